Source: an optimization exercise on an open RTL-to-GDS flow (aim: small area and a short achievable clock period). Production flows keep margins and buffers that such runs may drop.
RTL that was checked went through simulation tests only; none was proved equivalent to the original.
Runs are listed by start time; runs that overlapped did not see each other's results, and the first one shown may already differ from the original design.
The series may have gaps, and a smaller design here may also do less where the tests do not look.
Only the layout flow was run in runs 2 to 4, 7, 8, 10 to 13, 15, 16 and 19; the RTL was not checked for function there.
Power and IR drop assume default switching activity.

**flow/config.mk**
```make
export PLATFORM = sky130hd
export DESIGN_NAME = CPU_EEPROM
export DESIGN_NICKNAME = CPU_EEPROM
export VERILOG_FILES = /design/flow/design.v
export SDC_FILE = /design/flow/constraint.sdc
export NUM_CORES = 4
export LEC_CHECK = 0
export CAP_MARGIN = 20
export CORE_MARGIN = 2
export CORE_UTILIZATION = 40
export SLEW_MARGIN = 20
```
**flow/constraint.sdc**
```tcl
create_clock -name core_clock -period 7.5 [get_ports {clk}]
set_input_delay 1.5000 -clock core_clock [delete_from_list [all_inputs] [get_ports {clk}]]
set_output_delay 1.5000 -clock core_clock [all_outputs]
set_load 0.01 [all_outputs]
```
**flow/design.v**
```verilog
module CPU_EEPROM(clk, reset, PC, Data, Out, carry, parity, sign, zero);
input clk, reset;
output reg [12:0] PC;
input [7:0] Data;
output reg [7:0] Out;
output reg carry;	 
output reg parity;	 
output reg sign;	 
output reg zero;	 
reg update;
reg [7:0] A;
reg [7:0] B;
reg [7:0] C;
reg [12:0] Stack_mem [15:0];	 
reg [7:0] inst;
reg [3:0] SP;
always @(posedge clk)
begin
	if(!reset)
	begin
	update = 0;
	A = 8'b00000000;
	B = 8'b00000000;
	C = 8'b00000000;
	Out = 8'b00000000;
	carry = 0;
	parity <= 0;
	sign <= 0;
	zero <= 0;
	PC = 13'b0000000000000;
	SP = 4'b1111;
	end
	else
	begin
		if(!update)
			inst = Data;
		if(inst != 8'b11111111)
		begin
			if(!update)
				PC = PC + 1'b1;
			case(inst)
			8'b00000000: 
			begin
				{carry, A} = A + B;
				parity <= ~^A;
				sign <= A[7];
				zero <= ~| A;
			end
			8'b00000001: 
			begin
				{carry, A} = A + C;
				parity <= ~^A;
				sign <= A[7];
				zero <= ~| A;
			end
			8'b00000010: 
			begin
				if(update)
					begin
						Stack_mem[SP] = PC;
						{carry, A} = A + Data;
						parity <= ~^A;
						sign <= A[7];
						zero <= ~| A;
						update = 0;
					end
					else
					begin
						update = 1;
					end
			end
			8'b00000011: 
			begin
				A = A - B;
				carry = 0;
				parity <= ~^A;
				sign <= A[7];
				zero <= ~| A;
			end
			8'b00000100: 
			begin
				A = A - C;
				carry = 0;
				parity <= ~^A;
				sign <= A[7];
				zero <= ~| A;
			end
			8'b00000101: 
			begin
				if(update)
					begin
						Stack_mem[SP] = PC;
						A = A - Data;
						carry = 0;
						parity <= ~^A;
						sign <= A[7];
						zero <= ~| A;
						update = 0;
					end
					else
					begin
						update = 1;
					end
			end
			8'b00000110: 
			begin
				A = A | B;
				carry = 0;
				parity <= ~^A;
				sign <= A[7];
				zero <= ~| A;
			end
			8'b00000111: 
			begin
				A = A | C;
				carry = 0;
				parity <= ~^A;
				sign <= A[7];
				zero <= ~| A;
			end
			8'b00001000: 
			begin
				if(update)
					begin
						Stack_mem[SP] = PC;
						A = A | Data;
						carry = 0;
						parity <= ~^A;
						sign <= A[7];
						zero <= ~| A;
						update = 0;
					end
					else
					begin
						update = 1;
					end
			end
			8'b00001001: 
			begin
				A = A & B;
				carry = 0;
				parity <= ~^A;
				sign <= A[7];
				zero <= ~| A;
			end
			8'b00001010: 
			begin
				A = A & C;
				carry = 0;
				parity <= ~^A;
				sign <= A[7];
				zero <= ~| A;
			end
			8'b00001011: 
			begin
				if(update)
					begin
						Stack_mem[SP] = PC;
						A = A & Data;
						carry = 0;
						parity <= ~^A;
						sign <= A[7];
						zero <= ~| A;
						update = 0;
					end
					else
					begin
						update = 1;
					end
			end
			8'b00001100: 
			begin
				A = A ^ B;
				carry = 0;
				parity <= ~^A;
				sign <= A[7];
				zero <= ~| A;
			end
			8'b00001101: 
			begin
				A = A ^ C;
				carry = 0;
				parity <= ~^A;
				sign <= A[7];
				zero <= ~| A;
			end
			8'b00001110: 
			begin
				if(update)
					begin
						Stack_mem[SP] = PC;
						A = A ^ Data;
						carry = 0;
						parity <= ~^A;
						sign <= A[7];
						zero <= ~| A;
						update = 0;
					end
					else
					begin
						update = 1;
					end
			end
			8'b00001111:
			begin
				PC = {B[4:0], C};
			end
			8'b00010000:
			begin
				if(carry)
				begin
					PC = {B[4:0], C};
				end
			end
			8'b00010001:
			begin
				if(parity)
				begin
					PC = {B[4:0], C};
				end
			end
			8'b00010010:
			begin
				if(sign)
				begin
					PC = {B[4:0], C};
				end
			end
			8'b00010011:
			begin
				if(zero)
				begin
					PC = {B[4:0], C};
				end
			end
			8'b00010100:
			begin
				Stack_mem[SP] = PC;
				SP = SP - 1'b1;
				PC = {B[4:0], C};
			end
			8'b00010101:
			begin
				if(carry)
				begin
					Stack_mem[SP] = PC;
					SP = SP - 1'b1;
					PC = {B[4:0], C};
				end
			end
			8'b00010110:
			begin
				if(parity)
				begin
					Stack_mem[SP] = PC;
					SP = SP - 1'b1;
					PC = {B[4:0], C};
				end
			end
			8'b00010111:
			begin
				if(sign)
				begin
					Stack_mem[SP] = PC;
					SP = SP - 1'b1;
					PC = {B[4:0], C};
				end
			end
			8'b00011000:
			begin
				if(zero)
				begin
					Stack_mem[SP] = PC;
					SP = SP - 1'b1;
					PC = {B[4:0], C};
				end
			end
			8'b00011001:	
			begin
				SP = SP + 1'b1;
				PC = Stack_mem[SP];
			end
			8'b00011010:	
			begin
				A = {A[6:0], A[7]};
				carry = 0;
				parity <= ~^A;
				sign <= A[7];
				zero <= ~| A;
			end
			8'b00011011:	
			begin
				A = {A[0], A[7:1]};
				carry = 0;
				parity <= ~^A;
				sign <= A[7];
				zero <= ~| A;
			end
			8'b00011100:	
			begin
				Out = A;
			end
			8'b00011101:	
			begin
				{carry, A} = A + 1'b1;
				parity <= ~^A;
				sign <= A[7];
				zero <= ~| A;
			end
			8'b00011110:	
			begin
				B = B + 1'b1;
			end
			8'b00011111:	
			begin
				C = C + 1'b1;
			end
			8'b00100000:	
			begin
				A = A - 1'b1;
				carry = 0;
				parity <= ~^A;
				sign <= A[7];
				zero <= ~| A;
			end
			8'b00100001:	
			begin
				B = B - 1'b1;
			end
			8'b00100010:	
			begin
				C = C - 1'b1;
			end
			8'b00100011:	
			begin
				A = 0;
				carry = 0;
				parity <= 0;
				sign <= 0;
				zero <= 0;
			end
			8'b00100100:	
			begin
				B = 0;
			end
			8'b00100101:	
			begin
				C = 0;
			end
			8'b00100110:	
			begin
				A = ~A;
				carry = 0;
				parity <= ~^A;
				sign <= A[7];
				zero <= ~| A;
			end
			8'b00100111:	
			begin
				B = ~B;
			end
			8'b00101000:	
			begin
				C = ~C;
			end
			8'b00100110:	
			begin
				A = ~A;
				carry = 0;
				parity <= ~^A;
				sign <= A[7];
				zero <= ~| A;
			end
			8'b00100110:	
			begin
				A = ~A;
				carry = 0;
				parity <= ~^A;
				sign <= A[7];
				zero <= ~| A;
			end
			8'b00100110:	
			begin
				A = ~A;
				carry = 0;
				parity <= ~^A;
				sign <= A[7];
				zero <= ~| A;
			end
			8'b00101011:
			begin
				if(update)
					begin
						{carry, A} = A + Data;
						parity <= ~^A;
						sign <= A[7];
						zero <= ~| A;
						PC = PC + 1'b1;
						update = 0;
					end
					else
					begin
						update = 1;
					end
			end
			8'b00101100: 
			begin
				if(update)
					begin
						A = A - Data;
						carry = 0;
						parity <= ~^A;
						sign <= A[7];
						zero <= ~| A;
						PC = PC + 1'b1;
						update = 0;
					end
					else
					begin
						update = 1;
					end
			end
			8'b00101101: 
			begin
				if(update)
					begin
						A = A | Data;
						carry = 0;
						parity <= ~^A;
						sign <= A[7];
						zero <= ~| A;
						PC = PC + 1'b1;
						update = 0;
					end
					else
					begin
						update = 1;
					end
			end
			8'b00101110: 
			begin
				if(update)
					begin
						A = A & Data;
						carry = 0;
						parity <= ~^A;
						sign <= A[7];
						zero <= ~| A;
						PC = PC + 1'b1;
						update = 0;
					end
					else
					begin
						update = 1;
					end
			end
			8'b00101111: 
			begin
				if(update)
					begin
						A = A ^ Data;
						carry = 0;
						parity <= ~^A;
						sign <= A[7];
						zero <= ~| A;
						PC = PC + 1'b1;
						update = 0;
					end
					else
					begin
						update = 1;
					end
			end
			8'b00110000: 
			begin
				A = B;
				carry = 0;
				parity <= ~^A;
				sign <= A[7];
				zero <= ~| A;
			end
			8'b00110001: 
			begin
				B = C;
			end
			8'b00110010: 
			begin
				C = B;
			end
			8'b00110011: 
			begin
				A = C;
				carry = 0;
				parity <= ~^A;
				sign <= A[7];
				zero <= ~| A;
			end
			8'b00110100:
			begin
				if(update)
				begin
					A = Data;
					carry = 0;
					parity <= ~^A;
					sign <= A[7];
					zero <= ~| A;
					PC = PC + 1'b1;
					update = 0;
				end
				else
				begin
					update = 1;
				end
			end
			8'b00110101:
			begin
				if(update)
					begin
						B = Data;
						PC = PC + 1'b1;
						update = 0;
					end
					else
					begin
						update = 1;
					end
			end
			8'b00110110:
			begin
				if(update)
					begin
						C = Data;
						PC = PC + 1'b1;
						update = 0;
					end
					else
					begin
						update = 1;
					end
			end
			8'b00110111:	
			begin
				Stack_mem[SP] = A;
				SP = SP - 1'b1;
			end
			8'b00111000:	
			begin
				SP = SP + 1'b1;
				A = Stack_mem[SP];
			end
			8'b00111001:	
			begin
			end
			8'b00111010:
			begin
				Stack_mem[SP] = A;
				{A, B} = {B, A};
			end
			8'b00111011:
			begin
				Stack_mem[SP] = A;
				{A, C} = {C, A};
			end
			8'b00111100:
			begin
				Stack_mem[SP] = B;
				{B, C} = {C, B};
			end
			8'b00111101:
			begin
				A = {A[3:0], A[7:4]};
			end
			8'b00111110:
			begin
				B = {B[3:0], B[7:4]};
			end
			8'b00111111:
			begin
				C = {C[3:0], C[7:4]};
			end
			endcase
		end
	end
end
endmodule
```
**flow/run.sh**
```bash
#!/bin/bash
# synth_recipe.tcl (not shown) runs the flow's synth.tcl, then flattens the netlist and writes it again
# the make line also repeats each setting of config.mk as NAME=value (left out here)
make -C /OpenROAD-flow-scripts/flow DESIGN_CONFIG=/design/flow/config.mk WORK_HOME=/design/flow/orfs CLKGATE_MAP_FILE= SYNTH_SCRIPT=/design/flow/synth_recipe.tcl finish
```
==> impl_results.md, run 1 <==
* Total number of yosys warnings at 2
* Max Cap Violations at 0
* Status: finished clean
* Int Power at 0.00303 W
* Largest net degree at the start of global routing at 56
* I/O pin total at 35
* Multi-input gate area at 12100 um2
* WP data required at 7.92 ns
* Post-CTS sizing at 0
* Pleak at 8.32 nW
* Final setup fails at 0
* Final Cycle Share at 0.779
* Crit Path Max Fanout at 11
* Routed vias/inst at 6.85
* Ratio of cells with drive above 1 in the final layout at 0.0972
* Syn_nets at 2344
* Power Density at 202 nW/um2
* Part of the power in registers at 0.366
* Hold WC Path Type: reg2reg
* CP endpoint kind: flip-flop
* Yosys reg bits at 270
* Vias at 19700
* Crit start category: input pin
* Total Nets Final at 2382
* # clock sinks at 270
* Final Hold Viols at 0
* Relative slew slack at 0.232
* Switching pwr at 0.00162 W
* Minimum clock period at 5.84 ns
* Worst skew pair latency at 0.58 ns
* CTS buffer count at 29
* Area share of the leading cell type in the synthesized netlist at 0.316
* Synth-to-layout area growth at 11.8%
* EDFF count, synth at 216
* Initial antenna violation count at 2
* Pins Over Slew Limit at 0
* Reg area at 7570 um2
* Main synth FF type: edfxtp_1
* Async SR Flop Fraction at 0
* First-pass GRT wire length at 132000 um
* DIE AREA at 53100 um2
* Post-Synthesis Cells at 2131
* # fillers at 4873
* Bufs on Longest Clock Path at 3
* TNS Setup at 0 ns
* Net Sw Frac at 0.348
* Worst setup margin at 1.66 ns
* Setup Skew at 0.0164 ns
* Synth area leaders: edfxtp_1 (32%), ha_1 (12%), dfxtp_1 (5.3%)
* Mapped cell area at 20500 um2
* Avg Cell Area, Syn at 9.63 um2
* RSZ-0062 raised after global routing: no
* Reg clk slew, reported paths at 0.06 ns
* Buffer count from post-CTS setup fixing at 0
* DIE HEIGHT at 231 um
* DP Worst Slack at 1.36 ns
* Most common cell in the netlist: edfxtp_1
* WL/cell at 31.9 um
* Worst Path Arrival at 6.26 ns
* Critical path class: in2reg
* Grt ovf at 0
* Port bufs at 34
* Total track usage at 0.337
* Initial DRT Pass Iterations at 9
* Root buf cell: clkbuf_16
* Leading area contributor after synthesis: edfxtp_1
* Post-DP HPWL at 67000 um
* Seq/Total Area, Yosys at 0.369
* H-tree levels at 1
* Synth top cells by count: edfxtp_1 (216), ha_1 (195), nand2_1 (121)
* Number of DRC markers in iteration 0 at 3149
* Post-cts hold buffer count at 0
* Row cnt at 83
* DIE WIDTH at 231 um
* Starting Density at 0.403
* DRC violations left at 0
* Highest Clock Rate at 171 MHz
* WL final at 91800 um
* Actual slew at the worst max-slew pin at 1.15 ns
* Final GP Congestion at 1.08
* Power share of the clock group at 0.308
* Area of the core at 51000 um2
* CTS tree: done
* Cell variety after synth at 99
* Worst vdd ir at 0.269 mV
* Vias in the first global route at 18500
* Logic gate share of total power at 0.326
* Antenna Violating Nets Remaining at 0
sequential cells by signal, summed over array words and instances (netlist names):
| name | flops |
|---|---|
| inst | 8 |
| update | 1 |
| C | 8 |
| sign | 1 |
| carry | 1 |
| B | 8 |
| Out | 8 |
| A | 8 |
| SP | 4 |
| PC | 13 |
| Stack_mem | 208 |
| zero | 1 |
| parity | 1 |
power by group through the flow:
stage          combinational (W)  clock, W  sequential (W)
5_1_grt                  0.00160   0.00149         0.00170
2_1_floorplan           0.000972         0         0.00172
3_3_place_gp             0.00145         0         0.00173
4_1_cts                  0.00147   0.00144         0.00170
6_report                 0.00151   0.00143         0.00170
3_5_place_dp             0.00146         0         0.00173
layout by cell type (no fill, tap or decap), types with 12 or more instances in the layout:
| cell | instances |
|---|---|
| a31oi_1 | 31 |
| a21o_1 | 12 |
| xor2_1 | 34 |
| or3_1 | 14 |
| dfxtp_1 | 52 |
| nand2_1 | 121 |
| a211oi_1 | 25 |
| edfxtp_1 | 216 |
| nand3b_1 | 14 |
| ha_1 | 193 |
| a21oi_1 | 105 |
| o21ai_0 | 90 |
| o211ai_1 | 12 |
| and4_1 | 14 |
| xnor2_1 | 116 |
| clkdlybuf4s50_1 | 33 |
| o2111ai_1 | 12 |
| a222oi_1 | 13 |
| nand3_1 | 79 |
| clkbuf_16 | 29 |
| o221ai_1 | 14 |
| a32oi_1 | 25 |
| inv_1 | 112 |
| nor2_1 | 109 |
| and3_1 | 25 |
| o22ai_1 | 48 |
| nand2b_1 | 15 |
| a22oi_1 | 60 |
| a221o_1 | 15 |
| a22o_1 | 23 |
| clkinv_1 | 12 |
| a221oi_1 | 40 |
| nand4_1 | 47 |
| and2_1 | 12 |
| nor3_1 | 48 |
| a32o_1 | 19 |
| buf_4 | 95 |
area by class of cell:
type,count,share of cell area
antenna,2,0.000218
tap,680,0.0371
clock buffer,32,0.0321
timing repair buffer,129,0.0457
sequential,270,0.330
multi-input combinational,1623,0.528
inverter,116,0.0190
clock inverter,21,0.00861
worst max-delay path, cell delays in order:
cell,delay [ns]
clkdlybuf4s50_1,0.78
inv_1,0.24
ha_1,0.56
inv_1,0.14
a21o_1,0.19
a21oi_1,0.23
o21bai_1,0.09
a21oi_1,0.18
xnor2_1,0.18
inv_1,0.07
ha_1,0.31
xnor2_1,0.20
xnor2_1,0.15
a22oi_1,0.20
o21ai_0,0.12
nor4_1,0.69
and4_1,0.33
a311oi_1,0.09
worst paths after layout:
| kind | startpoint | end | slack (ns) | cells past startpoint |
|---|---|---|---|---|
| max reg2reg | update | PC[0] | 2.31 | 10 |
| min reg2reg | Out[2] | Out[2] | 0.48 | 2 |
| max | Data[2] | parity | 1.66 | 18 |
| min | Out[2] | Out[2] | 0.48 | 2 |
routing by layer:
layer | share of wire | track usage | up-vias | wire [um]
met5 | 0.00045 | 0 | - | 41
met3 | 0.13 | 0.0841 | 216 | 11700
met2 | 0.41 | 0.478 | 1445 | 37500
li1 | - | - | 8349 | -
met1 | 0.43 | 0.495 | 9666 | 39300
met4 | 0.036 | 0.114 | 2 | 3290
per-stage QoR:
stage | cells | power [W] | utilization | cell area (um2) | hold WS (ns)
floorplan | 2131 | 0.00269 | - | 20500 | 0.498
global placement | 2818 | 0.00318 | 0.431 | 22000 | 0.466
finish | 2873 | 0.00464 | 0.450 | 23000 | 0.477
CTS | 2871 | 0.00461 | 0.450 | 22900 | 0.483
global route | 2871 | 0.00480 | 0.450 | 23000 | 0.495
detailed placement | 2818 | 0.00319 | 0.431 | 22000 | 0.472
logic make-up after synthesis:
group                      Yosys count  synth area share
adders and majority gates          203             0.127
DFF                                270             0.369
muxes                                6           0.00347
xor gates and xnor gates           150            0.0640
and+or+nand+nor                    582             0.151
AOI/OAI and AO/OA                  682             0.241
buffers and inverters              238            0.0458
==> inputs of run 2 (changes only) <==
==> flow/design.v (replaced) <==
module CPU_EEPROM(clk, reset, PC, Data, Out, carry, parity, sign, zero);
input clk, reset;
output reg [12:0] PC;
input [7:0] Data;
output reg [7:0] Out;
output reg carry;
output parity;
output sign;
output zero;
reg        update;
reg [7:0]  A, B, C;
reg [5:0]  op2;           
reg [3:0]  SP;
reg [12:0] stk [15:0];
reg fa;                   
reg p_s, s_s, z_s;        
wire p_a = ~^A;
wire s_a = A[7];
wire z_a = ~|A;
assign parity = fa ? p_a : p_s;
assign sign   = fa ? s_a : s_s;
assign zero   = fa ? z_a : z_s;
wire [12:0] PC1 = PC + 1'b1;
wire [3:0]  SPp = SP + 1'b1;
wire [3:0]  SPm = SP - 1'b1;
wire [12:0] top = stk[SPp];
wire [12:0] BC  = {B[4:0], C};
wire [7:0] D = Data;
wire d_lo = (D[7:6] == 2'b00);
reg a_we;         
reg [2:0] a_sel;  
reg [1:0] m_sel;  
reg y_c;          
reg x_usey, x_inv, x_cin;
reg f_arith;      
reg f_logic;      
reg f_clr;        
reg f_keep;       
reg a_pop;        
reg a_clr;
reg b_we, c_we;
reg [2:0] b_sel;  
reg [2:0] c_sel;  
reg out_we;
reg jmp;          
reg ret;          
reg push;         
reg wr;           
reg pop;          
reg two;          
reg pc_hold;      
reg pc_inc2;      
always @* begin
	a_we = 0; a_sel = 0; m_sel = 0; y_c = 0; x_usey = 0; x_inv = 0; x_cin = 0;
	f_arith = 0; f_logic = 0; f_clr = 0; f_keep = 0; a_pop = 0; a_clr = 0;
	b_we = 0; c_we = 0; b_sel = 0; c_sel = 0; out_we = 0;
	jmp = 0; ret = 0; push = 0; wr = 0; pop = 0; two = 0; pc_hold = 0; pc_inc2 = 0;
	if (update) begin
		case (op2)
		6'h02: begin a_we=1; a_sel=0; x_usey=1; f_arith=1; wr=1; pc_hold=1; end
		6'h05: begin a_we=1; a_sel=0; x_usey=1; x_inv=1; x_cin=1; f_logic=1; wr=1; pc_hold=1; end
		6'h08: begin a_we=1; a_sel=1; f_logic=1; wr=1; pc_hold=1; end
		6'h0B: begin a_we=1; a_sel=2; f_logic=1; wr=1; pc_hold=1; end
		6'h0E: begin a_we=1; a_sel=3; f_logic=1; wr=1; pc_hold=1; end
		6'h2B: begin a_we=1; a_sel=0; x_usey=1; f_arith=1; pc_inc2=1; end
		6'h2C: begin a_we=1; a_sel=0; x_usey=1; x_inv=1; x_cin=1; f_logic=1; pc_inc2=1; end
		6'h2D: begin a_we=1; a_sel=1; f_logic=1; pc_inc2=1; end
		6'h2E: begin a_we=1; a_sel=2; f_logic=1; pc_inc2=1; end
		6'h2F: begin a_we=1; a_sel=3; f_logic=1; pc_inc2=1; end
		6'h34: begin a_we=1; a_sel=4; f_logic=1; pc_inc2=1; end
		6'h35: begin b_we=1; b_sel=5; pc_inc2=1; end
		6'h36: begin c_we=1; c_sel=5; pc_inc2=1; end
		default: ;
		endcase
	end else if (d_lo) begin
		case (D[5:0])
		6'h00: begin a_we=1; a_sel=0; x_usey=1; f_arith=1; end
		6'h01: begin a_we=1; a_sel=0; x_usey=1; y_c=1; f_arith=1; end
		6'h03: begin a_we=1; a_sel=0; x_usey=1; x_inv=1; x_cin=1; f_logic=1; end
		6'h04: begin a_we=1; a_sel=0; x_usey=1; y_c=1; x_inv=1; x_cin=1; f_logic=1; end
		6'h06: begin a_we=1; a_sel=1; f_logic=1; end
		6'h07: begin a_we=1; a_sel=1; y_c=1; f_logic=1; end
		6'h09: begin a_we=1; a_sel=2; f_logic=1; end
		6'h0A: begin a_we=1; a_sel=2; y_c=1; f_logic=1; end
		6'h0C: begin a_we=1; a_sel=3; f_logic=1; end
		6'h0D: begin a_we=1; a_sel=3; y_c=1; f_logic=1; end
		6'h02, 6'h05, 6'h08, 6'h0B, 6'h0E,
		6'h2B, 6'h2C, 6'h2D, 6'h2E, 6'h2F,
		6'h34, 6'h35, 6'h36: two = 1;
		6'h0F: jmp = 1;
		6'h10: jmp = carry;
		6'h11: jmp = parity;
		6'h12: jmp = sign;
		6'h13: jmp = zero;
		6'h14: begin jmp = 1; push = 1; end
		6'h15: begin jmp = carry;  push = carry;  end
		6'h16: begin jmp = parity; push = parity; end
		6'h17: begin jmp = sign;   push = sign;   end
		6'h18: begin jmp = zero;   push = zero;   end
		6'h19: begin ret = 1; pop = 1; end
		6'h1A: begin a_we=1; a_sel=5; m_sel=0; f_logic=1; end
		6'h1B: begin a_we=1; a_sel=5; m_sel=1; f_logic=1; end
		6'h1C: out_we = 1;
		6'h1D: begin a_we=1; a_sel=0; x_cin=1; f_arith=1; end
		6'h1E: begin b_we=1; b_sel=0; end
		6'h1F: begin c_we=1; c_sel=0; end
		6'h20: begin a_we=1; a_sel=0; x_inv=1; f_logic=1; end
		6'h21: begin b_we=1; b_sel=1; end
		6'h22: begin c_we=1; c_sel=1; end
		6'h23: begin a_we=1; a_clr=1; f_clr=1; end
		6'h24: begin b_we=1; b_sel=2; end
		6'h25: begin c_we=1; c_sel=2; end
		6'h26: begin a_we=1; a_sel=5; m_sel=2; f_logic=1; end
		6'h27: begin b_we=1; b_sel=3; end
		6'h28: begin c_we=1; c_sel=3; end
		6'h30: begin a_we=1; a_sel=4; f_logic=1; end
		6'h31: begin b_we=1; b_sel=4; end
		6'h32: begin c_we=1; c_sel=4; end
		6'h33: begin a_we=1; a_sel=4; y_c=1; f_logic=1; end
		6'h37: push = 1;
		6'h38: begin a_we=1; a_pop=1; f_keep=1; pop=1; end
		6'h3A: begin a_we=1; a_sel=4; f_keep=1; b_we=1; b_sel=6; wr=1; end
		6'h3B: begin a_we=1; a_sel=4; y_c=1; f_keep=1; c_we=1; c_sel=6; wr=1; end
		6'h3C: begin b_we=1; b_sel=4; c_we=1; c_sel=4; wr=1; end
		6'h3D: begin a_we=1; a_sel=5; m_sel=3; f_keep=1; end
		6'h3E: begin b_we=1; b_sel=7; end
		6'h3F: begin c_we=1; c_sel=7; end
		default: ;
		endcase
	end
end
wire halt = ~update & (Data == 8'hFF);
wire [7:0] Y = update ? Data : (y_c ? C : B);
wire [7:0] X = ({8{x_usey}} & Y) ^ {8{x_inv}};
wire [8:0] sum = {1'b0, A} + {1'b0, X} + {8'd0, x_cin};
reg [7:0] misc;
always @* begin
	case (m_sel)
	2'd0: misc = {A[6:0], A[7]};
	2'd1: misc = {A[0], A[7:1]};
	2'd2: misc = ~A;
	default: misc = {A[3:0], A[7:4]};
	endcase
end
reg [7:0] alu;
always @* begin
	case (a_sel)
	3'd0: alu = sum[7:0];
	3'd1: alu = A | Y;
	3'd2: alu = A & Y;
	3'd3: alu = A ^ Y;
	3'd4: alu = Y;
	default: alu = misc;
	endcase
end
wire [7:0] A_n = a_clr ? 8'd0 : a_pop ? top[7:0] : alu;
reg [7:0] B_n, C_n;
always @* begin
	case (b_sel)
	3'd0: B_n = B + 1'b1;
	3'd1: B_n = B - 1'b1;
	3'd2: B_n = 8'd0;
	3'd3: B_n = ~B;
	3'd4: B_n = C;
	3'd5: B_n = Data;
	3'd6: B_n = A;
	default: B_n = {B[3:0], B[7:4]};
	endcase
	case (c_sel)
	3'd0: C_n = C + 1'b1;
	3'd1: C_n = C - 1'b1;
	3'd2: C_n = 8'd0;
	3'd3: C_n = ~C;
	3'd4: C_n = B;
	3'd5: C_n = Data;
	3'd6: C_n = A;
	default: C_n = {C[3:0], C[7:4]};
	endcase
end
wire [12:0] wd = update ? PC :
                 ~D[5] ? PC1 :
                 (D[2] & ~D[1]) ? {5'd0, B} : {5'd0, A};
wire we = push | wr;
always @(posedge clk) begin
	if (reset && we)
		stk[SP] <= wd;
end
always @(posedge clk) begin
	if (!reset) begin
		update <= 0;
		A <= 0; B <= 0; C <= 0; Out <= 0;
		carry <= 0; fa <= 0; p_s <= 0; s_s <= 0; z_s <= 0;
		PC <= 0;
		SP <= 4'b1111;
	end else begin
		update <= two;
		if (a_we) A <= A_n;
		if (b_we) B <= B_n;
		if (c_we) C <= C_n;
		if (out_we) Out <= A;
		if (f_arith) begin carry <= sum[8]; fa <= 1; end
		if (f_logic) begin carry <= 0; fa <= 1; end
		if (f_clr) begin carry <= 0; fa <= 0; p_s <= 0; s_s <= 0; z_s <= 0; end
		if (f_keep) begin fa <= 0; p_s <= parity; s_s <= sign; z_s <= zero; end
		if (push) SP <= SPm;
		else if (pop) SP <= SPp;
		if (halt | pc_hold) PC <= PC;
		else if (jmp) PC <= BC;
		else if (ret) PC <= top;
		else PC <= PC1;
	end
end
always @(posedge clk)
	op2 <= Data[5:0];
endmodule
==> run 2 against run 1 <==
  * Clock skew is 0.020 ns higher
  * Sequential power is 3% lower
  * Non-clock buffer count is 63 lower
  * Total power is 21% lower
  * Die area is 24% lower
  * Core utilization is 0.61 points higher
  * Synthesized area is 24% lower
  * First-iteration DRC count is 66% lower
  * Critical path depth is 1 higher
  * Design area is 23% lower
  * Global-route usage is 10 points lower
  * Clock-buffer cell count is 1 higher
==> impl_results.md, run 2 <==
* Status: finished clean
* CTS buffer count at 31
* Minimum clock period at 6.27 ns
* Actual slew at the worst max-slew pin at 1.10 ns
* Worst Hold Depth at 2
* Async SR Flop Fraction at 0
* Area of the core at 38600 um2
* Initial antenna violation count at 1
* DIE AREA at 40500 um2
* Power Density at 208 nW/um2
* Syn_nets at 1429
* WP data required at 7.98 ns
* Net Sw Frac at 0.229
* CTS tree: done
* Antenna Violating Nets Remaining at 0
* Synth area leaders: edfxtp_1 (40%), mux4_2 (9.0%), dfxtp_1 (8.5%)
* Critical path cell sequence: clkdlybuf4s50_1 > inv_1 > ha_1 > mux2i_1 > and2_1 > o311ai_2 > nor2_1 > nor2_1 > nand2_1 > xnor2_1 > fa_1 > fa_1 > a211oi_1 > o21ai_0 > a21o_1 > nand3_1 > a21oi_1 > a2111oi_0 > nor2_1
* Critical Path Max Stage Delay at 0.64 ns
* Post-Synthesis Cells at 1366
* Final GP Congestion at 0.945
* Port bufs at 34
* Pwr Total at 0.00366 W
* Largest net degree at the start of global routing at 54
* # fillers at 3559
* Final Hold Viols at 0
* Relative slew slack at 0.267
* Yosys reg bits at 274
* WL/cell at 25.1 um
* Vias at 11800
* Max Cap Violations at 0
* Switching pwr at 0.000837 W
* Setup Skew at 0.0363 ns
* Avg Cell Area, Syn at 11.4 um2
* Cell at the slowest stage of the critical path: ha_1
* Buf/Inv on CP at 2
* Pleak at 6.25 nW
* Final Cycle Share at 0.837
* Total track usage at 0.234
* Reg-to-reg slack, setup at 3.06 ns
* Worst Path Arrival at 6.75 ns
* Buffer count from post-CTS setup fixing at 0
* Reg2reg end: A[6]
* I/O pin total at 35
* Starting Density at 0.404
* Row cnt at 72
* Initial DRT Pass Iterations at 5
* Pins Over Slew Limit at 0
* Most frequent cells in the layout: edfxtp_1 (208), nand2_1 (108), nor2_1 (96), o21ai_0 (86), a21oi_1 (83)
* Diode count at 0
* Area share of the leading cell type in the synthesized netlist at 0.401
* Most common cell in the netlist: edfxtp_1
* # clock sinks at 274
* Crit Path Max Fanout at 18
* Grt ovf at 0
* Worst vdd ir at 0.270 mV
* Main synth FF type: edfxtp_1
* Root buf cell: clkbuf_16
* Logic gate share of total power at 0.063
* Synth-to-layout area growth at 13.1%
* Total Nets Final at 1433
* WL final at 48100 um
* Commonest non-fill, non-tap cell in the layout: edfxtp_1
* Cell variety after synth at 98
* DIE HEIGHT at 201 um
* Hold Startpoint: Out[7]
* Hold WC Path Type: reg2reg
* Reg clk slew, reported paths at 0.06 ns
* WHS Endpoint: Out[7]
* RSZ-0062 raised after global routing: no
* Worst skew pair latency at 0.61 ns
* EDFF count, synth at 208
* Vias in the first global route at 11500
* Ratio of cells with drive above 1 in the final layout at 0.148
* Critical path class: in2reg
* Synth top cells by count: edfxtp_1 (208), nand2_1 (108), nor2_1 (96)
* Post-cts hold buffer count at 0
* Number of DRC markers in iteration 0 at 1060
* Post-DP HPWL at 31800 um
* Crit start category: input pin
* Highest Clock Rate at 159 MHz
* Post-CTS sizing at 0
* H-tree levels at 1
* Worst Reg-to-Reg Cells at 15
* Part of the power in registers at 0.451
* DRC violations left at 0
* Bufs on Longest Clock Path at 3
* TNS Setup at 0 ns
* Int Power at 0.00282 W
* CP endpoint kind: flip-flop
* First-pass GRT wire length at 72400 um
* Leading area contributor after synthesis: edfxtp_1
* Power share of the clock group at 0.485
* Mapped cell area at 15600 um2
* Routed vias/inst at 6.15
* R2r startpoint: update
* Final setup fails at 0
* Seq/Total Area, Yosys at 0.486
* Total number of yosys warnings at 1
* DIE WIDTH at 201 um
* Max reg flops at 208
* CP most frequent cell: nor2_1
* CP delay by family, top: adder cells
## run 2: how the worst max path moves through the flow
stage	startpoint	endpoint	cells after the start
detailed placement	Data[1]	A[6]	19
global route	Data[1]	A[6]	19
CTS	Data[1]	A[6]	19
floorplan	Data[6]	A[6]	18
global placement	Data[1]	A[6]	19
finish	Data[1]	A[6]	19
## run 2: per-stage QoR
stage	instances	util	instance area [um2]	hold WS [ns]	setup slack [ns]
after floorplan	1366	-	15600	0.498	2.36
after detailed placement	1854	0.425	16400	0.509	0.787
after global placement	1854	0.425	16400	0.497	0.922
final	1913	0.456	17600	0.524	1.23
after CTS	1912	0.456	17600	0.527	1.40
after global routing	1913	0.456	17600	0.561	0.841
## run 2: logic make-up after synthesis
group           synth area share
mux                        0.121
flops                      0.486
fa+ha+maj                 0.0445
compound gates             0.167
simple gates               0.120
buf+inv                   0.0359
xor+xnor                  0.0248
## run 2: layer usage
| layer | share of wire | GRT usage |
|---|---|---|
| met1 | 0.42 | 0.319 |
| met5 | 0.00025 | 0 |
| met2 | 0.47 | 0.376 |
| met4 | 0.036 | 0.0835 |
| met3 | 0.077 | 0.0444 |
## run 2: power by group through the flow
stage / combinational [W] / clock (W) / sequential (W)
after floorplan: 0.000158 / 0 / 0.00167
after global placement: 0.000223 / 0 / 0.00168
after detailed placement: 0.000225 / 0 / 0.00168
after CTS: 0.000226 / 0.00180 / 0.00165
after global routing: 0.000249 / 0.00186 / 0.00165
final: 0.000231 / 0.00178 / 0.00165
## run 2: final cells by class
type	instances	area (um2)	area share
multi-input cells	962	7480	0.425
repair buffers	66	566	0.0321
flip-flops and latches	274	7570	0.430
clock inverters	25	413	0.0235
clock buffers	33	783	0.0445
inverters	35	131	0.00747
well taps	518	648	0.0368
## run 2: tightest hold or removal path, cell delays in order, from the launching register on
cell,delay [ns]
dfxtp_1,0.33
mux2i_1,0.07
nor2b_1,0.09
==> inputs of run 3 (changes only) <==
--- a/flow/config.mk
+++ b/flow/config.mk
@@ -5,7 +5,9 @@
 export SDC_FILE = /design/flow/constraint.sdc
 export NUM_CORES = 4
 export LEC_CHECK = 0
+export ABC_CLOCK_PERIOD_IN_PS = 3000
 export CAP_MARGIN = 20
 export CORE_MARGIN = 2
 export CORE_UTILIZATION = 40
+export SETUP_SLACK_MARGIN = 4.0
 export SLEW_MARGIN = 20
==> run 3 against run 2 <==
  * Highest routed layer is now met4
  * Critical endpoint is now A[5]
  * Still clean
  * Clock-buffer cell count is 6 higher
  * Maximum frequency is 45% higher
  * First-iteration DRC count is 21% higher
  * Core utilization is 4.7 points higher
  * Largest cell class is now multi-input gates
  * Sequential share of layout area is 3.9 points lower
  * Die area stayed put
==> impl_results.md, run 3 <==
* Status: finished clean
* DIE WIDTH at 201 um
* DRC violations left at 0
* Cell Area, Placed at 16700 um2
* Avg Cell Area, Syn at 11.4 um2
* # fillers at 3459
* H-tree levels at 1
* Pleak at 6.93 nW
* Most frequent cells in the layout: edfxtp_1 (208), nand2_1 (102), buf_4 (94), nor2_1 (86)
* R2r startpoint: update
* Yosys reg bits at 274
* Worst Hold Depth at 2
* Most common cell in the netlist: edfxtp_1
* DIE HEIGHT at 201 um
* Area of the core at 38600 um2
* # clock sinks at 274
* Worst Reg-to-Reg Cells at 17
* WHS at 0.515 ns
* Worst skew pair latency at 0.61 ns
* Critical Path Max Stage Delay at 0.38 ns
* Highest Clock Rate at 230 MHz
* Part of the power in registers at 0.482
* Synth-to-layout area growth at 24.7%
* Max reg flops at 208
* Vias in the first global route at 12000
* Antenna Violating Nets Remaining at 0
* Initial antenna violation count at 0
* Worst Setup SP: Data[0]
* Post-DP HPWL at 32800 um
* Net Sw Frac at 0.242
* Async SR Flop Fraction at 0
* Finished Cell Area at 19400 um2
* Area share of the leading cell type in the synthesized netlist at 0.401
* Power share of the clock group at 0.434
* Synth top cells by count: edfxtp_1 (208), nand2_1 (108), nor2_1 (96)
* Post-cts hold buffer count at 0
* Critical path class: in2reg
* Pins Over Slew Limit at 0
* Switching pwr at 0.000830 W
* Worst vdd ir at 0.215 mV
* CTS tree: done
* Vias at 12400
* Port bufs at 34
* Final Cycle Share at 0.579
* Max Cap Violations at 0
* DIE AREA at 40500 um2
* Commonest non-fill, non-tap cell in the layout: edfxtp_1
* Final setup fails at 0
* Power Density at 177 nW/um2
* CP endpoint kind: flip-flop
* WP data required at 7.98 ns
* Int Power at 0.00260 W
* Seq/Total Area, Yosys at 0.486
* Hold WC Path Type: reg2reg
* Crit start category: input pin
* Crit Path Max Fanout at 4
* Worst Path Arrival at 4.82 ns
* Grt ovf at 0
* Bufs on Longest Clock Path at 3
* Initial DRT Pass Iterations at 7
* Row cnt at 72
* Total track usage at 0.252
* I/O pin total at 35
* Total number of yosys warnings at 1
* Main synth FF type: edfxtp_1
* EDFF count, synth at 208
* Mapped cell area at 15600 um2
* Relative slew slack at 0.327
* Syn_nets at 1429
* RSZ-0062 raised after global routing: yes
* Final Hold Viols at 0
* Worst setup margin at 3.16 ns
* Number of DRC markers in iteration 0 at 1284
* Largest net degree at the start of global routing at 54
* TNS Setup at 0 ns
* Starting Density at 0.404
* Cell variety after synth at 98
* Actual slew at the worst max-slew pin at 1.00 ns
* DP Worst Slack at 1.35 ns
* Final GP Congestion at 0.935
* Ratio of cells with drive above 1 in the final layout at 0.294
* Total Nets Final at 1535
* Cell at the slowest stage of the critical path: o311a_4
* Pwr Total at 0.00343 W
* WL final at 52000 um
* First-pass GRT wire length at 77200 um
* Setup Skew at 0.0363 ns
* CTS buffer count at 30
* Reg clk slew, reported paths at 0.07 ns
* Root buf cell: clkbuf_16
* Post-Synthesis Cells at 1366
* Routed vias/inst at 6.16
* Leading area contributor after synthesis: edfxtp_1
* Hold Startpoint: Out[6]
* Synth area leaders: edfxtp_1 (40%), mux4_2 (9.0%), dfxtp_1 (8.5%)
* Critical path cell sequence: buf_12 > clkinvlp_4 > buf_6 > ha_4 > mux2i_4 > and2_4 > o31a_1 > buf_6 > buf_4 > o311a_4 > nand2_4 > xnor2_4 > ha_4 > a21oi_4 > o2111ai_2 > xor2_1 > mux2_2 > nand3_1 > o211ai_1 > a22o_1
* Diode count at 0
* Minimum clock period at 4.34 ns
* Logic gate share of total power at 0.084
* WL/cell at 25.8 um
[run 3: cell counts after synthesis]
No cell type changed its count.
[run 3: stage by stage]
step	std cells	util
3_3_place_gp	1850	0.433
6_report	2013	0.503
2_1_floorplan	1366	-
3_5_place_dp	1850	0.433
4_1_cts	1989	0.490
5_1_grt	2013	0.503
[run 3: kinds of logic (layout without fill, tap and decap cells)]
family,after synthesis,in the layout,synth area share
simple gates,383,383,0.120
compound gates,373,373,0.167
flops,274,274,0.486
buf+inv,130,259,0.0359
mux,109,109,0.121
fa+ha+maj,53,53,0.0445
xor+xnor,44,44,0.0248
[run 3: cell type report]
class / instances / area, um2 / share of cell area
clock inverters: 16 / 191 / 0.00987
multi-input cells: 962 / 8260 / 0.426
well taps: 518 / 648 / 0.0334
repair buffers: 169 / 1750 / 0.0900
inverters: 35 / 175 / 0.00903
flip-flops and latches: 274 / 7590 / 0.391
clock buffers: 39 / 795 / 0.0409
[run 3: worst paths after layout]
| path | to | slack, ns |
|---|---|---|
| worst min register to register | Out[6] | 0.51 |
| worst min-delay path | Out[6] | 0.51 |
| worst max register to register | A[4] | 3.60 |
| worst max-delay path | A[5] | 3.16 |
[run 3: routing by layer]
metal | GRT usage | part of all wire | wire length (um) | vias to the layer above
met5 | 0 | 0 | 0 | -
met4 | 0.0843 | 0.039 | 2040 | 0
met3 | 0.0408 | 0.069 | 3570 | 134
met2 | 0.409 | 0.47 | 24600 | 556
met1 | 0.344 | 0.42 | 21800 | 6206
li1 | - | - | - | 5512
[run 3: what timing repair did]
item / CTS / global route
setup endpoints to repair: 393 / 292
pin swaps: 62 / 41
gates resized for setup: 126 / 50
buffers inserted: 83 / 24
gates cloned: 1 / 0
[run 3: power by group through the flow]
stage	Combinational, W	Clock [W]	Sequential, W
finish	0.000287	0.00149	0.00165
global route	0.000305	0.00157	0.00165
CTS	0.000268	0.00151	0.00165
detailed placement	0.000236	0	0.00168
global placement	0.000235	0	0.00168
floorplan	0.000174	0	0.00167
[run 3: critical path: cells and delay by family]
family,cells,cell delay [ns]
AO/OA/AOI/OAI,6,1.34
AND/OR/NAND/NOR,3,0.36
adder cells (fa/ha/maj),2,0.38
multiplexers,2,0.33
XOR/XNOR,2,0.30
buffers and inverters,5,0.60
==> inputs of run 4 (changes only) <==
==> flow/config.mk (replaced) <==
export PLATFORM = sky130hd
export DESIGN_NAME = CPU_EEPROM
export DESIGN_NICKNAME = CPU_EEPROM
export VERILOG_FILES = /design/flow/design.v
export SDC_FILE = /design/flow/constraint.sdc
export NUM_CORES = 4
export LEC_CHECK = 0
export ABC_CLOCK_PERIOD_IN_PS = 2500
export CAP_MARGIN = 20
export CORE_MARGIN = 2
export CORE_UTILIZATION = 65
export SETUP_SLACK_MARGIN = 4.5
export SLEW_MARGIN = 20
==> run 4 against run 3 <==
  * The flow now stops in global routing
  * Synthesized cell count is the same
  * Synthesized area is the same
==> impl_results.md, run 4 <==
* Mapped cell area at 15600 um2
* Area share of the leading cell type in the synthesized netlist at 0.401
* Initial antenna violation count at 10
* Bufs on Longest Clock Path at 3
* Most common cell in the netlist: edfxtp_1
* Worst endpoint after global-route timing repair: A[6]$_SDFFE_PN0P_/D
* Last stage: global routing
* Post-cts hold buffer count at 0
* Main synth FF type: edfxtp_1
* Synth area leaders: edfxtp_1 (40%), mux4_2 (9.0%), dfxtp_1 (8.5%)
* DIE WIDTH at 159 um
* Largest net degree at the start of global routing at 57
* XOR/XNOR share of the synthesized area at 0.0248
* Async SR Flop Fraction at 0
* Yosys reg bits at 274
* Cell variety after synth at 98
* Starting Density at 0.663
* Row cnt at 56
* Port bufs at 34
* H-tree levels at 1
* CTS buffer count at 28
* Post-DP HPWL at 30800 um
* Post-synthesis compound-gate area fraction at 0.167
* Status: stopped before the end
* Post-Synthesis Cells at 1366
* I/O pin total at 35
* Leading area contributor after synthesis: edfxtp_1
* Post-Synth Simple-Gate Area at 0.120
* Final GP Congestion at 0.978
* Mux cell area share after synthesis at 0.121
* Worst EP kind: register data pin
* Largest family of logic cells by synthesized area: compound AO/OA/AOI/OAI gates
* Syn_nets at 1429
* Adder-Cell Fraction of Synth Area at 0.0445
* Total number of yosys warnings at 1
* Avg Cell Area, Syn at 11.4 um2
* Root buf cell: clkbuf_16
* # clock sinks at 274
* Tool error: [ERROR DPL-0033] detailed placement checks failed during check placement.
* DIE HEIGHT at 159 um
* Seq/Total Area, Yosys at 0.486
* Synth top cells by count: edfxtp_1 (208), nand2_1 (108), nor2_1 (96)
* EDFF count, synth at 208
run 4: cell counts after synthesis:
No cell type changed its count.
run 4: worst max path at each step:
stage          startpoint   end  slack [ns]  depth (start not counted)
2_1_floorplan     Data[7]  A[6]        2.76                         18
3_3_place_gp      Data[1]  A[6]        1.44                         15
3_5_place_dp      Data[0]  A[6]        1.33                         19
4_1_cts           Data[0]  A[6]        3.27                         19
run 4: metrics by stage:
step                std cells  setup slack, ns  utilization  area, um2  hold WS, ns
CTS                      1851             3.27        0.850      20000        0.519
detailed placement       1644             1.33        0.704      16500        0.507
global placement         1643             1.44        0.704      16500        0.495
floorplan                1366             2.76            -      16200        0.491
run 4: what timing repair did:
item | 4_1_cts
pin swaps | 94
setup buffers | 144
resized for setup | 284
gates cloned | 12
setup endpoints to repair | 427
hold endpoints to repair | 0
run 4: cells by family after synthesis:
group                      Yosys count
adders and majority gates           53
AOI/OAI and AO/OA                  373
and+or+nand+nor                    383
xor gates and xnor gates            44
DFF                                274
muxes                              109
buffers and inverters              130
run 4: power groups by stage:
stage	combinational, W	sequential, W	clock (W)
after CTS	0.000303	0.00165	0.00141
after detailed placement	0.000236	0.00168	0
after global placement	0.000233	0.00168	0
after floorplan	0.000182	0.00167	0
==> inputs of run 5 (changes only) <==
==> flow/design.v (replaced) <==
module CPU_EEPROM(clk, reset, PC, Data, Out, carry, parity, sign, zero);
input clk, reset;
output reg [12:0] PC;
input [7:0] Data;
output reg [7:0] Out;
output reg carry;
output parity;
output sign;
output zero;
reg        update;
reg [7:0]  A, B, C;
reg [5:0]  op2;           
reg [3:0]  SQ;            
reg [12:0] stk [15:0];
reg fa;                   
reg p_s, s_s, z_s;        
assign parity = fa ? ~^A : p_s;
assign sign   = fa ? A[7] : s_s;
assign zero   = fa ? ~|A : z_s;
wire [12:0] PC1 = PC + 1'b1;
wire [12:0] top = stk[SQ];
wire [12:0] BC  = {B[4:0], C};
wire [7:0] D = Data;
wire n = ~update;
wire i00 = n & (D == 8'h00), i01 = n & (D == 8'h01), i03 = n & (D == 8'h03), i04 = n & (D == 8'h04);
wire i06 = n & (D == 8'h06), i07 = n & (D == 8'h07), i09 = n & (D == 8'h09), i0A = n & (D == 8'h0A);
wire i0C = n & (D == 8'h0C), i0D = n & (D == 8'h0D), i0F = n & (D == 8'h0F);
wire i10 = n & (D == 8'h10), i11 = n & (D == 8'h11), i12 = n & (D == 8'h12), i13 = n & (D == 8'h13);
wire i14 = n & (D == 8'h14), i15 = n & (D == 8'h15), i16 = n & (D == 8'h16), i17 = n & (D == 8'h17);
wire i18 = n & (D == 8'h18), i19 = n & (D == 8'h19), i1A = n & (D == 8'h1A), i1B = n & (D == 8'h1B);
wire i1C = n & (D == 8'h1C), i1D = n & (D == 8'h1D), i1E = n & (D == 8'h1E), i1F = n & (D == 8'h1F);
wire i20 = n & (D == 8'h20), i21 = n & (D == 8'h21), i22 = n & (D == 8'h22), i23 = n & (D == 8'h23);
wire i24 = n & (D == 8'h24), i25 = n & (D == 8'h25), i26 = n & (D == 8'h26), i27 = n & (D == 8'h27);
wire i28 = n & (D == 8'h28), i30 = n & (D == 8'h30), i31 = n & (D == 8'h31), i32 = n & (D == 8'h32);
wire i33 = n & (D == 8'h33), i37 = n & (D == 8'h37), i38 = n & (D == 8'h38), i3A = n & (D == 8'h3A);
wire i3B = n & (D == 8'h3B), i3C = n & (D == 8'h3C), i3D = n & (D == 8'h3D), i3E = n & (D == 8'h3E);
wire i3F = n & (D == 8'h3F);
wire two = n & ((D == 8'h02) | (D == 8'h05) | (D == 8'h08) | (D == 8'h0B) | (D == 8'h0E) |
                (D == 8'h2B) | (D == 8'h2C) | (D == 8'h2D) | (D == 8'h2E) | (D == 8'h2F) |
                (D == 8'h34) | (D == 8'h35) | (D == 8'h36));
wire halt = n & (D == 8'hFF);
wire u = update;
wire m_add = u & ((op2 == 6'h02) | (op2 == 6'h2B));
wire m_sub = u & ((op2 == 6'h05) | (op2 == 6'h2C));
wire m_or  = u & ((op2 == 6'h08) | (op2 == 6'h2D));
wire m_and = u & ((op2 == 6'h0B) | (op2 == 6'h2E));
wire m_xor = u & ((op2 == 6'h0E) | (op2 == 6'h2F));
wire m_mov = u & (op2 == 6'h34);
wire m_b   = u & (op2 == 6'h35);
wire m_c   = u & (op2 == 6'h36);
wire m_mem = u & ~op2[5];            
wire [8:0] r_addb = {1'b0, A} + {1'b0, B};
wire [8:0] r_addc = {1'b0, A} + {1'b0, C};
wire [7:0] r_subb = A - B;
wire [7:0] r_subc = A - C;
wire [8:0] r_inca = {1'b0, A} + 9'd1;
wire [7:0] r_deca = A - 8'd1;
wire [7:0] dx = Data ^ {8{m_sub}};
wire [8:0] r_m = {1'b0, A} + {1'b0, dx} + {8'd0, m_sub};
wire [7:0] A_n =
	({8{i00}} & r_addb[7:0]) | ({8{i01}} & r_addc[7:0]) |
	({8{i03}} & r_subb)      | ({8{i04}} & r_subc) |
	({8{i06}} & (A | B))     | ({8{i07}} & (A | C)) |
	({8{i09}} & (A & B))     | ({8{i0A}} & (A & C)) |
	({8{i0C}} & (A ^ B))     | ({8{i0D}} & (A ^ C)) |
	({8{i1A}} & {A[6:0], A[7]}) | ({8{i1B}} & {A[0], A[7:1]}) |
	({8{i1D}} & r_inca[7:0]) | ({8{i20}} & r_deca) |
	({8{i26}} & ~A) |
	({8{i30 | i3A}} & B) | ({8{i33 | i3B}} & C) |
	({8{i38}} & top[7:0]) | ({8{i3D}} & {A[3:0], A[7:4]}) |
	({8{m_add | m_sub}} & r_m[7:0]) |
	({8{m_or}} & (A | Data)) | ({8{m_and}} & (A & Data)) |
	({8{m_xor}} & (A ^ Data)) | ({8{m_mov}} & Data);
wire a_we = i00 | i01 | i03 | i04 | i06 | i07 | i09 | i0A | i0C | i0D |
            i1A | i1B | i1D | i20 | i23 | i26 | i30 | i3A | i33 | i3B | i38 | i3D |
            m_add | m_sub | m_or | m_and | m_xor | m_mov;
wire f_arith = i00 | i01 | i1D | m_add;
wire f_logic = i03 | i04 | i06 | i07 | i09 | i0A | i0C | i0D | i1A | i1B | i20 | i26 |
               i30 | i33 | m_sub | m_or | m_and | m_xor | m_mov;
wire f_keep  = i38 | i3A | i3B | i3D;
wire c_n = (i00 & r_addb[8]) | (i01 & r_addc[8]) | (i1D & r_inca[8]) | (m_add & r_m[8]);
wire [7:0] B_n =
	({8{i1E}} & (B + 8'd1)) | ({8{i21}} & (B - 8'd1)) |
	({8{i27}} & ~B) | ({8{i31 | i3C}} & C) | ({8{i3A}} & A) |
	({8{i3E}} & {B[3:0], B[7:4]}) | ({8{m_b}} & Data);
wire b_we = i1E | i21 | i24 | i27 | i31 | i3C | i3A | i3E | m_b;
wire [7:0] C_n =
	({8{i1F}} & (C + 8'd1)) | ({8{i22}} & (C - 8'd1)) |
	({8{i28}} & ~C) | ({8{i32 | i3C}} & B) | ({8{i3B}} & A) |
	({8{i3F}} & {C[3:0], C[7:4]}) | ({8{m_c}} & Data);
wire c_we = i1F | i22 | i25 | i28 | i32 | i3C | i3B | i3F | m_c;
wire call = i14 | (i15 & carry) | (i16 & parity) | (i17 & sign) | (i18 & zero);
wire jmp = i0F | (i10 & carry) | (i11 & parity) | (i12 & sign) | (i13 & zero) | call;
wire pop  = i19 | i38;
wire push = call | i37;
wire wr   = push | i3A | i3B | i3C | m_mem;
wire [12:0] wd = update ? PC :
                 ~D[5] ? PC1 :
                 (D[2] & ~D[1]) ? {5'd0, B} : {5'd0, A};
genvar gi;
generate for (gi = 0; gi < 16; gi = gi + 1) begin : g_stk
	always @(posedge clk)
		if (reset && wr && SQ == ((gi + 1) & 15))
			stk[gi] <= wd;
end endgenerate
always @(posedge clk) begin
	if (!reset) begin
		update <= 0;
		A <= 0; B <= 0; C <= 0; Out <= 0;
		carry <= 0; fa <= 0; p_s <= 0; s_s <= 0; z_s <= 0;
		PC <= 0;
		SQ <= 4'd0;
	end else begin
		update <= two;
		if (a_we) A <= A_n;
		if (b_we) B <= B_n;
		if (c_we) C <= C_n;
		if (i1C) Out <= A;
		if (f_arith | f_logic | i23) carry <= c_n;
		if (f_arith | f_logic) fa <= 1;
		if (i23) begin fa <= 0; p_s <= 0; s_s <= 0; z_s <= 0; end
		if (f_keep) begin fa <= 0; p_s <= parity; s_s <= sign; z_s <= zero; end
		if (push) SQ <= SQ - 1'b1;
		else if (pop) SQ <= SQ + 1'b1;
		if (halt | m_mem) PC <= PC;
		else if (jmp) PC <= BC;
		else if (i19) PC <= top;
		else PC <= PC1;
	end
end
always @(posedge clk)
	op2 <= Data[5:0];
endmodule
--- a/flow/config.mk
+++ b/flow/config.mk
@@ -8,6 +8,6 @@
 export ABC_CLOCK_PERIOD_IN_PS = 2500
 export CAP_MARGIN = 20
 export CORE_MARGIN = 2
-export CORE_UTILIZATION = 65
+export CORE_UTILIZATION = 40
 export SETUP_SLACK_MARGIN = 4.5
 export SLEW_MARGIN = 20
==> run 5 against run 4 <==
  * The run now finishes clean
  * Synthesized area increased by 6.9%
  * Synthesized cell count increased by 21%
==> impl_results.md, run 5 <==
* Status: finished clean
* Root buf cell: clkbuf_16
* Post-synthesis compound-gate area fraction at 0.230
* Avg Cell Area, Syn at 10.0 um2
* Routed vias/inst at 7.15
* Async SR Flop Fraction at 0
* DIE HEIGHT at 208 um
* DIE WIDTH at 208 um
* Largest family of logic cells by synthesized area: compound AO/OA/AOI/OAI gates
* Antenna Violating Nets Remaining at 0
* Max Cap Violations at 0
* Adder-Cell Fraction of Synth Area at 0.0737
* Initial DRT Pass Iterations at 9
* Relative slew slack at 0.261
* Worst Hold Depth at 2
* DIE AREA at 43200 um2
* Hold WC Path Type: reg2reg
* WL final at 81700 um
* XOR/XNOR share of the synthesized area at 0.0205
* I/O pin total at 35
* Yosys reg bits at 269
* M3 GR Usage at 0.125
* Highest Clock Rate at 258 MHz
* H-tree levels at 1
* Worst Path Arrival at 2.37 ns
* WL/cell at 33.6 um
* Row cnt at 74
* DRC violations left at 0
* Synth-to-layout area growth at 38.9%
* Final design utilization at 0.565
* Ratio of cells with drive above 1 in the final layout at 0.329
* Max reg flops at 208
* TNS Setup at 0 ns
* Grt ovf at 0
* Hold Startpoint: z_s
* Vias in the first global route at 16100
* Setup Skew at 0.0163 ns
* Post-Synthesis Cells at 1658
* Area share of the leading cell type in the synthesized netlist at 0.375
* Cell variety after synth at 89
* Most common cell in the netlist: edfxtp_1
* Synth top cells by count: edfxtp_1 (208), nor2_1 (101), nand2_1 (98)
* Pwr Total at 0.00415 W
* Reg2reg end: stk[4][11]
* Pleak at 8.35 nW
* WP data required at 6.00 ns
* Post-cts hold buffer count at 0
* Area of the core at 40900 um2
* EDFF count, synth at 208
* Final setup fails at 0
* Power Density at 180 nW/um2
* RSZ-0062 raised after global routing: yes
* Port bufs at 34
* Worst skew pair latency at 0.61 ns
* Reg clk slew, reported paths at 0.07 ns
* Crit start category: flip-flop
* Grt met2 use at 0.497
* Met1 GRT Util at 0.507
* GR peak layer: met1
* Total Nets Final at 1986
* CTS tree: done
* Most frequent cells in the layout: edfxtp_1 (208), buf_4 (168), nor2_1 (92), nand2_1 (89), ha_1 (85)
* CP endpoint kind: primary output
* R2r startpoint: A[3]
* First-pass GRT wire length at 115000 um
* Post-DP HPWL at 48600 um
* Main synth FF type: edfxtp_1
* # clock sinks at 269
* Critical path class: reg2out
* Bufs on Longest Clock Path at 3
* Worst vdd ir at 0.172 mV
* Initial antenna violation count at 0
* Finished Cell Area at 23100 um2
* Cell Area, Placed at 17900 um2
* Commonest non-fill, non-tap cell in the layout: edfxtp_1
* Mux cell area share after synthesis at 0.0224
* Synth area leaders: edfxtp_1 (38%), dfxtp_1 (7.3%), ha_1 (6.8%)
* Starting Density at 0.407
* Crit Path Max Fanout at 2
* Final Hold Viols at 0
* Setup crit end: parity
* Vias at 17400
* Total track usage at 0.361
* Largest net degree at the start of global routing at 49
* Syn_nets at 1763
* Worst Setup SP: A[3]
* Post-Synth Simple-Gate Area at 0.158
* Diode count at 0
* Total number of yosys warnings at 2
* Seq/Total Area, Yosys at 0.449
* Mapped cell area at 16600 um2
* Leading area contributor after synthesis: edfxtp_1
* Minimum clock period at 3.87 ns
* Actual slew at the worst max-slew pin at 1.10 ns
* CTS buffer count at 30
* Final Cycle Share at 0.516
* Final GP Congestion at 1.06
* Reg-to-reg slack, setup at 4.16 ns
* Number of DRC markers in iteration 0 at 3818
* Worst Reg-to-Reg Cells at 13
* Pins Over Slew Limit at 0
==> run 5: critical path: stages, from the launching register on <==
cell and delay (ns):
dfxtp_4 0.36, buf_12 0.12, clkinvlp_4 0.19, ha_4 0.31
xor2_4 0.16, xnor2_2 0.26, mux2i_4 0.14, inv_1 0.08
buf_2 0.13
==> run 5: layout make-up <==
class,instances,area (um2)
clock inverter,13,104
clock buffer,40,830
inverter,64,308
timing repair buffer,298,3330
tap,532,666
fill,3412,17800
multi-input combinational,1218,10300
sequential,269,7540
==> run 5: what timing repair did <==
action                     CTS  global route
pin swaps                  110            54
setup buffers              161            41
setup endpoints to repair  473           332
gates cloned                36             1
gates resized for setup    417            69
==> run 5: logic make-up after synthesis <==
family                   Yosys count
AO/OA/AOI/OAI                    533
XOR/XNOR                          39
adder cells (fa/ha/maj)           95
buffers and inverters            194
flip-flops                       269
multiplexers                      35
AND/OR/NAND/NOR                  493
==> run 5: per-stage QoR <==
step | hold WS [ns] | worst slack [ns] | cells
detailed placement | 0.446 | 2.36 | 2142
CTS | 0.469 | 3.68 | 2392
finish | 0.463 | 3.63 | 2434
floorplan | 0.424 | 3.82 | 1658
global placement | 0.438 | 2.36 | 2142
global route | 0.498 | 3.66 | 2434
==> run 5: layer usage <==
metal,share of wire,vias to the layer above
li1,-,7002
met1,0.38,8330
met2,0.39,1655
met3,0.16,406
met4,0.066,0
met5,0,-
==> run 5: how the worst min path moves through the flow <==
| stage | endpoint | slack, ns |
|---|---|---|
| 5_1_grt | z_s | 0.50 |
| 3_5_place_dp | s_s | 0.45 |
| 2_1_floorplan | p_s | 0.42 |
| 6_report | z_s | 0.46 |
| 4_1_cts | z_s | 0.47 |
| 3_3_place_gp | z_s | 0.44 |
==> run 5: power by group <==
part,leakage [nW],switching [W],internal [W],total (W)
combinational,5.45,0.000646,0.000403,0.00105
clock,0.449,0.000656,0.000781,0.00144
sequential,2.46,0.0000396,0.00163,0.00167
total,8.35,0.00134,0.00281,0.00415
==> inputs of run 6 (changes only) <==
--- a/flow/config.mk
+++ b/flow/config.mk
@@ -8,6 +8,6 @@
 export ABC_CLOCK_PERIOD_IN_PS = 2500
 export CAP_MARGIN = 20
 export CORE_MARGIN = 2
-export CORE_UTILIZATION = 40
-export SETUP_SLACK_MARGIN = 4.5
+export CORE_UTILIZATION = 50
+export SETUP_SLACK_MARGIN = 3.8
 export SLEW_MARGIN = 20
==> run 6 against run 5 <==
  * Core utilization rose by 3.5 points
  * Via count is 9.9% lower
  * Final cell count fell by 11%
  * Clock skew barely moved
  * First-iteration DRC count is 41% lower
  * Combinational power down 19%
  * Hold slack better by 0.011 ns
  * Global-route usage grew 4.4 points
  * Highest routed layer is now met5
==> impl_results.md, run 6 <==
* Status: finished clean
* Reg area at 7480 um2
* CTS buffer count at 29
* Actual slew at the worst max-slew pin at 1.05 ns
* First-pass GRT wire length at 104000 um
* Net Sw Frac at 0.302
* Post-cts hold buffer count at 0
* Most frequent cells in the layout: edfxtp_1 (208), nor2_1 (97), nand2_1 (97), ha_1 (85), a21oi_1 (84)
* Final GP Congestion at 1.03
* Logic gate share of total power at 0.214
* Worst Setup SP: Data[3]
* Post-Synth Simple-Gate Area at 0.158
* Power share of the clock group at 0.370
* Final Cycle Share at 0.509
* WL final at 72200 um
* Critical Path Max Stage Delay at 0.70 ns
* Hold Startpoint: z_s
* Multi-input gate area at 9030 um2
* Total number of yosys warnings at 2
* Synth-to-layout area growth at 17.6%
* EDFF count, synth at 208
* RSZ-0062 raised after global routing: yes
* Async SR Flop Fraction at 0
* Cell at the slowest stage of the critical path: o211ai_1
* Vias in the first global route at 14800
* Crit start category: input pin
* Diode count at 0
* DIE AREA at 34800 um2
* I/O pin total at 35
* Mapped cell area at 16600 um2
* Root buf cell: clkbuf_16
* Worst vdd ir at 0.266 mV
* WP data required at 8.01 ns
* Pleak at 6.75 nW
* XOR/XNOR share of the synthesized area at 0.0205
* Grt ovf at 0
* Ratio of cells with drive above 1 in the final layout at 0.168
* Setup Skew at 0.0161 ns
* Pwr Total at 0.00399 W
* DIE WIDTH at 186 um
* Number of DRC markers in iteration 0 at 2257
* Final Hold Viols at 0
* Main synth FF type: edfxtp_1
* CTS tree: done
* Minimum clock period at 3.82 ns
* Reg clk slew, reported paths at 0.07 ns
* Initial antenna violation count at 2
* Pins Over Slew Limit at 0
* Worst skew pair latency at 0.58 ns
* Most common cell in the netlist: edfxtp_1
* Switching pwr at 0.00120 W
* Avg Cell Area, Syn at 10.0 um2
* Vias at 15700
* Mux cell area share after synthesis at 0.0224
* Max reg flops at 208
* Commonest non-fill, non-tap cell in the layout: edfxtp_1
* Int Power at 0.00278 W
* Adder-Cell Fraction of Synth Area at 0.0737
* Synth top cells by count: edfxtp_1 (208), nor2_1 (101), nand2_1 (98)
* CP endpoint kind: flip-flop
* Syn_nets at 1763
* Antenna Violating Nets Remaining at 0
* Seq/Total Area, Yosys at 0.449
* Worst Hold Depth at 2
* DRC violations left at 0
* Post-Synthesis Cells at 1658
* Total track usage at 0.405
* Largest family of logic cells by synthesized area: compound AO/OA/AOI/OAI gates
* Area share of the leading cell type in the synthesized netlist at 0.375
* Critical path cell sequence: clkdlybuf4s50_1 > buf_12 > nor4bb_1 > buf_4 > nand3_1 > o211ai_1 > a2111oi_2 > buf_4 > and4b_1 > a21oi_1
* Part of the power in registers at 0.417
* Synth area leaders: edfxtp_1 (38%), dfxtp_1 (7.3%), ha_1 (6.8%)
* R2r startpoint: SQ[2]
* Power Density at 204 nW/um2
* Largest net degree at the start of global routing at 48
* Leading area contributor after synthesis: edfxtp_1
* Critical path class: in2reg
* H-tree levels at 1
* # fillers at 2765
* Routed vias/inst at 7.25
* Bufs on Longest Clock Path at 3
* Worst setup margin at 3.68 ns
* Final design utilization at 0.600
* Yosys reg bits at 269
* Worst Reg-to-Reg Cells at 8
* DP Worst Slack at 2.05 ns
* Row cnt at 66
* Area of the core at 32600 um2
* WL/cell at 33.4 um
* Starting Density at 0.510
* Highest Clock Rate at 262 MHz
* Post-synthesis compound-gate area fraction at 0.230
* Crit Path Max Fanout at 42
* Post-DP HPWL at 48400 um
* Worst Path Arrival at 4.33 ns
* # clock sinks at 269
* Hold WC Path Type: reg2reg
* TNS Setup at 0 ns
* Max Cap Violations at 0
* Total Nets Final at 1803
* DIE HEIGHT at 186 um
* Cell variety after synth at 89
* Initial DRT Pass Iterations at 8
* CP most frequent cell: buf_4
* Port bufs at 34
* Final setup fails at 0
* Relative slew slack at 0.295
## run 6: cell types whose count changed in the layout (fill, tap and decap cells not counted), moves of 12 or more
cell and change:
and3_4 -12, buf_12 -28, buf_4 -85, nor3_4 -12, dlygate4sd2_1 -13, o21ai_0 +18, dfxtp_4 -12, clkdlybuf4s50_1 +23
buf_6 -43, dfxtp_1 +19, nor3_1 +14
## run 6: final timing paths
| kind | endpoint | slack (ns) |
|---|---|---|
| max reg2reg | PC[3] | 3.90 |
| min | z_s | 0.47 |
| max | A[1] | 3.68 |
| min reg2reg | z_s | 0.47 |
## run 6: what timing repair did
| item | CTS | global route |
|---|---|---|
| gates resized for setup | 129 | 31 |
| setup endpoints to repair | 274 | 235 |
| pin swaps | 15 | 9 |
| buffers inserted | 23 | 9 |
| gates cloned | 11 | 0 |
## run 6: area by class of cell
type / instances / share of cell area
Clock buffer: 34 / 0.0380
Clock inverter: 19 / 0.0112
Inverter: 64 / 0.0137
Multi-Input combinational cell: 1202 / 0.461
Sequential cell: 269 / 0.382
Tap cell: 442 / 0.0283
Timing Repair Buffer: 132 / 0.0653
## run 6: power by group through the flow
stage	sequential, W	combinational [W]	clock, W
3_3_place_gp	0.00168	0.000688	0
2_1_floorplan	0.00168	0.000426	0
3_5_place_dp	0.00168	0.000685	0
6_report	0.00166	0.000852	0.00147
5_1_grt	0.00166	0.000891	0.00154
4_1_cts	0.00166	0.000778	0.00148
## run 6: cell families after synthesis
logic type                 after synthesis
muxes                                   35
AOI/OAI and AO/OA                      533
and+or+nand+nor                        493
xor gates and xnor gates                39
DFF                                    269
buffers and inverters                  194
adders and majority gates               95
## run 6: critical path, delay by kind of cell
family | cells | cell delay (ns)
AOI/OAI and AO/OA | 3 | 0.93
and+or+nand+nor | 3 | 0.83
buffers and inverters | 4 | 1.05
## run 6: per-layer routing
metal,vias up,GRT usage,part of all wire
li1,6590,-,-
met1,7506,0.491,0.35
met2,1195,0.629,0.44
met3,375,0.0878,0.11
met4,2,0.318,0.10
met5,-,0,0.00015
## run 6: metrics by stage
stage                     hold WS [ns]  cells  instance area, um2
after floorplan                  0.424   1658               16700
after global placement           0.436   2066               17600
after detailed placement         0.449   2066               17600
after CTS                        0.465   2153               19400
after global routing             0.509   2162               19600
final                            0.474   2162               19600
==> inputs of run 7 (changes only) <==
==> flow/design.v (replaced) <==
module CPU_EEPROM(clk, reset, PC, Data, Out, carry, parity, sign, zero);
input clk, reset;
output reg [12:0] PC;
input [7:0] Data;
output reg [7:0] Out;
output reg carry;
output reg parity;
output reg sign;
output reg zero;
reg        update;
reg [7:0]  A, B, C;
reg [5:0]  op2;           
reg [3:0]  SQ;            
reg [12:0] stk [15:0];
wire [12:0] PC1 = PC + 1'b1;
wire [12:0] top = stk[SQ];
wire [12:0] BC  = {B[4:0], C};
wire [7:0]  D = Data;
wire       sb = D[1];
wire [8:0] r_b = {1'b0, A} + {1'b0, B ^ {8{sb}}} + {8'd0, sb};
wire       sc = D[2];
wire [8:0] r_c = {1'b0, A} + {1'b0, C ^ {8{sc}}} + {8'd0, sc};
wire       dd = D[5];
wire [8:0] r_a1 = {1'b0, A} + {1'b0, {7{dd}}, 1'b1};
wire [7:0] r_b1 = B + {{7{dd}}, 1'b1};
wire [7:0] r_c1 = C + {{7{dd}}, 1'b1};
wire       u = update;
wire       s2 = (op2[2:0] == 3'b101) | (op2 == 6'h2C);    
wire [8:0] r_m = {1'b0, A} + {1'b0, D ^ {8{s2}}} + {8'd0, s2};
wire n  = ~update & (D[7:6] == 2'b00);
wire [5:0] o = D[5:0];
reg [7:0] a1;        
reg       a1_we, a1_fl, a1_c;
reg [7:0] b1, c1;
reg       b1_we, c1_we;
always @* begin
	a1 = 8'bx; a1_we = 0; a1_fl = 0; a1_c = 0;
	case (o)
	6'h00, 6'h03: begin a1 = r_b[7:0]; a1_we = 1; a1_fl = 1; a1_c = r_b[8] & ~sb; end
	6'h01, 6'h04: begin a1 = r_c[7:0]; a1_we = 1; a1_fl = 1; a1_c = r_c[8] & ~sc; end
	6'h06: begin a1 = A | B; a1_we = 1; a1_fl = 1; end
	6'h07: begin a1 = A | C; a1_we = 1; a1_fl = 1; end
	6'h09: begin a1 = A & B; a1_we = 1; a1_fl = 1; end
	6'h0A: begin a1 = A & C; a1_we = 1; a1_fl = 1; end
	6'h0C: begin a1 = A ^ B; a1_we = 1; a1_fl = 1; end
	6'h0D: begin a1 = A ^ C; a1_we = 1; a1_fl = 1; end
	6'h1A: begin a1 = {A[6:0], A[7]}; a1_we = 1; a1_fl = 1; end
	6'h1B: begin a1 = {A[0], A[7:1]}; a1_we = 1; a1_fl = 1; end
	6'h1D, 6'h20: begin a1 = r_a1[7:0]; a1_we = 1; a1_fl = 1; a1_c = r_a1[8] & ~dd; end
	6'h23: begin a1 = 8'd0; a1_we = 1; end
	6'h26: begin a1 = ~A; a1_we = 1; a1_fl = 1; end
	6'h30, 6'h3A: begin a1 = B; a1_we = 1; a1_fl = ~o[3]; end
	6'h33, 6'h3B: begin a1 = C; a1_we = 1; a1_fl = ~o[3]; end
	6'h38: begin a1 = top[7:0]; a1_we = 1; end
	6'h3D: begin a1 = {A[3:0], A[7:4]}; a1_we = 1; end
	default: ;
	endcase
	b1 = 8'bx; b1_we = 0;
	case (o)
	6'h1E, 6'h21: begin b1 = r_b1; b1_we = 1; end
	6'h24: begin b1 = 8'd0; b1_we = 1; end
	6'h27: begin b1 = ~B; b1_we = 1; end
	6'h31, 6'h3C: begin b1 = C; b1_we = 1; end
	6'h3A: begin b1 = A; b1_we = 1; end
	6'h3E: begin b1 = {B[3:0], B[7:4]}; b1_we = 1; end
	default: ;
	endcase
	c1 = 8'bx; c1_we = 0;
	case (o)
	6'h1F, 6'h22: begin c1 = r_c1; c1_we = 1; end
	6'h25: begin c1 = 8'd0; c1_we = 1; end
	6'h28: begin c1 = ~C; c1_we = 1; end
	6'h32, 6'h3C: begin c1 = B; c1_we = 1; end
	6'h3B: begin c1 = A; c1_we = 1; end
	6'h3F: begin c1 = {C[3:0], C[7:4]}; c1_we = 1; end
	default: ;
	endcase
end
reg [7:0] a2;
reg       a2_we, a2_c;
always @* begin
	a2 = 8'bx; a2_we = 0; a2_c = 0;
	case (op2)
	6'h02, 6'h2B: begin a2 = r_m[7:0]; a2_we = 1; a2_c = r_m[8]; end
	6'h05, 6'h2C: begin a2 = r_m[7:0]; a2_we = 1; end
	6'h08, 6'h2D: begin a2 = A | D; a2_we = 1; end
	6'h0B, 6'h2E: begin a2 = A & D; a2_we = 1; end
	6'h0E, 6'h2F: begin a2 = A ^ D; a2_we = 1; end
	6'h34: begin a2 = D; a2_we = 1; end
	default: ;
	endcase
end
wire m_b   = (op2 == 6'h35);
wire m_c   = (op2 == 6'h36);
wire m_mem = ~op2[5];                
wire [7:0] A_n  = u ? a2 : a1;
wire       a_we = u ? a2_we : (n & a1_we);
wire       f_we = u ? a2_we : (n & (a1_fl | (o == 6'h23)));
wire       fl   = u | (o != 6'h23);          
wire       c_n  = u ? a2_c : a1_c;
wire [7:0] B_n  = u ? D : b1;
wire       b_we = u ? m_b : (n & b1_we);
wire [7:0] C_n  = u ? D : c1;
wire       c_we = u ? m_c : (n & c1_we);
reg jmp1, call1, ret1, push1, wr1, pop1, two1, out1;
always @* begin
	jmp1 = 0; call1 = 0; ret1 = 0; push1 = 0; wr1 = 0; pop1 = 0; two1 = 0; out1 = 0;
	case (o)
	6'h02, 6'h05, 6'h08, 6'h0B, 6'h0E,
	6'h2B, 6'h2C, 6'h2D, 6'h2E, 6'h2F,
	6'h34, 6'h35, 6'h36: two1 = 1;
	6'h0F: jmp1 = 1;
	6'h10: jmp1 = carry;
	6'h11: jmp1 = parity;
	6'h12: jmp1 = sign;
	6'h13: jmp1 = zero;
	6'h14: call1 = 1;
	6'h15: call1 = carry;
	6'h16: call1 = parity;
	6'h17: call1 = sign;
	6'h18: call1 = zero;
	6'h19: ret1 = 1;
	6'h1C: out1 = 1;
	6'h37: push1 = 1;
	6'h38: pop1 = 1;
	6'h3A, 6'h3B, 6'h3C: wr1 = 1;
	default: ;
	endcase
end
wire halt = ~u & (D == 8'hFF);
wire jmp  = n & (jmp1 | call1);
wire ret  = n & ret1;
wire push = n & (call1 | push1);
wire pop  = n & (ret1 | pop1);
wire wr   = u ? m_mem : (n & (call1 | push1 | wr1));
wire [12:0] wd = u ? PC :
                 ~D[5] ? PC1 :
                 (D[2] & ~D[1]) ? {5'd0, B} : {5'd0, A};
genvar gi;
generate for (gi = 0; gi < 16; gi = gi + 1) begin : g_stk
	always @(posedge clk)
		if (reset && wr && SQ == ((gi + 1) & 15))
			stk[gi] <= wd;
end endgenerate
always @(posedge clk) begin
	if (!reset) begin
		update <= 0;
		A <= 0; B <= 0; C <= 0; Out <= 0;
		carry <= 0; parity <= 0; sign <= 0; zero <= 0;
		PC <= 0;
		SQ <= 4'd0;
	end else begin
		update <= n & two1;
		if (a_we) A <= A_n;
		if (b_we) B <= B_n;
		if (c_we) C <= C_n;
		if (n & out1) Out <= A;
		if (f_we) begin
			carry  <= c_n;
			parity <= fl & ~^A_n;
			sign   <= fl & A_n[7];
			zero   <= fl & ~|A_n;
		end
		if (push) SQ <= SQ - 1'b1;
		else if (pop) SQ <= SQ + 1'b1;
		if (halt | (u & m_mem)) PC <= PC;
		else if (jmp) PC <= BC;
		else if (ret) PC <= top;
		else PC <= PC1;
	end
end
always @(posedge clk)
	op2 <= D[5:0];
endmodule
--- a/flow/config.mk
+++ b/flow/config.mk
@@ -9,5 +9,5 @@
 export CAP_MARGIN = 20
 export CORE_MARGIN = 2
 export CORE_UTILIZATION = 50
-export SETUP_SLACK_MARGIN = 3.8
+export SETUP_SLACK_MARGIN = 3.9
 export SLEW_MARGIN = 20
==> run 7 against run 6 <==
  * Synthesized area is 2.1% lower
  * Sequential power hardly changed
  * First-iteration DRC count fell by 26%
  * Setup slack worse by 0.29 ns
  * Core utilization shrank 2.3 points
  * Sequential share of layout area is 1.8 points higher
  * Non-clock buffer count is 32 lower
  * Via count shrank 11%
  * Hold slack better by 0.018 ns
  * Final cell count shrank 3.7%
  * Maximum frequency shrank 7.1%
  * Critical path type unchanged
  * Highest routed layer is now met4
==> impl_results.md, run 7 <==
* Mapped cell area at 16300 um2
* Max reg flops at 208
* Final setup fails at 0
* Root buf cell: clkbuf_16
* Most frequent cells in the layout: edfxtp_1 (208), nor2_1 (130), a21oi_1 (120), nand2_1 (108), o21ai_0 (73)
* # clock sinks at 268
* Final GP Congestion at 1.03
* Synth area leaders: edfxtp_1 (38%), dfxtp_1 (7.4%), ha_1 (5.0%)
* H-tree levels at 1
* Post-Layout Cell Count at 2082
* Largest net degree at the start of global routing at 48
* CP delay by family, top: compound AO/OA/AOI/OAI gates
* Total Nets Final at 1698
* Power Density at 189 nW/um2
* DIE AREA at 34000 um2
* Vias at 13900
* Number of DRC markers in iteration 0 at 1668
* Leading area contributor after synthesis: edfxtp_1
* Initial antenna violation count at 0
* Finished Cell Area at 18600 um2
* Syn_nets at 1694
* Async SR Flop Fraction at 0
* First-pass GRT wire length at 84000 um
* Cell variety after synth at 101
* Critical Path Max Stage Delay at 0.36 ns
* Bufs on Longest Clock Path at 3
* Final Hold Viols at 0
* R2r startpoint: SQ[0]
* DIE HEIGHT at 184 um
* Total number of yosys warnings at 2
* Grt ovf at 0
* Area of the core at 32300 um2
* WL final at 56600 um
* Hold Startpoint: Out[5]
* Post-Synthesis Cells at 1613
* Starting Density at 0.504
* Avg Cell Area, Syn at 10.1 um2
* Cell at the slowest stage of the critical path: ha_2
* M3 GR Usage at 0.0456
* Routed vias/inst at 6.67
* Minimum clock period at 4.11 ns
* Actual slew at the worst max-slew pin at 1.15 ns
* Crit start category: input pin
* WP data required at 8.01 ns
* Highest Clock Rate at 243 MHz
* Relative slew slack at 0.227
* Synth-to-layout area growth at 14.4%
* Met1 GRT Util at 0.437
* GR peak layer: met2
* Final Cycle Share at 0.548
* DIE WIDTH at 184 um
* Diode count at 0
* Critical path class: in2reg
* Hold WC Path Type: reg2reg
* Post-DP HPWL at 37000 um
* Yosys reg bits at 268
* CTS tree: done
* Antenna Violating Nets Remaining at 0
* I/O pin total at 35
* Crit Path Max Fanout at 8
* Reg clk slew, reported paths at 0.06 ns
* CP endpoint kind: flip-flop
* WL/cell at 27.2 um
* Placed cells at 2006
* Pins Over Slew Limit at 0
* Cell Area, Placed at 17000 um2
* Max Cap Violations at 0
* Area share of the leading cell type in the synthesized netlist at 0.384
* EDFF count, synth at 208
* Main synth FF type: edfxtp_1
* DRC violations left at 0
* RSZ-0062 raised after global routing: yes
* Setup Skew at 0.0255 ns
* Ratio of cells with drive above 1 in the final layout at 0.147
* Buf/Inv on CP at 2
* Seq/Total Area, Yosys at 0.457
* Grt met2 use at 0.540
* Worst skew pair latency at 0.58 ns
* # fillers at 2773
* Post-cts hold buffer count at 0
* Vias in the first global route at 13100
* TNS Setup at 0 ns
* WHS at 0.493 ns
* CTS buffer count at 29
* Worst Setup SP: Data[2]
* Pleak at 6.51 nW
* Critical path cell sequence: buf_16 > buf_4 > xnor2_2 > ha_2 > a211oi_2 > o21ai_1 > a21oi_2 > xnor2_2 > a21oi_2 > a22oi_2 > o31ai_4 > ha_1 > xor2_1 > xnor2_1 > or3_1 > a21oi_1
* Worst vdd ir at 0.210 mV
* Initial DRT Pass Iterations at 7
* Status: finished clean
* Synth top cells by count: edfxtp_1 (208), nor2_1 (131), a21oi_1 (124)
* Row cnt at 66
* Port bufs at 34
* Worst Path Arrival at 4.63 ns
* Commonest non-fill, non-tap cell in the layout: edfxtp_1
* Total track usage at 0.329
* Most common cell in the netlist: edfxtp_1
[run 7: cell type report]
type                            instances  area [um2]  share of cell area
Timing Repair Buffer                  100        1030              0.0552
Clock buffer                           32         737              0.0396
Clock inverter                         22         180             0.00968
Sequential cell                       268        7450               0.400
Inverter                               45         178             0.00954
Multi-Input combinational cell       1173        8490               0.456
Tap cell                              442         553              0.0297
[run 7: cell families after synthesis]
kind of cell             Yosys count  synth area share
AO/OA/AOI/OAI                    531             0.230
AND/OR/NAND/NOR                  446             0.135
flip-flops                       268             0.457
buffers and inverters            172            0.0462
XOR/XNOR                          80            0.0430
adder cells (fa/ha/maj)           71            0.0573
multiplexers                      45            0.0310
[run 7: worst paths after layout]
check,end,slack [ns],cells past startpoint
setup / recovery,parity,3.39,16
hold / removal,Out[5],0.49,2
setup reg to reg,parity,3.46,15
hold reg to reg,Out[5],0.49,2
[run 7: stage by stage]
stage          total power, W   util  setup slack (ns)
6_report              0.00353  0.577              3.39
3_3_place_gp          0.00210  0.527              1.75
4_1_cts               0.00351  0.569              3.43
2_1_floorplan         0.00197      -              2.75
5_1_grt               0.00363  0.577              3.26
3_5_place_dp          0.00210  0.527              1.72
[run 7: worst register-to-register path, cell delays in order, from the launching register on]
cell and delay (ns):
dfxtp_1 0.37, inv_1 0.24, ha_4 0.33, buf_12 0.25
nor3_1 0.13, and2_1 0.27, a311o_1 0.38, o32ai_4 0.36
o22ai_1 0.16, a211o_1 0.28, a22oi_2 0.17, ha_2 0.32
xnor2_1 0.13, xnor2_1 0.12, or3_1 0.30, a21oi_1 0.14
[run 7: timing repair]
item,4_1_cts,5_1_grt
endpoints found under the setup margin,261,34
buffers inserted,10,7
cloned,2,3
pin swaps,5,20
gates resized for setup,91,28
[run 7: where the power goes]
group          switching [W]  internal, W  total, W
sequential         0.0000325      0.00161   0.00165
combinational       0.000289     0.000194  0.000483
clock               0.000619     0.000781   0.00140
total               0.000940      0.00259   0.00353
[run 7: metal layers]
metal  part of all wire  wire [um]  vias up
met3              0.077       4370      185
met5                  0          0        -
met4              0.049       2790        0
met2               0.47      26400      724
met1               0.41      23000     6783
li1                   -          -     6204
==> inputs of run 8 (changes only) <==
--- a/flow/design.v
+++ b/flow/design.v
@@ -4,14 +4,18 @@
 input [7:0] Data;
 output reg [7:0] Out;
 output reg carry;
-output reg parity;
-output reg sign;
-output reg zero;
+output parity;
+output sign;
+output zero;
 reg        update;
 reg [7:0]  A, B, C;
 reg [5:0]  op2;           
 reg [3:0]  SQ;            
 reg [12:0] stk [15:0];
+reg fa, pp, ss, zz;
+assign parity = (fa & ~^A) | pp;
+assign sign   = (fa & A[7]) | ss;
+assign zero   = (fa & ~|A) | zz;
 wire [12:0] PC1 = PC + 1'b1;
 wire [12:0] top = stk[SQ];
 wire [12:0] BC  = {B[4:0], C};
@@ -97,6 +101,7 @@
 wire       a_we = u ? a2_we : (n & a1_we);
 wire       f_we = u ? a2_we : (n & (a1_fl | (o == 6'h23)));
 wire       fl   = u | (o != 6'h23);          
+wire       f_keep = n & ((o == 6'h38) | (o == 6'h3A) | (o == 6'h3B) | (o == 6'h3D));
 wire       c_n  = u ? a2_c : a1_c;
 wire [7:0] B_n  = u ? D : b1;
 wire       b_we = u ? m_b : (n & b1_we);
@@ -146,7 +151,7 @@
 	if (!reset) begin
 		update <= 0;
 		A <= 0; B <= 0; C <= 0; Out <= 0;
-		carry <= 0; parity <= 0; sign <= 0; zero <= 0;
+		carry <= 0; fa <= 0; pp <= 0; ss <= 0; zz <= 0;
 		PC <= 0;
 		SQ <= 4'd0;
 	end else begin
@@ -156,10 +161,11 @@
 		if (c_we) C <= C_n;
 		if (n & out1) Out <= A;
 		if (f_we) begin
-			carry  <= c_n;
-			parity <= fl & ~^A_n;
-			sign   <= fl & A_n[7];
-			zero   <= fl & ~|A_n;
+			carry <= c_n;
+			fa <= fl; pp <= 0; ss <= 0; zz <= 0;
+		end
+		if (f_keep) begin
+			fa <= 0; pp <= parity; ss <= sign; zz <= zero;
 		end
 		if (push) SQ <= SQ - 1'b1;
 		else if (pop) SQ <= SQ + 1'b1;
--- a/flow/config.mk
+++ b/flow/config.mk
@@ -9,5 +9,5 @@
 export CAP_MARGIN = 20
 export CORE_MARGIN = 2
 export CORE_UTILIZATION = 50
-export SETUP_SLACK_MARGIN = 3.9
+export SETUP_SLACK_MARGIN = 4.0
 export SLEW_MARGIN = 20
==> run 8 against run 7 <==
  * Still clean on timing, DRC and antenna
  * Non-clock buffer count is 12 higher
  * Maximum frequency is 9.0% higher
  * Clock power hardly changed
  * Sequential share of layout area is 0.94 points lower
  * First-iteration DRC count is 11% higher
  * Register-to-register slack better by 0.68 ns
==> impl_results.md, run 8 <==
* WL/cell at 29.1 um
* Reg2reg end: A[4]
* Root buf cell: clkbuf_16
* CTS tree: done
* Initial DRT Pass Iterations at 7
* Seq/Total Area, Yosys at 0.454
* DIE WIDTH at 185 um
* Routed vias/inst at 6.77
* Worst vdd ir at 0.214 mV
* Async SR Flop Fraction at 0
* Total Nets Final at 1734
* Final design utilization at 0.590
* Power Density at 184 nW/um2
* Leading area contributor after synthesis: edfxtp_1
* Starting Density at 0.506
* Initial antenna violation count at 0
* Setup crit end: parity
* Worst skew pair latency at 0.60 ns
* Most frequent cells in the layout: edfxtp_1 (208), nand2_1 (125), a21oi_1 (104), nor2_1 (104), o21ai_0 (86)
* Minimum clock period at 3.77 ns
* Grt ovf at 0
* Synth area leaders: edfxtp_1 (38%), dfxtp_1 (7.4%), ha_1 (5.0%)
* Area share of the leading cell type in the synthesized netlist at 0.380
* Mapped cell area at 16400 um2
* Max reg flops at 208
* Final GP Congestion at 1.00
* WP data required at 6.00 ns
* R2r startpoint: SQ[1]
* Hold WC Path Type: reg2reg
* Relative slew slack at 0.285
* Crit start category: flip-flop
* CTS buffer count at 29
* CP Depth at 8
* Worst Reg-to-Reg Cells at 10
* CP endpoint kind: primary output
* Syn_nets at 1716
* Crit Path Max Fanout at 2
* RSZ-0062 raised after global routing: yes
* Bufs on Longest Clock Path at 3
* Worst Path Arrival at 2.27 ns
* Vias at 14300
* Pins Over Slew Limit at 0
* Largest net degree at the start of global routing at 62
* Setup Skew at 0.0373 ns
* Reg clk slew, reported paths at 0.07 ns
* DRC violations left at 0
* Post-DP HPWL at 41200 um
* Synth-to-layout area growth at 16.5%
* Row cnt at 66
* I/O pin total at 35
* DIE AREA at 34300 um2
* Post-cts hold buffer count at 0
* Area of the core at 32500 um2
* Cell variety after synth at 98
* Max Cap Violations at 0
* Worst Setup SP: A[6]
* Buf/Inv on CP at 4
* Total number of yosys warnings at 2
* Antenna Violating Nets Remaining at 0
* Pleak at 6.76 nW
* Final Hold Viols at 0
* Critical path cell sequence: buf_12 > clkinvlp_4 > ha_4 > xor2_2 > xnor2_2 > a21oi_2 > inv_2 > buf_6
* # clock sinks at 269
* Post-Synthesis Cells at 1635
* EDFF count, synth at 208
* Ratio of cells with drive above 1 in the final layout at 0.159
* Number of DRC markers in iteration 0 at 1857
* Cell at the slowest stage of the critical path: dfxtp_2
* Final setup fails at 0
* Final Cycle Share at 0.503
* CP delay by family, top: buffers and inverters
* Avg Cell Area, Syn at 10.0 um2
* Most common cell in the netlist: edfxtp_1
* WL final at 61600 um
* Main synth FF type: edfxtp_1
* Total track usage at 0.360
* Highest Clock Rate at 265 MHz
* First-pass GRT wire length at 90200 um
* Actual slew at the worst max-slew pin at 1.07 ns
* Yosys reg bits at 269
* TNS Setup at 0 ns
* Critical path class: reg2out
* DIE HEIGHT at 185 um
* Diode count at 0
* Reg-to-reg slack, setup at 4.14 ns
* H-tree levels at 1
* Vias in the first global route at 13500
* Synth top cells by count: edfxtp_1 (208), nand2_1 (128), a21oi_1 (109)
* Status: finished clean
* Port bufs at 34
* Critical Path Max Stage Delay at 0.34 ns
* Commonest non-fill, non-tap cell in the layout: edfxtp_1
run 8: cell count changes after synthesis, moves of 15 or more:
cell	change
a211oi_1	-20
a21oi_1	-15
o21ai_0	+16
nor2_1	-23
nand2_1	+16
a31oi_1	-17
run 8: report_power, final:
part / internal, W / total [W] / switching [W]
Clock: 0.000783 / 0.00139 / 0.000603
Combinational: 0.000174 / 0.000499 / 0.000325
Sequential: 0.00161 / 0.00163 / 0.0000212
run 8: per-layer routing:
metal	vias to the layer above	wire length (um)	share of wire	global-route usage
met5	-	0	0	0
li1	6336	-	-	-
met4	0	5410	0.088	0.263
met2	864	28500	0.46	0.575
met1	6890	22500	0.37	0.441
met3	241	5160	0.084	0.0574
run 8: cell type report:
cell class	count	area [um2]
Fill cell	2783	13300
Timing Repair Buffer	112	1210
Clock buffer	42	774
Tap cell	442	553
Inverter	46	208
Sequential cell	269	7480
Clock inverter	11	111
Multi-Input combinational cell	1195	8800
run 8: tightest hold or removal path, stage by stage, from the launching register on:
cell,delay (ns)
dfxtp_1,0.32
nand2_1,0.05
a21oi_1,0.05
run 8: kinds of logic (layout without fill, tap and decap cells):
kind of cell               after synthesis  count (layout)  share of synthesized area
xor gates and xnor gates                79              79                     0.0421
muxes                                   42              42                     0.0272
and+or+nand+nor                        478             479                      0.149
AOI/OAI and AO/OA                      524             524                      0.224
adders and majority gates               71              71                     0.0568
buffers and inverters                  172             211                     0.0465
DFF                                    269             269                      0.454
run 8: metrics by stage:
step	hold slack (ns)	std cells	setup WS, ns	total power [W]	cell area (um2)
final	0.463	2117	3.73	0.00352	19100
after global routing	0.486	2117	3.69	0.00361	19100
after CTS	0.460	2112	3.79	0.00350	18900
after detailed placement	0.448	2026	2.49	0.00210	17300
after global placement	0.439	2026	2.53	0.00210	17300
after floorplan	0.429	1635	3.72	0.00196	16700
run 8: how the worst min path moves through the flow:
stage,from,to,cells past startpoint
final,zz,zz,2
after global routing,ss,ss,2
after CTS,zz,zz,2
after detailed placement,zz,zz,2
after global placement,ss,ss,2
after floorplan,zz,zz,2
run 8: repair_timing:
action,4_1_cts,5_1_grt
gates resized for setup,116,34
cloned,2,1
buffers inserted,31,3
setup endpoints to repair,389,32
pin swaps,17,9
==> inputs of run 9 (changes only) <==
--- a/flow/design.v
+++ b/flow/design.v
@@ -13,9 +13,8 @@
 reg [3:0]  SQ;            
 reg [12:0] stk [15:0];
 reg fa, pp, ss, zz;
-assign parity = (fa & ~^A) | pp;
-assign sign   = (fa & A[7]) | ss;
-assign zero   = (fa & ~|A) | zz;
+cpu_flags u_flags(.A(A), .fa(fa), .pp(pp), .ss(ss), .zz(zz),
+                  .parity(parity), .sign(sign), .zero(zero));
 wire [12:0] PC1 = PC + 1'b1;
 wire [12:0] top = stk[SQ];
 wire [12:0] BC  = {B[4:0], C};
@@ -178,3 +177,11 @@
 always @(posedge clk)
 	op2 <= D[5:0];
 endmodule
+module cpu_flags(A, fa, pp, ss, zz, parity, sign, zero);
+input [7:0] A;
+input fa, pp, ss, zz;
+output parity, sign, zero;
+assign parity = (fa & ~^A) | pp;
+assign sign   = (fa & A[7]) | ss;
+assign zero   = (fa & ~|A) | zz;
+endmodule
--- a/flow/config.mk
+++ b/flow/config.mk
@@ -9,5 +9,6 @@
 export CAP_MARGIN = 20
 export CORE_MARGIN = 2
 export CORE_UTILIZATION = 50
-export SETUP_SLACK_MARGIN = 4.0
+export SETUP_SLACK_MARGIN = 4.1
 export SLEW_MARGIN = 20
+export SYNTH_HIERARCHICAL = 1
==> run 9 against run 8 <==
  * Routed wire length grew 7.9%
  * Hold slack gained 0.0078 ns
  * Sequential cell count is the same
  * Die area grew 3.1%
  * Global-route usage grew 0.92 points
  * Via count grew 5.2%
  * Sequential share of layout area shrank 1.5 points
==> impl_results.md, run 9 <==
* Status: finished clean
* Worst setup margin at 3.96 ns
* DIE HEIGHT at 188 um
* Final setup fails at 0
* Vias in the first global route at 14200
* Number of DRC markers in iteration 0 at 2108
* Reg area at 7480 um2
* DRC violations left at 0
* Max reg flops at 208
* Part of the power in registers at 0.447
* Port bufs at 34
* Hold WC Path Type: reg2reg
* Worst skew pair latency at 0.59 ns
* I/O pin total at 35
* Syn_nets at 1767
* Relative slew slack at 0.222
* Cell Area, Placed at 17700 um2
* Worst vdd ir at 0.191 mV
* DP Worst Slack at 2.01 ns
* Synth area leaders: edfxtp_1 (37%), dfxtp_1 (7.2%), ha_1 (4.9%)
* Actual slew at the worst max-slew pin at 1.17 ns
* Setup crit end: A[5]
* Pins Over Slew Limit at 0
* Reg2reg end: A[5]
* Max Cap Violations at 0
* Highest Clock Rate at 282 MHz
* WL/cell at 30.5 um
* Initial DRT Pass Iterations at 6
* Total track usage at 0.369
* Mapped cell area at 17000 um2
* Post-cts hold buffer count at 0
* Routed vias/inst at 6.92
* Bufs on Longest Clock Path at 3
* GR peak layer: met2
* TNS Setup at 0 ns
* Worst Reg-to-Reg Cells at 10
* Vias at 15100
* Leading area contributor after synthesis: edfxtp_1
* Commonest non-fill, non-tap cell in the layout: edfxtp_1
* Main synth FF type: edfxtp_1
* WP data required at 7.97 ns
* Yosys reg bits at 269
* Reg-to-reg slack, setup at 4.08 ns
* Pwr Total at 0.00368 W
* Grt met2 use at 0.601
* Total number of yosys warnings at 8
* Finished Cell Area at 19900 um2
* Root buf cell: clkbuf_16
* Diode count at 0
* Antenna Violating Nets Remaining at 0
* Avg Cell Area, Syn at 10.1 um2
* EDFF count, synth at 208
* Final Cycle Share at 0.473
* WL final at 66500 um
* Grt ovf at 0
* Final GP Congestion at 0.997
* Cell variety after synth at 114
* Most frequent cells in the layout: edfxtp_1 (208), nand2_1 (121), nor2_1 (108), a21oi_1 (89), o21ai_0 (86)
* Largest net degree at the start of global routing at 63
* Async SR Flop Fraction at 0
* RSZ-0062 raised after global routing: yes
* Total Nets Final at 1792
* Crit Path Max Fanout at 4
* Reg clk slew, reported paths at 0.06 ns
* Synth-to-layout area growth at 17.4%
* Initial antenna violation count at 0
* Post-Synthesis Cells at 1685
* Int Power at 0.00269 W
* Synth top cells by count: edfxtp_1 (208), nand2_1 (122), nor2_1 (110)
* Area share of the leading cell type in the synthesized netlist at 0.368
* Pleak at 7.03 nW
* DIE WIDTH at 188 um
* CTS buffer count at 30
* Setup Skew at 0.0228 ns
* M3 GR Usage at 0.0459
* Power Density at 185 nW/um2
* Most common cell in the netlist: edfxtp_1
* Power share of the clock group at 0.409
* DIE AREA at 35400 um2
* Seq/Total Area, Yosys at 0.440
* Final design utilization at 0.595
* Switching pwr at 0.000990 W
* Critical path class: in2reg
* Ratio of cells with drive above 1 in the final layout at 0.169
* # clock sinks at 269
* Worst Setup SP: Data[2]
* Worst Path Arrival at 4.02 ns
* Post-DP HPWL at 44700 um
* Multi-input gate area at 9230 um2
* Logic gate share of total power at 0.145
* Minimum clock period at 3.54 ns
* Final Hold Viols at 0
* Area of the core at 33400 um2
* Met1 GRT Util at 0.461
* # fillers at 2788
* First-pass GRT wire length at 96700 um
* R2r startpoint: SQ[0]
* Row cnt at 67
* CTS tree: done
* Net Sw Frac at 0.269
* Starting Density at 0.507
* CP endpoint kind: flip-flop
* H-tree levels at 1
* Crit start category: input pin
## run 9: changes by cell type after synthesis, moves of 8 or more
cell	previous run	this run
nor2b_1	13	25
a21oi_1	109	90
nor3b_1	7	18
nor3_1	40	25
a32oi_1	21	10
nand3_1	46	63
inv_1	43	51
and3_1	30	22
and2_1	7	15
xnor2_1	40	27
a31oi_1	8	23
## run 9: timing repair
item / in CTS / in global routing
endpoints found under the setup margin: 378 / 172
hold endpoints to repair: 0 / 0
buffers inserted: 42 / 7
pin swaps: 37 / 15
gates resized for setup: 98 / 39
gates cloned: 4 / 1
## run 9: logic make-up (layout without fill, tap and decap cells)
group | after synthesis | count (layout) | synth area share
AO/OA/AOI/OAI | 554 | 554 | 0.238
AND/OR/NAND/NOR | 502 | 502 | 0.158
flip-flops | 269 | 269 | 0.440
buffers and inverters | 188 | 234 | 0.0520
adder cells (fa/ha/maj) | 72 | 72 | 0.0558
XOR/XNOR | 65 | 65 | 0.0336
multiplexers | 35 | 35 | 0.0223
## run 9: layer usage
| metal | routed length (um) | vias up |
|---|---|---|
| li1 | - | 6567 |
| met1 | 24400 | 7270 |
| met2 | 31100 | 982 |
| met3 | 5730 | 259 |
| met4 | 5200 | 0 |
| met5 | 0 | - |
## run 9: layout make-up
cell class | instances | area share
Tap cell | 448 | 0.0282
Multi-Input combinational cell | 1228 | 0.463
Clock inverter | 19 | 0.0112
Inverter | 55 | 0.0109
Sequential cell | 269 | 0.376
Clock buffer | 34 | 0.0385
Timing Repair Buffer | 126 | 0.0718
## run 9: how the worst min path moves through the flow
stage / from / to / slack, ns / cells past startpoint
2_1_floorplan: zz / zz / 0.45 / 2
3_3_place_gp: ss / ss / 0.46 / 2
3_5_place_dp: ss / ss / 0.46 / 2
4_1_cts: ss / ss / 0.47 / 2
5_1_grt: ss / ss / 0.51 / 2
6_report: ss / ss / 0.47 / 2
## run 9: per-stage QoR
| stage | instances | hold WS, ns |
|---|---|---|
| final | 2179 | 0.471 |
| after global placement | 2071 | 0.460 |
| after floorplan | 1685 | 0.448 |
| after CTS | 2170 | 0.472 |
| after detailed placement | 2071 | 0.464 |
| after global routing | 2179 | 0.505 |
## run 9: critical path, cell delays in order
cell and delay [ns]:
buf_12 0.12, buf_12 0.14, xor2_2 0.14, ha_1 0.34
and3_4 0.21, a2111oi_4 0.41, mux2i_2 0.32, a2bb2oi_2 0.22
o21ai_1 0.11, o221a_1 0.24, o31a_1 0.24
## run 9: power groups by stage
stage                     clock [W]  combinational, W  sequential (W)
after floorplan                   0          0.000317         0.00166
after global routing        0.00158          0.000561         0.00164
after CTS                   0.00152          0.000493         0.00164
final                       0.00150          0.000531         0.00164
after detailed placement          0          0.000454         0.00167
after global placement            0          0.000451         0.00167
## run 9: Yosys stat by module (local to each module, per instance)
module	cells inside	flops+latches	area, um2
CPU_EEPROM	1666	269	16800
cpu_flags	19	0	136
==> inputs of run 10 (changes only) <==
==> flow/design.v (replaced) <==
module CPU_EEPROM(clk, reset, PC, Data, Out, carry, parity, sign, zero);
input clk, reset;
output reg [12:0] PC;
input [7:0] Data;
output reg [7:0] Out;
output reg carry;
output parity;
output sign;
output zero;
reg        update;
reg [7:0]  A, B, C;
reg [5:0]  op2;           
reg [3:0]  SQ;            
reg [12:0] stk [15:0];
reg fa, pp, ss, zz;
cpu_flags u_flags(.A(A), .fa(fa), .pp(pp), .ss(ss), .zz(zz),
                  .parity(parity), .sign(sign), .zero(zero));
wire [12:0] top = stk[SQ];
wire [21:0] sa;
wire [3:0]  sc_;
wire [6:0]  sb, scc;
wire [3:0]  spc;
wire f_we, fl, f_keep, push, pop, wr, two, out_we;
cpu_dec u_dec(.D(Data), .u(update), .op2(op2),
              .carry(carry), .parity(parity), .sign(sign), .zero(zero),
              .sa(sa), .scar(sc_), .sb(sb), .sc(scc), .spc(spc),
              .f_we(f_we), .fl(fl), .f_keep(f_keep),
              .push(push), .pop(pop), .wr(wr), .two(two), .out_we(out_we));
wire [8:0] r_b, r_c, r_a1, r_m;
wire [7:0] r_b1, r_c1;
cpu_alu u_alu(.A(A), .B(B), .C(C), .D(Data), .op2(op2),
              .r_b(r_b), .r_c(r_c), .r_a1(r_a1), .r_b1(r_b1), .r_c1(r_c1), .r_m(r_m));
wire [7:0] A_n, B_n, C_n;
wire       c_n;
wire [12:0] PC_n;
cpu_sela u_sela(.s(sa), .A(A), .B(B), .C(C), .D(Data), .top(top[7:0]),
                .r_b(r_b[7:0]), .r_c(r_c[7:0]), .r_a1(r_a1[7:0]), .r_m(r_m[7:0]), .y(A_n));
cpu_selc u_selc(.s(sc_), .c({r_m[8], r_a1[8], r_c[8], r_b[8]}), .y(c_n));
cpu_selr u_selb(.s(sb), .R(B), .O(C), .A(A), .D(Data), .pm1(r_b1), .y(B_n));
cpu_selr u_selcc(.s(scc), .R(C), .O(B), .A(A), .D(Data), .pm1(r_c1), .y(C_n));
cpu_selpc u_selpc(.s(spc), .PC(PC), .BC({B[4:0], C}), .top(top), .y(PC_n));
wire [12:0] PC1 = PC + 1'b1;
wire [12:0] wd = update ? PC :
                 ~Data[5] ? PC1 :
                 (Data[2] & ~Data[1]) ? {5'd0, B} : {5'd0, A};
genvar gi;
generate for (gi = 0; gi < 16; gi = gi + 1) begin : g_stk
	always @(posedge clk)
		if (reset && wr && SQ == ((gi + 1) & 15))
			stk[gi] <= wd;
end endgenerate
always @(posedge clk) begin
	if (!reset) begin
		update <= 0;
		A <= 0; B <= 0; C <= 0; Out <= 0;
		carry <= 0; fa <= 0; pp <= 0; ss <= 0; zz <= 0;
		PC <= 0;
		SQ <= 4'd0;
	end else begin
		update <= two;
		A <= A_n;
		B <= B_n;
		C <= C_n;
		PC <= PC_n;
		if (out_we) Out <= A;
		if (f_we) begin
			carry <= c_n;
			fa <= fl; pp <= 0; ss <= 0; zz <= 0;
		end
		if (f_keep) begin
			fa <= 0; pp <= parity; ss <= sign; zz <= zero;
		end
		if (push) SQ <= SQ - 1'b1;
		else if (pop) SQ <= SQ + 1'b1;
	end
end
always @(posedge clk)
	op2 <= Data[5:0];
endmodule
module cpu_flags(A, fa, pp, ss, zz, parity, sign, zero);
input [7:0] A;
input fa, pp, ss, zz;
output parity, sign, zero;
assign parity = (fa & ~^A) | pp;
assign sign   = (fa & A[7]) | ss;
assign zero   = (fa & ~|A) | zz;
endmodule
module cpu_dec(D, u, op2, carry, parity, sign, zero, sa, scar, sb, sc, spc,
               f_we, fl, f_keep, push, pop, wr, two, out_we);
input [7:0] D;
input u;
input [5:0] op2;
input carry, parity, sign, zero;
output [21:0] sa;
output [3:0] scar;
output [6:0] sb, sc;
output [3:0] spc;
output f_we, fl, f_keep, push, pop, wr, two, out_we;
wire n = ~u & (D[7:6] == 2'b00);
wire [5:0] o = D[5:0];
function is; input [5:0] x; is = n & (o == x); endfunction
function m2; input [5:0] x; m2 = u & (op2 == x); endfunction
wire i00 = is(6'h00), i01 = is(6'h01), i03 = is(6'h03), i04 = is(6'h04);
wire i06 = is(6'h06), i07 = is(6'h07), i09 = is(6'h09), i0A = is(6'h0A);
wire i0C = is(6'h0C), i0D = is(6'h0D), i0F = is(6'h0F);
wire i10 = is(6'h10), i11 = is(6'h11), i12 = is(6'h12), i13 = is(6'h13);
wire i14 = is(6'h14), i15 = is(6'h15), i16 = is(6'h16), i17 = is(6'h17);
wire i18 = is(6'h18), i19 = is(6'h19), i1A = is(6'h1A), i1B = is(6'h1B);
wire i1C = is(6'h1C), i1D = is(6'h1D), i1E = is(6'h1E), i1F = is(6'h1F);
wire i20 = is(6'h20), i21 = is(6'h21), i22 = is(6'h22), i23 = is(6'h23);
wire i24 = is(6'h24), i25 = is(6'h25), i26 = is(6'h26), i27 = is(6'h27);
wire i28 = is(6'h28), i30 = is(6'h30), i31 = is(6'h31), i32 = is(6'h32);
wire i33 = is(6'h33), i37 = is(6'h37), i38 = is(6'h38), i3A = is(6'h3A);
wire i3B = is(6'h3B), i3C = is(6'h3C), i3D = is(6'h3D), i3E = is(6'h3E);
wire i3F = is(6'h3F);
wire m_add = m2(6'h02) | m2(6'h2B);
wire m_sub = m2(6'h05) | m2(6'h2C);
wire m_or  = m2(6'h08) | m2(6'h2D);
wire m_and = m2(6'h0B) | m2(6'h2E);
wire m_xor = m2(6'h0E) | m2(6'h2F);
wire m_mov = m2(6'h34);
wire m_b   = m2(6'h35);
wire m_c   = m2(6'h36);
wire m_mem = u & ~op2[5];
wire [20:0] sa_w = {m_mov, m_xor, m_and, m_or, m_add | m_sub,
             i3D, i38, i33 | i3B, i30 | i3A, i26, i1D | i20, i1B, i1A,
             i0D, i0C, i0A, i09, i07, i06, i01 | i04, i00 | i03};
wire a_we = (|sa_w) | i23;
assign sa = {~a_we, sa_w};
assign scar = {m_add, i1D, i01, i00};
wire b_chg = i1E | i21 | i24 | i27 | i31 | i3C | i3A | i3E | m_b;
assign sb = {m_b, i3E, i3A, i31 | i3C, i27, i1E | i21, ~b_chg};
wire c_chg = i1F | i22 | i25 | i28 | i32 | i3C | i3B | i3F | m_c;
assign sc = {m_c, i3F, i3B, i32 | i3C, i28, i1F | i22, ~c_chg};
wire call = i14 | (i15 & carry) | (i16 & parity) | (i17 & sign) | (i18 & zero);
wire jmp  = i0F | (i10 & carry) | (i11 & parity) | (i12 & sign) | (i13 & zero) | call;
wire halt = ~u & (D == 8'hFF);
wire hold = halt | m_mem;
assign spc = {~hold & ~jmp & ~i19, i19, jmp, hold};
assign f_we   = (|sa_w[11:0]) | i30 | i33 | (|sa_w[20:16]) | i23;
assign fl     = ~i23;
assign f_keep = i38 | i3A | i3B | i3D;
assign push   = call | i37;
assign pop    = i19 | i38;
assign wr     = call | i37 | i3A | i3B | i3C | m_mem;
assign two    = n & ((o == 6'h02) | (o == 6'h05) | (o == 6'h08) | (o == 6'h0B) | (o == 6'h0E) |
                     (o == 6'h2B) | (o == 6'h2C) | (o == 6'h2D) | (o == 6'h2E) | (o == 6'h2F) |
                     (o == 6'h34) | (o == 6'h35) | (o == 6'h36));
assign out_we = i1C;
endmodule
module cpu_alu(A, B, C, D, op2, r_b, r_c, r_a1, r_b1, r_c1, r_m);
input [7:0] A, B, C, D;
input [5:0] op2;
output [8:0] r_b, r_c, r_a1, r_m;
output [7:0] r_b1, r_c1;
wire sb = D[1];      
wire sc = D[2];      
wire dd = D[5];      
wire s2 = (op2[2:0] == 3'b101) | (op2 == 6'h2C);    
assign r_b  = {1'b0, A} + {1'b0, B ^ {8{sb}}} + {8'd0, sb};
assign r_c  = {1'b0, A} + {1'b0, C ^ {8{sc}}} + {8'd0, sc};
assign r_a1 = {1'b0, A} + {1'b0, {7{dd}}, 1'b1};
assign r_b1 = B + {{7{dd}}, 1'b1};
assign r_c1 = C + {{7{dd}}, 1'b1};
assign r_m  = {1'b0, A} + {1'b0, D ^ {8{s2}}} + {8'd0, s2};
endmodule
module cpu_sela(s, A, B, C, D, top, r_b, r_c, r_a1, r_m, y);
input [21:0] s;
input [7:0] A, B, C, D, top, r_b, r_c, r_a1, r_m;
output [7:0] y;
wire [7:0] v [21:0];
assign v[0] = r_b;         assign v[1] = r_c;
assign v[2] = A | B;       assign v[3] = A | C;
assign v[4] = A & B;       assign v[5] = A & C;
assign v[6] = A ^ B;       assign v[7] = A ^ C;
assign v[8] = {A[6:0], A[7]};  assign v[9] = {A[0], A[7:1]};
assign v[10] = r_a1;       assign v[11] = ~A;
assign v[12] = B;          assign v[13] = C;
assign v[14] = top;        assign v[15] = {A[3:0], A[7:4]};
assign v[16] = r_m;        assign v[17] = A | D;
assign v[18] = A & D;      assign v[19] = A ^ D;
assign v[20] = D;         assign v[21] = A;
integer k;
reg [7:0] acc;
always @* begin
	acc = 8'd0;
	for (k = 0; k < 22; k = k + 1)
		acc = acc | (v[k] & {8{s[k]}});
end
assign y = acc;
endmodule
module cpu_selc(s, c, y);
input [3:0] s, c;
output y;
assign y = |(s & c);
endmodule
module cpu_selr(s, R, O, A, D, pm1, y);
input [6:0] s;
input [7:0] R, O, A, D, pm1;
output [7:0] y;
assign y = ({8{s[0]}} & R) | ({8{s[1]}} & pm1) | ({8{s[2]}} & ~R) |
           ({8{s[3]}} & O) | ({8{s[4]}} & A) | ({8{s[5]}} & {R[3:0], R[7:4]}) |
           ({8{s[6]}} & D);
endmodule
module cpu_selpc(s, PC, BC, top, y);
input [3:0] s;
input [12:0] PC, BC, top;
output [12:0] y;
wire [12:0] PC1 = PC + 1'b1;
assign y = ({13{s[0]}} & PC) | ({13{s[1]}} & BC) | ({13{s[2]}} & top) | ({13{s[3]}} & PC1);
endmodule
--- a/flow/config.mk
+++ b/flow/config.mk
@@ -9,6 +9,6 @@
 export CAP_MARGIN = 20
 export CORE_MARGIN = 2
 export CORE_UTILIZATION = 50
-export SETUP_SLACK_MARGIN = 4.1
+export SETUP_SLACK_MARGIN = 4.3
 export SLEW_MARGIN = 20
 export SYNTH_HIERARCHICAL = 1
==> run 10 against run 9 <==
  * Largest power group unchanged
  * Core utilization up 3.5 points
  * Highest routed layer unchanged
  * Routed wire length down 7.4%
  * Register-to-register slack better by 0.06 ns
  * Critical path type is now reg2out
==> impl_results.md, run 10 <==
* WL/cell at 28.5 um
* # clock sinks at 269
* Crit Path Max Fanout at 2
* Starting Density at 0.504
* Ratio of cells with drive above 1 in the final layout at 0.251
* Syn_nets at 1706
* Worst vdd ir at 0.202 mV
* Highest Clock Rate at 288 MHz
* Reg-to-reg slack, setup at 4.14 ns
* Most frequent cells in the layout: edfxtp_1 (208), buf_4 (99), ha_1 (89), a22oi_1 (81), nand2_1 (77)
* Pwr Total at 0.00352 W
* Synth-to-layout area growth at 25.0%
* Grt met2 use at 0.545
* DIE AREA at 35000 um2
* Worst Reg-to-Reg Cells at 8
* Post-Synthesis Cells at 1591
* Root buf cell: clkbuf_16
* Number of DRC markers in iteration 0 at 2004
* Minimum clock period at 3.47 ns
* Most common cell in the netlist: edfxtp_1
* Synth top cells by count: edfxtp_1 (208), ha_1 (99), nor2_1 (90)
* Vias at 14500
* Crit start category: flip-flop
* Final Hold Viols at 0
* Vias in the first global route at 13700
* Critical path class: reg2out
* Total Nets Final at 1800
* Antenna Violating Nets Remaining at 0
* DIE WIDTH at 187 um
* Buf/Inv on CP at 3
* Row cnt at 67
* Cell at the slowest stage of the critical path: dfxtp_2
* DIE HEIGHT at 187 um
* WP data required at 6.00 ns
* Post-DP HPWL at 37600 um
* Synth area leaders: edfxtp_1 (37%), ha_1 (7.4%), dfxtp_1 (7.3%)
* Critical Path Max Stage Delay at 0.35 ns
* EDFF count, synth at 208
* Power Density at 168 nW/um2
* Initial antenna violation count at 0
* WL final at 61500 um
* DP Worst Slack at 2.33 ns
* M3 GR Usage at 0.0480
* Hold Startpoint: Out[2]
* Max reg flops at 208
* Area share of the leading cell type in the synthesized netlist at 0.373
* Status: finished clean
* Finished Cell Area at 21000 um2
* Actual slew at the worst max-slew pin at 1.07 ns
* Routed vias/inst at 6.72
* Initial DRT Pass Iterations at 8
* Max Cap Violations at 0
* Bufs on Longest Clock Path at 3
* RSZ-0062 raised after global routing: yes
* H-tree levels at 1
* TNS Setup at 0 ns
* Area of the core at 33300 um2
* Cell Area, Placed at 17600 um2
* Diode count at 0
* Worst Path Arrival at 1.97 ns
* Pins Over Slew Limit at 0
* DRC violations left at 0
* WHS Endpoint: Out[2]
* Worst setup margin at 4.03 ns
* Setup Skew at 0.0117 ns
* Worst Hold Depth at 2
* Yosys reg bits at 269
* Total number of yosys warnings at 10
* Grt ovf at 0
* Critical path cell sequence: buf_12 > inv_4 > ha_4 > xor2_4 > xnor2_2 > a21o_1 > buf_2
* Main synth FF type: edfxtp_1
* I/O pin total at 35
* # fillers at 2701
* Async SR Flop Fraction at 0
* WHS at 0.518 ns
* Worst Setup SP: A[1]
* Avg Cell Area, Syn at 10.5 um2
* Hold WC Path Type: reg2reg
* Commonest non-fill, non-tap cell in the layout: edfxtp_1
* Seq/Total Area, Yosys at 0.445
* Post-cts hold buffer count at 0
* Relative slew slack at 0.285
* Largest net degree at the start of global routing at 60
* Met1 GRT Util at 0.454
* Worst skew pair latency at 0.58 ns
* CP Depth at 7
* Final GP Congestion at 0.937
* First-pass GRT wire length at 90700 um
* Mapped cell area at 16800 um2
* CTS buffer count at 29
* Port bufs at 34
* Cell variety after synth at 99
* Reg2reg end: A[5]
* R2r startpoint: SQ[2]
* Total track usage at 0.343
* Final setup fails at 0
* Leading area contributor after synthesis: edfxtp_1
* CP endpoint kind: primary output
* CTS tree: done
* Reg clk slew, reported paths at 0.07 ns
* Pleak at 7.52 nW
* CP delay by family, top: flip-flops
* Final Cycle Share at 0.462
* GR peak layer: met2
[run 10: what timing repair did]
| action | CTS | global route |
|---|---|---|
| endpoints found under the hold margin | 0 | 0 |
| resized for setup | 206 | 72 |
| setup endpoints to repair | 405 | 263 |
| setup buffers | 77 | 28 |
| gates cloned | 14 | 0 |
| pin swaps | 51 | 49 |
[run 10: how the worst max path moves through the flow]
| stage | endpoint | slack [ns] |
|---|---|---|
| after floorplan | A[1] | 3.74 |
| after global placement | stk[12][6] | 2.38 |
| after detailed placement | stk[10][5] | 2.33 |
| after CTS | parity | 4.01 |
| after global routing | parity | 3.97 |
| final | parity | 4.03 |
[run 10: area by class of cell]
type	count	area (um2)	share of cell area
multi-input cells	1099	9060	0.433
flip-flops and latches	269	7510	0.358
repair buffers	207	2520	0.120
clock buffers	30	729	0.0348
well taps	448	561	0.0267
inverters	79	310	0.0148
clock inverters	24	258	0.0123
[run 10: cell families (layout without fill, tap and decap cells)]
kind of cell,count (synthesis),count (layout),share of synthesized area
xor gates and xnor gates,69,69,0.0361
DFF,269,269,0.445
and+or+nand+nor,438,438,0.137
adders and majority gates,105,105,0.0811
muxes,62,62,0.0393
AOI/OAI and AO/OA,425,425,0.196
buffers and inverters,223,340,0.0652
[run 10: stage by stage]
stage | std cells | utilization
2_1_floorplan | 1591 | -
3_3_place_gp | 1983 | 0.528
3_5_place_dp | 1983 | 0.528
4_1_cts | 2128 | 0.613
5_1_grt | 2156 | 0.630
6_report | 2156 | 0.630
[run 10: tightest hold or removal path, cell delays in order, from the launching register on]
cell	delay (ns)
dfxtp_1	0.32
mux2i_1	0.06
nor2b_1	0.10
[run 10: routing by layer]
layer  wire length [um]  share of wire
met1              23700           0.39
met2              28200           0.46
met3               5390          0.088
met4               4260          0.069
met5                  0              0
[run 10: per-module statistics from Yosys (local to each module, per instance)]
module,cell area (um2),times used
cpu_alu,2040,1
cpu_flags,136,1
cpu_dec,1370,1
cpu_selr,308,2
cpu_selc,18.8,1
cpu_sela,1720,1
cpu_selpc,465,1
CPU_EEPROM,10400,1
[run 10: where the power goes]
group	total [W]	internal, W	switching, W
logic	0.000391	0.000156	0.000235
clock network	0.00150	0.000878	0.000623
registers	0.00162	0.00161	0.0000158
==> inputs of run 11 (changes only) <==
--- a/flow/design.v
+++ b/flow/design.v
@@ -15,7 +15,12 @@
 reg fa, pp, ss, zz;
 cpu_flags u_flags(.A(A), .fa(fa), .pp(pp), .ss(ss), .zz(zz),
                   .parity(parity), .sign(sign), .zero(zero));
-wire [12:0] top = stk[SQ];
+wire [15:0] sqd = 16'd1 << SQ;
+wire [12:0] top;
+cpu_stkrd u_stkrd(.sel(sqd), .e0(stk[0]), .e1(stk[1]), .e2(stk[2]), .e3(stk[3]),
+                  .e4(stk[4]), .e5(stk[5]), .e6(stk[6]), .e7(stk[7]),
+                  .e8(stk[8]), .e9(stk[9]), .e10(stk[10]), .e11(stk[11]),
+                  .e12(stk[12]), .e13(stk[13]), .e14(stk[14]), .e15(stk[15]), .y(top));
 wire [21:0] sa;
 wire [3:0]  sc_;
 wire [6:0]  sb, scc;
@@ -38,15 +43,15 @@
 cpu_selc u_selc(.s(sc_), .c({r_m[8], r_a1[8], r_c[8], r_b[8]}), .y(c_n));
 cpu_selr u_selb(.s(sb), .R(B), .O(C), .A(A), .D(Data), .pm1(r_b1), .y(B_n));
 cpu_selr u_selcc(.s(scc), .R(C), .O(B), .A(A), .D(Data), .pm1(r_c1), .y(C_n));
-cpu_selpc u_selpc(.s(spc), .PC(PC), .BC({B[4:0], C}), .top(top), .y(PC_n));
 wire [12:0] PC1 = PC + 1'b1;
+cpu_selpc u_selpc(.s(spc), .PC(PC), .PC1(PC1), .BC({B[4:0], C}), .top(top), .y(PC_n));
 wire [12:0] wd = update ? PC :
                  ~Data[5] ? PC1 :
                  (Data[2] & ~Data[1]) ? {5'd0, B} : {5'd0, A};
 genvar gi;
 generate for (gi = 0; gi < 16; gi = gi + 1) begin : g_stk
 	always @(posedge clk)
-		if (reset && wr && SQ == ((gi + 1) & 15))
+		if (reset && wr && sqd[(gi + 1) & 15])
 			stk[gi] <= wd;
 end endgenerate
 always @(posedge clk) begin
@@ -202,10 +207,18 @@
            ({8{s[3]}} & O) | ({8{s[4]}} & A) | ({8{s[5]}} & {R[3:0], R[7:4]}) |
            ({8{s[6]}} & D);
 endmodule
-module cpu_selpc(s, PC, BC, top, y);
+module cpu_selpc(s, PC, PC1, BC, top, y);
 input [3:0] s;
-input [12:0] PC, BC, top;
+input [12:0] PC, PC1, BC, top;
 output [12:0] y;
-wire [12:0] PC1 = PC + 1'b1;
 assign y = ({13{s[0]}} & PC) | ({13{s[1]}} & BC) | ({13{s[2]}} & top) | ({13{s[3]}} & PC1);
 endmodule
+module cpu_stkrd(sel, e0, e1, e2, e3, e4, e5, e6, e7, e8, e9, e10, e11, e12, e13, e14, e15, y);
+input [15:0] sel;
+input [12:0] e0, e1, e2, e3, e4, e5, e6, e7, e8, e9, e10, e11, e12, e13, e14, e15;
+output [12:0] y;
+assign y = ({13{sel[0]}} & e0) | ({13{sel[1]}} & e1) | ({13{sel[2]}} & e2) | ({13{sel[3]}} & e3) |
+           ({13{sel[4]}} & e4) | ({13{sel[5]}} & e5) | ({13{sel[6]}} & e6) | ({13{sel[7]}} & e7) |
+           ({13{sel[8]}} & e8) | ({13{sel[9]}} & e9) | ({13{sel[10]}} & e10) | ({13{sel[11]}} & e11) |
+           ({13{sel[12]}} & e12) | ({13{sel[13]}} & e13) | ({13{sel[14]}} & e14) | ({13{sel[15]}} & e15);
+endmodule
--- a/flow/config.mk
+++ b/flow/config.mk
@@ -9,6 +9,8 @@
 export CAP_MARGIN = 20
 export CORE_MARGIN = 2
 export CORE_UTILIZATION = 50
+export CTS_CLUSTER_DIAMETER = 100
+export CTS_CLUSTER_SIZE = 20
 export SETUP_SLACK_MARGIN = 4.3
 export SLEW_MARGIN = 20
 export SYNTH_HIERARCHICAL = 1
==> run 11 against run 10 <==
  * Still clean
  * Maximum frequency fell by 2.6%
  * Design area down 2.6%
  * Core utilization fell by 0.088 points
  * Largest cell class unchanged
  * Largest power group unchanged
==> impl_results.md, run 11 <==
* Final Cycle Share at 0.475
* Async SR Flop Fraction at 0
* Reg clk slew, reported paths at 0.08 ns
* Total number of yosys warnings at 11
* Initial antenna violation count at 0
* Grt ovf at 0
* Reg2reg end: A[1]
* Leading area contributor after synthesis: edfxtp_1
* Worst setup margin at 3.94 ns
* Row cnt at 66
* Hold WC Path Type: reg2reg
* Worst skew pair latency at 0.53 ns
* WL final at 57600 um
* Root buf cell: clkbuf_16
* # clock sinks at 269
* Highest Clock Rate at 281 MHz
* DIE WIDTH at 185 um
* Post-DP HPWL at 35300 um
* H-tree levels at 1
* Worst Reg-to-Reg Cells at 11
* Area of the core at 32500 um2
* Diode count at 0
* Initial DRT Pass Iterations at 7
* Number of DRC markers in iteration 0 at 1743
* Worst vdd ir at 0.223 mV
* Total Nets Final at 1740
* WL/cell at 27.7 um
* R2r startpoint: update
* TNS Setup at 0 ns
* Minimum clock period at 3.56 ns
* DP Worst Slack at 1.84 ns
* Placed cells at 1915
* Relative slew slack at 0.257
* Commonest non-fill, non-tap cell in the layout: edfxtp_1
* # fillers at 2566
* Post-Layout Cell Count at 2082
* Final GP Congestion at 0.952
* Most frequent cells in the layout: edfxtp_1 (208), buf_4 (117), ha_1 (84), nand2_1 (73), inv_1 (70)
* Actual slew at the worst max-slew pin at 1.11 ns
* WP data required at 7.90 ns
* M3 GR Usage at 0.0531
* Area share of the leading cell type in the synthesized netlist at 0.380
* Ratio of cells with drive above 1 in the final layout at 0.265
* Vias in the first global route at 13100
* Yosys reg bits at 269
* Antenna Violating Nets Remaining at 0
* Starting Density at 0.506
* Worst Setup SP: Data[3]
* Final setup fails at 0
* Vias at 13800
* Final Hold Viols at 0
* Seq/Total Area, Yosys at 0.454
* Met1 GRT Util at 0.419
* Total track usage at 0.334
* Setup Skew at 0.0324 ns
* Post-Synthesis Cells at 1516
* Max Cap Violations at 0
* Cell variety after synth at 91
* Synth top cells by count: edfxtp_1 (208), ha_1 (95), nor2_1 (91)
* Post-cts hold buffer count at 0
* Worst Path Arrival at 3.96 ns
* GR peak layer: met2
* Most common cell in the netlist: edfxtp_1
* Critical path class: in2reg
* RSZ-0062 raised after global routing: yes
* Max reg flops at 208
* EDFF count, synth at 208
* Bufs on Longest Clock Path at 3
* Main synth FF type: edfxtp_1
* Cell Area, Placed at 17100 um2
* CP endpoint kind: flip-flop
* Largest net degree at the start of global routing at 63
* Port bufs at 34
* Power Density at 150 nW/um2
* WHS at 0.521 ns
* Reg area at 7490 um2
* DIE HEIGHT at 185 um
* Grt met2 use at 0.535
* Finished Cell Area at 20400 um2
* I/O pin total at 35
* Synth-to-layout area growth at 24.2%
* CTS tree: done
* Crit start category: input pin
* Status: finished clean
* Routed vias/inst at 6.61
* Pleak at 7.27 nW
* CTS buffer count at 18
* Setup crit end: A[1]
* Avg Cell Area, Syn at 10.8 um2
* Reg-to-reg slack, setup at 4.14 ns
* Crit Path Max Fanout at 16
* DRC violations left at 0
* Multi-input gate area at 9010 um2
* Pins Over Slew Limit at 0
* Synth area leaders: edfxtp_1 (38%), dfxtp_1 (7.4%), ha_1 (7.2%)
* Mapped cell area at 16400 um2
* Syn_nets at 1628
* DIE AREA at 34300 um2
* First-pass GRT wire length at 84200 um
[run 11: report_power, final]
| group | internal, W | switching, W | total, W |
|---|---|---|---|
| registers | 0.00160 | 0.0000157 | 0.00162 |
| clock network | 0.000512 | 0.000515 | 0.00103 |
| logic | 0.000176 | 0.000232 | 0.000409 |
| total | 0.00229 | 0.000763 | 0.00305 |
[run 11: kinds of logic (layout without fill, tap and decap cells)]
group                      after synthesis  in the layout  synth area share
AOI/OAI and AO/OA                      396            396             0.193
xor gates and xnor gates                72             72            0.0384
adders and majority gates              102            102            0.0809
buffers and inverters                  205            329            0.0665
DFF                                    269            269             0.454
muxes                                   47             47            0.0295
and+or+nand+nor                        425            425             0.138
[run 11: repair_timing]
action,4_1_cts,5_1_grt
gates cloned,9,1
pin swaps,95,89
endpoints found under the setup margin,445,253
gates resized for setup,214,116
setup buffers,92,33
[run 11: worst min path at each step]
stage                     startpoint  endpoint  slack [ns]  depth (start not counted)
after floorplan                   fa        fa        0.53                          2
after global placement        Out[0]    Out[0]        0.50                          2
after detailed placement      Out[6]    Out[6]        0.50                          2
after CTS                     Out[6]    Out[6]        0.52                          2
after global routing          Out[1]    Out[1]        0.56                          2
final                         Out[7]    Out[7]        0.52                          2
[run 11: area by class of cell]
| class | instances | share of cell area |
|---|---|---|
| inverters | 79 | 0.0150 |
| multi-input cells | 1042 | 0.442 |
| flip-flops and latches | 269 | 0.367 |
| clock inverters | 5 | 0.00325 |
| well taps | 442 | 0.0271 |
| repair buffers | 218 | 0.121 |
| clock buffers | 27 | 0.0248 |
[run 11: per-module statistics from Yosys (local to each module, per instance)]
module | cell area (um2) | flip-flops and latches | cells inside | times used
CPU_EEPROM | 9090 | 269 | 526 | 1
cpu_alu | 2060 | 0 | 270 | 1
cpu_sela | 1720 | 0 | 226 | 1
cpu_dec | 1370 | 0 | 220 | 1
cpu_stkrd | 1140 | 0 | 133 | 1
cpu_selr | 308 | 0 | 38 | 2
cpu_selpc | 285 | 0 | 43 | 1
cpu_flags | 136 | 0 | 19 | 1
cpu_selc | 18.8 | 0 | 3 | 1
[run 11: metrics by stage]
step | utilization | total power [W]
2_1_floorplan | - | 0.00183
3_3_place_gp | 0.526 | 0.00193
3_5_place_dp | 0.527 | 0.00193
4_1_cts | 0.604 | 0.00303
5_1_grt | 0.629 | 0.00314
6_report | 0.629 | 0.00305
[run 11: per-layer routing]
layer | vias to the layer above | routed length (um) | part of all wire
met2 | 822 | 26300 | 0.46
met3 | 266 | 5100 | 0.089
met1 | 6671 | 21400 | 0.37
met5 | - | 0 | 0
li1 | 6011 | - | -
met4 | 0 | 4810 | 0.083
[run 11: critical path: stages]
cell,delay [ns]
buf_2,0.16
buf_12,0.17
nor2_1,0.39
nand3_2,0.20
nor2_1,0.18
a311o_1,0.18
nor4_2,0.07
buf_4,0.16
mux2_4,0.26
a221oi_2,0.17
and4_1,0.22
nand4_1,0.12
and2_1,0.16
==> inputs of run 12 (changes only) <==
--- a/flow/config.mk
+++ b/flow/config.mk
@@ -9,8 +9,7 @@
 export CAP_MARGIN = 20
 export CORE_MARGIN = 2
 export CORE_UTILIZATION = 50
-export CTS_CLUSTER_DIAMETER = 100
-export CTS_CLUSTER_SIZE = 20
+export CTS_BUF_LIST = sky130_fd_sc_hd__clkbuf_8
 export SETUP_SLACK_MARGIN = 4.3
 export SLEW_MARGIN = 20
 export SYNTH_HIERARCHICAL = 1
==> run 12 against run 11 <==
  * Sequential power hardly changed
  * Non-clock buffer count is 17 higher
  * Sequential share of layout area is 0.33 points lower
  * Critical endpoint is now parity
  * Synthesized area stayed put
  * Critical path type is now reg2out
==> impl_results.md, run 12 <==
* Synth area leaders: edfxtp_1 (38%), dfxtp_1 (7.4%), ha_1 (7.2%)
* CTS tree: done
* CP Depth at 7
* Port bufs at 34
* Logic gate share of total power at 0.123
* DIE WIDTH at 185 um
* Critical path class: reg2out
* Commonest non-fill, non-tap cell in the layout: edfxtp_1
* Worst Path Arrival at 1.99 ns
* Worst setup margin at 4.01 ns
* TNS Setup at 0 ns
* Setup Skew at 0.0423 ns
* Area of the core at 32500 um2
* Bufs on Longest Clock Path at 3
* Relative slew slack at 0.281
* Most frequent cells in the layout: edfxtp_1 (208), buf_4 (140), ha_1 (87), inv_1 (84), nand2_1 (73)
* DIE AREA at 34300 um2
* Number of DRC markers in iteration 0 at 1747
* Pleak at 7.51 nW
* Power share of the clock group at 0.382
* Worst vdd ir at 0.166 mV
* Worst Reg-to-Reg Cells at 11
* # clock sinks at 269
* Int Power at 0.00239 W
* DRC violations left at 0
* Syn_nets at 1628
* Post-DP HPWL at 35300 um
* Worst Hold Depth at 2
* WHS at 0.516 ns
* Diode count at 0
* Final Hold Viols at 0
* First-pass GRT wire length at 84200 um
* Seq/Total Area, Yosys at 0.454
* Hold WC Path Type: reg2reg
* Minimum clock period at 3.49 ns
* Synth-to-layout area growth at 25.5%
* Largest net degree at the start of global routing at 63
* RSZ-0062 raised after global routing: yes
* Critical Path Max Stage Delay at 0.34 ns
* Part of the power in registers at 0.495
* Crit start category: flip-flop
* Most common cell in the netlist: edfxtp_1
* Initial antenna violation count at 0
* Yosys reg bits at 269
* Actual slew at the worst max-slew pin at 1.08 ns
* Final Cycle Share at 0.465
* Synth top cells by count: edfxtp_1 (208), ha_1 (95), nor2_1 (91)
* Buf/Inv on CP at 3
* Starting Density at 0.506
* Status: finished clean
* CP endpoint kind: primary output
* Total number of yosys warnings at 11
* Crit Path Max Fanout at 2
* Worst Setup SP: A[2]
* Total Nets Final at 1786
* Worst skew pair latency at 0.62 ns
* Ratio of cells with drive above 1 in the final layout at 0.282
* DP Worst Slack at 1.84 ns
* I/O pin total at 35
* DIE HEIGHT at 185 um
* Post-cts hold buffer count at 0
* Vias at 14100
* CTS buffer count at 47
* Pins Over Slew Limit at 0
* WL final at 58400 um
* Cell variety after synth at 91
* Avg Cell Area, Syn at 10.8 um2
* Final design utilization at 0.636
* Final GP Congestion at 0.952
* Row cnt at 66
* Initial DRT Pass Iterations at 6
* Max reg flops at 208
* Post-Synthesis Cells at 1516
* CP delay by family, top: XOR/XNOR gates
* Highest Clock Rate at 287 MHz
* EDFF count, synth at 208
* Reg clk slew, reported paths at 0.06 ns
* Setup crit end: parity
* WL/cell at 27.1 um
* Critical path cell sequence: buf_12 > inv_6 > ha_4 > xor2_4 > xnor2_2 > a21o_1 > buf_2
* # fillers at 2593
* Cell at the slowest stage of the critical path: dfxtp_2
* WP data required at 6.00 ns
* H-tree levels at 2
* Switching pwr at 0.000881 W
* Net Sw Frac at 0.269
* Root buf cell: clkbuf_8
* Total track usage at 0.333
* Max Cap Violations at 0
* Reg2reg end: A[1]
* Routed vias/inst at 6.55
* Vias in the first global route at 13400
* R2r startpoint: update
* Async SR Flop Fraction at 0
* Reg-to-reg slack, setup at 4.15 ns
* Leading area contributor after synthesis: edfxtp_1
* Grt ovf at 0
* Power Density at 159 nW/um2
* Antenna Violating Nets Remaining at 0
* Main synth FF type: edfxtp_1
* Area share of the leading cell type in the synthesized netlist at 0.380
* Mapped cell area at 16400 um2
* Final setup fails at 0
* Multi-input gate area at 8880 um2
* Reg area at 7500 um2
==> run 12: cell counts after synthesis <==
Identical to the previous run, type by type.
==> run 12: routing by layer <==
metal  GRT usage  vias up  part of all wire
met5           0        -                 0
met4       0.209        0             0.081
met3      0.0556      301             0.080
met2       0.543      840              0.46
met1       0.413     6831              0.38
li1            -     6127                 -
==> run 12: cells by family after synthesis <==
| family | share of synthesized area |
|---|---|
| mux | 0.0295 |
| flops | 0.454 |
| compound gates | 0.193 |
| buf+inv | 0.0665 |
| fa+ha+maj | 0.0809 |
| xor+xnor | 0.0384 |
| simple gates | 0.138 |
==> run 12: area by class of cell <==
class | instances | area share
well taps | 442 | 0.0268
flip-flops and latches | 269 | 0.364
clock buffers | 49 | 0.0327
repair buffers | 235 | 0.123
multi-input cells | 1042 | 0.430
inverters | 79 | 0.0150
clock inverters | 36 | 0.00879
==> run 12: modules after synthesis (local to each module, per instance), a selection <==
module | times used | area, um2 | cells inside
cpu_alu | 1 | 2060 | 270
cpu_selc | 1 | 18.8 | 3
cpu_selpc | 1 | 285 | 43
cpu_stkrd | 1 | 1140 | 133
cpu_flags | 1 | 136 | 19
cpu_sela | 1 | 1720 | 226
CPU_EEPROM | 1 | 9090 | 526
cpu_selr | 2 | 308 | 38
==> run 12: repair_timing <==
item,4_1_cts,5_1_grt
cloned,8,4
setup buffers,80,60
setup endpoints to repair,418,267
pin swaps,71,75
gates resized for setup,194,118
hold endpoints to repair,0,0
==> run 12: worst min-delay path by stage <==
stage	start	endpoint
finish	Out[6]	Out[6]
global route	Out[1]	Out[1]
CTS	Out[6]	Out[6]
detailed placement	Out[6]	Out[6]
global placement	Out[0]	Out[0]
floorplan	fa	fa
==> run 12: stage by stage <==
stage,total power (W),area [um2],instances
floorplan,0.00183,16600,1516
global placement,0.00193,17100,1914
detailed placement,0.00193,17100,1915
CTS,0.00324,19600,2088
global route,0.00337,20600,2152
finish,0.00327,20600,2152
==> run 12: tightest hold or removal path: cells and delay by family, from the launching register on <==
kind / cells / cell delay, ns
DFF: 1 / 0.32
and+or+nand+nor: 1 / 0.09
muxes: 1 / 0.06
==> run 12: power by group through the flow <==
stage                     registers (W)  logic [W]  clock network (W)
after global routing            0.00162   0.000421            0.00133
after floorplan                 0.00165   0.000183                  0
final                           0.00162   0.000403            0.00125
after detailed placement        0.00165   0.000283                  0
after global placement          0.00165   0.000280                  0
after CTS                       0.00162   0.000354            0.00127
==> inputs of run 13 (changes only) <==
--- a/flow/config.mk
+++ b/flow/config.mk
@@ -9,7 +9,7 @@
 export CAP_MARGIN = 20
 export CORE_MARGIN = 2
 export CORE_UTILIZATION = 50
-export CTS_BUF_LIST = sky130_fd_sc_hd__clkbuf_8
-export SETUP_SLACK_MARGIN = 4.3
+export SETUP_SLACK_MARGIN = 4.5
 export SLEW_MARGIN = 20
 export SYNTH_HIERARCHICAL = 1
+export TNS_END_PERCENT = 0
==> run 13 against run 12 <==
  * Core utilization shrank 4.5 points
  * Synthesized area is the same
  * Still clean
  * Clock-buffer cell count shrank 18
  * Largest cell class unchanged
  * Critical endpoint is now A[6]
==> impl_results.md, run 13 <==
* Total number of yosys warnings at 11
* H-tree levels at 1
* Most frequent cells in the layout: edfxtp_1 (208), ha_1 (91), inv_1 (75), nand2_1 (74), nor2_1 (74)
* Total Nets Final at 1663
* First-pass GRT wire length at 79400 um
* Syn_nets at 1628
* Cell variety after synth at 91
* CTS tree: done
* Final Hold Viols at 0
* Worst skew pair latency at 0.58 ns
* Vias in the first global route at 12500
* # fillers at 2705
* Vias at 13200
* Highest Clock Rate at 281 MHz
* Avg Cell Area, Syn at 10.8 um2
* Area share of the leading cell type in the synthesized netlist at 0.380
* Port bufs at 34
* # clock sinks at 269
* Power Density at 177 nW/um2
* WL/cell at 26.7 um
* Final design utilization at 0.591
* Leading area contributor after synthesis: edfxtp_1
* Pins Over Slew Limit at 0
* Routed vias/inst at 6.53
* Antenna Violating Nets Remaining at 0
* CP endpoint kind: flip-flop
* DIE WIDTH at 185 um
* Reg clk slew, reported paths at 0.08 ns
* Starting Density at 0.506
* Setup Skew at 0.0404 ns
* Synth-to-layout area growth at 16.6%
* Post-Synthesis Cells at 1516
* Mapped cell area at 16400 um2
* DIE AREA at 34300 um2
* Reg-to-reg slack, setup at 4.16 ns
* CTS buffer count at 29
* Max reg flops at 208
* Multi-input gate area at 8390 um2
* Area of the core at 32500 um2
* WL final at 53800 um
* DP Worst Slack at 1.82 ns
* Critical path class: in2reg
* Bufs on Longest Clock Path at 3
* Root buf cell: clkbuf_16
* Diode count at 0
* Actual slew at the worst max-slew pin at 1.19 ns
* Worst Path Arrival at 4.09 ns
* Critical path cell sequence: buf_12 > or3_4 > or3_4 > buf_4 > nor2_1 > nand2_1 > o2111ai_1 > a2111oi_2 > nand4_1 > and2_1
* I/O pin total at 35
* DIE HEIGHT at 185 um
* Pleak at 6.74 nW
* Minimum clock period at 3.56 ns
* Total track usage at 0.314
* Async SR Flop Fraction at 0
* Main synth FF type: edfxtp_1
* WP data required at 8.02 ns
* Final setup fails at 0
* Final Cycle Share at 0.475
* Reg area at 7480 um2
* Hold WC Path Type: reg2reg
* Initial DRT Pass Iterations at 9
* Synth top cells by count: edfxtp_1 (208), ha_1 (95), nor2_1 (91)
* Commonest non-fill, non-tap cell in the layout: edfxtp_1
* Max Cap Violations at 0
* Yosys reg bits at 269
* CP most frequent cell: or3_4
* EDFF count, synth at 208
* Post-DP HPWL at 34800 um
* Row cnt at 66
* TNS Setup at 0 ns
* Worst setup margin at 3.94 ns
* Synth area leaders: edfxtp_1 (38%), dfxtp_1 (7.4%), ha_1 (7.2%)
* Cell at the slowest stage of the critical path: nor2_1
* Crit Path Max Fanout at 10
* Worst vdd ir at 0.194 mV
* Final GP Congestion at 0.931
* Largest net degree at the start of global routing at 63
* DRC violations left at 0
* WHS at 0.517 ns
* Initial antenna violation count at 0
* Grt ovf at 0
* Critical Path Max Stage Delay at 0.75 ns
* Ratio of cells with drive above 1 in the final layout at 0.176
* Most common cell in the netlist: edfxtp_1
* Relative slew slack at 0.198
* Number of DRC markers in iteration 0 at 1473
* RSZ-0062 raised after global routing: yes
* Status: finished clean
* Seq/Total Area, Yosys at 0.454
* Crit start category: input pin
==> run 13: cell counts after synthesis <==
Identical to the previous run, type by type.
==> run 13: path summary, 6_finish.rpt <==
check,depth (start not counted),to,from
setup / recovery,10,A[6],Data[6]
hold / removal,2,Out[7],Out[7]
setup reg to reg,10,A[0],SQ[3]
hold reg to reg,2,Out[7],Out[7]
==> run 13: cell families (layout without fill, tap and decap cells) <==
group / Yosys count / in the layout / synth area share
and+or+nand+nor: 425 / 425 / 0.138
AOI/OAI and AO/OA: 396 / 396 / 0.193
DFF: 269 / 269 / 0.454
buffers and inverters: 205 / 263 / 0.0665
adders and majority gates: 102 / 102 / 0.0809
xor gates and xnor gates: 72 / 72 / 0.0384
muxes: 47 / 47 / 0.0295
==> run 13: power by group <==
| part | switching (W) | internal, W |
|---|---|---|
| Clock | 0.000628 | 0.000820 |
| Sequential | 0.0000149 | 0.00160 |
| Combinational | 0.000195 | 0.000126 |
| Total | 0.000838 | 0.00255 |
==> run 13: routing by layer <==
metal / GRT usage / routed length (um)
met5: 0 / 0
met4: 0.172 / 3180
met3: 0.0425 / 3850
met2: 0.523 / 25900
met1: 0.396 / 20900
==> run 13: timing repair <==
item,CTS,global route
endpoints found under the hold margin,0,0
hold buffers,0,0
gates cloned,4,0
buffers inserted,43,1
pin swaps,31,3
gates resized for setup,150,24
setup endpoints to repair,456,418
==> run 13: layout make-up <==
cell class / instances / share of cell area
multi-input combinational: 1042 / 0.438
sequential: 269 / 0.390
timing repair buffer: 130 / 0.0777
clock buffer: 31 / 0.0382
tap: 442 / 0.0288
inverter: 79 / 0.0156
clock inverter: 23 / 0.0115
==> run 13: modules after synthesis (local to each module, per instance) <==
module,times used,flip-flops and latches,cell area [um2]
cpu_selpc,1,0,285
cpu_flags,1,0,136
cpu_stkrd,1,0,1140
cpu_alu,1,0,2060
cpu_dec,1,0,1370
cpu_selc,1,0,18.8
cpu_sela,1,0,1720
CPU_EEPROM,1,269,9090
cpu_selr,2,0,308
==> run 13: critical path: cells and delay by family <==
family          cells  cell delay [ns]
simple gates        6             2.03
compound gates      2             0.25
buf+inv             2             0.29
==> run 13: per-stage QoR <==
| stage | instances | power, W | cell area (um2) |
|---|---|---|---|
| floorplan | 1516 | 0.00183 | 16500 |
| global placement | 1913 | 0.00192 | 17000 |
| detailed placement | 1914 | 0.00192 | 17000 |
| CTS | 2015 | 0.00339 | 19100 |
| global route | 2016 | 0.00350 | 19200 |
| finish | 2016 | 0.00339 | 19200 |
==> inputs of run 14 (changes only) <==
==> flow/design.v: back to that of run 9 <==
==> run 14 against run 13 <==
  * Non-clock buffer count grew 12
  * Synthesized cell count grew 11%
  * Die area grew 3.1%
  * Sequential cell count is the same
  * Highest routed layer unchanged
  * Global-route usage grew 6.6 points
  * Clock-buffer cell count grew 3
  * Hold slack lost 0.036 ns
  * Setup slack gained 0.11 ns
  * Final cell count grew 8.9%
  * Still clean on timing, DRC and antenna
  * Largest cell class unchanged
  * Clock skew shrank 0.023 ns
  * Largest power group unchanged
  * Via count grew 17%
  * Core utilization grew 0.56 points
==> impl_results.md, run 14 <==
* Status: finished clean
* Total number of yosys warnings at 8
* Reg2reg end: A[7]
* Port bufs at 34
* Ratio of cells with drive above 1 in the final layout at 0.172
* Max Cap Violations at 0
* Diode count at 0
* RSZ-0062 raised after global routing: yes
* Antenna Violating Nets Remaining at 0
* Cell variety after synth at 114
* Final Cycle Share at 0.461
* Most frequent cells in the layout: edfxtp_1 (208), nand2_1 (120), nor2_1 (107), o21ai_0 (94), a21oi_1 (89)
* Yosys reg bits at 269
* DIE HEIGHT at 188 um
* Syn_nets at 1767
* GR peak layer: met2
* Hold Startpoint: ss
* Worst Reg-to-Reg Cells at 8
* CP endpoint kind: flip-flop
* Number of DRC markers in iteration 0 at 2159
* Bufs on Longest Clock Path at 3
* Root buf cell: clkbuf_16
* Final setup fails at 0
* CTS buffer count at 29
* Met1 GRT Util at 0.465
* WL final at 68700 um
* Reg area at 7490 um2
* Total Nets Final at 1808
* Worst Hold Depth at 2
* Cell at the slowest stage of the critical path: dfxtp_4
* Leading area contributor after synthesis: edfxtp_1
* H-tree levels at 1
* Setup Skew at 0.0171 ns
* Post-Synthesis Cells at 1685
* CP delay by family, top: compound AO/OA/AOI/OAI gates
* Area share of the leading cell type in the synthesized netlist at 0.368
* EDFF count, synth at 208
* Starting Density at 0.507
* CTS tree: done
* Row cnt at 67
* WP data required at 7.92 ns
* TNS Setup at 0 ns
* Async SR Flop Fraction at 0
* Grt ovf at 0
* Power Density at 179 nW/um2
* Highest Clock Rate at 289 MHz
* Crit start category: flip-flop
* Synth-to-layout area growth at 17.6%
* Initial antenna violation count at 0
* Mapped cell area at 17000 um2
* Finished Cell Area at 19900 um2
* Actual slew at the worst max-slew pin at 1.05 ns
* Multi-input gate area at 9220 um2
* # fillers at 2770
* Largest net degree at the start of global routing at 54
* Pins Over Slew Limit at 0
* DP Worst Slack at 2.46 ns
* # clock sinks at 269
* Final GP Congestion at 1.04
* Grt met2 use at 0.599
* Critical path cell sequence: buf_4 > and3b_1 > a222oi_1 > nand3_1 > o22ai_1 > o221a_1 > o2111a_1 > a2111oi_2
* DIE AREA at 35400 um2
* Reg-to-reg slack, setup at 4.04 ns
* Synth top cells by count: edfxtp_1 (208), nand2_1 (122), nor2_1 (110)
* Minimum clock period at 3.46 ns
* Vias at 15400
* Worst setup margin at 4.04 ns
* Initial DRT Pass Iterations at 6
* Relative slew slack at 0.297
* Commonest non-fill, non-tap cell in the layout: edfxtp_1
* Vias in the first global route at 14600
* Worst skew pair latency at 0.55 ns
* R2r startpoint: SQ[3]
* Reg clk slew, reported paths at 0.06 ns
* Most common cell in the netlist: edfxtp_1
* Total track usage at 0.380
* First-pass GRT wire length at 99300 um
* DRC violations left at 0
* Worst vdd ir at 0.187 mV
* Buf/Inv on CP at 1
* WL/cell at 31.3 um
* Synth area leaders: edfxtp_1 (37%), dfxtp_1 (7.2%), ha_1 (4.9%)
* Routed vias/inst at 7.00
* Critical path class: reg2reg
* Crit Path Max Fanout at 37
* Post-DP HPWL at 45500 um
* Main synth FF type: edfxtp_1
* Cell Area, Placed at 17700 um2
* Seq/Total Area, Yosys at 0.440
* WHS Endpoint: ss
* Hold WC Path Type: reg2reg
* Worst Path Arrival at 3.88 ns
* DIE WIDTH at 188 um
* Final Hold Viols at 0
* Area of the core at 33400 um2
* M3 GR Usage at 0.0503
* Pleak at 7.11 nW
* Max reg flops at 208
* I/O pin total at 35
* Critical Path Max Stage Delay at 0.67 ns
* Avg Cell Area, Syn at 10.1 um2
[run 14: area by class of cell]
type,count,area share
inverters,55,0.0109
flip-flops and latches,269,0.376
multi-input cells,1229,0.462
well taps,448,0.0281
clock inverters,18,0.00872
clock buffers,34,0.0373
repair buffers,142,0.0770
[run 14: stage by stage]
stage	hold slack (ns)	total power [W]	util	cells
2_1_floorplan	0.448	0.00197	-	1685
5_1_grt	0.509	0.00367	0.596	2195
3_3_place_gp	0.463	0.00212	0.528	2077
3_5_place_dp	0.477	0.00212	0.528	2077
6_report	0.481	0.00357	0.596	2195
4_1_cts	0.488	0.00356	0.591	2189
[run 14: cell families after synthesis]
logic type / synth area share
buffers and inverters: 0.0520
adder cells (fa/ha/maj): 0.0558
AND/OR/NAND/NOR: 0.158
flip-flops: 0.440
XOR/XNOR: 0.0336
multiplexers: 0.0223
AO/OA/AOI/OAI: 0.238
[run 14: worst max-delay path by stage]
stage                 end    start  slack (ns)  cells after the start
6_report             A[7]    SQ[3]        4.04                      8
4_1_cts            parity     A[7]        4.10                      6
2_1_floorplan        A[5]  Data[2]        3.43                     13
3_5_place_dp   stk[10][8]  Data[0]        2.46                      9
5_1_grt            parity     A[1]        4.04                      6
3_3_place_gp   stk[9][12]  Data[0]        2.54                      9
[run 14: per-module statistics from Yosys, one instance, submodules excluded]
module / cell area, um2 / flops+latches / cells inside
CPU_EEPROM: 16800 / 269 / 1666
cpu_flags: 136 / 0 / 19
[run 14: per-layer routing]
layer	wire length [um]	vias to the layer above
met3	6390	312
met1	24400	7372
met5	0	-
li1	-	6589
met4	7200	0
met2	30800	1098
[run 14: tightest hold or removal path, stage by stage (launching register included)]
cell and delay (ns):
dfxtp_1 0.31, nand3_1 0.06, a21oi_1 0.06
[run 14: timing repair]
item	4_1_cts	5_1_grt
gates cloned	5	2
gates resized for setup	126	37
pin swaps	36	10
hold buffers	0	0
setup buffers	55	4
setup endpoints to repair	423	371
[run 14: power by group]
| part | switching (W) | internal [W] | total, W |
|---|---|---|---|
| clock network | 0.000598 | 0.000809 | 0.00141 |
| logic | 0.000336 | 0.000190 | 0.000527 |
| registers | 0.0000249 | 0.00162 | 0.00164 |
==> inputs of run 15 (changes only) <==
==> flow/design.v: back to that of run 11 <==
--- a/flow/config.mk
+++ b/flow/config.mk
@@ -10,6 +10,6 @@
 export CORE_MARGIN = 2
 export CORE_UTILIZATION = 50
 export SETUP_SLACK_MARGIN = 4.5
-export SLEW_MARGIN = 20
+export SLEW_MARGIN = 50
 export SYNTH_HIERARCHICAL = 1
 export TNS_END_PERCENT = 0
==> run 15 against run 14 <==
  * Still clean on timing, DRC and antenna
  * Routed wire length fell by 21%
  * Non-clock buffer count fell by 6
  * Clock-buffer cell count fell by 3
  * Critical path type is now in2reg
  * Largest cell class unchanged
  * Largest power group unchanged
==> impl_results.md, run 15 <==
* DIE AREA at 34300 um2
* Worst Path Arrival at 3.91 ns
* Pwr Total at 0.00345 W
* WL final at 54200 um
* Antenna Violating Nets Remaining at 0
* EDFF count, synth at 208
* Root buf cell: clkbuf_16
* Post-Synthesis Cells at 1516
* Worst skew pair latency at 0.57 ns
* Worst Setup SP: Data[6]
* Critical path cell sequence: buf_12 > or3_4 > or4_4 > o31a_1 > nand4_2 > nor4_4 > buf_6 > mux2_4 > a221oi_2 > and4_1 > nand4_1 > and2_1
* CP endpoint kind: flip-flop
* DRC violations left at 0
* Area share of the leading cell type in the synthesized netlist at 0.380
* Max Cap Violations at 0
* Ratio of cells with drive above 1 in the final layout at 0.199
* Hold Startpoint: Out[6]
* Worst Reg-to-Reg Cells at 9
* Buf/Inv on CP at 2
* First-pass GRT wire length at 80100 um
* Critical Path Max Stage Delay at 0.53 ns
* RSZ-0062 raised after global routing: yes
* Critical path class: in2reg
* Mapped cell area at 16400 um2
* Syn_nets at 1628
* Pins Over Slew Limit at 0
* R2r startpoint: SQ[0]
* Area of the core at 32500 um2
* XOR/XNOR share of the synthesized area at 0.0384
* Adder-Cell Fraction of Synth Area at 0.0809
* Async SR Flop Fraction at 0
* Max reg flops at 208
* Final setup fails at 0
* # fillers at 2652
* Avg Cell Area, Syn at 10.8 um2
* Row cnt at 66
* CTS tree: done
* Most common cell in the netlist: edfxtp_1
* Routed vias/inst at 6.52
* Minimum clock period at 3.46 ns
* Final Cycle Share at 0.462
* Post-Synth Simple-Gate Area at 0.138
* Status: finished clean
* Power Density at 178 nW/um2
* Port bufs at 34
* Setup Skew at 0.0232 ns
* Most frequent cells in the layout: edfxtp_1 (208), ha_1 (92), buf_4 (77), inv_1 (74), nand2_1 (73)
* CTS buffer count at 29
* # clock sinks at 269
* Crit start category: input pin
* CP delay by family, top: simple AND/OR/NAND/NOR gates
* Total Nets Final at 1669
* Worst vdd ir at 0.232 mV
* Final GP Congestion at 0.931
* I/O pin total at 35
* WP data required at 7.95 ns
* Diode count at 0
* Main synth FF type: edfxtp_1
* Highest Clock Rate at 289 MHz
* Relative slew slack at 0.482
* Final Hold Viols at 0
* Mux cell area share after synthesis at 0.0295
* Starting Density at 0.506
* Pleak at 6.81 nW
* Number of DRC markers in iteration 0 at 1494
* Largest net degree at the start of global routing at 63
* H-tree levels at 1
* Initial DRT Pass Iterations at 8
* Leading area contributor after synthesis: edfxtp_1
* Post-cts hold buffer count at 0
* WL/cell at 26.8 um
* Post-synthesis compound-gate area fraction at 0.193
* Grt ovf at 0
* Post-DP HPWL at 35000 um
* Largest family of logic cells by synthesized area: compound AO/OA/AOI/OAI gates
* Hold WC Path Type: reg2reg
* Synth top cells by count: edfxtp_1 (208), ha_1 (95), nor2_1 (91)
* Initial antenna violation count at 0
* CP Depth at 12
* Total number of yosys warnings at 11
* Commonest non-fill, non-tap cell in the layout: edfxtp_1
* Vias at 13200
* Cell at the slowest stage of the critical path: or4_4
* TNS Setup at 0 ns
* Seq/Total Area, Yosys at 0.454
* Crit Path Max Fanout at 7
* Bufs on Longest Clock Path at 3
* Reg clk slew, reported paths at 0.07 ns
* Synth area leaders: edfxtp_1 (38%), dfxtp_1 (7.4%), ha_1 (7.2%)
* DIE HEIGHT at 185 um
* Yosys reg bits at 269
* DIE WIDTH at 185 um
* Synth-to-layout area growth at 17.5%
* Worst Hold Depth at 2
* Cell variety after synth at 91
* Vias in the first global route at 12600
* Total track usage at 0.316
* Actual slew at the worst max-slew pin at 0.771 ns
## run 15: cell types whose count changed after synthesis, moves of 30 or more
cell and change:
nand2_1 -46, a21oi_1 -58, a221oi_1 +40, a22oi_1 +30, a22o_1 +44, o21ai_0 -69
## run 15: routing by layer
| metal | share of wire | vias up | wire length, um | global-route usage |
|---|---|---|---|---|
| met3 | 0.069 | 177 | 3740 | 0.0364 |
| li1 | - | 5901 | - | - |
| met4 | 0.059 | 0 | 3190 | 0.174 |
| met5 | 0 | - | 0 | 0 |
| met2 | 0.48 | 638 | 26000 | 0.527 |
| met1 | 0.39 | 6455 | 21300 | 0.400 |
## run 15: final cells by class
type / count / area (um2) / share of cell area
clock buffer: 31 / 733 / 0.0380
clock inverter: 22 / 253 / 0.0131
inverter: 79 / 297 / 0.0154
multi-input combinational: 1042 / 8510 / 0.441
sequential: 269 / 7490 / 0.388
tap: 442 / 553 / 0.0286
timing repair buffer: 136 / 1480 / 0.0766
## run 15: kinds of logic (layout without fill, tap and decap cells)
| family | after synthesis | count (layout) |
|---|---|---|
| and+or+nand+nor | 425 | 425 |
| AOI/OAI and AO/OA | 396 | 396 |
| DFF | 269 | 269 |
| buffers and inverters | 205 | 268 |
| adders and majority gates | 102 | 102 |
| xor gates and xnor gates | 72 | 72 |
| muxes | 47 | 47 |
## run 15: worst paths after layout
| check | slack [ns] | end |
|---|---|---|
| min | 0.52 | Out[6] |
| min reg2reg | 0.52 | Out[6] |
| max reg2reg | 4.12 | A[5] |
| max | 4.04 | A[1] |
## run 15: repair_timing
| item | 4_1_cts | 5_1_grt |
|---|---|---|
| setup buffers | 48 | 2 |
| pin swaps | 36 | 16 |
| cloned | 3 | 0 |
| setup endpoints to repair | 456 | 271 |
| gates resized for setup | 138 | 39 |
## run 15: power by group
| group | internal, W | switching (W) |
|---|---|---|
| registers | 0.00160 | 0.0000153 |
| clock network | 0.000881 | 0.000619 |
| logic | 0.000128 | 0.000200 |
## run 15: worst min-delay path: stages (launching register included)
cell	delay [ns]
dfxtp_1	0.32
mux2i_1	0.07
nor2b_1	0.09
## run 15: modules after synthesis (local to each module, per instance)
module	copies in the design	flops+latches	cells	area, um2
cpu_dec	1	0	220	1370
cpu_stkrd	1	0	133	1140
cpu_selr	2	0	38	308
cpu_selc	1	0	3	18.8
CPU_EEPROM	1	269	526	9090
cpu_selpc	1	0	43	285
cpu_alu	1	0	270	2060
cpu_flags	1	0	19	136
cpu_sela	1	0	226	1720
## run 15: metrics by stage
stage | instances | cell area (um2) | hold WS (ns) | utilization | setup slack [ns]
3_5_place_dp | 1915 | 17100 | 0.506 | 0.528 | 1.68
4_1_cts | 2019 | 19100 | 0.523 | 0.590 | 4.04
5_1_grt | 2021 | 19300 | 0.540 | 0.595 | 3.99
2_1_floorplan | 1516 | 16500 | 0.529 | - | 3.60
6_report | 2021 | 19300 | 0.518 | 0.595 | 4.04
3_3_place_gp | 1913 | 17000 | 0.495 | 0.524 | 2.02
==> inputs of run 16 (changes only) <==
--- a/flow/config.mk
+++ b/flow/config.mk
@@ -12,4 +12,4 @@
 export SETUP_SLACK_MARGIN = 4.5
 export SLEW_MARGIN = 50
 export SYNTH_HIERARCHICAL = 1
-export TNS_END_PERCENT = 0
+export TNS_END_PERCENT = 10
==> run 16 against run 15 <==
  * Clock power fell by 6%
  * Final cell count is 3.0% higher
  * Register-to-register slack got worse by 0.04 ns
  * Sequential share of layout area is 1.7 points lower
  * Synthesized cell count unchanged
  * Setup slack worse by 0.045 ns
  * Critical endpoint unchanged
  * Largest cell class unchanged
  * Largest power group unchanged
==> impl_results.md, run 16 <==
* Status: finished clean
* Synth-to-layout area growth at 22.9%
* DIE AREA at 34300 um2
* Bufs on Longest Clock Path at 3
* DRC violations left at 0
* Leading area contributor after synthesis: edfxtp_1
* # clock sinks at 269
* EDFF count, synth at 208
* Total number of yosys warnings at 11
* Max Cap Violations at 0
* Total Nets Final at 1729
* Initial antenna violation count at 0
* Vias at 13800
* Commonest non-fill, non-tap cell in the layout: edfxtp_1
* Minimum clock period at 3.51 ns
* Critical path cell sequence: buf_12 > or3_4 > buf_6 > or2_4 > buf_4 > nor3_2 > a41o_1 > a22o_1 > a221oi_1 > and4_1 > nand4_1 > and2_1
* Final Cycle Share at 0.468
* Most common cell in the netlist: edfxtp_1
* H-tree levels at 1
* Final Hold Viols at 0
* First-pass GRT wire length at 81400 um
* Synth area leaders: edfxtp_1 (38%), dfxtp_1 (7.4%), ha_1 (7.2%)
* Post-Synthesis Cells at 1516
* Critical path class: in2reg
* Setup Skew at 0.0273 ns
* WL final at 57600 um
* Seq/Total Area, Yosys at 0.454
* Worst skew pair latency at 0.56 ns
* Ratio of cells with drive above 1 in the final layout at 0.240
* Highest Clock Rate at 285 MHz
* Yosys reg bits at 269
* Critical Path Max Stage Delay at 0.45 ns
* Syn_nets at 1628
* Power Density at 169 nW/um2
* Largest net degree at the start of global routing at 63
* Worst Reg-to-Reg Cells at 11
* DIE HEIGHT at 185 um
* Max reg flops at 208
* Diode count at 0
* CTS tree: done
* WP data required at 8.00 ns
* Worst vdd ir at 0.189 mV
* Avg Cell Area, Syn at 10.8 um2
* Area of the core at 32500 um2
* Relative slew slack at 0.428
* TNS Setup at 0 ns
* Mapped cell area at 16400 um2
* Cell variety after synth at 91
* Root buf cell: clkbuf_16
* Finished Cell Area at 20200 um2
* Pleak at 7.21 nW
* Cell at the slowest stage of the critical path: a41o_1
* Final design utilization at 0.622
* Crit Path Max Fanout at 8
* Most frequent cells in the layout: edfxtp_1 (208), buf_4 (114), ha_1 (90), inv_1 (73), nand2_1 (72)
* Reg clk slew, reported paths at 0.07 ns
* Area share of the leading cell type in the synthesized netlist at 0.380
* Row cnt at 66
* Initial DRT Pass Iterations at 9
* Worst Path Arrival at 4.01 ns
* Port bufs at 34
* Final setup fails at 0
* Crit start category: input pin
* Async SR Flop Fraction at 0
* DP Worst Slack at 1.55 ns
* CTS buffer count at 29
* Worst Hold Depth at 2
* Post-DP HPWL at 35700 um
* Worst setup margin at 3.99 ns
* DIE WIDTH at 185 um
* CP endpoint kind: flip-flop
* Post-cts hold buffer count at 0
* Main synth FF type: edfxtp_1
* Starting Density at 0.506
* Cell Area, Placed at 17200 um2
* RSZ-0062 raised after global routing: yes
* Actual slew at the worst max-slew pin at 0.852 ns
* # fillers at 2630
* Total track usage at 0.319
* Vias in the first global route at 12700
* Antenna Violating Nets Remaining at 0
* Routed vias/inst at 6.61
* Pins Over Slew Limit at 0
* Number of DRC markers in iteration 0 at 1855
* Hold WC Path Type: reg2reg
* Final GP Congestion at 0.933
* WL/cell at 27.7 um
* Grt ovf at 0
* I/O pin total at 35
* Synth top cells by count: edfxtp_1 (208), ha_1 (95), nor2_1 (91)
[run 16: cell counts after synthesis]
No cell type changed its count.
[run 16: power breakdown]
part / internal, W / total [W] / switching [W]
Sequential: 0.00160 / 0.00162 / 0.0000149
Clock: 0.000817 / 0.00141 / 0.000594
Combinational: 0.000158 / 0.000379 / 0.000221
[run 16: cells by family after synthesis]
kind of cell,Yosys count,synth area share
AOI/OAI and AO/OA,396,0.193
xor gates and xnor gates,72,0.0384
adders and majority gates,102,0.0809
buffers and inverters,205,0.0665
DFF,269,0.454
muxes,47,0.0295
and+or+nand+nor,425,0.138
[run 16: critical path: cells and delay by family]
family                 cells  cell delay, ns
buffers and inverters      3            0.38
AOI/OAI and AO/OA          3            0.71
and+or+nand+nor            6            1.43
[run 16: Yosys stat by module, one instance, submodules excluded, a selection]
module,flip-flops and latches,times used,area [um2]
cpu_selc,0,1,18.8
cpu_stkrd,0,1,1140
cpu_alu,0,1,2060
CPU_EEPROM,269,1,9090
cpu_dec,0,1,1370
cpu_sela,0,1,1720
cpu_flags,0,1,136
[run 16: path summary, 6_finish.rpt]
check	slack [ns]	from	endpoint
worst min-delay path	0.51	Out[6]	Out[6]
worst max register to register	4.08	SQ[1]	A[0]
worst max-delay path	3.99	Data[7]	A[1]
worst min register to register	0.51	Out[6]	Out[6]
[run 16: per-layer routing]
metal / up-vias / GRT usage / share of wire
met4: 0 / 0.176 / 0.076
met3: 263 / 0.0438 / 0.087
li1: 6022 / - / -
met1: 6621 / 0.408 / 0.38
met2: 854 / 0.525 / 0.46
met5: - / 0 / 0
[run 16: area by class of cell]
| type | count | area, um2 | share of cell area |
|---|---|---|---|
| Multi-Input combinational cell | 1042 | 8710 | 0.431 |
| Sequential cell | 269 | 7480 | 0.371 |
| Timing Repair Buffer | 196 | 2230 | 0.110 |
| Clock buffer | 38 | 759 | 0.0376 |
| Tap cell | 442 | 553 | 0.0274 |
| Inverter | 79 | 308 | 0.0152 |
| Clock inverter | 15 | 160 | 0.00793 |
[run 16: repair_timing]
action                     in CTS  in global routing
gates cloned                    4                 10
resized for setup             119                116
setup endpoints to repair     456                295
pin swaps                      28                 64
buffers inserted               44                 54
[run 16: metrics by stage]
step / power [W] / hold slack [ns] / cells
3_5_place_dp: 0.00193 / 0.505 / 1916
2_1_floorplan: 0.00183 / 0.529 / 1516
4_1_cts: 0.00336 / 0.521 / 2017
5_1_grt: 0.00351 / 0.533 / 2081
6_report: 0.00341 / 0.511 / 2081
3_3_place_gp: 0.00192 / 0.496 / 1913
==> inputs of run 17 (changes only) <==
--- a/flow/design.v
+++ b/flow/design.v
@@ -26,7 +26,7 @@
 wire [6:0]  sb, scc;
 wire [3:0]  spc;
 wire f_we, fl, f_keep, push, pop, wr, two, out_we;
-cpu_dec u_dec(.D(Data), .u(update), .op2(op2),
+cpu_dec u_dec(.D(Data), .u(update), .op2(op2), .rst(reset),
               .carry(carry), .parity(parity), .sign(sign), .zero(zero),
               .sa(sa), .scar(sc_), .sb(sb), .sc(scc), .spc(spc),
               .f_we(f_we), .fl(fl), .f_keep(f_keep),
@@ -57,16 +57,11 @@
 always @(posedge clk) begin
 	if (!reset) begin
 		update <= 0;
-		A <= 0; B <= 0; C <= 0; Out <= 0;
+		Out <= 0;
 		carry <= 0; fa <= 0; pp <= 0; ss <= 0; zz <= 0;
-		PC <= 0;
 		SQ <= 4'd0;
 	end else begin
 		update <= two;
-		A <= A_n;
-		B <= B_n;
-		C <= C_n;
-		PC <= PC_n;
 		if (out_we) Out <= A;
 		if (f_we) begin
 			carry <= c_n;
@@ -79,8 +74,13 @@
 		else if (pop) SQ <= SQ + 1'b1;
 	end
 end
-always @(posedge clk)
+always @(posedge clk) begin
+	A <= A_n;
+	B <= B_n;
+	C <= C_n;
+	PC <= PC_n;
 	op2 <= Data[5:0];
+end
 endmodule
 module cpu_flags(A, fa, pp, ss, zz, parity, sign, zero);
 input [7:0] A;
@@ -90,10 +90,10 @@
 assign sign   = (fa & A[7]) | ss;
 assign zero   = (fa & ~|A) | zz;
 endmodule
-module cpu_dec(D, u, op2, carry, parity, sign, zero, sa, scar, sb, sc, spc,
+module cpu_dec(D, u, op2, rst, carry, parity, sign, zero, sa, scar, sb, sc, spc,
                f_we, fl, f_keep, push, pop, wr, two, out_we);
 input [7:0] D;
-input u;
+input u, rst;
 input [5:0] op2;
 input carry, parity, sign, zero;
 output [21:0] sa;
@@ -131,17 +131,17 @@
              i3D, i38, i33 | i3B, i30 | i3A, i26, i1D | i20, i1B, i1A,
              i0D, i0C, i0A, i09, i07, i06, i01 | i04, i00 | i03};
 wire a_we = (|sa_w) | i23;
-assign sa = {~a_we, sa_w};
+assign sa = {22{rst}} & {~a_we, sa_w};
 assign scar = {m_add, i1D, i01, i00};
 wire b_chg = i1E | i21 | i24 | i27 | i31 | i3C | i3A | i3E | m_b;
-assign sb = {m_b, i3E, i3A, i31 | i3C, i27, i1E | i21, ~b_chg};
+assign sb = {7{rst}} & {m_b, i3E, i3A, i31 | i3C, i27, i1E | i21, ~b_chg};
 wire c_chg = i1F | i22 | i25 | i28 | i32 | i3C | i3B | i3F | m_c;
-assign sc = {m_c, i3F, i3B, i32 | i3C, i28, i1F | i22, ~c_chg};
+assign sc = {7{rst}} & {m_c, i3F, i3B, i32 | i3C, i28, i1F | i22, ~c_chg};
 wire call = i14 | (i15 & carry) | (i16 & parity) | (i17 & sign) | (i18 & zero);
 wire jmp  = i0F | (i10 & carry) | (i11 & parity) | (i12 & sign) | (i13 & zero) | call;
 wire halt = ~u & (D == 8'hFF);
 wire hold = halt | m_mem;
-assign spc = {~hold & ~jmp & ~i19, i19, jmp, hold};
+assign spc = {4{rst}} & {~hold & ~jmp & ~i19, i19, jmp, hold};
 assign f_we   = (|sa_w[11:0]) | i30 | i33 | (|sa_w[20:16]) | i23;
 assign fl     = ~i23;
 assign f_keep = i38 | i3A | i3B | i3D;
--- a/flow/config.mk
+++ b/flow/config.mk
@@ -12,4 +12,4 @@
 export SETUP_SLACK_MARGIN = 4.5
 export SLEW_MARGIN = 50
 export SYNTH_HIERARCHICAL = 1
-export TNS_END_PERCENT = 10
+export TNS_END_PERCENT = 0
==> run 17 against run 16 <==
  * Critical path type is now reg2reg
  * Sequential cell count unchanged
  * Critical endpoint is now A[0]
  * Clock power is essentially flat
  * Sequential power is essentially flat
  * Core utilization shrank 2.2 points
  * Synthesized area down 2.7%
  * Total power fell by 0.66%
==> impl_results.md, run 17 <==
* Most common cell in the netlist: edfxtp_1
* Pleak at 6.82 nW
* Mapped cell area at 16000 um2
* EDFF count, synth at 208
* # clock sinks at 269
* Commonest non-fill, non-tap cell in the layout: edfxtp_1
* Pwr Total at 0.00339 W
* Total track usage at 0.318
* CTS tree: done
* Row cnt at 65
* Root buf cell: clkbuf_16
* DIE WIDTH at 183 um
* Final setup fails at 0
* Reg-to-reg slack, setup at 3.98 ns
* Leading area contributor after synthesis: edfxtp_1
* Avg Cell Area, Syn at 11.0 um2
* Grt ovf at 0
* RSZ-0062 raised after global routing: yes
* H-tree levels at 1
* Async SR Flop Fraction at 0
* Grt met2 use at 0.529
* Vias in the first global route at 12500
* Synth top cells by count: edfxtp_1 (208), ha_1 (95), nor2_1 (84)
* Area of the core at 31600 um2
* Final GP Congestion at 1.01
* WP data required at 7.90 ns
* Worst skew pair latency at 0.55 ns
* GR peak layer: met2
* Number of DRC markers in iteration 0 at 1583
* DIE HEIGHT at 183 um
* Post-synthesis compound-gate area fraction at 0.195
* Most frequent cells in the layout: edfxtp_1 (208), ha_1 (93), buf_4 (84), a22oi_1 (76), inv_1 (73)
* Adder-Cell Fraction of Synth Area at 0.0831
* Vias at 13200
* Largest family of logic cells by synthesized area: compound AO/OA/AOI/OAI gates
* Mux cell area share after synthesis at 0.0340
* Final Cycle Share at 0.469
* Hold Startpoint: Out[3]
* Post-Synth Simple-Gate Area at 0.128
* CP endpoint kind: flip-flop
* Worst Path Arrival at 3.92 ns
* Reg clk slew, reported paths at 0.07 ns
* Area share of the leading cell type in the synthesized netlist at 0.391
* Setup Skew at 0.0175 ns
* Yosys reg bits at 269
* M3 GR Usage at 0.0391
* Seq/Total Area, Yosys at 0.467
* WL/cell at 27.8 um
* Max Cap Violations at 0
* CTS buffer count at 28
* WHS Endpoint: Out[3]
* Main synth FF type: edfxtp_1
* # fillers at 2594
* Multi-input gate area at 8160 um2
* Reg2reg end: A[0]
* Minimum clock period at 3.52 ns
* Starting Density at 0.507
* XOR/XNOR share of the synthesized area at 0.0389
* Port bufs at 34
* Ratio of cells with drive above 1 in the final layout at 0.192
* WL final at 54400 um
* Relative slew slack at 0.462
* DRC violations left at 0
* Synth area leaders: edfxtp_1 (39%), dfxtp_1 (7.6%), ha_1 (7.4%)
* Final Hold Viols at 0
* Routed vias/inst at 6.73
* Worst Reg-to-Reg Cells at 10
* Worst vdd ir at 0.219 mV
* Initial antenna violation count at 0
* Initial DRT Pass Iterations at 6
* First-pass GRT wire length at 79400 um
* Cell variety after synth at 82
* Bufs on Longest Clock Path at 3
* Total number of yosys warnings at 11
* TNS Setup at 0 ns
* I/O pin total at 35
* Reg area at 7480 um2
* Antenna Violating Nets Remaining at 0
* Power Density at 179 nW/um2
* Synth-to-layout area growth at 18.5%
* Total Nets Final at 1649
* Actual slew at the worst max-slew pin at 0.807 ns
* Pins Over Slew Limit at 0
* R2r startpoint: SQ[2]
* Largest net degree at the start of global routing at 48
* Post-cts hold buffer count at 0
* Met1 GRT Util at 0.403
* Max reg flops at 208
* Critical path class: reg2reg
* Syn_nets at 1567
* Post-Synthesis Cells at 1455
* Status: finished clean
* Crit Path Max Fanout at 12
* DIE AREA at 33400 um2
* Post-DP HPWL at 35900 um
* Hold WC Path Type: reg2reg
* Crit start category: flip-flop
* Worst Hold Depth at 2
* Highest Clock Rate at 284 MHz
run 17: changes by cell type in the layout (fill, tap and decap cells not counted), moves of 9 or more:
cell     change
and2_1      -32
or3_1        -9
o21ai_0      +9
buf_12       -9
nor3_1      +10
buf_6       -10
buf_4       -30
a21oi_1     +12
run 17: what timing repair did:
action	4_1_cts	5_1_grt
pin swaps	24	22
endpoints found under the setup margin	431	399
resized for setup	104	39
cloned	3	3
setup buffers	27	22
run 17: cell families after synthesis:
family / after synthesis
adders and majority gates: 102
and+or+nand+nor: 392
xor gates and xnor gates: 71
AOI/OAI and AO/OA: 399
DFF: 269
muxes: 52
buffers and inverters: 170
run 17: per-layer routing:
layer | vias up | wire [um]
li1 | 5828 | -
met5 | - | 0
met3 | 187 | 4090
met1 | 6461 | 21000
met4 | 0 | 3660
met2 | 720 | 25700
run 17: how the worst max path moves through the flow:
stage / to / startpoint / cells after the start / slack (ns)
floorplan: stk[9][0] / Data[2] / 9 / 3.85
global placement: stk[5][10] / Data[7] / 8 / 2.32
detailed placement: stk[5][8] / Data[7] / 8 / 2.27
CTS: parity / A[7] / 7 / 3.98
global route: A[6] / Data[1] / 13 / 3.93
finish: A[0] / SQ[2] / 10 / 3.98
run 17: worst max-delay path, stage by stage, from the launching register on:
cell and delay (ns):
dfxtp_2 0.54, or2_2 0.35, nor3_1 0.10, buf_4 0.20
a22o_1 0.24, a221oi_1 0.54, nand4_1 0.45, a22oi_1 0.30
o221ai_1 0.15, nor4_1 0.32, nand4_1 0.17
run 17: where the power goes:
group | internal (W) | switching (W)
registers | 0.00161 | 0.0000152
logic | 0.000126 | 0.000203
clock network | 0.000846 | 0.000590
total | 0.00258 | 0.000808
run 17: Yosys stat by module (local to each module, per instance):
module / times used / flip-flops and latches
cpu_dec: 1 / 0
cpu_stkrd: 1 / 0
cpu_selpc: 1 / 0
cpu_selr: 2 / 0
CPU_EEPROM: 1 / 269
cpu_alu: 1 / 0
cpu_sela: 1 / 0
cpu_selc: 1 / 0
cpu_flags: 1 / 0
run 17: per-stage QoR:
stage / cells / hold WS, ns / utilization / instance area [um2] / setup WS, ns
finish: 1960 / 0.520 / 0.601 / 18900 / 3.98
global route: 1959 / 0.537 / 0.600 / 18900 / 3.93
CTS: 1933 / 0.524 / 0.589 / 18600 / 3.98
detailed placement: 1853 / 0.510 / 0.535 / 16900 / 2.27
global placement: 1849 / 0.499 / 0.531 / 16800 / 2.32
floorplan: 1455 / 0.529 / - / 16000 / 3.85
run 17: cell type report:
class,count,area share
multi-input combinational,1016,0.430
sequential,269,0.395
timing repair buffer,146,0.0824
clock buffer,39,0.0440
tap,402,0.0265
inverter,76,0.0153
clock inverter,11,0.00640
antenna,1,0.000132
==> inputs of run 18 (changes only) <==
==> flow/flow/run.sh (new file) <==
#!/bin/bash
# Own layout flow: the standard flow (standard.sh), with the port buffers
# that buffer_ports inserts made plain buf_4 cells instead of the default
# delay-buffer cells; synthesis is the standard synthesis, unchanged.
# Each step's full output goes to a log file in the work folder.
set -euo pipefail
bash standard.sh synth > synth.log 2>&1
export BUFFER_PORTS_ARGS="-buffer_cell sky130_fd_sc_hd__buf_4"
bash standard.sh > layout.log 2>&1
==> flow/standard.sh (new file) <==
#!/bin/bash
# synth_recipe.tcl (not shown) runs the flow's synth.tcl, then flattens the netlist and writes it again
# the make line also repeats each setting of config.mk as NAME=value (left out here)
make -C /OpenROAD-flow-scripts/flow DESIGN_CONFIG=/design/flow/config.mk WORK_HOME=/design/flow/orfs CLKGATE_MAP_FILE= SYNTH_SCRIPT=/design/flow/synth_recipe.tcl "${@:-finish}"
removed: flow/run.sh
==> run 18 against run 17 <==
  * Final cell count is 0.92% lower
  * Synthesized area stayed put
  * Non-clock buffer count is 19 lower
  * Die area stayed put
  * Critical path type is now reg2out
  * Critical endpoint is now parity
  * Hold slack hardly changed
  * Synthesized cell count stayed put
  * Setup slack better by 0.094 ns
  * Still clean
==> impl_results.md, run 18 <==
* Worst skew pair latency at 0.56 ns
* Critical path class: reg2out
* Crit Path Max Fanout at 2
* Pleak at 6.74 nW
* Worst vdd ir at 0.258 mV
* Highest Clock Rate at 292 MHz
* Reg area at 7480 um2
* Post-Layout Cell Count at 1942
* Main synth FF type: edfxtp_1
* Async SR Flop Fraction at 0
* GR peak layer: met2
* Setup Skew at 0.0253 ns
* Port bufs at 34
* Cell Area, Placed at 16800 um2
* Vias in the first global route at 12200
* DRC violations left at 0
* Total number of yosys warnings at 11
* DIE HEIGHT at 183 um
* Final design utilization at 0.594
* Post-DP HPWL at 36000 um
* Antenna Violating Nets Remaining at 0
* Synth area leaders: edfxtp_1 (39%), dfxtp_1 (7.6%), ha_1 (7.4%)
* Final setup fails at 0
* Most common cell in the netlist: edfxtp_1
* CTS tree: done
* Commonest non-fill, non-tap cell in the layout: edfxtp_1
* Root buf cell: clkbuf_16
* Initial DRT Pass Iterations at 9
* WP data required at 6.00 ns
* Most frequent cells in the layout: edfxtp_1 (208), buf_4 (102), ha_1 (91), a22oi_1 (76), inv_1 (73)
* Synth-to-layout area growth at 17.3%
* Minimum clock period at 3.43 ns
* Finished Cell Area at 18700 um2
* Bufs on Longest Clock Path at 3
* Starting Density at 0.507
* Row cnt at 65
* Max reg flops at 208
* WL final at 53700 um
* Grt ovf at 0
* Pins Over Slew Limit at 0
* Status: finished clean
* WL/cell at 27.7 um
* H-tree levels at 1
* Mapped cell area at 16000 um2
* Leading area contributor after synthesis: edfxtp_1
* Power Density at 184 nW/um2
* DIE AREA at 33400 um2
* DIE WIDTH at 183 um
* Final GP Congestion at 0.920
* Routed vias/inst at 6.66
* Placed cells at 1845
* Reg clk slew, reported paths at 0.08 ns
* Worst Path Arrival at 1.93 ns
* RSZ-0062 raised after global routing: yes
* M3 GR Usage at 0.0520
* Multi-input gate area at 8210 um2
* Diode count at 0
* Total track usage at 0.314
* CTS buffer count at 29
* Largest net degree at the start of global routing at 62
* WHS at 0.520 ns
* Yosys reg bits at 269
* Hold WC Path Type: reg2reg
* Final Cycle Share at 0.457
* Cell variety after synth at 82
* Area share of the leading cell type in the synthesized netlist at 0.391
* Vias at 12900
* Max Cap Violations at 0
* Relative slew slack at 0.478
* Grt met2 use at 0.518
* Syn_nets at 1567
* EDFF count, synth at 208
* First-pass GRT wire length at 78200 um
* Met1 GRT Util at 0.399
* Crit start category: flip-flop
* Post-Synthesis Cells at 1455
* Total Nets Final at 1631
* Seq/Total Area, Yosys at 0.467
* TNS Setup at 0 ns
* Actual slew at the worst max-slew pin at 0.777 ns
* I/O pin total at 35
* Number of DRC markers in iteration 0 at 1589
* Post-cts hold buffer count at 0
* Area of the core at 31600 um2
* Initial antenna violation count at 0
* Avg Cell Area, Syn at 11.0 um2
* CP endpoint kind: primary output
* # fillers at 2620
* Synth top cells by count: edfxtp_1 (208), ha_1 (95), nor2_1 (84)
* Ratio of cells with drive above 1 in the final layout at 0.197
* Final Hold Viols at 0
* # clock sinks at 269
## run 18: worst paths after layout
path	start	end	slack [ns]	cells past startpoint
worst max-delay path	A[2]	parity	4.07	7
worst min-delay path	Out[6]	Out[6]	0.52	2
worst max register to register	SQ[2]	A[0]	4.12	10
worst min register to register	Out[6]	Out[6]	0.52	2
## run 18: cells by family (layout without fill, tap and decap cells)
family          after synthesis  after routing  share of synthesized area
simple gates                392            392                      0.128
mux                          52             52                     0.0340
flops                       269            269                      0.467
compound gates              399            399                      0.195
xor+xnor                     71             71                     0.0389
fa+ha+maj                   102            102                     0.0831
buf+inv                     170            255                     0.0545
## run 18: power breakdown
| group | leakage [nW] | total, W | switching, W | internal (W) |
|---|---|---|---|---|
| Sequential | 2.36 | 0.00162 | 0.0000151 | 0.00161 |
| Clock | 0.481 | 0.00152 | 0.000605 | 0.000915 |
| Combinational | 3.90 | 0.000310 | 0.000197 | 0.000114 |
## run 18: timing repair
action	CTS	global route
buffers inserted	26	17
gates cloned	1	1
pin swaps	26	11
gates resized for setup	58	34
endpoints found under the setup margin	312	265
## run 18: worst max-delay path, cell delays in order, from the launching register on
cell and delay (ns):
dfxtp_2 0.36, buf_12 0.11, inv_4 0.03, ha_4 0.28, xor2_4 0.18, xnor2_2 0.14, a21o_1 0.17, buf_6 0.11
## run 18: through the flow
step	total power [W]	setup WS, ns
floorplan	0.00182	3.85
global placement	0.00192	2.71
detailed placement	0.00193	2.82
CTS	0.00345	4.07
global route	0.00355	4.02
finish	0.00345	4.07
## run 18: cell type report
class                           count  share of cell area
Multi-Input combinational cell   1016               0.438
Inverter                           76              0.0155
Clock inverter                     19              0.0139
Clock buffer                       33              0.0395
Tap cell                          402              0.0268
Timing Repair Buffer              127              0.0672
Sequential cell                   269               0.399
## run 18: modules after synthesis (local to each module, per instance), excerpt
module	cell area, um2	times used
cpu_alu	2070	1
cpu_dec	1250	1
cpu_stkrd	1140	1
CPU_EEPROM	8750	1
cpu_selpc	285	1
cpu_selr	308	2
cpu_selc	18.8	1
## run 18: layer usage
layer	up-vias	routed length [um]
met4	0	3190
met1	6275	20200
li1	5780	-
met2	699	25700
met3	173	4570
met5	-	0
==> inputs of run 19 (changes only) <==
--- a/flow/design.v
+++ b/flow/design.v
@@ -86,9 +86,15 @@
 input [7:0] A;
 input fa, pp, ss, zz;
 output parity, sign, zero;
-assign parity = (fa & ~^A) | pp;
+cpu_par u_par(.A(A), .fa(fa), .pp(pp), .y(parity));
 assign sign   = (fa & A[7]) | ss;
 assign zero   = (fa & ~|A) | zz;
+endmodule
+module cpu_par(A, fa, pp, y);
+input [7:0] A;
+input fa, pp;
+output y;
+assign y = (fa & ~^A) | pp;
 endmodule
 module cpu_dec(D, u, op2, rst, carry, parity, sign, zero, sa, scar, sb, sc, spc,
                f_we, fl, f_keep, push, pop, wr, two, out_we);
@@ -162,12 +168,15 @@
 wire sc = D[2];      
 wire dd = D[5];      
 wire s2 = (op2[2:0] == 3'b101) | (op2 == 6'h2C);    
-assign r_b  = {1'b0, A} + {1'b0, B ^ {8{sb}}} + {8'd0, sb};
-assign r_c  = {1'b0, A} + {1'b0, C ^ {8{sc}}} + {8'd0, sc};
+wire [8:0] t_b = {1'b0, A ^ {8{sb}}} + {1'b0, B};
+wire [8:0] t_c = {1'b0, A ^ {8{sc}}} + {1'b0, C};
+wire [8:0] t_m = {1'b0, A ^ {8{s2}}} + {1'b0, D};
+assign r_b  = {t_b[8], t_b[7:0] ^ {8{sb}}};
+assign r_c  = {t_c[8], t_c[7:0] ^ {8{sc}}};
 assign r_a1 = {1'b0, A} + {1'b0, {7{dd}}, 1'b1};
 assign r_b1 = B + {{7{dd}}, 1'b1};
 assign r_c1 = C + {{7{dd}}, 1'b1};
-assign r_m  = {1'b0, A} + {1'b0, D ^ {8{s2}}} + {8'd0, s2};
+assign r_m  = {t_m[8], t_m[7:0] ^ {8{s2}}};
 endmodule
 module cpu_sela(s, A, B, C, D, top, r_b, r_c, r_a1, r_m, y);
 input [21:0] s;
==> run 19 against run 18 <==
  * Critical path type is now in2reg
  * Sequential power barely moved
  * Register-to-register slack worse by 0.04 ns
  * Design area is 1.2% higher
  * Die area hardly changed
  * First-iteration DRC count is 3.5% lower
  * Critical path depth up 4
  * Final cell count down 0.10%
  * Setup slack worse by 0.042 ns
  * Largest cell class unchanged
  * Routed wire length grew 0.44%
  * Largest power group unchanged
==> impl_results.md, run 19 <==
* Status: finished clean
* CP most frequent cell: buf_4
* I/O pin total at 35
* Part of the power in registers at 0.485
* Total track usage at 0.320
* Max reg flops at 208
* Root buf cell: clkbuf_16
* Grt ovf at 0
* Cell at the slowest stage of the critical path: a221oi_1
* Area of the core at 31600 um2
* Syn_nets at 1546
* WL/cell at 27.8 um
* Setup crit end: A[1]
* Worst Setup SP: Data[7]
* # clock sinks at 269
* Bufs on Longest Clock Path at 3
* Diode count at 0
* DIE WIDTH at 183 um
* First-pass GRT wire length at 80100 um
* CP endpoint kind: flip-flop
* CTS tree: done
* Met1 GRT Util at 0.389
* Final Cycle Share at 0.463
* Grt met2 use at 0.556
* Post-Layout Cell Count at 1940
* Buf/Inv on CP at 2
* Main synth FF type: edfxtp_1
* # fillers at 2577
* GR peak layer: met2
* Setup Skew at 0.0304 ns
* Worst Reg-to-Reg Cells at 10
* Cell variety after synth at 80
* Most common cell in the netlist: edfxtp_1
* Critical path cell sequence: buf_4 > nor2_2 > nand3_1 > a211oi_1 > nand4b_1 > nor4_1 > buf_4 > mux2_2 > a221oi_1 > and4_1 > nand4_1
* Crit Path Max Fanout at 10
* Total Nets Final at 1627
* CTS buffer count at 28
* R2r startpoint: SQ[1]
* WP data required at 7.93 ns
* CP Depth at 11
* Total number of yosys warnings at 11
* WL final at 53900 um
* Routed vias/inst at 6.73
* Critical path class: in2reg
* Post-cts hold buffer count at 0
* Highest Clock Rate at 288 MHz
* Number of DRC markers in iteration 0 at 1533
* Initial DRT Pass Iterations at 6
* Max Cap Violations at 0
* DRC violations left at 0
* Multi-input gate area at 8230 um2
* Final GP Congestion at 0.979
* Reg clk slew, reported paths at 0.06 ns
* Antenna Violating Nets Remaining at 0
* Power Density at 176 nW/um2
* Leading area contributor after synthesis: edfxtp_1
* Minimum clock period at 3.47 ns
* Net Sw Frac at 0.245
* Reg-to-reg slack, setup at 4.08 ns
* Placed cells at 1820
* Reg area at 7480 um2
* Relative slew slack at 0.462
* Port bufs at 34
* Power share of the clock group at 0.414
* Actual slew at the worst max-slew pin at 0.803 ns
* Finished Cell Area at 19000 um2
* Pins Over Slew Limit at 0
* Vias in the first global route at 12800
* Seq/Total Area, Yosys at 0.467
* DIE AREA at 33400 um2
* Async SR Flop Fraction at 0
* Pleak at 6.95 nW
* Avg Cell Area, Syn at 11.1 um2
* Hold WC Path Type: reg2reg
* Initial antenna violation count at 0
* Int Power at 0.00252 W
* Worst skew pair latency at 0.58 ns
* Reg2reg end: A[2]
* Final setup fails at 0
* Largest net degree at the start of global routing at 37
* Logic gate share of total power at 0.101
* Worst Path Arrival at 3.89 ns
* M3 GR Usage at 0.0490
* Yosys reg bits at 269
* Post-Synthesis Cells at 1436
* TNS Setup at 0 ns
* RSZ-0062 raised after global routing: yes
* Synth top cells by count: edfxtp_1 (208), ha_1 (93), a22oi_1 (77), nand2_1 (77), nor2_1 (68)
* H-tree levels at 1
* Most frequent cells in the layout: edfxtp_1 (208), buf_4 (110), ha_1 (92), a22oi_1 (76), nand2_1 (74)
* Post-DP HPWL at 34900 um
* EDFF count, synth at 208
* Final Hold Viols at 0
* Ratio of cells with drive above 1 in the final layout at 0.201
* Area share of the leading cell type in the synthesized netlist at 0.391
* Row cnt at 65
* Switching pwr at 0.000819 W
* Vias at 13000
* Critical Path Max Stage Delay at 0.32 ns
* Cell Area, Placed at 16800 um2
* Synth area leaders: edfxtp_1 (39%), dfxtp_1 (7.6%), ha_1 (7.3%)
* Starting Density at 0.507
* Commonest non-fill, non-tap cell in the layout: edfxtp_1
* CP delay by family, top: simple AND/OR/NAND/NOR gates
* Crit start category: input pin
* Synth-to-layout area growth at 18.7%
* Mapped cell area at 16000 um2
* DIE HEIGHT at 183 um
* Worst vdd ir at 0.182 mV
run 19: cell types whose count changed after synthesis, sizes merged, moves of 5 or more:
| cell | change |
|---|---|
| xor2 | +15 |
| nand3 | -5 |
| xnor2 | +23 |
| nand2 | +8 |
| a21o | +5 |
| nor2 | -16 |
| nor3 | +5 |
| inv | -15 |
| a21boi | -6 |
run 19: repair_timing:
item	CTS	global route
setup buffers	56	5
cloned	5	2
resized for setup	82	7
pin swaps	35	13
endpoints found under the setup margin	304	276
run 19: tightest hold or removal path, stage by stage (launching register included):
cell and delay (ns):
dfxtp_1 0.32, mux2i_1 0.07, nor2b_1 0.09
run 19: worst min path at each step:
stage | startpoint | to | slack [ns] | cells after the start
6_report | Out[6] | Out[6] | 0.52 | 2
5_1_grt | Out[4] | Out[4] | 0.55 | 2
4_1_cts | Out[7] | Out[7] | 0.53 | 2
3_5_place_dp | Out[7] | Out[7] | 0.51 | 2
3_3_place_gp | Out[6] | Out[6] | 0.50 | 2
2_1_floorplan | fa | fa | 0.53 | 2
run 19: power by group through the flow:
stage	clock network, W	registers [W]	logic [W]
global placement	0	0.00165	0.000276
finish	0.00138	0.00162	0.000337
detailed placement	0	0.00165	0.000282
CTS	0.00140	0.00162	0.000321
floorplan	0	0.00165	0.000188
global route	0.00146	0.00162	0.000356
run 19: metrics by stage:
step | util | hold slack (ns) | power (W) | worst slack, ns
after global routing | 0.602 | 0.548 | 0.00344 | 3.98
final | 0.602 | 0.522 | 0.00334 | 4.03
after floorplan | - | 0.529 | 0.00184 | 3.62
after CTS | 0.597 | 0.526 | 0.00334 | 4.13
after detailed placement | 0.532 | 0.508 | 0.00193 | 2.76
after global placement | 0.526 | 0.500 | 0.00193 | 2.67
run 19: logic make-up (layout without fill, tap and decap cells):
family,Yosys count,in the layout,synth area share
AO/OA/AOI/OAI,378,378,0.186
XOR/XNOR,109,109,0.0597
adder cells (fa/ha/maj),100,100,0.0815
buffers and inverters,157,259,0.0510
flip-flops,269,269,0.467
multiplexers,50,50,0.0323
AND/OR/NAND/NOR,373,373,0.122
run 19: cell type report:
cell class | instances | share of cell area
Clock inverter | 20 | 0.0105
Tap cell | 402 | 0.0265
Multi-Input combinational cell | 1010 | 0.434
Timing Repair Buffer | 147 | 0.0854
Clock buffer | 31 | 0.0375
Sequential cell | 269 | 0.394
Inverter | 61 | 0.0124
run 19: per-module statistics from Yosys, one instance, submodules excluded:
module	cell area, um2	cells
cpu_selr	308	38
cpu_flags	37.5	5
cpu_stkrd	1140	133
cpu_sela	1720	226
cpu_selc	18.8	3
cpu_dec	1250	211
cpu_par	68.8	8
cpu_alu	2100	256
cpu_selpc	285	43
CPU_EEPROM	8750	475
run 19: layer usage:
layer	routed length (um)	vias to the layer above	share of wire
met3	4120	196	0.076
met5	0	-	0
met1	20300	6420	0.38
met2	26300	687	0.49
li1	-	5745	-
met4	3200	0	0.059
==> inputs of run 20 (changes only) <==
--- a/flow/design.v
+++ b/flow/design.v
@@ -86,15 +86,9 @@
 input [7:0] A;
 input fa, pp, ss, zz;
 output parity, sign, zero;
-cpu_par u_par(.A(A), .fa(fa), .pp(pp), .y(parity));
+assign parity = (fa & ~^A) | pp;
 assign sign   = (fa & A[7]) | ss;
 assign zero   = (fa & ~|A) | zz;
-endmodule
-module cpu_par(A, fa, pp, y);
-input [7:0] A;
-input fa, pp;
-output y;
-assign y = (fa & ~^A) | pp;
 endmodule
 module cpu_dec(D, u, op2, rst, carry, parity, sign, zero, sa, scar, sb, sc, spc,
                f_we, fl, f_keep, push, pop, wr, two, out_we);
@@ -168,15 +162,12 @@
 wire sc = D[2];      
 wire dd = D[5];      
 wire s2 = (op2[2:0] == 3'b101) | (op2 == 6'h2C);    
-wire [8:0] t_b = {1'b0, A ^ {8{sb}}} + {1'b0, B};
-wire [8:0] t_c = {1'b0, A ^ {8{sc}}} + {1'b0, C};
-wire [8:0] t_m = {1'b0, A ^ {8{s2}}} + {1'b0, D};
-assign r_b  = {t_b[8], t_b[7:0] ^ {8{sb}}};
-assign r_c  = {t_c[8], t_c[7:0] ^ {8{sc}}};
+assign r_b  = {1'b0, A} + {1'b0, B ^ {8{sb}}} + {8'd0, sb};
+assign r_c  = {1'b0, A} + {1'b0, C ^ {8{sc}}} + {8'd0, sc};
 assign r_a1 = {1'b0, A} + {1'b0, {7{dd}}, 1'b1};
 assign r_b1 = B + {{7{dd}}, 1'b1};
 assign r_c1 = C + {{7{dd}}, 1'b1};
-assign r_m  = {t_m[8], t_m[7:0] ^ {8{s2}}};
+assign r_m  = {1'b0, A} + {1'b0, D ^ {8{s2}}} + {8'd0, s2};
 endmodule
 module cpu_sela(s, A, B, C, D, top, r_b, r_c, r_a1, r_m, y);
 input [21:0] s;
--- a/flow/config.mk
+++ b/flow/config.mk
@@ -8,7 +8,7 @@
 export ABC_CLOCK_PERIOD_IN_PS = 2500
 export CAP_MARGIN = 20
 export CORE_MARGIN = 2
-export CORE_UTILIZATION = 50
+export CORE_UTILIZATION = 60
 export SETUP_SLACK_MARGIN = 4.5
 export SLEW_MARGIN = 50
 export SYNTH_HIERARCHICAL = 1
==> run 20 against run 19 <==
  * First-iteration DRC count increased by 38%
  * Hold slack improved by 0.0021 ns
  * Synthesized cell count increased by 1.3%
  * Total power increased by 1.3%
  * Setup slack improved by 0.11 ns
  * Combinational power decreased by 5.9%
  * Via count increased by 2.5%
  * Critical path type is now reg2out
  * Still clean
  * Sequential share of layout area increased by 0.58 points
  * Synthesized area about the same
  * Largest cell class unchanged
  * Die area decreased by 16%
==> impl_results.md, run 20 <==
* First-pass GRT wire length at 76900 um
* Most common cell in the netlist: edfxtp_1
* H-tree levels at 1
* Synth area leaders: edfxtp_1 (39%), dfxtp_1 (7.6%), ha_1 (7.4%)
* Critical Path Max Stage Delay at 0.34 ns
* Cell at the slowest stage of the critical path: dfxtp_2
* Pwr Total at 0.00339 W
* Power Density at 181 nW/um2
* Synth top cells by count: edfxtp_1 (208), ha_1 (95), nor2_1 (84)
* Worst Path Arrival at 1.86 ns
* Synth-to-layout area growth at 17.1%
* Highest Clock Rate at 298 MHz
* Post-Synthesis Cells at 1455
* Relative slew slack at 0.441
* Actual slew at the worst max-slew pin at 0.834 ns
* Leading area contributor after synthesis: edfxtp_1
* Hold Startpoint: Out[0]
* Most frequent cells in the layout: edfxtp_1 (208), buf_4 (102), ha_1 (89), a22oi_1 (76), inv_1 (73)
* Post-Layout Cell Count at 1878
* Total track usage at 0.363
* Initial DRT Pass Iterations at 18
* Setup Skew at 0.0164 ns
* Critical path class: reg2out
* Yosys reg bits at 269
* Grt ovf at 0
* Commonest non-fill, non-tap cell in the layout: edfxtp_1
* Seq/Total Area, Yosys at 0.467
* Bufs on Longest Clock Path at 3
* Minimum clock period at 3.36 ns
* Critical path cell sequence: buf_12 > inv_4 > ha_4 > xor2_2 > xnor2_1 > a21o_1 > buf_6
* Pleak at 6.77 nW
* DIE HEIGHT at 167 um
* Starting Density at 0.612
* Syn_nets at 1567
* DIE AREA at 28000 um2
* DIE WIDTH at 167 um
* R2r startpoint: SQ[2]
* Status: finished clean
* Final setup fails at 0
* Pins Over Slew Limit at 0
* Initial antenna violation count at 0
* Final Cycle Share at 0.448
* Worst vdd ir at 0.230 mV
* Worst Setup SP: A[2]
* EDFF count, synth at 208
* Diode count at 0
* Vias in the first global route at 12500
* Row cnt at 59
* CP endpoint kind: primary output
* Async SR Flop Fraction at 0
* Main synth FF type: edfxtp_1
* Mapped cell area at 16000 um2
* Root buf cell: clkbuf_16
* WL/cell at 27.9 um
* Area of the core at 26100 um2
* Number of DRC markers in iteration 0 at 2120
* Final GP Congestion at 0.973
* Max Cap Violations at 0
* Post-DP HPWL at 33900 um
* Area share of the leading cell type in the synthesized netlist at 0.391
* CTS buffer count at 29
* Port bufs at 34
* Vias at 13400
* Reg clk slew, reported paths at 0.06 ns
* Ratio of cells with drive above 1 in the final layout at 0.209
* Antenna Violating Nets Remaining at 0
* Post-cts hold buffer count at 0
* Total number of yosys warnings at 11
* Worst skew pair latency at 0.55 ns
* Cell variety after synth at 82
* WL final at 52500 um
* Placed cells at 1777
* I/O pin total at 35
* Hold WC Path Type: reg2reg
* Final Hold Viols at 0
* WP data required at 6.00 ns
* Crit Path Max Fanout at 2
* Largest net degree at the start of global routing at 61
* TNS Setup at 0 ns
* # clock sinks at 269
* Avg Cell Area, Syn at 11.0 um2
* Crit start category: flip-flop
* RSZ-0062 raised after global routing: yes
* Max reg flops at 208
* Total Nets Final at 1634
* Routed vias/inst at 7.12
* CTS tree: done
* DRC violations left at 0
[run 20: cell types whose count changed after synthesis, sizes merged, moves of 5 or more]
cell / previous run / this run
nand3: 35 / 40
nand2: 78 / 70
nor2: 69 / 85
xor2: 49 / 34
inv: 61 / 76
nor3: 52 / 47
a21o: 19 / 14
a21boi: 0 / 6
xnor2: 60 / 37
[run 20: final cells by class]
type / instances / area (um2)
well taps: 335 / 419
repair buffers: 130 / 1320
fillers: 1911 / 7410
inverters: 76 / 290
clock buffers: 36 / 752
multi-input cells: 1016 / 8250
flip-flops and latches: 269 / 7480
clock inverters: 16 / 204
[run 20: critical path, delay by kind of cell (launching register included)]
| kind | cells | cell delay, ns |
|---|---|---|
| AO/OA/AOI/OAI | 1 | 0.17 |
| XOR/XNOR | 2 | 0.27 |
| adder cells (fa/ha/maj) | 1 | 0.27 |
| buffers and inverters | 3 | 0.26 |
| flip-flops | 1 | 0.34 |
[run 20: stage by stage]
step | utilization | hold WS [ns] | setup slack (ns) | cell area (um2)
after floorplan | - | 0.529 | 3.85 | 16000
after global placement | 0.633 | 0.503 | 2.89 | 16500
after detailed placement | 0.640 | 0.515 | 2.81 | 16700
after CTS | 0.701 | 0.532 | 4.14 | 18300
after global routing | 0.716 | 0.544 | 4.06 | 18700
final | 0.716 | 0.524 | 4.14 | 18700
[run 20: layer usage]
layer	wire [um]	track usage
met1	19600	0.472
met2	23500	0.571
met3	4980	0.0579
met4	4390	0.229
met5	0	0
[run 20: what timing repair did]
action / CTS / global route
gates cloned: 1 / 3
setup buffers: 27 / 16
pin swaps: 25 / 30
setup endpoints to repair: 297 / 257
resized for setup: 68 / 46
[run 20: power by group]
part           leakage [nW]  internal (W)  switching, W
registers              2.36       0.00161     0.0000154
clock network         0.459      0.000853      0.000595
logic                  3.94      0.000118      0.000199
total                  6.77       0.00258      0.000809
[run 20: worst paths after layout]
| path | cells past startpoint | slack, ns | endpoint |
|---|---|---|---|
| setup / recovery | 7 | 4.14 | parity |
| hold / removal | 2 | 0.52 | Out[0] |
| setup reg to reg | 10 | 4.19 | A[0] |
| hold reg to reg | 2 | 0.52 | Out[0] |
[run 20: kinds of logic after synthesis]
group / share of synthesized area
XOR/XNOR: 0.0389
AND/OR/NAND/NOR: 0.128
AO/OA/AOI/OAI: 0.195
flip-flops: 0.467
adder cells (fa/ha/maj): 0.0831
buffers and inverters: 0.0545
multiplexers: 0.0340
[run 20: per-module statistics from Yosys, one instance, submodules excluded, excerpt]
module	times used	cell area (um2)	cells inside	flip-flops and latches
cpu_sela	1	1720	226	0
cpu_selpc	1	285	43	0
cpu_alu	1	2070	269	0
cpu_stkrd	1	1140	133	0
cpu_dec	1	1250	211	0
CPU_EEPROM	1	8750	475	269
cpu_selc	1	18.8	3	0
cpu_selr	2	308	38	0
==> inputs of run 21 (changes only) <==
--- a/flow/config.mk
+++ b/flow/config.mk
@@ -8,7 +8,9 @@
 export ABC_CLOCK_PERIOD_IN_PS = 2500
 export CAP_MARGIN = 20
 export CORE_MARGIN = 2
-export CORE_UTILIZATION = 60
+export CORE_UTILIZATION = 50
+export CTS_CLUSTER_DIAMETER = 100
+export CTS_CLUSTER_SIZE = 24
 export SETUP_SLACK_MARGIN = 4.5
 export SLEW_MARGIN = 50
 export SYNTH_HIERARCHICAL = 1
==> run 21 against run 20 <==
  * Hold slack improved by 0.0040 ns
  * Total power fell by 15%
  * Critical path depth rose by 4
  * Routed wire length rose by 2.8%
  * Combinational power rose by 2%
  * Clock power fell by 34%
  * Setup slack got worse by 0.0080 ns
  * Register-to-register slack barely moved
  * First-iteration DRC count fell by 20%
  * Largest cell class unchanged
  * Clock skew rose by 0.0089 ns
==> impl_results.md, run 21 <==
* Status: finished clean
* Area of the core at 31600 um2
* CP endpoint kind: flip-flop
* Post-cts hold buffer count at 0
* Seq/Total Area, Yosys at 0.467
* # fillers at 2637
* Most common cell in the netlist: edfxtp_1
* Vias at 12900
* # clock sinks at 269
* Final Hold Viols at 0
* Max reg flops at 208
* Setup Skew at 0.0253 ns
* Initial DRT Pass Iterations at 9
* Reg2reg end: A[0]
* Relative slew slack at 0.464
* Worst Hold Depth at 2
* Hold Startpoint: Out[6]
* Part of the power in registers at 0.560
* H-tree levels at 1
* Post-Layout Cell Count at 1927
* Worst vdd ir at 0.205 mV
* Total Nets Final at 1627
* Most frequent cells in the layout: edfxtp_1 (208), buf_4 (109), ha_1 (90), a22oi_1 (76), inv_1 (73)
* Starting Density at 0.507
* DIE WIDTH at 183 um
* Main synth FF type: edfxtp_1
* Diode count at 0
* Power share of the clock group at 0.328
* Row cnt at 65
* WP data required at 7.87 ns
* Reg-to-reg slack, setup at 4.18 ns
* WHS Endpoint: Out[6]
* Placed cells at 1845
* Power Density at 157 nW/um2
* Async SR Flop Fraction at 0
* Pleak at 6.59 nW
* First-pass GRT wire length at 78900 um
* Crit Path Max Fanout at 24
* Antenna Violating Nets Remaining at 0
* Ratio of cells with drive above 1 in the final layout at 0.195
* Synth top cells by count: edfxtp_1 (208), ha_1 (95), nor2_1 (84)
* EDFF count, synth at 208
* Routed vias/inst at 6.72
* Crit start category: input pin
* DRC violations left at 0
* Max Cap Violations at 0
* Critical path class: in2reg
* Area share of the leading cell type in the synthesized netlist at 0.391
* DIE HEIGHT at 183 um
* WL final at 53900 um
* Total number of yosys warnings at 11
* Vias in the first global route at 12300
* DIE AREA at 33400 um2
* Final GP Congestion at 0.920
* Mapped cell area at 16000 um2
* Port bufs at 34
* Total track usage at 0.315
* Syn_nets at 1567
* Actual slew at the worst max-slew pin at 0.805 ns
* WL/cell at 28.0 um
* Reg clk slew, reported paths at 0.10 ns
* Commonest non-fill, non-tap cell in the layout: edfxtp_1
* RSZ-0062 raised after global routing: yes
* Net Sw Frac at 0.252
* Yosys reg bits at 269
* Largest net degree at the start of global routing at 62
* Initial antenna violation count at 0
* Pins Over Slew Limit at 0
* Worst Path Arrival at 3.74 ns
* Final design utilization at 0.584
* Number of DRC markers in iteration 0 at 1702
* Synth area leaders: edfxtp_1 (39%), dfxtp_1 (7.6%), ha_1 (7.4%)
* I/O pin total at 35
* Worst Reg-to-Reg Cells at 11
* Int Power at 0.00216 W
* Highest Clock Rate at 297 MHz
* Post-Synthesis Cells at 1455
* Hold WC Path Type: reg2reg
* Bufs on Longest Clock Path at 3
* CTS buffer count at 16
* Cell variety after synth at 82
* Leading area contributor after synthesis: edfxtp_1
* Minimum clock period at 3.37 ns
* Grt ovf at 0
* Post-DP HPWL at 36000 um
* Logic gate share of total power at 0.112
* Avg Cell Area, Syn at 11.0 um2
* Final Cycle Share at 0.449
* CTS tree: done
* Root buf cell: clkbuf_16
* Final setup fails at 0
* R2r startpoint: SQ[0]
* Synth-to-layout area growth at 15.3%
* WHS at 0.528 ns
* TNS Setup at 0 ns
* Switching pwr at 0.000730 W
* Worst skew pair latency at 0.52 ns
-- run 21: metal layers --
layer	GRT usage	vias up	routed length [um]
met1	0.407	6305	20600
met2	0.524	689	25700
met5	0	-	0
met4	0.159	0	3170
li1	-	5769	-
met3	0.0419	186	4430
-- run 21: cells by family (layout without fill, tap and decap cells) --
group / after synthesis / in the layout / share of synthesized area
and+or+nand+nor: 392 / 392 / 0.128
adders and majority gates: 102 / 102 / 0.0831
xor gates and xnor gates: 71 / 71 / 0.0389
DFF: 269 / 269 / 0.467
muxes: 52 / 52 / 0.0340
AOI/OAI and AO/OA: 399 / 399 / 0.195
buffers and inverters: 170 / 240 / 0.0545
-- run 21: worst max path at each step --
stage	slack [ns]	from	to
final	4.13	Data[1]	A[7]
after global routing	4.04	Data[7]	A[0]
after CTS	4.12	A[1]	parity
after detailed placement	2.82	Data[5]	stk[5][6]
after global placement	2.71	Data[5]	stk[5][5]
after floorplan	3.85	Data[2]	stk[9][0]
-- run 21: final cells by class --
cell class	count	area (um2)	area share
clock buffers	24	452	0.0245
clock inverters	4	50.0	0.00271
flip-flops and latches	269	7480	0.406
repair buffers	136	1390	0.0754
multi-input cells	1016	8270	0.449
inverters	76	290	0.0157
well taps	402	503	0.0273
-- run 21: what timing repair did --
| action | CTS | global route |
|---|---|---|
| resized for setup | 72 | 34 |
| gates cloned | 2 | 2 |
| pin swaps | 32 | 24 |
| buffers inserted | 34 | 16 |
| setup endpoints to repair | 312 | 263 |
-- run 21: critical path, stage by stage --
cell	delay, ns
buf_16	0.15
xor2_1	0.18
ha_1	0.38
and3_1	0.18
a31oi_1	0.21
o21ai_2	0.11
nand4_1	0.12
nand3_2	0.12
a221oi_2	0.24
o2111ai_1	0.16
or3_1	0.37
-- run 21: per-stage QoR --
stage,instance area (um2),setup slack [ns],power (W)
finish,18400,4.13,0.00289
global route,18400,4.04,0.00298
CTS,18100,4.12,0.00289
detailed placement,16800,2.82,0.00193
global placement,16600,2.71,0.00192
floorplan,16000,3.85,0.00182
-- run 21: modules after synthesis (local to each module, per instance) --
module      area (um2)  flip-flops and latches
cpu_selr           308                       0
cpu_selc          18.8                       0
cpu_flags          136                       0
cpu_stkrd         1140                       0
cpu_selpc          285                       0
CPU_EEPROM        8750                     269
cpu_alu           2070                       0
cpu_sela          1720                       0
cpu_dec           1250                       0
-- run 21: power by group through the flow --
stage	Combinational, W	Sequential [W]	Clock (W)
after detailed placement	0.000275	0.00165	0
after global placement	0.000267	0.00165	0
after CTS	0.000297	0.00162	0.000972
final	0.000323	0.00162	0.000950
after global routing	0.000343	0.00162	0.00102
after floorplan	0.000174	0.00165	0
==> inputs of run 22 (changes only) <==
--- a/flow/config.mk
+++ b/flow/config.mk
@@ -8,7 +8,7 @@
 export ABC_CLOCK_PERIOD_IN_PS = 2500
 export CAP_MARGIN = 20
 export CORE_MARGIN = 2
-export CORE_UTILIZATION = 50
+export CORE_UTILIZATION = 60
 export CTS_CLUSTER_DIAMETER = 100
 export CTS_CLUSTER_SIZE = 24
 export SETUP_SLACK_MARGIN = 4.5
==> run 22 against run 21 <==
  * Still clean
  * Combinational power is 1% higher
  * Non-clock buffer count is 4 higher
  * Final cell count shrank 3.4%
  * Routed wire length is 2.8% lower
  * Critical path depth did not move
  * Synthesized cell count stayed put
  * Total power fell by 1.7%
  * Setup slack got worse by 0.0079 ns
  * Sequential cell count unchanged
  * Global-route usage increased by 4.6 points
  * Critical path type unchanged
==> impl_results.md, run 22 <==
* M1 WL at 19800 um
* Hold Startpoint: Out[0]
* Highest Clock Rate at 296 MHz
* CTS tree: done
* Root buf cell: clkbuf_16
* I/O pin total at 35
* Max Cap Violations at 0
* Initial antenna violation count at 0
* Post-Layout Cell Count at 1861
* Async SR Flop Fraction at 0
* Worst Reg-to-Reg Cells at 17
* WP data required at 7.89 ns
* Starting Density at 0.612
* Row cnt at 59
* Routed length on met2 at 23500 um
* CP endpoint kind: flip-flop
* WHS Endpoint: Out[0]
* Final GP Congestion at 0.973
* Final Cycle Share at 0.450
* Hold WC Path Type: reg2reg
* Relative slew slack at 0.451
* Most frequent cells in the layout: edfxtp_1 (208), buf_4 (105), ha_1 (87), a22oi_1 (76), inv_1 (72)
* Final Hold Viols at 0
* Actual slew at the worst max-slew pin at 0.819 ns
* Max reg flops at 208
* Power Density at 154 nW/um2
* Post-Synthesis Cells at 1455
* Synth-to-layout area growth at 15.3%
* Vias at 13200
* Post-DP HPWL at 33900 um
* Worst Path Arrival at 3.76 ns
* Pleak at 6.62 nW
* Area share of the leading cell type in the synthesized netlist at 0.391
* DIE AREA at 28000 um2
* Synth area leaders: edfxtp_1 (39%), dfxtp_1 (7.6%), ha_1 (7.4%)
* Total track usage at 0.362
* Most common cell in the netlist: edfxtp_1
* R2r startpoint: A[0]
* Status: finished clean
* Vias in the first global route at 12300
* Grt ovf at 0
* Diode count at 0
* Syn_nets at 1567
* Main synth FF type: edfxtp_1
* Avg Cell Area, Syn at 11.0 um2
* Setup Skew at 0.0172 ns
* Area of the core at 26100 um2
* Total number of yosys warnings at 11
* Reg clk slew, reported paths at 0.10 ns
* Pins Over Slew Limit at 0
* Commonest non-fill, non-tap cell in the layout: edfxtp_1
* Crit start category: input pin
* Worst Hold Depth at 2
* Mapped cell area at 16000 um2
* Initial DRT Pass Iterations at 18
* Final setup fails at 0
* Finished Cell Area at 18400 um2
* Ratio of cells with drive above 1 in the final layout at 0.208
* Antenna Violating Nets Remaining at 0
* Worst vdd ir at 0.204 mV
* # clock sinks at 269
* Reg-to-reg slack, setup at 4.19 ns
* Reg2reg end: stk[15][12]
* Number of DRC markers in iteration 0 at 2040
* Total Nets Final at 1630
* Largest net degree at the start of global routing at 49
* Leading area contributor after synthesis: edfxtp_1
* First-pass GRT wire length at 76600 um
* Worst skew pair latency at 0.50 ns
* Critical path class: in2reg
* Placed cells at 1777
* Bufs on Longest Clock Path at 3
* CTS buffer count at 15
* Cell variety after synth at 82
* Yosys reg bits at 269
* Cell Area, Placed at 16700 um2
* DIE HEIGHT at 167 um
* WL met3 at 4750 um
* Minimum clock period at 3.38 ns
* TNS Setup at 0 ns
* Routed vias/inst at 7.11
* Top layer in use: met4
* RSZ-0062 raised after global routing: yes
* WL final at 52400 um
* EDFF count, synth at 208
* H-tree levels at 1
* DIE WIDTH at 167 um
* WL/cell at 28.2 um
* Crit Path Max Fanout at 7
* Port bufs at 34
* DRC violations left at 0
* Synth top cells by count: edfxtp_1 (208), ha_1 (95), nor2_1 (84)
* Seq/Total Area, Yosys at 0.467
* WHS at 0.532 ns
[run 22: cell counts after synthesis]
Identical to the previous run, type by type.
[run 22: modules after synthesis (local to each module, per instance)]
module,flops+latches,cell area (um2),copies in the design
cpu_selr,0,308,2
cpu_dec,0,1250,1
cpu_alu,0,2070,1
cpu_sela,0,1720,1
cpu_selc,0,18.8,1
cpu_selpc,0,285,1
cpu_stkrd,0,1140,1
CPU_EEPROM,269,8750,1
cpu_flags,0,136,1
[run 22: final cells by class]
type                    count  area, um2
clock inverters             3       50.0
flip-flops and latches    269       7490
repair buffers            140       1470
fillers                  1933       7700
multi-input cells        1016       8310
well taps                 335        419
clock buffers              22        402
inverters                  76        293
[run 22: logic make-up after synthesis]
kind of cell,share of synthesized area
AO/OA/AOI/OAI,0.195
XOR/XNOR,0.0389
adder cells (fa/ha/maj),0.0831
buffers and inverters,0.0545
flip-flops,0.467
multiplexers,0.0340
AND/OR/NAND/NOR,0.128
[run 22: critical path, stage by stage]
cell	delay, ns
buf_16	0.12
xor2_1	0.16
ha_1	0.39
a21o_1	0.20
a21oi_1	0.24
o21ai_2	0.11
nand4_1	0.11
nand3_2	0.12
a221oi_2	0.29
o2111ai_1	0.14
or3_1	0.37
[run 22: where the power goes]
part / internal (W) / switching [W] / total [W]
sequential: 0.00160 / 0.0000153 / 0.00162
combinational: 0.000125 / 0.000202 / 0.000327
clock: 0.000416 / 0.000479 / 0.000896
total: 0.00214 / 0.000697 / 0.00284
[run 22: metal layers]
metal | track usage | up-vias
met2 | 0.575 | 874
met1 | 0.476 | 6328
met3 | 0.0518 | 257
met4 | 0.216 | 0
li1 | - | 5775
met5 | 0 | -
[run 22: worst max-delay path by stage]
stage | start | end | slack [ns] | depth (start not counted)
finish | Data[1] | A[7] | 4.12 | 11
global route | Data[1] | A[7] | 4.03 | 11
CTS | A[2] | parity | 4.18 | 7
detailed placement | Data[2] | stk[3][10] | 2.81 | 8
global placement | Data[5] | stk[3][10] | 2.89 | 9
floorplan | Data[2] | stk[9][0] | 3.85 | 9
[run 22: what timing repair did]
item                                    4_1_cts  5_1_grt
buffers inserted                             30       20
endpoints found under the setup margin      319      273
gates cloned                                  2        5
resized for setup                            85       51
pin swaps                                    29       44
hold buffers                                  0        0
[run 22: stage by stage]
step / utilization / power, W / worst slack [ns]
after detailed placement: 0.640 / 0.00192 / 2.81
final: 0.705 / 0.00284 / 4.12
after CTS: 0.686 / 0.00281 / 4.18
after global placement: 0.633 / 0.00191 / 2.89
after floorplan: - / 0.00182 / 3.85
after global routing: 0.705 / 0.00292 / 4.03
==> inputs of run 23 (changes only) <==
--- a/flow/design.v
+++ b/flow/design.v
@@ -86,9 +86,15 @@
 input [7:0] A;
 input fa, pp, ss, zz;
 output parity, sign, zero;
-assign parity = (fa & ~^A) | pp;
+cpu_par u_par(.A(A), .fa(fa), .pp(pp), .y(parity));
 assign sign   = (fa & A[7]) | ss;
 assign zero   = (fa & ~|A) | zz;
+endmodule
+module cpu_par(A, fa, pp, y);
+input [7:0] A;
+input fa, pp;
+output y;
+assign y = (fa & ~^A) | pp;
 endmodule
 module cpu_dec(D, u, op2, rst, carry, parity, sign, zero, sa, scar, sb, sc, spc,
                f_we, fl, f_keep, push, pop, wr, two, out_we);
--- a/flow/config.mk
+++ b/flow/config.mk
@@ -8,7 +8,7 @@
 export ABC_CLOCK_PERIOD_IN_PS = 2500
 export CAP_MARGIN = 20
 export CORE_MARGIN = 2
-export CORE_UTILIZATION = 60
+export CORE_UTILIZATION = 50
 export CTS_CLUSTER_DIAMETER = 100
 export CTS_CLUSTER_SIZE = 24
 export SETUP_SLACK_MARGIN = 4.5
==> run 23 against run 22 <==
  * Global-route usage shrank 4.8 points
  * Largest cell class unchanged
  * Final cell count grew 2.7%
  * Core utilization fell by 13 points
  * Clock power rose by 9.6%
  * Combinational power decreased by 4%
  * Sequential cell count unchanged
  * Highest routed layer unchanged
==> impl_results.md, run 23 <==
* Syn_nets at 1557
* Largest family of logic cells by synthesized area: compound AO/OA/AOI/OAI gates
* Synth top cells by count: edfxtp_1 (208), ha_1 (91), nor2_1 (86)
* Mux cell area share after synthesis at 0.0340
* Largest net degree at the start of global routing at 37
* Number of DRC markers in iteration 0 at 1639
* Vias at 12900
* Initial antenna violation count at 0
* Avg Cell Area, Syn at 11.0 um2
* DRC violations left at 0
* Area of the core at 31500 um2
* CTS buffer count at 17
* Critical path cell sequence: buf_16 > mux2_4 > fa_2 > a21o_1 > a21oi_2 > buf_4 > buf_4 > buf_4 > xnor2_1 > a22oi_1 > o211ai_1 > nor4_1 > nand4_1
* Mapped cell area at 16000 um2
* Most frequent cells in the layout: edfxtp_1 (208), buf_4 (98), ha_1 (90), a22oi_1 (77), inv_1 (67)
* Post-DP HPWL at 34300 um
* Max reg flops at 208
* Highest Clock Rate at 293 MHz
* CTS tree: done
* Async SR Flop Fraction at 0
* Row cnt at 65
* Crit start category: input pin
* CP most frequent cell: buf_4
* # clock sinks at 269
* Minimum clock period at 3.41 ns
* Initial DRT Pass Iterations at 9
* EDFF count, synth at 208
* DIE WIDTH at 183 um
* Yosys reg bits at 269
* Worst Path Arrival at 3.79 ns
* Antenna Violating Nets Remaining at 0
* Post-synthesis compound-gate area fraction at 0.195
* Leading area contributor after synthesis: edfxtp_1
* Final Cycle Share at 0.454
* Critical Path Max Stage Delay at 0.35 ns
* Diode count at 0
* Commonest non-fill, non-tap cell in the layout: edfxtp_1
* CP endpoint kind: flip-flop
* Critical path class: in2reg
* Setup Skew at 0.0327 ns
* Actual slew at the worst max-slew pin at 0.785 ns
* Bufs on Longest Clock Path at 3
* Final GP Congestion at 0.919
* Final Hold Viols at 0
* WL final at 52400 um
* Final design utilization at 0.579
* TNS Setup at 0 ns
* Cell at the slowest stage of the critical path: fa_2
* RSZ-0062 raised after global routing: yes
* Most common cell in the netlist: edfxtp_1
* Root buf cell: clkbuf_16
* Main synth FF type: edfxtp_1
* WL/cell at 27.4 um
* Vias in the first global route at 12300
* Adder-Cell Fraction of Synth Area at 0.0801
* Cell variety after synth at 84
* H-tree levels at 1
* Pins Over Slew Limit at 0
* Worst vdd ir at 0.197 mV
* Worst skew pair latency at 0.52 ns
* Final setup fails at 0
* Total number of yosys warnings at 11
* Grt ovf at 0
* Relative slew slack at 0.476
* Total track usage at 0.313
* Pleak at 6.52 nW
* Crit Path Max Fanout at 17
* Port bufs at 34
* Total Nets Final at 1608
* Status: finished clean
* XOR/XNOR share of the synthesized area at 0.0412
* Reg clk slew, reported paths at 0.09 ns
* Max Cap Violations at 0
* Post-Synth Simple-Gate Area at 0.129
* Synth-to-layout area growth at 14.3%
* WP data required at 7.88 ns
* Power Density at 160 nW/um2
* DIE HEIGHT at 183 um
* Starting Density at 0.507
* DIE AREA at 33400 um2
* Synth area leaders: edfxtp_1 (39%), dfxtp_1 (7.7%), ha_1 (7.1%)
* Hold WC Path Type: reg2reg
* Post-Synthesis Cells at 1449
* First-pass GRT wire length at 78600 um
* Area share of the leading cell type in the synthesized netlist at 0.391
* Routed vias/inst at 6.73
* I/O pin total at 35
* Ratio of cells with drive above 1 in the final layout at 0.181
* Seq/Total Area, Yosys at 0.468
-- run 23: cell count changes after synthesis, moves of 2 or more --
cell / before / now
xnor2_1: 37 / 43
nor2_1: 84 / 86
inv_1: 75 / 67
ha_1: 95 / 91
xor2_1: 34 / 32
-- run 23: Yosys stat by module (local to each module, per instance) --
module / flip-flops and latches / copies in the design / cells inside / cell area (um2)
cpu_sela: 0 / 1 / 226 / 1720
cpu_par: 0 / 1 / 8 / 68.8
cpu_flags: 0 / 1 / 5 / 37.5
cpu_selc: 0 / 1 / 3 / 18.8
cpu_selpc: 0 / 1 / 43 / 285
CPU_EEPROM: 269 / 1 / 475 / 8750
cpu_alu: 0 / 1 / 269 / 2070
cpu_dec: 0 / 1 / 211 / 1250
cpu_selr: 0 / 2 / 38 / 308
cpu_stkrd: 0 / 1 / 133 / 1140
-- run 23: cells by family after synthesis --
| group | count (synthesis) |
|---|---|
| muxes | 52 |
| adders and majority gates | 98 |
| AOI/OAI and AO/OA | 399 |
| and+or+nand+nor | 394 |
| DFF | 269 |
| buffers and inverters | 162 |
| xor gates and xnor gates | 75 |
-- run 23: timing repair --
action,in CTS,in global routing
resized for setup,88,10
hold endpoints to repair,0,0
endpoints found under the setup margin,289,248
setup buffers,42,1
gates cloned,4,0
pin swaps,40,1
hold buffers,0,0
-- run 23: critical path: cells and delay by family --
family / cells / cell delay, ns
buffers and inverters: 4 / 0.47
and+or+nand+nor: 2 / 0.41
muxes: 1 / 0.29
xor gates and xnor gates: 1 / 0.08
adders and majority gates: 1 / 0.35
AOI/OAI and AO/OA: 4 / 0.67
-- run 23: area by class of cell --
cell class	count	area (um2)
Timing Repair Buffer	126	1320
Tap cell	402	503
Clock inverter	5	72.6
Inverter	68	255
Clock buffer	24	452
Sequential cell	269	7480
Multi-Input combinational cell	1018	8150
Fill cell	2649	13200
-- run 23: final timing paths --
path,startpoint,to,slack (ns),cells past startpoint
hold / removal,Out[1],Out[1],0.53,2
setup reg to reg,SQ[3],A[7],4.22,9
setup / recovery,Data[2],A[4],4.09,13
hold reg to reg,Out[1],Out[1],0.53,2
-- run 23: metrics by stage --
step / std cells / worst slack [ns] / hold WS [ns] / instance area (um2) / total power, W
global placement: 1833 / 2.73 / 0.499 / 16600 / 0.00192
floorplan: 1449 / 3.85 / 0.529 / 16000 / 0.00182
finish: 1912 / 4.09 / 0.526 / 18200 / 0.00291
detailed placement: 1836 / 2.58 / 0.510 / 16700 / 0.00192
CTS: 1911 / 4.22 / 0.531 / 18200 / 0.00292
global route: 1912 / 4.06 / 0.552 / 18200 / 0.00300
-- run 23: power breakdown --
part           internal [W]  total (W)  switching [W]  leakage [nW]
Clock              0.000447   0.000982       0.000536         0.247
Combinational      0.000120   0.000313       0.000193          3.91
Sequential          0.00160    0.00162      0.0000154          2.36
-- run 23: per-layer routing --
metal,share of wire,track usage
met1,0.39,0.404
met2,0.47,0.513
met3,0.079,0.0485
met4,0.064,0.164
met5,0,0

==> afterwards: timing with drivers on the ports <==
No port has a modelled driver above. Below, the same layouts with a new extraction and two added sets of constraints.
Step 1 assumes that a clkbuf_16 drives the clock port and a buf_2 every other input.
Step 2 times the ports against the registers' clock, not the clock port: input delays grow and output delays shrink by t, the midpoint of the rising clock arrivals with the driver on.
Slacks: ideal / step 1 / step 2; pairs: ideal / step 1.
| run | t, ns | setup slack, ns | worst slew at a driven data input, ns |
|---|---|---|---|
| run 1 | 0.635 | 1.658 / 1.651 / 1.016 | 0.06 |
| run 2 | 0.639 | 1.226 / 1.250 / 0.611 | 0.06 |
| run 3 | 0.638 | 3.160 / 3.164 / 2.526 | 0.06 |
| run 5 | 0.660 | 3.629 / 3.576 / 3.310 | 0.16 |
| run 6 | 0.625 | 3.682 / 3.709 / 3.084 | 0.03 |
| run 7 | 0.625 | 3.388 / 3.307 / 2.682 | 0.20 |
| run 8 | 0.630 | 3.729 / 3.676 / 3.442 | 0.04 |
| run 9 | 0.627 | 3.955 / 3.958 / 3.331 | 0.06 |
| run 10 | 0.625 | 4.033 / 3.982 / 3.458 | 0.09 |
| run 11 | 0.566 | 3.940 / 3.969 / 3.403 | 0.14 |
| run 12 | 0.643 | 4.010 / 3.962 / 3.368 | 0.16 |
| run 13 | 0.615 | 3.935 / 3.940 / 3.324 | 0.06 |
| run 14 | 0.603 | 4.044 / 3.947 / 3.344 | 0.16 |
| run 15 | 0.612 | 4.039 / 4.006 / 3.422 | 0.07 |
| run 16 | 0.601 | 3.993 / 3.898 / 3.297 | 0.25 |
| run 17 | 0.593 | 3.979 / 3.956 / 3.364 | 0.18 |
| run 18 | 0.603 | 4.073 / 4.022 / 3.488 | 0.26 |
| run 19 | 0.615 | 4.031 / 3.902 / 3.287 | 0.27 |
| run 20 | 0.591 | 4.141 / 4.090 / 3.537 | 0.19 |
| run 21 | 0.554 | 4.133 / 4.058 / 3.503 | 0.23 |
| run 22 | 0.540 | 4.125 / 4.057 / 3.518 | 0.18 |
| run 23 | 0.553 | 4.092 / 4.035 / 3.482 | 0.25 |
After both steps every run listed still meets setup and hold. For run 19, which loses most, drivers alone change the setup slack by -0.129 ns; drivers and shift together by -0.744 ns.
